Context: an optimization exercise on an open-source flow, tuned for small area. The choices shown serve that exercise and are no tape-out recipe. Only simulation tests tie the RTL to the original design; equivalence was not proved. Order is by start time. A run may have started before the one above it ended, and the first run may already hold edits. Not every run is shown, and edits may drop behaviour that the tests do not exercise. In runs 9 to 11 the design's own scripts or RTL, not TritonCTS, make the clock network. The flow treats the clock pin as an ideal source. Dropping or thinning the clock tree relies on that and would not hold on a real chip. Power figures rest on the tool's default switching activity, not on a simulated workload.

==> flow/run.sh <==
#!/bin/bash
# synth_recipe.tcl (not shown) runs the flow's synth.tcl, then flattens the netlist and writes it again
# the make line also repeats each setting of config.mk as NAME=value (left out here)
make -C /OpenROAD-flow-scripts/flow DESIGN_CONFIG=/design/flow/config.mk WORK_HOME=/design/flow/orfs CLKGATE_MAP_FILE= SYNTH_SCRIPT=/design/flow/synth_recipe.tcl finish
==> flow/constraint.sdc <==
create_clock -name core_clock -period 10.0 [get_ports {clk}]
set_input_delay 2.0000 -clock core_clock [delete_from_list [all_inputs] [get_ports {clk}]]
set_output_delay 2.0000 -clock core_clock [all_outputs]
set_load 0.01 [all_outputs]
==> flow/config.mk <==
export PLATFORM = sky130hd
export DESIGN_NAME = dart
export DESIGN_NICKNAME = dart
export VERILOG_FILES = /design/flow/design.v
export SDC_FILE = /design/flow/constraint.sdc
export NUM_CORES = 4
export LEC_CHECK = 0
export CAP_MARGIN = 20
export CORE_MARGIN = 2
export CORE_UTILIZATION = 40
export SLEW_MARGIN = 20
==> flow/design.v <==
`timescale 1ns / 1ps
module dart(
            game_set_o, 
            player_1_done_o, 
            player_2_done_o, 
            player_1_win_o, 
            player_2_win_o, 
            player_1_pt_o,
            player_2_pt_o,
            dart_come_i, 
            dart_position_x_i, 
            dart_position_y_i, 
            clk,
            reset
            );
parameter [3:0] START         =4'b0000; 
parameter [3:0] INITIALIZE    =4'b0001; 
parameter [3:0] IDLE          =4'b0010; 
parameter [3:0] TOUCH         =4'b0011; 
parameter [3:0] COUNT         =4'b0100; 
parameter [3:0] COMPARE       =4'b0101; 
parameter [3:0] PLAYER_DONE   =4'b0110; 
parameter [3:0] RESULT        =4'b1100; 
parameter [3:0] FINISH        =4'b1101; 
output              game_set_o;
output              player_1_done_o;
output              player_2_done_o;
output              player_1_win_o;
output              player_2_win_o;
output [8:0]        player_1_pt_o;
output [8:0]        player_2_pt_o;
input               dart_come_i;
input  [7:0]        dart_position_x_i;
input  [7:0]        dart_position_y_i;
input               clk;
input               reset;
reg  [3:0]          state; 
reg  [3:0]          next_state; 
reg  [9-1:0]        player_1_point; 
reg  [9-1:0]        player_2_point; 
reg  [9-1:0]        dart_point; 
reg  [1:0]          counter;
reg                 who_turn;
wire  [9-1:0]       point_table[0:30][0:30]; 
wire  [961*9-1:0]   temp_table; 
assign player_1_done_o=(state==PLAYER_DONE&&who_turn==1'b0)?1'b1:1'b0;
assign player_2_done_o=(state==PLAYER_DONE&&who_turn==1'b1)?1'b1:1'b0;
assign player_1_win_o=(player_1_point==9'd0)?1'b1:1'b0;
assign player_2_win_o=(player_2_point==9'd0)?1'b1:1'b0;
assign player_1_pt_o=player_1_point;
assign player_2_pt_o=player_2_point;
assign game_set_o=(next_state==RESULT)?1'b1:1'b0;
assign temp_table={ 9'd0, 9'd0, 9'd0, 9'd0, 9'd0, 9'd0, 9'd0, 9'd0, 9'd0, 9'd0, 9'd0, 9'd0, 9'd0, 9'd0, 9'd0, 9'd40, 9'd0, 9'd0, 9'd0, 9'd0, 9'd0, 9'd0, 9'd0, 9'd0, 9'd0, 9'd0, 9'd0, 9'd0, 9'd0, 9'd0, 9'd0,
                    9'd0, 9'd0, 9'd0, 9'd0, 9'd0, 9'd0, 9'd0, 9'd0, 9'd0, 9'd0, 9'd10, 9'd10, 9'd10, 9'd40, 9'd40, 9'd20, 9'd40, 9'd40, 9'd2, 9'd2, 9'd2, 9'd0, 9'd0, 9'd0, 9'd0, 9'd0, 9'd0, 9'd0, 9'd0, 9'd0, 9'd0,
                    9'd0, 9'd0, 9'd0, 9'd0, 9'd0, 9'd0, 9'd0, 9'd0, 9'd24, 9'd10, 9'd5, 9'd5, 9'd5, 9'd20, 9'd20, 9'd20, 9'd20, 9'd20, 9'd1, 9'd1, 9'd1, 9'd2, 9'd36, 9'd0, 9'd0, 9'd0, 9'd0, 9'd0, 9'd0, 9'd0, 9'd0,
                    9'd0, 9'd0, 9'd0, 9'd0, 9'd0, 9'd0, 9'd24, 9'd24, 9'd12, 9'd5, 9'd5, 9'd5, 9'd5, 9'd5, 9'd60, 9'd60, 9'd60, 9'd1, 9'd1, 9'd1, 9'd1, 9'd1, 9'd18, 9'd36, 9'd36, 9'd0, 9'd0, 9'd0, 9'd0, 9'd0, 9'd0,
                    9'd0, 9'd0, 9'd0, 9'd0, 9'd0, 9'd24, 9'd24, 9'd12, 9'd12, 9'd12, 9'd15, 9'd15, 9'd15, 9'd15, 9'd20, 9'd20, 9'd20, 9'd3, 9'd3, 9'd3, 9'd3, 9'd18, 9'd18, 9'd18, 9'd36, 9'd36, 9'd0, 9'd0, 9'd0, 9'd0, 9'd0,
                    9'd0, 9'd0, 9'd0, 9'd0, 9'd18, 9'd24, 9'd12, 9'd12, 9'd12, 9'd36, 9'd15, 9'd5, 9'd5, 9'd5, 9'd20, 9'd20, 9'd20, 9'd1, 9'd1, 9'd1, 9'd3, 9'd54, 9'd18, 9'd18, 9'd18, 9'd8, 9'd8, 9'd0, 9'd0, 9'd0, 9'd0,
                    9'd0, 9'd0, 9'd0, 9'd18, 9'd18, 9'd9, 9'd12, 9'd36, 9'd36, 9'd12, 9'd12, 9'd5, 9'd5, 9'd5, 9'd20, 9'd20, 9'd20, 9'd1, 9'd1, 9'd1, 9'd18, 9'd18, 9'd54, 9'd54, 9'd4, 9'd4, 9'd8, 9'd8, 9'd0, 9'd0, 9'd0,
                    9'd0, 9'd0, 9'd0, 9'd18, 9'd9, 9'd9, 9'd27, 9'd36, 9'd12, 9'd12, 9'd12, 9'd5, 9'd5, 9'd5, 9'd20, 9'd20, 9'd20, 9'd1, 9'd1, 9'd1, 9'd18, 9'd18, 9'd18, 9'd12, 9'd12, 9'd4, 9'd4, 9'd8, 9'd0, 9'd0, 9'd0,
                    9'd0, 9'd0, 9'd18, 9'd9, 9'd9, 9'd9, 9'd27, 9'd9, 9'd12, 9'd12, 9'd12, 9'd12, 9'd5, 9'd5, 9'd20, 9'd20, 9'd20, 9'd1, 9'd1, 9'd18, 9'd18, 9'd18, 9'd4, 9'd4, 9'd12, 9'd4, 9'd4, 9'd4, 9'd8, 9'd0, 9'd0,
                    9'd0, 9'd0, 9'd28, 9'd14, 9'd9, 9'd27, 9'd9, 9'd9, 9'd9, 9'd12, 9'd12, 9'd12, 9'd5, 9'd5, 9'd5, 9'd20, 9'd1, 9'd1, 9'd1, 9'd18, 9'd18, 9'd4, 9'd4, 9'd4, 9'd4, 9'd12, 9'd4, 9'd13, 9'd26, 9'd0, 9'd0,
                    9'd0, 9'd28, 9'd14, 9'd14, 9'd42, 9'd42, 9'd9, 9'd9, 9'd9, 9'd9, 9'd12, 9'd12, 9'd12, 9'd5, 9'd5, 9'd20, 9'd1, 9'd1, 9'd18, 9'd18, 9'd4, 9'd4, 9'd4, 9'd4, 9'd4, 9'd39, 9'd39, 9'd13, 9'd13, 9'd26, 9'd0,
                    9'd0, 9'd28, 9'd14, 9'd14, 9'd42, 9'd14, 9'd14, 9'd14, 9'd9, 9'd9, 9'd9, 9'd12, 9'd12, 9'd5, 9'd5, 9'd20, 9'd1, 9'd1, 9'd18, 9'd4, 9'd4, 9'd4, 9'd4, 9'd13, 9'd13, 9'd13, 9'd39, 9'd13, 9'd13, 9'd26, 9'd0,
                    9'd0, 9'd28, 9'd14, 9'd14, 9'd42, 9'd14, 9'd14, 9'd14, 9'd14, 9'd14, 9'd9, 9'd9, 9'd12, 9'd12, 9'd5, 9'd20, 9'd1, 9'd18, 9'd4, 9'd4, 9'd4, 9'd13, 9'd13, 9'd13, 9'd13, 9'd13, 9'd39, 9'd13, 9'd13, 9'd26, 9'd0,
                    9'd0, 9'd22, 9'd11, 9'd14, 9'd42, 9'd14, 9'd14, 9'd14, 9'd14, 9'd14, 9'd14, 9'd14, 9'd9, 9'd12, 9'd50, 9'd50, 9'd50, 9'd4, 9'd4, 9'd13, 9'd13, 9'd13, 9'd13, 9'd13, 9'd13, 9'd13, 9'd39, 9'd13, 9'd6, 9'd12, 9'd0,
                    9'd0, 9'd22, 9'd11, 9'd33, 9'd11, 9'd11, 9'd11, 9'd11, 9'd11, 9'd14, 9'd14, 9'd14, 9'd14, 9'd50, 9'd50, 9'd50, 9'd50, 9'd50, 9'd13, 9'd13, 9'd13, 9'd13, 9'd6, 9'd6, 9'd6, 9'd6, 9'd6, 9'd18, 9'd6, 9'd12, 9'd0,
                    9'd22, 9'd11, 9'd11, 9'd33, 9'd11, 9'd11, 9'd11, 9'd11, 9'd11, 9'd11, 9'd11, 9'd11, 9'd11, 9'd50, 9'd50, 9'd50, 9'd50, 9'd50, 9'd6, 9'd6, 9'd6, 9'd6, 9'd6, 9'd6, 9'd6, 9'd6, 9'd6, 9'd18, 9'd6, 9'd6, 9'd12, 
                    9'd0, 9'd22, 9'd11, 9'd33, 9'd11, 9'd11, 9'd11, 9'd11, 9'd11, 9'd8, 9'd8, 9'd8, 9'd8, 9'd50, 9'd50, 9'd50, 9'd50, 9'd50, 9'd10, 9'd10, 9'd10, 9'd10, 9'd6, 9'd6, 9'd6, 9'd6, 9'd6, 9'd18, 9'd6, 9'd12, 9'd0,
                    9'd0, 9'd22, 9'd11, 9'd8, 9'd24, 9'd8, 9'd8, 9'd8, 9'd8, 9'd8, 9'd8, 9'd8, 9'd16, 9'd16, 9'd50, 9'd50, 9'd50, 9'd2, 9'd15, 9'd10, 9'd10, 9'd10, 9'd10, 9'd10, 9'd10, 9'd10, 9'd30, 9'd10, 9'd6, 9'd12, 9'd0,
                    9'd0, 9'd16, 9'd8, 9'd8, 9'd24, 9'd8, 9'd8, 9'd8, 9'd8, 9'd8, 9'd16, 9'd16, 9'd16, 9'd7, 9'd19, 9'd3, 9'd17, 9'd2, 9'd2, 9'd15, 9'd15, 9'd10, 9'd10, 9'd10, 9'd10, 9'd10, 9'd30, 9'd10, 9'd10, 9'd20, 9'd0,
                    9'd0, 9'd16, 9'd8, 9'd8, 9'd24, 9'd8, 9'd8, 9'd8, 9'd16, 9'd16, 9'd16, 9'd16, 9'd7, 9'd19, 9'd19, 9'd3, 9'd17, 9'd17, 9'd2, 9'd2, 9'd15, 9'd15, 9'd15, 9'd10, 9'd10, 9'd10, 9'd30, 9'd10, 9'd10, 9'd20, 9'd0,
                    9'd0, 9'd16, 9'd8, 9'd8, 9'd24, 9'd24, 9'd16, 9'd16, 9'd16, 9'd16, 9'd16, 9'd7, 9'd7, 9'd19, 9'd19, 9'd3, 9'd17, 9'd17, 9'd2, 9'd2, 9'd2, 9'd15, 9'd15, 9'd15, 9'd15, 9'd30, 9'd30, 9'd10, 9'd10, 9'd20, 9'd0,
                    9'd0, 9'd0, 9'd16, 9'd8, 9'd16, 9'd48, 9'd16, 9'd16, 9'd16, 9'd16, 9'd7, 9'd7, 9'd19, 9'd19, 9'd19, 9'd3, 9'd17, 9'd17, 9'd17, 9'd2, 9'd2, 9'd2, 9'd15, 9'd15, 9'd15, 9'd45, 9'd15, 9'd10, 9'd20, 9'd0, 9'd0,
                    9'd0, 9'd0, 9'd32, 9'd16, 9'd16, 9'd16, 9'd48, 9'd16, 9'd16, 9'd7, 9'd7, 9'd7, 9'd19, 9'd19, 9'd3, 9'd3, 9'd3, 9'd17, 9'd17, 9'd2, 9'd2, 9'd2, 9'd2, 9'd15, 9'd45, 9'd15, 9'd15, 9'd15, 9'd30, 9'd0, 9'd0,
                    9'd0, 9'd0, 9'd0, 9'd32, 9'd16, 9'd16, 9'd48, 9'd48, 9'd7, 9'd7, 9'd7, 9'd19, 9'd19, 9'd19, 9'd3, 9'd3, 9'd3, 9'd17, 9'd17, 9'd17, 9'd2, 9'd2, 9'd2, 9'd6, 9'd45, 9'd15, 9'd15, 9'd30, 9'd0, 9'd0, 9'd0,
                    9'd0, 9'd0, 9'd0, 9'd32, 9'd32, 9'd16, 9'd16, 9'd21, 9'd21, 9'd7, 9'd7, 9'd19, 9'd19, 9'd19, 9'd3, 9'd3, 9'd3, 9'd17, 9'd17, 9'd17, 9'd2, 9'd2, 9'd6, 9'd6, 9'd2, 9'd15, 9'd30, 9'd30, 9'd0, 9'd0, 9'd0,
                    9'd0, 9'd0, 9'd0, 9'd0, 9'd32, 9'd32, 9'd7, 9'd7, 9'd7, 9'd21, 9'd57, 9'd19, 9'd19, 9'd19, 9'd3, 9'd3, 9'd3, 9'd17, 9'd17, 9'd17, 9'd51, 9'd6, 9'd2, 9'd2, 9'd2, 9'd4, 9'd30, 9'd0, 9'd0, 9'd0, 9'd0,
                    9'd0, 9'd0, 9'd0, 9'd0, 9'd0, 9'd14, 9'd14, 9'd7, 9'd7, 9'd7, 9'd57, 9'd57, 9'd57, 9'd57, 9'd3, 9'd3, 9'd3, 9'd51, 9'd51, 9'd51, 9'd51, 9'd2, 9'd2, 9'd2, 9'd4, 9'd4, 9'd0, 9'd0, 9'd0, 9'd0, 9'd0,
                    9'd0, 9'd0, 9'd0, 9'd0, 9'd0, 9'd0, 9'd14, 9'd14, 9'd7, 9'd19, 9'd19, 9'd19, 9'd19, 9'd19, 9'd9, 9'd9, 9'd9, 9'd17, 9'd17, 9'd17, 9'd17, 9'd17, 9'd2, 9'd4, 9'd4, 9'd0, 9'd0, 9'd0, 9'd0, 9'd0, 9'd0,
                    9'd0, 9'd0, 9'd0, 9'd0, 9'd0, 9'd0, 9'd0, 9'd0, 9'd14, 9'd38, 9'd19, 9'd19, 9'd19, 9'd3, 9'd3, 9'd3, 9'd3, 9'd3, 9'd17, 9'd17, 9'd17, 9'd34, 9'd4, 9'd0, 9'd0, 9'd0, 9'd0, 9'd0, 9'd0, 9'd0, 9'd0,
                    9'd0, 9'd0, 9'd0, 9'd0, 9'd0, 9'd0, 9'd0, 9'd0, 9'd0, 9'd0, 9'd38, 9'd38, 9'd38, 9'd6, 9'd6, 9'd3, 9'd6, 9'd6, 9'd34, 9'd34, 9'd34, 9'd0, 9'd0, 9'd0, 9'd0, 9'd0, 9'd0, 9'd0, 9'd0, 9'd0, 9'd0,
                    9'd0, 9'd0, 9'd0, 9'd0, 9'd0, 9'd0, 9'd0, 9'd0, 9'd0, 9'd0, 9'd0, 9'd0, 9'd0, 9'd0, 9'd0, 9'd6, 9'd0, 9'd0, 9'd0, 9'd0, 9'd0, 9'd0, 9'd0, 9'd0, 9'd0, 9'd0, 9'd0, 9'd0, 9'd0, 9'd0, 9'd0
                    };
genvar i;
generate 
    for(i=0; i<31; i=i+1) begin 
        assign point_table[0][i]=temp_table[8648-279*0-i*9:8640-279*0-i*9];
        assign point_table[1][i]=temp_table[8648-279*1-i*9:8640-279*1-i*9];
        assign point_table[2][i]=temp_table[8648-279*2-i*9:8640-279*2-i*9];
        assign point_table[3][i]=temp_table[8648-279*3-i*9:8640-279*3-i*9];
        assign point_table[4][i]=temp_table[8648-279*4-i*9:8640-279*4-i*9];
        assign point_table[5][i]=temp_table[8648-279*5-i*9:8640-279*5-i*9];
        assign point_table[6][i]=temp_table[8648-279*6-i*9:8640-279*6-i*9];
        assign point_table[7][i]=temp_table[8648-279*7-i*9:8640-279*7-i*9];
        assign point_table[8][i]=temp_table[8648-279*8-i*9:8640-279*8-i*9];
        assign point_table[9][i]=temp_table[8648-279*9-i*9:8640-279*9-i*9];
        assign point_table[10][i]=temp_table[8648-279*10-i*9:8640-279*10-i*9];
        assign point_table[11][i]=temp_table[8648-279*11-i*9:8640-279*11-i*9];
        assign point_table[12][i]=temp_table[8648-279*12-i*9:8640-279*12-i*9];
        assign point_table[13][i]=temp_table[8648-279*13-i*9:8640-279*13-i*9];
        assign point_table[14][i]=temp_table[8648-279*14-i*9:8640-279*14-i*9];
        assign point_table[15][i]=temp_table[8648-279*15-i*9:8640-279*15-i*9];
        assign point_table[16][i]=temp_table[8648-279*16-i*9:8640-279*16-i*9];
        assign point_table[17][i]=temp_table[8648-279*17-i*9:8640-279*17-i*9];
        assign point_table[18][i]=temp_table[8648-279*18-i*9:8640-279*18-i*9];
        assign point_table[19][i]=temp_table[8648-279*19-i*9:8640-279*19-i*9];
        assign point_table[20][i]=temp_table[8648-279*20-i*9:8640-279*20-i*9];
        assign point_table[21][i]=temp_table[8648-279*21-i*9:8640-279*21-i*9];
        assign point_table[22][i]=temp_table[8648-279*22-i*9:8640-279*22-i*9];
        assign point_table[23][i]=temp_table[8648-279*23-i*9:8640-279*23-i*9];
        assign point_table[24][i]=temp_table[8648-279*24-i*9:8640-279*24-i*9];
        assign point_table[25][i]=temp_table[8648-279*25-i*9:8640-279*25-i*9];
        assign point_table[26][i]=temp_table[8648-279*26-i*9:8640-279*26-i*9];
        assign point_table[27][i]=temp_table[8648-279*27-i*9:8640-279*27-i*9];
        assign point_table[28][i]=temp_table[8648-279*28-i*9:8640-279*28-i*9];
        assign point_table[29][i]=temp_table[8648-279*29-i*9:8640-279*29-i*9];
        assign point_table[30][i]=temp_table[8648-279*30-i*9:8640-279*30-i*9];
    end
endgenerate
always@(*)begin 
    case (state)
        START:
            next_state=INITIALIZE;
        INITIALIZE:
            next_state=IDLE;
        IDLE:
            if(dart_come_i)next_state=TOUCH;
            else next_state=IDLE;
        TOUCH:
            next_state=COUNT;
        COUNT:
            next_state=PLAYER_DONE;
        PLAYER_DONE:
            if(player_1_win_o||player_2_win_o)next_state=RESULT;
            else next_state=IDLE;
        RESULT:
            next_state=FINISH;
        FINISH:
            next_state=FINISH;
        default:
            next_state=START;
    endcase
end
always@(posedge clk)begin 
    if(~reset)state<=START;
    else state<=next_state;
end
always@(posedge clk)begin 
    if(~reset)dart_point<=9'd0;
    else if(state==TOUCH)dart_point<=(dart_position_x_i<8'd31&&dart_position_y_i<8'd31)?point_table[dart_position_y_i][dart_position_x_i]:9'd0; 
    else dart_point<=dart_point;
end
always@(posedge clk)begin 
    if(~reset)player_1_point<=9'd0;
    else if(state==INITIALIZE)player_1_point<=9'd501;
    else if(state==COUNT&&who_turn==1'b0)player_1_point<=(player_1_point>=dart_point)?player_1_point-dart_point:player_1_point;
    else player_1_point<=player_1_point;
end
always@(posedge clk)begin 
    if(~reset)player_2_point<=9'd0;
    else if(state==INITIALIZE)player_2_point<=9'd501;
    else if(state==COUNT&&who_turn==1'b1)player_2_point<=(player_2_point>=dart_point)?player_2_point-dart_point:player_2_point;
    else player_2_point<=player_2_point;
end
always@(posedge clk)begin 
    if(~reset)counter<=2'b00;
    else if(state==TOUCH)counter<=(counter==2'b10)?2'b00:counter+2'b01;
	else if(state==COUNT&&who_turn==1'b0)counter<=(player_1_point>=dart_point)?counter:2'b00;
	else if(state==COUNT&&who_turn==1'b1)counter<=(player_2_point>=dart_point)?counter:2'b00;
    else counter<=counter;
end
always@(posedge clk)begin 
    if(~reset)who_turn<=1'b0;
    else if(state==PLAYER_DONE&&counter==2'b00)who_turn<=~who_turn;
    else who_turn<=who_turn;
end
endmodule
==> metrics.yaml, run 1 <==
fmax_mhz: 115
synth-async-reset-ratio: 0
drtPass1Iterations: 11
ys_ff_latch: 31
h-tree-depth: 2
synth-edff-count: 0
grt_use_met3: 0.232
die-area_um2: 22700
path_delay_family: "adder cells"
syn_area_um2: 8590
clk_pin_slew_ns: 0.05
met2_usage: 0.624
setup_tns_ns: 0
antenna_found_initial: 4
min_path_type: "reg2reg"
die_y_um: 151
worstMarginPinSlew_ns: 1.32
yosysTopAreaCell: "dfxtp_1"
grt_util_all_layers: 0.462
ys_seq_area_frac: 0.0723
port_buffers: 41
synth_cells: 1310
grt_overflow: 0
viasPerCell: 7.63
rows: 53
core-area_um2: 21000
crit_required_ns: 10.20
ant_nets: 0
area_growth_syn_to_layout_pct: 12.8
synth_commonest_cells: "nor2_1, nand2_1, o21ai_0"
cts_setup_buffers: 0
cp_cell_sequence: "clkdlybuf4s50_1 > fa_1 > inv_1 > fa_1 > fa_1 > inv_1 > ha_1 > and2b_1 > buf_4 > o22ai_4 > xor2_4 > buf_4 > o21ai_0 > o211ai_1 > o211ai_1 > nor4_1 > a31oi_1 > nor4_1 > nand4_1 > a31oi_1"
synth_area_leaders: "dfxtp_1, nor2_1, fa_1, o21ai_0, nand2_1"
hold_violations: 0
crit_top_cell: "fa_1"
dp_hpwl_mm: 39.4
grt-busiest-layer: "met2"
rsz0062_at_grt: "false"
io_pins: 42
wl_per_cell_um: 33.3
grtUsageMet1: 0.593
grt_max_degree: 45
yosys_warnings: 1
drt_iter0_drc: 2476
place.gp.congestion: 1.21
fin_skew_ns: 0.00535
preCtsSetupSlack_ns: 1.20
synth_top_area_frac: 0.0723
insertion_delay_ns: 0.28
drive_above_1_share: 0.0960
drc: 0
max_stage_delay_ns: 0.67
r2r_slack_ns: 6.57
grt_pass1_wl_mm: 76.2
finalMaxSlewViolations: 0
vias: 12200
cts_buffers: 5
cp-end-kind: "flop"
cpMaxStageDelayCell: "xor2_4"
clock_sinks: 31
worst-path-buf-inv: 5
cts_resized: 0
die_w_um: 151
cts.path.max_buffers: 2
yosysMostFrequentCell: "nor2_1"
timing.max_cap.violations: 0
fin_nets: 1396
status: "complete, no violations"
start_util: 0.408
start_kind: "primary input"
antennaDiodeCount: 0
cts_hold_buf: 0
syn_nets: 1384
synth_cell_types: 96
worst_ep_arrival_time_ns: 8.92
relSlewSlack: 0.114
fin_crit_ns: 8.72
finalSetupViolCount: 0
crit_fanout: 24
fin_crit_sh: 0.872
synthFlopType: "dfxtp_1"
grt_pass1_vias: 11200
root_buffer: "clkbuf_16"
wl_mm: 53.2
syn_avg_cell_area_um2: 6.55
setup_ws_ns: 1.28
cts_tree: "done"
criticalPathCategory: "in2reg"
==> area by class of cell <==
type | count | area (µm²)
flip-flops and latches | 31 | 621
multi-input cells | 1098 | 7280
well taps | 275 | 344
repair buffers | 121 | 1020
clock inverters | 2 | 35.0
fillers | 2206 | 11300
clock buffers | 6 | 139
inverters | 65 | 244
==> logic make-up after synthesis <==
| family | after synthesis | share of synthesized area |
|---|---|---|
| fa+ha+maj | 56 | 0.104 |
| compound gates | 469 | 0.377 |
| flops | 31 | 0.0723 |
| xor+xnor | 34 | 0.0455 |
| mux | 24 | 0.0283 |
| simple gates | 515 | 0.285 |
| buf+inv | 181 | 0.0882 |
==> state kept, by name, summed over array words and instances, names as in the netlist <==
signal and flops:
who_turn 1, state 4, player_1_point 9, counter 2, player_2_point 9, dart_point 6
==> final timing paths <==
kind,to,start,depth (start not counted)
worst min-delay path,dart_point[2],dart_point[2],2
worst min register to register,dart_point[2],dart_point[2],2
worst max-delay path,dart_point[5],dart_position_y_i[3],20
worst max register to register,player_2_point[8],dart_point[1],13
==> placed cells by master (no fill, tap or decap), types with 7 or more instances in the layout <==
master,instances
a221oi_1,13
xnor2_1,16
nor4_1,32
nand4_1,19
fa_1,26
o221ai_1,13
dfxtp_1,31
o21ai_0,97
a32oi_1,13
o2111ai_1,11
buf_4,79
xor2_1,7
nor2_1,151
a22oi_1,22
o31ai_1,13
nand3_1,48
a21o_1,8
a21oi_1,83
mux2i_1,22
o22ai_1,30
nor3_1,65
nand2_1,126
ha_1,28
and2_1,7
o32ai_1,11
inv_1,63
a31oi_1,32
nand2b_1,11
a211oi_1,23
clkdlybuf4s50_1,41
nor2b_1,11
o211ai_1,14
==> worst reg2reg max path, cell delays in order, from the launching register on <==
cell	delay, ns
dfxtp_1	0.44
inv_1	0.10
ha_1	0.30
nor2b_1	0.12
o21ai_0	0.11
a21boi_0	0.25
o21ai_0	0.14
a21boi_0	0.34
o41ai_1	0.15
nor2_1	0.69
nand2_1	0.19
nor3_1	0.23
xor2_1	0.10
o21a_1	0.17
==> layer usage <==
layer	part of all wire	vias to the layer above
met1	0.37	5633
met4	0.079	6
met5	0.0023	-
met2	0.38	1213
met3	0.18	357
li1	-	4991
==> metrics by stage <==
stage	utilization	cell area, µm²	hold slack [ns]	instances
after detailed placement	0.452	9510	0.454	1590
after global placement	0.452	9510	0.448	1590
after floorplan	-	8590	0.432	1310
after CTS	0.461	9690	0.462	1598
after global routing	0.461	9690	0.490	1598
final	0.461	9690	0.467	1598
Power of run 1 is left out: the tool's default activity adds up to more than one toggle a clock period on the data nets, which glitch-free logic cannot reach.
==> inputs of run 2 (changes only) <==
==> flow/design.v (replaced) <==
`timescale 1ns / 1ps
module dart(
            game_set_o,
            player_1_done_o,
            player_2_done_o,
            player_1_win_o,
            player_2_win_o,
            player_1_pt_o,
            player_2_pt_o,
            dart_come_i,
            dart_position_x_i,
            dart_position_y_i,
            clk,
            reset
            );
localparam [2:0] START       = 3'd0;
localparam [2:0] INITIALIZE  = 3'd1;
localparam [2:0] IDLE        = 3'd2;
localparam [2:0] TOUCH       = 3'd3;
localparam [2:0] COUNT       = 3'd4;
localparam [2:0] PLAYER_DONE = 3'd5;
localparam [2:0] RESULT      = 3'd6;
localparam [2:0] FINISH      = 3'd7;
output              game_set_o;
output              player_1_done_o;
output              player_2_done_o;
output              player_1_win_o;
output              player_2_win_o;
output [8:0]        player_1_pt_o;
output [8:0]        player_2_pt_o;
input               dart_come_i;
input  [7:0]        dart_position_x_i;
input  [7:0]        dart_position_y_i;
input               clk;
input               reset;
reg  [2:0]          state;
reg  [2:0]          next_state;
reg  [8:0]          player_1_point;
reg  [8:0]          player_2_point;
reg  [5:0]          dart_point;
reg  [1:0]          counter;
reg                 who_turn;
wire [7:0] px = dart_position_x_i;
wire [7:0] py = dart_position_y_i;
wire on_board = (px[7:5] == 3'd0) && (py[7:5] == 3'd0) && (px[4:0] != 5'd31) && (py[4:0] != 5'd31);
wire [3:0] ax = px[4] ? px[3:0] + 4'd1 : ~px[3:0];
wire [3:0] ay = py[4] ? py[3:0] + 4'd1 : ~py[3:0];
wire       right = px[4];      
wire       upper = ~py[4];     
reg  [1:0] ring_m;     
reg  [2:0] ang_band;
always @(*) begin
    case ({ax, ay})
            8'd0: begin ring_m = 2'd2; ang_band = 3'd7; end
            8'd1: begin ring_m = 2'd2; ang_band = 3'd7; end
            8'd2: begin ring_m = 2'd2; ang_band = 3'd7; end
            8'd3: begin ring_m = 2'd1; ang_band = 3'd0; end
            8'd4: begin ring_m = 2'd1; ang_band = 3'd0; end
            8'd5: begin ring_m = 2'd1; ang_band = 3'd0; end
            8'd6: begin ring_m = 2'd1; ang_band = 3'd0; end
            8'd7: begin ring_m = 2'd1; ang_band = 3'd0; end
            8'd8: begin ring_m = 2'd1; ang_band = 3'd0; end
            8'd9: begin ring_m = 2'd1; ang_band = 3'd0; end
            8'd10: begin ring_m = 2'd1; ang_band = 3'd0; end
            8'd11: begin ring_m = 2'd1; ang_band = 3'd0; end
            8'd12: begin ring_m = 2'd3; ang_band = 3'd0; end
            8'd13: begin ring_m = 2'd1; ang_band = 3'd0; end
            8'd14: begin ring_m = 2'd1; ang_band = 3'd0; end
            8'd15: begin ring_m = 2'd2; ang_band = 3'd0; end
            8'd16: begin ring_m = 2'd2; ang_band = 3'd7; end
            8'd17: begin ring_m = 2'd2; ang_band = 3'd7; end
            8'd18: begin ring_m = 2'd2; ang_band = 3'd7; end
            8'd19: begin ring_m = 2'd1; ang_band = 3'd1; end
            8'd20: begin ring_m = 2'd1; ang_band = 3'd1; end
            8'd21: begin ring_m = 2'd1; ang_band = 3'd1; end
            8'd22: begin ring_m = 2'd1; ang_band = 3'd1; end
            8'd23: begin ring_m = 2'd1; ang_band = 3'd0; end
            8'd24: begin ring_m = 2'd1; ang_band = 3'd0; end
            8'd25: begin ring_m = 2'd1; ang_band = 3'd0; end
            8'd26: begin ring_m = 2'd1; ang_band = 3'd0; end
            8'd27: begin ring_m = 2'd1; ang_band = 3'd0; end
            8'd28: begin ring_m = 2'd3; ang_band = 3'd0; end
            8'd29: begin ring_m = 2'd1; ang_band = 3'd0; end
            8'd30: begin ring_m = 2'd2; ang_band = 3'd0; end
            8'd31: begin ring_m = 2'd0; ang_band = 3'd0; end
            8'd32: begin ring_m = 2'd2; ang_band = 3'd7; end
            8'd33: begin ring_m = 2'd2; ang_band = 3'd7; end
            8'd34: begin ring_m = 2'd1; ang_band = 3'd6; end
            8'd35: begin ring_m = 2'd1; ang_band = 3'd2; end
            8'd36: begin ring_m = 2'd1; ang_band = 3'd1; end
            8'd37: begin ring_m = 2'd1; ang_band = 3'd1; end
            8'd38: begin ring_m = 2'd1; ang_band = 3'd1; end
            8'd39: begin ring_m = 2'd1; ang_band = 3'd1; end
            8'd40: begin ring_m = 2'd1; ang_band = 3'd1; end
            8'd41: begin ring_m = 2'd1; ang_band = 3'd1; end
            8'd42: begin ring_m = 2'd1; ang_band = 3'd1; end
            8'd43: begin ring_m = 2'd3; ang_band = 3'd1; end
            8'd44: begin ring_m = 2'd1; ang_band = 3'd1; end
            8'd45: begin ring_m = 2'd1; ang_band = 3'd0; end
            8'd46: begin ring_m = 2'd2; ang_band = 3'd0; end
            8'd47: begin ring_m = 2'd0; ang_band = 3'd0; end
            8'd48: begin ring_m = 2'd1; ang_band = 3'd5; end
            8'd49: begin ring_m = 2'd1; ang_band = 3'd4; end
            8'd50: begin ring_m = 2'd1; ang_band = 3'd3; end
            8'd51: begin ring_m = 2'd1; ang_band = 3'd6; end
            8'd52: begin ring_m = 2'd1; ang_band = 3'd2; end
            8'd53: begin ring_m = 2'd1; ang_band = 3'd2; end
            8'd54: begin ring_m = 2'd1; ang_band = 3'd1; end
            8'd55: begin ring_m = 2'd1; ang_band = 3'd1; end
            8'd56: begin ring_m = 2'd1; ang_band = 3'd1; end
            8'd57: begin ring_m = 2'd1; ang_band = 3'd1; end
            8'd58: begin ring_m = 2'd1; ang_band = 3'd1; end
            8'd59: begin ring_m = 2'd3; ang_band = 3'd1; end
            8'd60: begin ring_m = 2'd1; ang_band = 3'd1; end
            8'd61: begin ring_m = 2'd1; ang_band = 3'd1; end
            8'd62: begin ring_m = 2'd2; ang_band = 3'd1; end
            8'd63: begin ring_m = 2'd0; ang_band = 3'd1; end
            8'd64: begin ring_m = 2'd1; ang_band = 3'd5; end
            8'd65: begin ring_m = 2'd1; ang_band = 3'd4; end
            8'd66: begin ring_m = 2'd1; ang_band = 3'd4; end
            8'd67: begin ring_m = 2'd1; ang_band = 3'd3; end
            8'd68: begin ring_m = 2'd1; ang_band = 3'd6; end
            8'd69: begin ring_m = 2'd1; ang_band = 3'd2; end
            8'd70: begin ring_m = 2'd1; ang_band = 3'd2; end
            8'd71: begin ring_m = 2'd1; ang_band = 3'd2; end
            8'd72: begin ring_m = 2'd1; ang_band = 3'd1; end
            8'd73: begin ring_m = 2'd1; ang_band = 3'd1; end
            8'd74: begin ring_m = 2'd1; ang_band = 3'd1; end
            8'd75: begin ring_m = 2'd3; ang_band = 3'd1; end
            8'd76: begin ring_m = 2'd1; ang_band = 3'd1; end
            8'd77: begin ring_m = 2'd1; ang_band = 3'd1; end
            8'd78: begin ring_m = 2'd2; ang_band = 3'd1; end
            8'd79: begin ring_m = 2'd0; ang_band = 3'd1; end
            8'd80: begin ring_m = 2'd1; ang_band = 3'd5; end
            8'd81: begin ring_m = 2'd1; ang_band = 3'd4; end
            8'd82: begin ring_m = 2'd1; ang_band = 3'd4; end
            8'd83: begin ring_m = 2'd1; ang_band = 3'd3; end
            8'd84: begin ring_m = 2'd1; ang_band = 3'd3; end
            8'd85: begin ring_m = 2'd1; ang_band = 3'd6; end
            8'd86: begin ring_m = 2'd1; ang_band = 3'd2; end
            8'd87: begin ring_m = 2'd1; ang_band = 3'd2; end
            8'd88: begin ring_m = 2'd1; ang_band = 3'd2; end
            8'd89: begin ring_m = 2'd1; ang_band = 3'd2; end
            8'd90: begin ring_m = 2'd3; ang_band = 3'd1; end
            8'd91: begin ring_m = 2'd3; ang_band = 3'd1; end
            8'd92: begin ring_m = 2'd1; ang_band = 3'd1; end
            8'd93: begin ring_m = 2'd1; ang_band = 3'd1; end
            8'd94: begin ring_m = 2'd2; ang_band = 3'd1; end
            8'd95: begin ring_m = 2'd0; ang_band = 3'd1; end
            8'd96: begin ring_m = 2'd1; ang_band = 3'd5; end
            8'd97: begin ring_m = 2'd1; ang_band = 3'd4; end
            8'd98: begin ring_m = 2'd1; ang_band = 3'd4; end
            8'd99: begin ring_m = 2'd1; ang_band = 3'd4; end
            8'd100: begin ring_m = 2'd1; ang_band = 3'd3; end
            8'd101: begin ring_m = 2'd1; ang_band = 3'd3; end
            8'd102: begin ring_m = 2'd1; ang_band = 3'd6; end
            8'd103: begin ring_m = 2'd1; ang_band = 3'd2; end
            8'd104: begin ring_m = 2'd1; ang_band = 3'd2; end
            8'd105: begin ring_m = 2'd1; ang_band = 3'd2; end
            8'd106: begin ring_m = 2'd3; ang_band = 3'd2; end
            8'd107: begin ring_m = 2'd1; ang_band = 3'd2; end
            8'd108: begin ring_m = 2'd1; ang_band = 3'd1; end
            8'd109: begin ring_m = 2'd2; ang_band = 3'd1; end
            8'd110: begin ring_m = 2'd0; ang_band = 3'd1; end
            8'd111: begin ring_m = 2'd0; ang_band = 3'd1; end
            8'd112: begin ring_m = 2'd1; ang_band = 3'd5; end
            8'd113: begin ring_m = 2'd1; ang_band = 3'd5; end
            8'd114: begin ring_m = 2'd1; ang_band = 3'd4; end
            8'd115: begin ring_m = 2'd1; ang_band = 3'd4; end
            8'd116: begin ring_m = 2'd1; ang_band = 3'd3; end
            8'd117: begin ring_m = 2'd1; ang_band = 3'd3; end
            8'd118: begin ring_m = 2'd1; ang_band = 3'd3; end
            8'd119: begin ring_m = 2'd1; ang_band = 3'd6; end
            8'd120: begin ring_m = 2'd1; ang_band = 3'd2; end
            8'd121: begin ring_m = 2'd3; ang_band = 3'd2; end
            8'd122: begin ring_m = 2'd1; ang_band = 3'd2; end
            8'd123: begin ring_m = 2'd1; ang_band = 3'd2; end
            8'd124: begin ring_m = 2'd1; ang_band = 3'd2; end
            8'd125: begin ring_m = 2'd2; ang_band = 3'd2; end
            8'd126: begin ring_m = 2'd0; ang_band = 3'd1; end
            8'd127: begin ring_m = 2'd0; ang_band = 3'd1; end
            8'd128: begin ring_m = 2'd1; ang_band = 3'd5; end
            8'd129: begin ring_m = 2'd1; ang_band = 3'd5; end
            8'd130: begin ring_m = 2'd1; ang_band = 3'd4; end
            8'd131: begin ring_m = 2'd1; ang_band = 3'd4; end
            8'd132: begin ring_m = 2'd1; ang_band = 3'd4; end
            8'd133: begin ring_m = 2'd1; ang_band = 3'd3; end
            8'd134: begin ring_m = 2'd1; ang_band = 3'd3; end
            8'd135: begin ring_m = 2'd1; ang_band = 3'd3; end
            8'd136: begin ring_m = 2'd3; ang_band = 3'd6; end
            8'd137: begin ring_m = 2'd3; ang_band = 3'd2; end
            8'd138: begin ring_m = 2'd1; ang_band = 3'd2; end
            8'd139: begin ring_m = 2'd1; ang_band = 3'd2; end
            8'd140: begin ring_m = 2'd2; ang_band = 3'd2; end
            8'd141: begin ring_m = 2'd0; ang_band = 3'd2; end
            8'd142: begin ring_m = 2'd0; ang_band = 3'd2; end
            8'd143: begin ring_m = 2'd0; ang_band = 3'd2; end
            8'd144: begin ring_m = 2'd1; ang_band = 3'd5; end
            8'd145: begin ring_m = 2'd1; ang_band = 3'd5; end
            8'd146: begin ring_m = 2'd1; ang_band = 3'd4; end
            8'd147: begin ring_m = 2'd1; ang_band = 3'd4; end
            8'd148: begin ring_m = 2'd1; ang_band = 3'd4; end
            8'd149: begin ring_m = 2'd1; ang_band = 3'd3; end
            8'd150: begin ring_m = 2'd1; ang_band = 3'd3; end
            8'd151: begin ring_m = 2'd3; ang_band = 3'd3; end
            8'd152: begin ring_m = 2'd3; ang_band = 3'd3; end
            8'd153: begin ring_m = 2'd1; ang_band = 3'd6; end
            8'd154: begin ring_m = 2'd1; ang_band = 3'd2; end
            8'd155: begin ring_m = 2'd2; ang_band = 3'd2; end
            8'd156: begin ring_m = 2'd2; ang_band = 3'd2; end
            8'd157: begin ring_m = 2'd0; ang_band = 3'd2; end
            8'd158: begin ring_m = 2'd0; ang_band = 3'd2; end
            8'd159: begin ring_m = 2'd0; ang_band = 3'd2; end
            8'd160: begin ring_m = 2'd1; ang_band = 3'd5; end
            8'd161: begin ring_m = 2'd1; ang_band = 3'd5; end
            8'd162: begin ring_m = 2'd1; ang_band = 3'd4; end
            8'd163: begin ring_m = 2'd1; ang_band = 3'd4; end
            8'd164: begin ring_m = 2'd1; ang_band = 3'd4; end
            8'd165: begin ring_m = 2'd3; ang_band = 3'd4; end
            8'd166: begin ring_m = 2'd3; ang_band = 3'd3; end
            8'd167: begin ring_m = 2'd1; ang_band = 3'd3; end
            8'd168: begin ring_m = 2'd1; ang_band = 3'd3; end
            8'd169: begin ring_m = 2'd1; ang_band = 3'd3; end
            8'd170: begin ring_m = 2'd2; ang_band = 3'd6; end
            8'd171: begin ring_m = 2'd2; ang_band = 3'd2; end
            8'd172: begin ring_m = 2'd0; ang_band = 3'd2; end
            8'd173: begin ring_m = 2'd0; ang_band = 3'd2; end
            8'd174: begin ring_m = 2'd0; ang_band = 3'd2; end
            8'd175: begin ring_m = 2'd0; ang_band = 3'd2; end
            8'd176: begin ring_m = 2'd1; ang_band = 3'd5; end
            8'd177: begin ring_m = 2'd1; ang_band = 3'd5; end
            8'd178: begin ring_m = 2'd3; ang_band = 3'd4; end
            8'd179: begin ring_m = 2'd3; ang_band = 3'd4; end
            8'd180: begin ring_m = 2'd3; ang_band = 3'd4; end
            8'd181: begin ring_m = 2'd3; ang_band = 3'd4; end
            8'd182: begin ring_m = 2'd1; ang_band = 3'd3; end
            8'd183: begin ring_m = 2'd1; ang_band = 3'd3; end
            8'd184: begin ring_m = 2'd1; ang_band = 3'd3; end
            8'd185: begin ring_m = 2'd2; ang_band = 3'd3; end
            8'd186: begin ring_m = 2'd2; ang_band = 3'd3; end
            8'd187: begin ring_m = 2'd0; ang_band = 3'd6; end
            8'd188: begin ring_m = 2'd0; ang_band = 3'd2; end
            8'd189: begin ring_m = 2'd0; ang_band = 3'd2; end
            8'd190: begin ring_m = 2'd0; ang_band = 3'd2; end
            8'd191: begin ring_m = 2'd0; ang_band = 3'd2; end
            8'd192: begin ring_m = 2'd3; ang_band = 3'd5; end
            8'd193: begin ring_m = 2'd3; ang_band = 3'd5; end
            8'd194: begin ring_m = 2'd1; ang_band = 3'd4; end
            8'd195: begin ring_m = 2'd1; ang_band = 3'd4; end
            8'd196: begin ring_m = 2'd1; ang_band = 3'd4; end
            8'd197: begin ring_m = 2'd1; ang_band = 3'd4; end
            8'd198: begin ring_m = 2'd1; ang_band = 3'd4; end
            8'd199: begin ring_m = 2'd1; ang_band = 3'd3; end
            8'd200: begin ring_m = 2'd2; ang_band = 3'd3; end
            8'd201: begin ring_m = 2'd2; ang_band = 3'd3; end
            8'd202: begin ring_m = 2'd0; ang_band = 3'd3; end
            8'd203: begin ring_m = 2'd0; ang_band = 3'd3; end
            8'd204: begin ring_m = 2'd0; ang_band = 3'd6; end
            8'd205: begin ring_m = 2'd0; ang_band = 3'd2; end
            8'd206: begin ring_m = 2'd0; ang_band = 3'd2; end
            8'd207: begin ring_m = 2'd0; ang_band = 3'd2; end
            8'd208: begin ring_m = 2'd1; ang_band = 3'd5; end
            8'd209: begin ring_m = 2'd1; ang_band = 3'd5; end
            8'd210: begin ring_m = 2'd1; ang_band = 3'd5; end
            8'd211: begin ring_m = 2'd1; ang_band = 3'd4; end
            8'd212: begin ring_m = 2'd1; ang_band = 3'd4; end
            8'd213: begin ring_m = 2'd1; ang_band = 3'd4; end
            8'd214: begin ring_m = 2'd2; ang_band = 3'd4; end
            8'd215: begin ring_m = 2'd2; ang_band = 3'd3; end
            8'd216: begin ring_m = 2'd0; ang_band = 3'd3; end
            8'd217: begin ring_m = 2'd0; ang_band = 3'd3; end
            8'd218: begin ring_m = 2'd0; ang_band = 3'd3; end
            8'd219: begin ring_m = 2'd0; ang_band = 3'd3; end
            8'd220: begin ring_m = 2'd0; ang_band = 3'd3; end
            8'd221: begin ring_m = 2'd0; ang_band = 3'd6; end
            8'd222: begin ring_m = 2'd0; ang_band = 3'd2; end
            8'd223: begin ring_m = 2'd0; ang_band = 3'd2; end
            8'd224: begin ring_m = 2'd1; ang_band = 3'd5; end
            8'd225: begin ring_m = 2'd2; ang_band = 3'd5; end
            8'd226: begin ring_m = 2'd2; ang_band = 3'd5; end
            8'd227: begin ring_m = 2'd2; ang_band = 3'd4; end
            8'd228: begin ring_m = 2'd2; ang_band = 3'd4; end
            8'd229: begin ring_m = 2'd2; ang_band = 3'd4; end
            8'd230: begin ring_m = 2'd0; ang_band = 3'd4; end
            8'd231: begin ring_m = 2'd0; ang_band = 3'd4; end
            8'd232: begin ring_m = 2'd0; ang_band = 3'd3; end
            8'd233: begin ring_m = 2'd0; ang_band = 3'd3; end
            8'd234: begin ring_m = 2'd0; ang_band = 3'd3; end
            8'd235: begin ring_m = 2'd0; ang_band = 3'd3; end
            8'd236: begin ring_m = 2'd0; ang_band = 3'd3; end
            8'd237: begin ring_m = 2'd0; ang_band = 3'd3; end
            8'd238: begin ring_m = 2'd0; ang_band = 3'd6; end
            8'd239: begin ring_m = 2'd0; ang_band = 3'd2; end
            8'd240: begin ring_m = 2'd2; ang_band = 3'd5; end
            8'd241: begin ring_m = 2'd0; ang_band = 3'd5; end
            8'd242: begin ring_m = 2'd0; ang_band = 3'd5; end
            8'd243: begin ring_m = 2'd0; ang_band = 3'd4; end
            8'd244: begin ring_m = 2'd0; ang_band = 3'd4; end
            8'd245: begin ring_m = 2'd0; ang_band = 3'd4; end
            8'd246: begin ring_m = 2'd0; ang_band = 3'd4; end
            8'd247: begin ring_m = 2'd0; ang_band = 3'd4; end
            8'd248: begin ring_m = 2'd0; ang_band = 3'd3; end
            8'd249: begin ring_m = 2'd0; ang_band = 3'd3; end
            8'd250: begin ring_m = 2'd0; ang_band = 3'd3; end
            8'd251: begin ring_m = 2'd0; ang_band = 3'd3; end
            8'd252: begin ring_m = 2'd0; ang_band = 3'd3; end
            8'd253: begin ring_m = 2'd0; ang_band = 3'd3; end
            8'd254: begin ring_m = 2'd0; ang_band = 3'd3; end
            8'd255: begin ring_m = 2'd0; ang_band = 3'd6; end
    endcase
end
reg  [4:0] sector_val;
always @(*) begin
    case ({ang_band, right, upper})
            5'd0: sector_val = 5'd3;
            5'd1: sector_val = 5'd20;
            5'd2: sector_val = 5'd3;
            5'd3: sector_val = 5'd20;
            5'd4: sector_val = 5'd19;
            5'd5: sector_val = 5'd5;
            5'd6: sector_val = 5'd17;
            5'd7: sector_val = 5'd1;
            5'd8: sector_val = 5'd7;
            5'd9: sector_val = 5'd12;
            5'd10: sector_val = 5'd2;
            5'd11: sector_val = 5'd18;
            5'd12: sector_val = 5'd16;
            5'd13: sector_val = 5'd9;
            5'd14: sector_val = 5'd15;
            5'd15: sector_val = 5'd4;
            5'd16: sector_val = 5'd8;
            5'd17: sector_val = 5'd14;
            5'd18: sector_val = 5'd10;
            5'd19: sector_val = 5'd13;
            5'd20: sector_val = 5'd11;
            5'd21: sector_val = 5'd11;
            5'd22: sector_val = 5'd6;
            5'd23: sector_val = 5'd6;
            5'd24: sector_val = 5'd16;
            5'd25: sector_val = 5'd12;
            5'd26: sector_val = 5'd2;
            5'd27: sector_val = 5'd4;
            5'd28: sector_val = 5'd25;
            5'd29: sector_val = 5'd25;
            5'd30: sector_val = 5'd25;
            5'd31: sector_val = 5'd25;
        default: sector_val = 5'd0;
    endcase
end
wire [1:0] mult = ring_m & {2{on_board}};
wire [5:0] lookup_point = ({6{mult[0]}} & {1'b0, sector_val}) + ({6{mult[1]}} & {sector_val, 1'b0});
wire p1_win = (player_1_point == 9'd0);
wire p2_win = (player_2_point == 9'd0);
assign player_1_done_o = (state == PLAYER_DONE) && !who_turn;
assign player_2_done_o = (state == PLAYER_DONE) && who_turn;
assign player_1_win_o  = p1_win;
assign player_2_win_o  = p2_win;
assign player_1_pt_o   = player_1_point;
assign player_2_pt_o   = player_2_point;
assign game_set_o      = (state == PLAYER_DONE) && (p1_win || p2_win);
always @(*) begin
    case (state)
        START:       next_state = INITIALIZE;
        INITIALIZE:  next_state = IDLE;
        IDLE:        next_state = dart_come_i ? TOUCH : IDLE;
        TOUCH:       next_state = COUNT;
        COUNT:       next_state = PLAYER_DONE;
        PLAYER_DONE: next_state = (p1_win || p2_win) ? RESULT : IDLE;
        RESULT:      next_state = FINISH;
        default:     next_state = FINISH;
    endcase
end
always @(posedge clk) begin
    if (~reset) state <= START;
    else        state <= next_state;
end
always @(posedge clk) begin
    dart_point <= lookup_point;
end
wire [8:0] cur_point = who_turn ? player_2_point : player_1_point;
wire [9:0] diff = {1'b0, cur_point} - {4'd0, dart_point};
wire       bust = diff[9];
always @(posedge clk) begin
    if (~reset)                                   player_1_point <= 9'd0;
    else if (state == INITIALIZE)                 player_1_point <= 9'd501;
    else if (state == COUNT && !who_turn && !bust) player_1_point <= diff[8:0];
end
always @(posedge clk) begin
    if (~reset)                                   player_2_point <= 9'd0;
    else if (state == INITIALIZE)                 player_2_point <= 9'd501;
    else if (state == COUNT && who_turn && !bust)  player_2_point <= diff[8:0];
end
always @(posedge clk) begin
    if (~reset)                     counter <= 2'd0;
    else if (state == TOUCH)        counter <= (counter == 2'd2) ? 2'd0 : counter + 2'd1;
    else if (state == COUNT && bust) counter <= 2'd0;
end
always @(posedge clk) begin
    if (~reset)                                     who_turn <= 1'b0;
    else if (state == PLAYER_DONE && counter == 2'd0) who_turn <= ~who_turn;
end
endmodule
--- a/flow/config.mk
+++ b/flow/config.mk
@@ -7,2 +7,3 @@
 export LEC_CHECK = 0
+export ABC_AREA = 1
 export CAP_MARGIN = 20
==> metrics.yaml, run 2 <==
start_util: 0.414
drtPass1Iterations: 5
cts_resized: 0
antenna_found_initial: 0
filler_cell_count: 908
viasPerCell: 5.66
core-area_um2: 8720
cp_cell_sequence: "clkdlybuf4s50_1 > ha_1 > o21ai_4 > inv_2 > nand2_1 > o21ai_1 > nand2_1 > o21ai_1 > o21ai_4 > inv_2 > nand3_1 > nand3_1 > nand2_1 > nor2_1 > ha_1 > fa_1 > a31oi_1 > inv_1 > nand2_1 > nand2_1"
pwr-share-comb: 0.546
syn_nets: 623
rows: 34
final_cell_mix: "nand2_1, nand3_1, inv_1"
p_switching_w: 0.000264
yosysMostFrequentCell: "nand2_1"
place.gp.congestion: 0.942
cts.path.max_buffers: 2
clock_sinks: 30
criticalPathCategory: "in2reg"
internal_power_w: 0.000330
fin_crit_ns: 6.23
multiInputGateArea_um2: 2610
die_y_um: 99.0
status: "complete, no violations"
vias: 4009
synth_cell_types: 49
synthFlopType: "dfxtp_1"
ys_seq_area_frac: 0.166
dp_hpwl_mm: 8.21
die_w_um: 99.0
synth-edff-count: 0
min_path_type: "reg2reg"
synth_commonest_cells: "nand2_1, nand3_1, inv_1"
power.density_nw_per_um2: 144
syn_avg_cell_area_um2: 6.33
fin_nets: 651
synth_cells: 571
rsz0062_at_grt: "false"
root_buffer: "clkbuf_8"
ant_nets: 0
grt_overflow: 0
port_buffers: 41
worst_ep_arrival_time_ns: 6.41
cts_tree: "done"
relSlewSlack: 0.369
area_growth_syn_to_layout_pct: 14.2
synth-async-reset-ratio: 0
insertion_delay_ns: 0.29
vdd_drop_max_mv: 0.0605
finalMaxSlewViolations: 0
finalSetupViolCount: 0
start_kind: "primary input"
drc: 0
fmax_mhz: 161
hold_violations: 0
wl_per_cell_um: 14.9
grt_pass1_wl_mm: 17.8
total_power_w: 0.000594
wl_mm: 10.6
timing.max_cap.violations: 0
yosys_warnings: 1
yosysTopAreaCell: "dfxtp_1"
cts_hold_buf: 0
top_regs: "player_1_point: 9 flops, player_2_point: 9 flops, dart_point: 6 flops"
drt_iter0_drc: 486
synth_area_leaders: "dfxtp_1, nand2_1, ha_1, nand3_1, o21ai_0"
fin_crit_sh: 0.623
setup_tns_ns: 0
drive_above_1_share: 0.0883
ys_ff_latch: 30
antennaDiodeCount: 0
grt_pass1_vias: 3756
io_pins: 42
synth_top_area_frac: 0.166
h-tree-depth: 2
regArea_um2: 601
crit_required_ns: 10.18
syn_area_um2: 3610
power_leakage_nw: 1.86
grt_max_degree: 34
grt_util_all_layers: 0.218
crit_top_cell: "nand2_1"
final_common_cell: "nand2_1"
crit_fanout: 27
max_stage_delay_ns: 1.09
clockPowerShare: 0.203
worstMarginPinSlew_ns: 0.943
clk_pin_slew_ns: 0.07
cp-end-kind: "flop"
fin_skew_ns: 0.00696
cpMaxStageDelayCell: "clkdlybuf4s50_1"
cts_setup_buffers: 0
seqPwrFrac: 0.250
die-area_um2: 9810
switching_share: 0.444
cts_buffers: 5
run 2: kinds of logic (layout without fill, tap and decap cells):
| group | after synthesis | in the layout | share of synthesized area |
|---|---|---|---|
| buffers and inverters | 88 | 117 | 0.110 |
| AND/OR/NAND/NOR | 289 | 289 | 0.367 |
| XOR/XNOR | 11 | 11 | 0.0371 |
| flip-flops | 30 | 30 | 0.166 |
| AO/OA/AOI/OAI | 120 | 120 | 0.201 |
| adder cells (fa/ha/maj) | 33 | 33 | 0.118 |
run 2: stage by stage:
| step | cells | instance area (µm²) | util | hold slack, ns | setup slack (ns) |
|---|---|---|---|---|---|
| global placement | 700 | 4020 | 0.461 | 0.457 | 3.60 |
| detailed placement | 700 | 4020 | 0.461 | 0.449 | 3.53 |
| CTS | 708 | 4130 | 0.473 | 0.459 | 3.81 |
| finish | 708 | 4130 | 0.473 | 0.461 | 3.77 |
| global route | 708 | 4130 | 0.473 | 0.482 | 3.33 |
| floorplan | 571 | 3610 | - | 0.433 | 4.92 |
run 2: final cells by class:
| class | count | area share |
|---|---|---|
| Multi-Input combinational cell | 453 | 0.633 |
| Timing Repair Buffer | 41 | 0.0995 |
| Clock buffer | 5 | 0.0167 |
| Clock inverter | 3 | 0.00970 |
| Tap cell | 108 | 0.0327 |
| Inverter | 68 | 0.0625 |
| Sequential cell | 30 | 0.146 |
run 2: final timing paths:
check / from / endpoint / slack, ns / depth (start not counted)
max: dart_position_x_i[0] / dart_point[5] / 3.77 / 20
min: counter[1] / counter[1] / 0.46 / 1
max reg2reg: who_turn / player_2_point[2] / 6.03 / 17
min reg2reg: counter[1] / counter[1] / 0.46 / 1
run 2: routing by layer:
layer | vias up | GRT usage | wire length [µm]
met3 | 33 | 0.0404 | 836
met4 | 0 | 0.0622 | 284
li1 | 1987 | - | -
met5 | - | 0 | 0
met1 | 1797 | 0.301 | 4830
met2 | 192 | 0.348 | 4620
run 2: worst max-delay path: cells and delay by family:
kind	cells	cell delay (ns)
buffers and inverters	4	1.55
and+or+nand+nor	8	0.62
AOI/OAI and AO/OA	5	1.18
adders and majority gates	3	1.06
run 2: power groups by stage:
stage               Sequential [W]  Clock (W)  Combinational, W
floorplan                 0.000153          0          0.000222
global placement          0.000151          0          0.000319
detailed placement        0.000151          0          0.000319
CTS                       0.000148   0.000124          0.000320
global route              0.000151   0.000129          0.000362
finish                    0.000149   0.000121          0.000325
==> inputs of run 3 (changes only) <==
==> flow/design.v (replaced) <==
`timescale 1ns / 1ps
module dart(
            game_set_o,
            player_1_done_o,
            player_2_done_o,
            player_1_win_o,
            player_2_win_o,
            player_1_pt_o,
            player_2_pt_o,
            dart_come_i,
            dart_position_x_i,
            dart_position_y_i,
            clk,
            reset
            );
localparam [2:0] START       = 3'd0;
localparam [2:0] INITIALIZE  = 3'd1;
localparam [2:0] IDLE        = 3'd2;
localparam [2:0] TOUCH       = 3'd3;
localparam [2:0] COUNT       = 3'd4;
localparam [2:0] PLAYER_DONE = 3'd5;
localparam [2:0] RESULT      = 3'd6;
localparam [2:0] FINISH      = 3'd7;
output              game_set_o;
output              player_1_done_o;
output              player_2_done_o;
output              player_1_win_o;
output              player_2_win_o;
output [8:0]        player_1_pt_o;
output [8:0]        player_2_pt_o;
input               dart_come_i;
input  [7:0]        dart_position_x_i;
input  [7:0]        dart_position_y_i;
input               clk;
input               reset;
reg  [2:0]          state;
reg  [2:0]          next_state;
reg  [8:0]          player_1_point;
reg  [8:0]          player_2_point;
reg  [5:0]          dart_point;
reg  [1:0]          counter;
reg                 who_turn;
genvar gi;
function ge5;
    input [4:0] a;
    input [4:0] b;
    integer i;
    reg g;
    begin
        g = 1'b1;
        for (i = 0; i < 5; i = i + 1) g = (a[i] & ~b[i]) | (~(a[i] ^ b[i]) & g);
        ge5 = g;
    end
endfunction
wire [7:0] px = dart_position_x_i;
wire [7:0] py = dart_position_y_i;
wire on_board = (px[7:5] == 3'd0) && (py[7:5] == 3'd0) && (px[4:0] != 5'd31) && (py[4:0] != 5'd31);
wire [3:0] px_inc = {px[3] ^ (px[2] & px[1] & px[0]), px[2] ^ (px[1] & px[0]), px[1] ^ px[0], ~px[0]};
wire [3:0] py_inc = {py[3] ^ (py[2] & py[1] & py[0]), py[2] ^ (py[1] & py[0]), py[1] ^ py[0], ~py[0]};
wire [3:0] ax = px[4] ? px_inc : ~px[3:0];
wire [3:0] ay = py[4] ? py_inc : ~py[3:0];
wire       right = px[4];      
wire       upper = ~py[4];     
wire [1:0] ring_m;
wire rg_n11;
wire rg_n12;
wire rg_n13;
wire rg_n14;
wire rg_n15;
wire rg_n16;
wire rg_n17;
wire rg_n18;
wire rg_n19;
wire rg_n20;
wire rg_n21;
wire rg_n22;
wire rg_n23;
wire rg_n24;
wire rg_n25;
wire rg_n26;
wire rg_n27;
wire rg_n28;
wire rg_n29;
wire rg_n30;
wire rg_n31;
wire rg_n32;
wire rg_n33;
wire rg_n34;
wire rg_n35;
wire rg_n36;
wire rg_n37;
wire rg_n38;
wire rg_n39;
wire rg_n40;
wire rg_n41;
wire rg_n42;
wire rg_n43;
wire rg_n44;
wire rg_n45;
wire rg_n46;
wire rg_n47;
wire rg_n48;
wire rg_n49;
wire rg_n50;
wire rg_n51;
wire rg_n52;
wire rg_n53;
wire rg_n54;
wire rg_n55;
wire rg_n56;
wire rg_n57;
wire rg_n58;
wire rg_n59;
wire rg_n60;
wire rg_n61;
wire rg_n62;
wire rg_n63;
wire rg_n64;
wire rg_n65;
wire rg_n66;
wire rg_n67;
wire rg_n68;
wire rg_n69;
wire rg_n70;
wire rg_n71;
wire rg_n72;
wire rg_n73;
wire rg_n74;
wire rg_n75;
wire rg_n76;
wire rg_n77;
wire rg_n78;
wire rg_n79;
wire rg_n80;
wire rg_n81;
wire rg_n82;
wire rg_n83;
wire rg_n84;
wire rg_n85;
wire rg_n86;
wire rg_n87;
wire rg_n88;
wire rg_n89;
wire rg_n90;
wire rg_n91;
wire rg_n92;
wire rg_n93;
wire rg_n94;
wire rg_n95;
wire rg_n96;
wire rg_n97;
wire rg_n98;
wire rg_n99;
wire rg_n100;
wire rg_n101;
wire rg_n102;
wire rg_n103;
wire rg_n104;
wire rg_n106;
wire rg_n107;
wire rg_n108;
wire rg_n109;
wire rg_n110;
wire rg_n111;
wire rg_n112;
wire rg_n113;
wire rg_n114;
wire rg_n115;
wire rg_n116;
wire rg_n117;
wire rg_n118;
wire rg_n119;
wire rg_n120;
wire rg_n121;
wire rg_n122;
wire rg_n123;
wire rg_n124;
wire rg_n125;
assign rg_n11 = (ay[2] & ay[1]);
assign rg_n12 = (~ax[3] & ay[3]);
assign rg_n13 = (ay[0] & rg_n12);
assign rg_n14 = (~ax[1] & ~ay[1]);
assign rg_n15 = (ax[1] & ~ay[2]);
assign rg_n16 = (~rg_n14 & ~rg_n15);
assign rg_n17 = (rg_n13 & rg_n16);
assign rg_n18 = (~rg_n11 & rg_n17);
assign rg_n19 = (ax[1] & ax[0]);
assign rg_n20 = (~ay[0] & rg_n12);
assign rg_n21 = (ay[1] & rg_n20);
assign rg_n22 = (~rg_n19 & rg_n21);
assign rg_n23 = (~ax[1] & ay[2]);
assign rg_n24 = (~rg_n15 & ~rg_n23);
assign rg_n25 = (rg_n22 & ~rg_n24);
assign rg_n26 = (ax[1] & ay[1]);
assign rg_n27 = (ax[1] & rg_n13);
assign rg_n28 = (~rg_n21 & ~rg_n27);
assign rg_n29 = (~rg_n26 & ~rg_n28);
assign rg_n30 = (ax[1] & ~ay[1]);
assign rg_n31 = (~ay[2] & ~ay[0]);
assign rg_n32 = (rg_n30 & ~rg_n31);
assign rg_n33 = (~ay[3] & ~rg_n26);
assign rg_n34 = (~ax[1] & ~rg_n11);
assign rg_n35 = (rg_n33 & ~rg_n34);
assign rg_n36 = (~rg_n32 & rg_n35);
assign rg_n37 = (ax[0] & ~rg_n36);
assign rg_n38 = (ax[3] & ~rg_n37);
assign rg_n39 = (~rg_n29 & ~rg_n38);
assign rg_n40 = (~ay[3] & rg_n26);
assign rg_n41 = (~rg_n14 & ~rg_n40);
assign rg_n42 = (ax[3] & ~ay[2]);
assign rg_n43 = (~rg_n41 & rg_n42);
assign rg_n44 = (ax[3] & ~ay[3]);
assign rg_n45 = (rg_n32 & rg_n44);
assign rg_n46 = (~rg_n43 & ~rg_n45);
assign rg_n47 = (~ax[0] & rg_n46);
assign rg_n48 = (~rg_n39 & ~rg_n47);
assign rg_n49 = (~rg_n25 & ~rg_n48);
assign rg_n50 = (~rg_n18 & rg_n49);
assign rg_n51 = (ax[2] & ~rg_n50);
assign rg_n52 = (ay[0] & ~rg_n14);
assign rg_n53 = (~rg_n26 & ~rg_n52);
assign rg_n54 = (ay[3] & rg_n26);
assign rg_n55 = (~rg_n33 & ~rg_n54);
assign rg_n56 = (ax[3] & ax[0]);
assign rg_n57 = (rg_n55 & rg_n56);
assign rg_n58 = (~rg_n53 & rg_n57);
assign rg_n59 = (ay[0] & rg_n54);
assign rg_n60 = (~ax[3] & ~ay[3]);
assign rg_n61 = (~ay[1] & rg_n60);
assign rg_n62 = (~rg_n19 & rg_n61);
assign rg_n63 = (~rg_n59 & ~rg_n62);
assign rg_n64 = (~rg_n56 & ~rg_n63);
assign rg_n65 = (~rg_n58 & ~rg_n64);
assign rg_n66 = (~ay[2] & ~rg_n65);
assign rg_n67 = (ax[3] & rg_n14);
assign rg_n68 = (ay[3] & rg_n67);
assign rg_n69 = (~ay[0] & rg_n68);
assign rg_n70 = (~ax[3] & ~ax[1]);
assign rg_n71 = (~rg_n54 & ~rg_n70);
assign rg_n72 = (~rg_n12 & ~rg_n71);
assign rg_n73 = (rg_n31 & rg_n72);
assign rg_n74 = (~rg_n69 & ~rg_n73);
assign rg_n75 = (ay[3] & ~ay[0]);
assign rg_n76 = (rg_n14 & rg_n75);
assign rg_n77 = (rg_n30 & rg_n44);
assign rg_n78 = (ax[0] & rg_n77);
assign rg_n79 = (~rg_n76 & ~rg_n78);
assign rg_n80 = (rg_n20 & rg_n26);
assign rg_n81 = (rg_n79 & ~rg_n80);
assign rg_n82 = (ay[2] & ~rg_n81);
assign rg_n83 = (ax[1] & ~ay[0]);
assign rg_n84 = (~rg_n70 & ~rg_n83);
assign rg_n85 = (~ax[0] & ~rg_n60);
assign rg_n86 = (rg_n11 & rg_n85);
assign rg_n87 = (~rg_n84 & rg_n86);
assign rg_n88 = (~rg_n75 & rg_n87);
assign rg_n89 = (~rg_n82 & ~rg_n88);
assign rg_n90 = (rg_n74 & rg_n89);
assign rg_n91 = (~rg_n66 & rg_n90);
assign rg_n92 = (~ax[2] & ~rg_n91);
assign rg_n93 = (~ay[2] & ~rg_n68);
assign rg_n94 = (ay[0] & rg_n44);
assign rg_n95 = (rg_n30 & rg_n94);
assign rg_n96 = (~ax[0] & ay[2]);
assign rg_n97 = (~rg_n95 & rg_n96);
assign rg_n98 = (~rg_n20 & ~rg_n94);
assign rg_n99 = (~ax[1] & rg_n11);
assign rg_n100 = (~rg_n98 & rg_n99);
assign rg_n101 = (ax[0] & ~rg_n100);
assign rg_n102 = (~rg_n97 & ~rg_n101);
assign rg_n103 = (~rg_n93 & rg_n102);
assign rg_n104 = (~rg_n92 & ~rg_n103);
assign ring_m[1] = ~((~rg_n51 & rg_n104));
assign rg_n106 = (rg_n60 & rg_n92);
assign rg_n107 = (~ax[2] & ~ax[0]);
assign rg_n108 = (ay[1] & ~rg_n107);
assign rg_n109 = (rg_n53 & ~rg_n108);
assign rg_n110 = (~ax[2] & ~ay[1]);
assign rg_n111 = (ay[3] & ~rg_n110);
assign rg_n112 = (ay[2] & rg_n111);
assign rg_n113 = (~rg_n109 & rg_n112);
assign rg_n114 = (ax[0] & rg_n52);
assign rg_n115 = (~ax[2] & ~ay[2]);
assign rg_n116 = (~rg_n114 & rg_n115);
assign rg_n117 = (~ay[3] & ~rg_n32);
assign rg_n118 = (~ax[0] & rg_n117);
assign rg_n119 = (~rg_n116 & ~rg_n118);
assign rg_n120 = (~rg_n26 & ~rg_n119);
assign rg_n121 = (ax[2] & ~rg_n34);
assign rg_n122 = (~ay[3] & ~rg_n121);
assign rg_n123 = (ax[3] & ~rg_n122);
assign rg_n124 = (~rg_n120 & rg_n123);
assign rg_n125 = (~rg_n113 & ~rg_n124);
assign ring_m[0] = (~rg_n106 & rg_n125);
wire bull = (ax[3:2] == 2'd0) && (ay[3:2] == 2'd0) && !(ax[1] && ay[1]) && !(ax[1] && ax[0]) && !(ay[1] && ay[0]);
wire b0 = (ax == 4'd0) || (ax == 4'd1 && (ay[3] || ay[2] & ay[1] & ay[0])) || (ax == 4'd2 && ay[3] & ay[2] & (ay[1] | ay[0]));
wire b5 = (ay == 4'd0) || (ay == 4'd1 && (ax[3] || ax[2] & ax[1] & ax[0])) || (ay == 4'd2 && ax[3] & ax[2] & (ax[1] | ax[0]));
wire b1 = ge5({1'b0, ay}, {ax, 1'b0});
wire h2 = ge5({1'b0, ax}, {ay, 1'b0});
wire lt = ~ge5({1'b0, ax}, {1'b0, ay});
wire eq = (ax == ay);
reg  [4:0] sector_val;
always @(*) begin
    if (bull)       sector_val = 5'd25;
    else if (b0)    case ({right, upper}) 2'd0: sector_val = 5'd3; 2'd1: sector_val = 5'd20; 2'd2: sector_val = 5'd3; default: sector_val = 5'd20; endcase
    else if (b1)    case ({right, upper}) 2'd0: sector_val = 5'd19; 2'd1: sector_val = 5'd5; 2'd2: sector_val = 5'd17; default: sector_val = 5'd1; endcase
    else if (lt)    case ({right, upper}) 2'd0: sector_val = 5'd7; 2'd1: sector_val = 5'd12; 2'd2: sector_val = 5'd2; default: sector_val = 5'd18; endcase
    else if (eq)    case ({right, upper}) 2'd0: sector_val = 5'd16; 2'd1: sector_val = 5'd12; 2'd2: sector_val = 5'd2; default: sector_val = 5'd4; endcase
    else if (~h2)   case ({right, upper}) 2'd0: sector_val = 5'd16; 2'd1: sector_val = 5'd9; 2'd2: sector_val = 5'd15; default: sector_val = 5'd4; endcase
    else if (~b5)   case ({right, upper}) 2'd0: sector_val = 5'd8; 2'd1: sector_val = 5'd14; 2'd2: sector_val = 5'd10; default: sector_val = 5'd13; endcase
    else            case ({right, upper}) 2'd0: sector_val = 5'd11; 2'd1: sector_val = 5'd11; 2'd2: sector_val = 5'd6; default: sector_val = 5'd6; endcase
end
wire [1:0] mult = ring_m & {2{on_board}};
wire [5:0] pa = {6{mult[0]}} & {1'b0, sector_val};
wire [5:0] pb = {6{mult[1]}} & {sector_val, 1'b0};
wire [6:0] pc;
wire [5:0] lookup_point;
assign pc[0] = 1'b0;
generate for (gi = 0; gi < 6; gi = gi + 1) begin : g_mul
    assign lookup_point[gi] = pa[gi] ^ pb[gi] ^ pc[gi];
    assign pc[gi+1] = (pa[gi] & pb[gi]) | ((pa[gi] ^ pb[gi]) & pc[gi]);
end endgenerate
wire p1_win = (player_1_point == 9'd0);
wire p2_win = (player_2_point == 9'd0);
assign player_1_done_o = (state == PLAYER_DONE) && !who_turn;
assign player_2_done_o = (state == PLAYER_DONE) && who_turn;
assign player_1_win_o  = p1_win;
assign player_2_win_o  = p2_win;
assign player_1_pt_o   = player_1_point;
assign player_2_pt_o   = player_2_point;
assign game_set_o      = (state == PLAYER_DONE) && (p1_win || p2_win);
always @(*) begin
    case (state)
        START:       next_state = INITIALIZE;
        INITIALIZE:  next_state = IDLE;
        IDLE:        next_state = dart_come_i ? TOUCH : IDLE;
        TOUCH:       next_state = COUNT;
        COUNT:       next_state = PLAYER_DONE;
        PLAYER_DONE: next_state = (p1_win || p2_win) ? RESULT : IDLE;
        RESULT:      next_state = FINISH;
        default:     next_state = FINISH;
    endcase
end
always @(posedge clk) begin
    if (~reset) state <= START;
    else        state <= next_state;
end
always @(posedge clk) begin
    dart_point <= lookup_point;
end
wire [8:0] cur_point = who_turn ? player_2_point : player_1_point;
wire [8:0] sub_b = {3'd0, dart_point};
wire [9:0] brw;
wire [8:0] diff;
assign brw[0] = 1'b0;
generate for (gi = 0; gi < 9; gi = gi + 1) begin : g_sub
    assign diff[gi]  = cur_point[gi] ^ sub_b[gi] ^ brw[gi];
    assign brw[gi+1] = (~cur_point[gi] & sub_b[gi]) | (~(cur_point[gi] ^ sub_b[gi]) & brw[gi]);
end endgenerate
wire bust = brw[9];
wire init_st = (state == INITIALIZE);
wire ld1 = init_st | ((state == COUNT) & ~who_turn & ~bust);
wire ld2 = init_st | ((state == COUNT) &  who_turn & ~bust);
wire [8:0] new_point = init_st ? 9'd501 : diff;
wire en1 = reset & ld1, hold1 = reset & ~ld1;
wire en2 = reset & ld2, hold2 = reset & ~ld2;
always @(posedge clk) begin
    player_1_point <= ({9{en1}} & new_point) | ({9{hold1}} & player_1_point);
    player_2_point <= ({9{en2}} & new_point) | ({9{hold2}} & player_2_point);
end
always @(posedge clk) begin
    if (~reset)                      counter <= 2'd0;
    else if (state == TOUCH)         counter <= (counter == 2'd2) ? 2'd0 : counter + 2'd1;
    else if (state == COUNT && bust) counter <= 2'd0;
end
always @(posedge clk) begin
    if (~reset)                                       who_turn <= 1'b0;
    else if (state == PLAYER_DONE && counter == 2'd0) who_turn <= ~who_turn;
end
endmodule
==> metrics.yaml, run 3 <==
status: "complete, no violations"
io_pins: 42
viasPerCell: 5.10
final_common_cell: "nand2_1"
grt_overflow: 0
die_y_um: 89.1
cts_setup_buffers: 0
synth_compound_area_frac: 0.163
timing.max_cap.violations: 0
filler_cell_count: 775
synthMuxAreaShare: 0
clockPowerShare: 0.230
cts_tree: "done"
cpMaxStageDelayCell: "clkdlybuf4s50_1"
place.gp.congestion: 0.933
max_stage_delay_ns: 0.84
antennaDiodeCount: 0
clock_sinks: 30
ant_nets: 0
cts_resized: 0
grt_pass1_vias: 2667
area_growth_syn_to_layout_pct: 19.4
synth_cells: 448
synthAdderAreaFrac: 0.150
cp-end-kind: "flop"
fin_nets: 534
synth_top_family_by_area: "simple AND/OR/NAND/NOR gates"
core-area_um2: 7140
synth_cell_types: 42
yosysTopAreaCell: "dfxtp_1"
wl_mm: 7.25
fin_crit_sh: 0.621
synth-async-reset-ratio: 0
start_util: 0.406
clk_pin_slew_ns: 0.07
power.density_nw_per_um2: 128
grt_max_degree: 23
final_cell_mix: "nand2_1, inv_1, clkdlybuf4s50_1"
ys_seq_area_frac: 0.207
crit_top_cell: "nand2_1"
root_buffer: "clkbuf_8"
path_delay_family: "adder cells"
finalSetupViolCount: 0
fmax_mhz: 161
drtPass1Iterations: 4
place_inst: 577
relSlewSlack: 0.533
dp_hpwl_mm: 5.72
port_buffers: 41
ys_ff_latch: 30
drc: 0
cts_buffers: 5
switching_share: 0.399
synth-simple-area-share: 0.346
finalMaxSlewViolations: 0
fin_skew_ns: 0.00571
die_w_um: 89.1
top_regs: "player_1_point: 9 flops, player_2_point: 9 flops, dart_point: 6 flops"
worstMarginPinSlew_ns: 0.699
pwr-share-comb: 0.457
synthXorXnorAreaFrac: 0
drive_above_1_share: 0.0741
rows: 31
p_switching_w: 0.000177
synth_commonest_cells: "nand2_1, inv_1, nand3_1"
cts.path.max_buffers: 2
crit_required_ns: 10.18
synth-edff-count: 0
min_path_type: "reg2reg"
synth_top_area_frac: 0.207
yosysMostFrequentCell: "nand2_1"
setup_tns_ns: 0
grt_util_all_layers: 0.193
crit_fanout: 13
syn_area_um2: 2900
h-tree-depth: 2
worst-path-buf-inv: 6
synthFlopType: "dfxtp_1"
worst_ep_arrival_time_ns: 6.39
grt_pass1_wl_mm: 12.3
antenna_found_initial: 0
drt_iter0_drc: 178
vdd_drop_max_mv: 0.0559
finalNonFillerCells: 585
die-area_um2: 7940
start_kind: "primary input"
wl_per_cell_um: 12.4
synth_area_leaders: "dfxtp_1, nand2_1, inv_1, ha_1, nand3_1"
fin_crit_ns: 6.21
cts_hold_buf: 0
hold_violations: 0
insertion_delay_ns: 0.28
criticalPathCategory: "in2reg"
rsz0062_at_grt: "false"
vias: 2986
internal_power_w: 0.000267
power_leakage_nw: 1.62
syn_avg_cell_area_um2: 6.47
yosys_warnings: 1
syn_nets: 497
seqPwrFrac: 0.313
[run 3: changes by cell type in the layout (fill, tap and decap cells not counted), sizes merged, moves of 4 or more]
cell	before	now
nand2	132	119
inv	67	86
o21ai	58	26
o22ai	2	19
o211ai	6	2
fa	2	8
a21oi	32	16
nand4	7	13
ha	31	22
nand3	81	40
xor2	9	0
nor2	52	31
a31oi	7	3
[run 3: logic make-up (layout without fill, tap and decap cells)]
logic type               Yosys count  in the layout
AND/OR/NAND/NOR                  217            217
buffers and inverters             97            135
AO/OA/AOI/OAI                     74             74
adder cells (fa/ha/maj)           30             30
flip-flops                        30             30
[run 3: power groups by stage]
stage	registers (W)	clock network, W	logic [W]
4_1_cts	0.000139	0.000105	0.000202
5_1_grt	0.000140	0.000111	0.000231
2_1_floorplan	0.000143	0	0.000133
6_report	0.000139	0.000102	0.000203
3_5_place_dp	0.000142	0	0.000201
3_3_place_gp	0.000142	0	0.000202
[run 3: through the flow]
| step | hold WS (ns) | utilization | area (µm²) | total power [W] | setup WS, ns |
|---|---|---|---|---|---|
| 2_1_floorplan | 0.403 | - | 2900 | 0.000276 | 4.87 |
| 3_3_place_gp | 0.414 | 0.472 | 3370 | 0.000343 | 3.60 |
| 3_5_place_dp | 0.416 | 0.472 | 3370 | 0.000343 | 3.55 |
| 4_1_cts | 0.425 | 0.485 | 3460 | 0.000446 | 3.87 |
| 5_1_grt | 0.476 | 0.485 | 3460 | 0.000483 | 3.45 |
| 6_report | 0.423 | 0.485 | 3460 | 0.000444 | 3.79 |
[run 3: area by class of cell]
class	instances	area [µm²]	area share
multi-input combinational	321	1910	0.551
sequential	30	601	0.173
timing repair buffer	41	410	0.119
inverter	86	323	0.0932
tap	99	124	0.0358
clock buffer	6	82.6	0.0239
clock inverter	2	12.5	0.00361
[run 3: routing by layer]
metal,GRT usage,share of wire
met1,0.271,0.48
met2,0.301,0.46
met3,0.0434,0.048
met4,0.0488,0.012
met5,0,0
[run 3: worst register-to-register path, delay by kind of cell, from the launching register on]
family / cells / cell delay (ns)
adders and majority gates: 9 / 2.45
DFF: 1 / 0.77
AOI/OAI and AO/OA: 2 / 0.48
and+or+nand+nor: 3 / 0.46
buffers and inverters: 3 / 0.22
[run 3: final timing paths]
path	from	cells after the start	slack (ns)	to
setup / recovery	dart_position_x_i[0]	25	3.79	dart_point[5]
hold reg to reg	counter[1]	1	0.42	counter[1]
hold / removal	counter[1]	1	0.42	counter[1]
setup reg to reg	who_turn	17	5.58	player_2_point[5]
==> inputs of run 4 (changes only) <==
--- a/flow/config.mk
+++ b/flow/config.mk
@@ -11,2 +11,5 @@
 export CORE_UTILIZATION = 40
+export CTS_BUF_LIST = sky130_fd_sc_hd__clkbuf_4
+export CTS_CLUSTER_DIAMETER = 300
+export CTS_CLUSTER_SIZE = 40
 export SLEW_MARGIN = 20
==> metrics.yaml, run 4 <==
yosysMostFrequentCell: "nand2_1"
ys_ff_latch: 30
grt_pass1_wl_mm: 12.3
core-area_um2: 7140
syn_area_um2: 2900
drive_above_1_share: 0.0720
drt_iter0_drc: 169
hold_violations: 0
setup_ws_ns: 3.84
setup_tns_ns: 0
die_w_um: 89.1
h-tree-depth: 2
filler_cell_count: 781
grt_max_degree: 23
timing.max_cap.violations: 0
relSlewSlack: 0.533
min_to: "counter[1]"
yosysTopAreaCell: "dfxtp_1"
syn_nets: 497
synth_area_leaders: "dfxtp_1, nand2_1, inv_1, ha_1, nand3_1"
r2r_end: "player_2_point[5]"
die-area_um2: 7940
io_pins: 42
rsz0062_at_grt: "false"
cts_resized: 0
grt_pass1_vias: 2662
final_common_cell: "nand2_1"
finalNonFillerCells: 585
drc: 0
place.gp.congestion: 0.933
reg2reg_depth: 17
ant_nets: 0
fin_crit_ns: 6.16
vdd_drop_max_mv: 0.0467
syn_avg_cell_area_um2: 6.47
grt_overflow: 0
rows: 31
fin_skew_ns: 0.0155
synth-edff-count: 0
status: "complete, no violations"
min_from: "counter[1]"
drtPass1Iterations: 5
crit_fanout: 13
antenna_found_initial: 0
finalMaxSlewViolations: 0
root_buffer: "clkbuf_4"
cts_tree: "done"
worst_ep_arrival_time_ns: 6.40
crit_required_ns: 10.23
area_growth_syn_to_layout_pct: 18.0
cts_setup_buffers: 0
fin_nets: 534
viasPerCell: 5.12
yosys_warnings: 1
cts_hold_buf: 0
synth_commonest_cells: "nand2_1, inv_1, nand3_1"
cts.path.max_buffers: 2
synthFlopType: "dfxtp_1"
synth_cell_types: 42
start_util: 0.406
die_y_um: 89.1
power_leakage_nw: 1.60
holdPathStages: 1
regArea_um2: 601
multiInputGateArea_um2: 1910
port_buffers: 41
synth_top_area_frac: 0.207
ys_seq_area_frac: 0.207
criticalPathCategory: "in2reg"
synth-async-reset-ratio: 0
cts_buffers: 5
insertion_delay_ns: 0.34
preCtsSetupSlack_ns: 3.55
vias: 2994
final_cell_mix: "nand2_1, inv_1, clkdlybuf4s50_1"
synth_cells: 448
wl_mm: 7.22
fin_crit_sh: 0.616
power.density_nw_per_um2: 120
finalSetupViolCount: 0
clock_sinks: 30
top_regs: "player_1_point: 9 flops, player_2_point: 9 flops, dart_point: 6 flops"
place_inst: 577
worstMarginPinSlew_ns: 0.700
grt_util_all_layers: 0.193
clk_pin_slew_ns: 0.09
cp-end-kind: "flop"
fmax_mhz: 162
fin_util: 0.479
antennaDiodeCount: 0
hold-worst-slack_ns: 0.428
r2r_slack_ns: 5.57
start_kind: "primary input"
min_path_type: "reg2reg"
wl_per_cell_um: 12.3
crit_start: "dart_position_x_i[0]"
r2r_start: "who_turn"
dp_hpwl_mm: 5.72
==> run 4: final cells by class <==
type / instances / area share
Tap cell: 99 / 0.0362
Sequential cell: 30 / 0.176
Timing Repair Buffer: 41 / 0.120
Clock buffer: 5 / 0.0110
Clock inverter: 3 / 0.00475
Multi-Input combinational cell: 321 / 0.558
Inverter: 86 / 0.0944
==> run 4: power breakdown <==
group          internal (W)  switching [W]
registers          0.000130     0.00000865
logic             0.0000812       0.000121
clock network     0.0000261      0.0000435
==> run 4: logic make-up (layout without fill, tap and decap cells) <==
family	Yosys count	count (layout)	share of synthesized area
fa+ha+maj	30	30	0.150
compound gates	74	74	0.163
flops	30	30	0.207
buf+inv	97	135	0.134
simple gates	217	217	0.346
==> run 4: metrics by stage <==
stage,cell area [µm²],power [W]
finish,3420,0.000411
global route,3420,0.000451
global placement,3370,0.000343
CTS,3420,0.000414
floorplan,2900,0.000276
detailed placement,3370,0.000343
==> run 4: how the worst max path moves through the flow <==
stage / slack [ns] / to / cells past startpoint
finish: 3.84 / dart_point[5] / 25
floorplan: 4.87 / dart_point[5] / 22
detailed placement: 3.55 / dart_point[5] / 25
global route: 3.53 / dart_point[5] / 25
global placement: 3.60 / dart_point[5] / 25
CTS: 3.92 / dart_point[5] / 25
==> run 4: per-layer routing <==
layer | up-vias | GRT usage | share of wire
met5 | - | 0 | 0
met4 | 0 | 0.0448 | 0.011
met3 | 11 | 0.0489 | 0.055
met2 | 87 | 0.300 | 0.46
met1 | 1359 | 0.271 | 0.48
li1 | 1537 | - | -
==> run 4: worst max-delay path, stage by stage <==
cell and delay (ns):
clkdlybuf4s50_1 0.85, ha_1 0.33, nand2_1 0.07, o21ai_2 0.14, inv_2 0.23, ha_1 0.30
inv_1 0.09, a21oi_1 0.24, inv_1 0.06, nand2_1 0.06, inv_1 0.04, nand3_1 0.05
nand2_1 0.06, nand2_1 0.06, nand3_1 0.13, nand4_1 0.10, nand2_1 0.13, nor2_1 0.14
ha_1 0.17, fa_1 0.16, inv_1 0.05, fa_1 0.37, fa_1 0.40, nand4_1 0.11
nand2_1 0.05
==> inputs of run 5 (changes only) <==
==> flow/flow/run.sh (new file) <==
#!/bin/bash
# Own layout flow: the standard flow with two changes:
#  - synthesis maps with an area-oriented ABC script (flow/abc_area.script, run by
#    ORFS's unchanged synth scripts from a copy of the scripts folder);
#  - port buffers use the smallest buffer cell (buf_1).
# Each step's full output goes to a log file in this folder.
set -euo pipefail
W=$(pwd)
rm -rf "$W/scripts_area"
cp -r "$FLOW_HOME/scripts" "$W/scripts_area"
cp "$W/flow/abc_area.script" "$W/scripts_area/abc_area.script"
bash "$W/standard.sh" "SCRIPTS_DIR=$W/scripts_area" ABC_AREA=1 synth > "$W/synth.log" 2>&1
bash "$W/standard.sh" "BUFFER_PORTS_ARGS=-buffer_cell sky130_fd_sc_hd__buf_1" finish > "$W/layout.log" 2>&1
test -f "$W/out/final.def"
==> flow/flow/abc_area.script (new file) <==
strash
&get -n
&fraig -x
&put
scorr
dc2
dretime
strash
&get -n
&dch -f
&nf -R 1000
&put
topo
dnsize -c
==> flow/standard.sh (new file) <==
#!/bin/bash
# synth_recipe.tcl (not shown) runs the flow's synth.tcl, then flattens the netlist and writes it again
# the make line also repeats each setting of config.mk as NAME=value (left out here)
make -C /OpenROAD-flow-scripts/flow DESIGN_CONFIG=/design/flow/config.mk WORK_HOME=/design/flow/orfs CLKGATE_MAP_FILE= SYNTH_SCRIPT=/design/flow/synth_recipe.tcl "${@:-finish}"
removed: flow/run.sh
==> metrics.yaml, run 5 <==
fin_crit_ns: 6.79
cp_cell_sequence: "buf_1 > ha_1 > nand2b_1 > xnor2_1 > clkinv_1 > nor2_1 > or4b_1 > a21oi_1 > o21ai_0 > a32o_1 > a211oi_1 > a21oi_1 > a21oi_1 > and2_0 > fa_1 > clkinv_1 > fa_1 > fa_1 > clkinv_1"
cp-end-kind: "flop"
grt_pass1_vias: 2305
switching_share: 0.420
synth_cell_types: 46
finalMaxSlewViolations: 0
dp_hpwl_mm: 4.65
ant_nets: 0
rsz0062_at_grt: "false"
clockPowerShare: 0.184
io_pins: 42
fmax_mhz: 147
internal_power_w: 0.000219
wl_per_cell_um: 14.1
synth-edff-count: 0
drtPass1Iterations: 5
fin_nets: 405
viasPerCell: 5.84
fin_crit_sh: 0.679
yosysTopAreaCell: "dfxtp_1"
drt_iter0_drc: 109
yosys_warnings: 1
synth-async-reset-ratio: 0
fin_skew_ns: 0.00771
cpMaxStageDelayCell: "xnor2_1"
antennaDiodeCount: 0
max_stage_delay_ns: 0.71
die-area_um2: 6800
place.gp.congestion: 0.922
final_common_cell: "buf_1"
antenna_found_initial: 0
worstMarginPinSlew_ns: 0.913
drive_above_1_share: 0.0224
cts_buffers: 5
grt_pass1_wl_mm: 10.0
die_y_um: 82.4
core-area_um2: 5920
vdd_drop_max_mv: 0.0861
criticalPathCategory: "in2reg"
insertion_delay_ns: 0.32
power.density_nw_per_um2: 137
clock_sinks: 30
port_buffers: 41
worst-path-buf-inv: 4
setup_tns_ns: 0
crit_fanout: 17
synth_cells: 308
cts_tree: "done"
worst_ep_arrival_time_ns: 7.02
syn_area_um2: 2460
cts.path.max_buffers: 2
yosysMostFrequentCell: "nor2_1"
p_switching_w: 0.000159
synth_area_leaders: "dfxtp_1, ha_1, fa_1, a22o_1, nor2_1"
root_buffer: "clkbuf_4"
relSlewSlack: 0.385
die_w_um: 82.4
synth_commonest_cells: "nor2_1, dfxtp_1, nand2_1"
pwr-share-comb: 0.437
min_path_type: "reg2reg"
drc: 0
rows: 28
timing.max_cap.violations: 0
cts_resized: 0
top_regs: "player_1_point: 9 flops, player_2_point: 9 flops, dart_point: 6 flops"
wl_mm: 6.09
total_power_w: 0.000378
filler_cell_count: 612
clk_pin_slew_ns: 0.09
hold_violations: 0
cts_setup_buffers: 0
status: "complete, no violations"
vias: 2523
crit_required_ns: 10.23
cts_hold_buf: 0
synthFlopType: "dfxtp_1"
seqPwrFrac: 0.378
area_growth_syn_to_layout_pct: 12.4
start_kind: "primary input"
finalSetupViolCount: 0
power_leakage_nw: 1.06
start_util: 0.416
path_delay_family: "adder cells"
syn_avg_cell_area_um2: 7.99
syn_nets: 357
final_cell_mix: "buf_1, nor2_1, nand2_1, dfxtp_1, clkinv_1"
grt_util_all_layers: 0.190
synth_top_area_frac: 0.244
grt_overflow: 0
h-tree-depth: 2
ys_seq_area_frac: 0.244
grt_max_degree: 18
ys_ff_latch: 30
[run 5: changes by cell type after synthesis, sizes merged, moves of 8 or more]
cell | previous run | this run
a22o | 0 | 16
nand2 | 119 | 30
clkinv | 0 | 22
inv | 86 | 0
nand3 | 40 | 9
nand4 | 13 | 4
o22ai | 19 | 2
nor2b | 0 | 8
mux2i | 0 | 8
[run 5: layout make-up]
cell class / instances / area, µm² / share of cell area
Tap cell: 75 / 93.8 / 0.0339
Inverter: 22 / 82.6 / 0.0299
Clock buffer: 6 / 45.0 / 0.0163
Clock inverter: 2 / 8.76 / 0.00317
Multi-Input combinational cell: 255 / 1770 / 0.641
Timing Repair Buffer: 42 / 161 / 0.0583
Sequential cell: 30 / 601 / 0.217
[run 5: power by group through the flow]
stage | combinational (W) | clock [W] | sequential, W
3_5_place_dp | 0.000164 | 0 | 0.000146
6_report | 0.000166 | 0.0000697 | 0.000143
4_1_cts | 0.000164 | 0.0000726 | 0.000143
2_1_floorplan | 0.000114 | 0 | 0.000147
3_3_place_gp | 0.000165 | 0 | 0.000146
5_1_grt | 0.000187 | 0.0000779 | 0.000145
[run 5: cells by family after synthesis]
family	synth area share
simple gates	0.223
compound gates	0.263
fa+ha+maj	0.177
flops	0.244
buf+inv	0.0351
mux	0.0371
xor+xnor	0.0214
[run 5: path summary, 6_finish.rpt]
| path | to | startpoint | cells past startpoint | slack (ns) |
|---|---|---|---|---|
| min reg2reg | player_1_point[3] | player_1_point[3] | 1 | 0.53 |
| max | dart_point[4] | dart_position_y_i[0] | 19 | 3.22 |
| min | player_1_point[3] | player_1_point[3] | 1 | 0.53 |
| max reg2reg | player_2_point[3] | who_turn | 16 | 5.28 |
[run 5: per-stage QoR]
step	setup slack [ns]	instance area [µm²]	util	hold slack [ns]	std cells
3_5_place_dp	2.97	2710	0.458	0.506	424
4_1_cts	3.31	2770	0.467	0.532	432
3_3_place_gp	3.00	2710	0.458	0.514	424
2_1_floorplan	3.94	2460	-	0.488	308
5_1_grt	2.80	2770	0.467	0.562	432
6_report	3.22	2770	0.467	0.528	432
[run 5: routing by layer]
layer / GRT usage / vias up / share of wire
li1: - / 1243 / -
met1: 0.226 / 1127 / 0.44
met2: 0.330 / 124 / 0.46
met3: 0.0370 / 29 / 0.077
met4: 0.0800 / 0 / 0.024
met5: 0 / - / 0
==> inputs of run 6 (changes only) <==
==> flow/flow/run.sh (replaced) <==
#!/bin/bash
# Own layout flow: the standard flow with these changes:
#  - synthesis maps with an area-oriented ABC script (flow/abc_area.script, run by
#    ORFS's unchanged synth scripts from a copy of the scripts folder);
#  - port buffers use the smallest buffer cell (buf_1);
#  - clock tree synthesis without dummy loads.
# Each step's full output goes to a log file in this folder.
set -euo pipefail
W=$(pwd)
rm -rf "$W/scripts_area"
cp -r "$FLOW_HOME/scripts" "$W/scripts_area"
cp "$W/flow/abc_area.script" "$W/scripts_area/abc_area.script"
bash "$W/standard.sh" "SCRIPTS_DIR=$W/scripts_area" ABC_AREA=1 synth > "$W/synth.log" 2>&1
bash "$W/standard.sh" \
  "BUFFER_PORTS_ARGS=-buffer_cell sky130_fd_sc_hd__buf_1" \
  "CTS_ARGS=-sink_clustering_enable -repair_clock_nets -dont_use_dummy_load -buf_list sky130_fd_sc_hd__clkbuf_4 -sink_clustering_size 40 -sink_clustering_max_diameter 300" \
  finish > "$W/layout.log" 2>&1
test -f "$W/out/final.def"
==> metrics.yaml, run 6 <==
cts.path.max_buffers: 2
clockPowerShare: 0.164
wl_per_cell_um: 14.2
fin_crit_ns: 6.76
antenna_found_initial: 0
grtUsageMet1: 0.224
crit_fanout: 17
syn_nets: 357
r2r_slack_ns: 5.28
root_buffer: "clkbuf_4"
cts_tree: "done"
core-area_um2: 5920
syn_avg_cell_area_um2: 7.99
setup_tns_ns: 0
die_w_um: 82.4
synth-async-reset-ratio: 0
reg2reg_depth: 16
seqPwrFrac: 0.388
grt_use_met3: 0.0370
pwr-share-comb: 0.448
clk_pin_slew_ns: 0.09
dp_hpwl_mm: 4.65
ys_seq_area_frac: 0.244
drive_above_1_share: 0.0169
cts_hold_buf: 0
synth_cell_types: 46
worstMarginPinSlew_ns: 0.912
cts_resized: 0
finalMaxSlewViolations: 0
status: "complete, no violations"
timing.max_cap.violations: 0
final_common_cell: "buf_1"
synth_cells: 308
synth-edff-count: 0
port_buffers: 41
fin_nets: 405
rsz0062_at_grt: "false"
min_from: "player_1_point[3]"
filler_cell_count: 610
internal_power_w: 0.000214
top_regs: "player_1_point: 9 flops, player_2_point: 9 flops, dart_point: 6 flops"
fin_skew_ns: 0.0173
yosysTopAreaCell: "dfxtp_1"
crit_required_ns: 10.23
synthFlopType: "dfxtp_1"
p_switching_w: 0.000156
cts_buffers: 5
start_util: 0.416
synth_commonest_cells: "nor2_1, dfxtp_1, nand2_1"
h-tree-depth: 2
antennaDiodeCount: 0
syn_area_um2: 2460
grt_util_all_layers: 0.188
insertion_delay_ns: 0.32
switching_share: 0.421
place.gp.congestion: 0.922
grt_pass1_vias: 2297
yosysMostFrequentCell: "nor2_1"
vias: 2498
area_growth_syn_to_layout_pct: 11.7
grt_max_degree: 18
power_leakage_nw: 1.05
r2r_start: "who_turn"
vdd_drop_max_mv: 0.0900
rows: 28
relSlewSlack: 0.385
io_pins: 42
power.density_nw_per_um2: 134
holdPathStages: 1
viasPerCell: 5.82
drtPass1Iterations: 5
yosys_warnings: 1
start_kind: "primary input"
fin_crit_sh: 0.676
final_cell_mix: "buf_1, nor2_1, nand2_1, dfxtp_1"
hold_violations: 0
grt_overflow: 0
clock_sinks: 30
wl_mm: 6.11
finalSetupViolCount: 0
die-area_um2: 6800
min_path_type: "reg2reg"
worst_ep_arrival_time_ns: 6.99
cts_setup_buffers: 0
met2_usage: 0.331
ant_nets: 0
drt_iter0_drc: 130
hold-worst-slack_ns: 0.530
grt_pass1_wl_mm: 9.99
synth_area_leaders: "dfxtp_1, ha_1, fa_1, a22o_1, nor2_1"
synth_top_area_frac: 0.244
cp-end-kind: "flop"
grt-busiest-layer: "met2"
r2r_end: "player_2_point[3]"
ys_ff_latch: 30
fmax_mhz: 148
criticalPathCategory: "in2reg"
min_to: "player_1_point[3]"
drc: 0
die_y_um: 82.4
## run 6: cell counts after synthesis
No cell type changed its count.
## run 6: worst max path at each step
stage | cells after the start | slack, ns | to | start
global placement | 19 | 3.00 | dart_point[4] | dart_position_y_i[0]
floorplan | 18 | 3.94 | dart_point[4] | dart_position_y_i[0]
finish | 19 | 3.24 | dart_point[4] | dart_position_y_i[0]
CTS | 19 | 3.30 | dart_point[4] | dart_position_y_i[0]
detailed placement | 19 | 2.97 | dart_point[4] | dart_position_y_i[0]
global route | 19 | 2.79 | dart_point[4] | dart_position_y_i[0]
## run 6: per-layer routing
metal | share of wire | wire length, µm
met5 | 0 | 0
met4 | 0.018 | 107
met1 | 0.44 | 2690
met3 | 0.075 | 456
met2 | 0.47 | 2850
## run 6: critical path, cell delays in order
cell      delay, ns
buf_1          0.30
ha_1           0.33
nand2b_1       0.15
xnor2_1        0.68
clkinv_1       0.37
nor2_1         0.22
or4b_1         0.54
a21oi_1        0.16
o21ai_0        0.09
a32o_1         0.27
a211oi_1       0.24
a21oi_1        0.07
a21oi_1        0.19
and2_0         0.19
fa_1           0.18
clkinv_1       0.07
fa_1           0.37
fa_1           0.49
clkinv_1       0.05
## run 6: logic make-up (layout without fill, tap and decap cells)
family                     Yosys count  in the layout  synth area share
and+or+nand+nor                    115            115             0.223
buffers and inverters               23             69            0.0351
xor gates and xnor gates             6              6            0.0214
AOI/OAI and AO/OA                   95             95             0.263
muxes                                9              9            0.0371
adders and majority gates           30             30             0.177
DFF                                 30             30             0.244
## run 6: final cells by class
type	count	area, µm²	share of cell area
timing repair buffer	42	161	0.0587
inverter	22	82.6	0.0300
tap	75	93.8	0.0341
multi-input combinational	255	1770	0.645
clock buffer	5	37.5	0.0136
sequential	30	601	0.218
## run 6: power by group through the flow
stage               sequential [W]  clock (W)  combinational, W
floorplan                 0.000147          0          0.000114
global placement          0.000146          0          0.000165
detailed placement        0.000146          0          0.000164
CTS                       0.000143  0.0000629          0.000164
global route              0.000145  0.0000678          0.000187
finish                    0.000143  0.0000607          0.000166
## run 6: stage by stage
stage / area [µm²] / power, W / cells / util / setup slack (ns)
3_5_place_dp: 2710 / 0.000310 / 424 / 0.458 / 2.97
4_1_cts: 2750 / 0.000371 / 429 / 0.464 / 3.30
2_1_floorplan: 2460 / 0.000261 / 308 / - / 3.94
6_report: 2750 / 0.000369 / 429 / 0.464 / 3.24
3_3_place_gp: 2710 / 0.000310 / 424 / 0.458 / 3.00
5_1_grt: 2750 / 0.000400 / 429 / 0.464 / 2.79
==> inputs of run 7 (changes only) <==
==> flow/design.v (replaced) <==
`timescale 1ns / 1ps
module dart(
            game_set_o,
            player_1_done_o,
            player_2_done_o,
            player_1_win_o,
            player_2_win_o,
            player_1_pt_o,
            player_2_pt_o,
            dart_come_i,
            dart_position_x_i,
            dart_position_y_i,
            clk,
            reset
            );
localparam [2:0] START       = 3'd0;
localparam [2:0] INITIALIZE  = 3'd1;
localparam [2:0] IDLE        = 3'd2;
localparam [2:0] TOUCH       = 3'd3;
localparam [2:0] COUNT       = 3'd4;
localparam [2:0] PLAYER_DONE = 3'd5;
localparam [2:0] RESULT      = 3'd6;
localparam [2:0] FINISH      = 3'd7;
output              game_set_o;
output              player_1_done_o;
output              player_2_done_o;
output              player_1_win_o;
output              player_2_win_o;
output [8:0]        player_1_pt_o;
output [8:0]        player_2_pt_o;
input               dart_come_i;
input  [7:0]        dart_position_x_i;
input  [7:0]        dart_position_y_i;
input               clk;
input               reset;
reg  [2:0]          state;
reg  [2:0]          next_state;
reg  [8:0]          player_1_point;
reg  [8:0]          player_2_point;
reg  [5:0]          dart_point;
reg  [1:0]          counter;
reg                 who_turn;
genvar gi;
function ge5;
    input [4:0] a;
    input [4:0] b;
    integer i;
    reg g;
    begin
        g = 1'b1;
        for (i = 0; i < 5; i = i + 1) g = (a[i] & ~b[i]) | (~(a[i] ^ b[i]) & g);
        ge5 = g;
    end
endfunction
wire [7:0] px = dart_position_x_i;
wire [7:0] py = dart_position_y_i;
wire on_board = (px[7:5] == 3'd0) && (py[7:5] == 3'd0) && (px[4:0] != 5'd31) && (py[4:0] != 5'd31);
wire [3:0] px_inc = {px[3] ^ (px[2] & px[1] & px[0]), px[2] ^ (px[1] & px[0]), px[1] ^ px[0], ~px[0]};
wire [3:0] py_inc = {py[3] ^ (py[2] & py[1] & py[0]), py[2] ^ (py[1] & py[0]), py[1] ^ py[0], ~py[0]};
wire [3:0] ax = px[4] ? px_inc : ~px[3:0];
wire [3:0] ay = py[4] ? py_inc : ~py[3:0];
wire       right = px[4];      
wire       upper = ~py[4];     
wire lt = ~ge5({1'b0, ax}, {1'b0, ay});       
wire eq = (ax == ay);
wire [3:0] lo = lt ? ax : ay;
wire [3:0] hi = lt ? ay : ax;
wire [1:0] ring_m;
wire rg_n11;
wire rg_n12;
wire rg_n13;
wire rg_n14;
wire rg_n15;
wire rg_n16;
wire rg_n17;
wire rg_n18;
wire rg_n19;
wire rg_n20;
wire rg_n21;
wire rg_n22;
wire rg_n23;
wire rg_n24;
wire rg_n25;
wire rg_n26;
wire rg_n27;
wire rg_n28;
wire rg_n29;
wire rg_n30;
wire rg_n31;
wire rg_n32;
wire rg_n33;
wire rg_n34;
wire rg_n35;
wire rg_n36;
wire rg_n37;
wire rg_n38;
wire rg_n39;
wire rg_n40;
wire rg_n41;
wire rg_n42;
wire rg_n43;
wire rg_n44;
wire rg_n45;
wire rg_n46;
wire rg_n47;
wire rg_n48;
wire rg_n49;
wire rg_n50;
wire rg_n51;
wire rg_n52;
wire rg_n54;
wire rg_n55;
wire rg_n56;
wire rg_n57;
wire rg_n58;
wire rg_n59;
wire rg_n60;
wire rg_n61;
wire rg_n62;
wire rg_n63;
wire rg_n64;
wire rg_n65;
assign rg_n11 = (~lo[0] & ~hi[2]);
assign rg_n12 = (lo[3] & rg_n11);
assign rg_n13 = (hi[3] & hi[2]);
assign rg_n14 = (~hi[0] & rg_n13);
assign rg_n15 = (~lo[1] & rg_n14);
assign rg_n16 = (~rg_n12 & ~rg_n15);
assign rg_n17 = (~hi[1] & ~rg_n16);
assign rg_n18 = (~lo[1] & hi[3]);
assign rg_n19 = (hi[1] & hi[0]);
assign rg_n20 = (lo[0] & rg_n19);
assign rg_n21 = (~hi[2] & rg_n20);
assign rg_n22 = (rg_n18 & ~rg_n21);
assign rg_n23 = (~lo[0] & ~rg_n13);
assign rg_n24 = (~rg_n18 & ~rg_n23);
assign rg_n25 = (lo[3] & ~rg_n24);
assign rg_n26 = (~rg_n22 & rg_n25);
assign rg_n27 = (~rg_n17 & ~rg_n26);
assign rg_n28 = (~lo[2] & ~rg_n27);
assign rg_n29 = (lo[2] & lo[1]);
assign rg_n30 = (~rg_n11 & rg_n29);
assign rg_n31 = (~lo[2] & ~hi[2]);
assign rg_n32 = (~lo[2] & ~lo[1]);
assign rg_n33 = (~lo[0] & rg_n32);
assign rg_n34 = (hi[2] & ~rg_n33);
assign rg_n35 = (~lo[1] & ~lo[0]);
assign rg_n36 = (~rg_n34 & rg_n35);
assign rg_n37 = (~rg_n31 & ~rg_n36);
assign rg_n38 = (~rg_n30 & rg_n37);
assign rg_n39 = (~hi[0] & ~rg_n38);
assign rg_n40 = (~hi[1] & ~rg_n30);
assign rg_n41 = (hi[3] & ~rg_n40);
assign rg_n42 = (~lo[1] & rg_n31);
assign rg_n43 = (~rg_n29 & ~rg_n42);
assign rg_n44 = (~rg_n34 & rg_n43);
assign rg_n45 = (rg_n19 & ~rg_n44);
assign rg_n46 = (~lo[3] & ~rg_n45);
assign rg_n47 = (rg_n41 & rg_n46);
assign rg_n48 = (~rg_n39 & rg_n47);
assign rg_n49 = (~lo[3] & ~hi[3]);
assign rg_n50 = (~rg_n19 & rg_n49);
assign rg_n51 = (rg_n42 & rg_n50);
assign rg_n52 = (~rg_n48 & ~rg_n51);
assign ring_m[1] = ~((~rg_n28 & rg_n52));
assign rg_n54 = (lo[3] & hi[3]);
assign rg_n55 = (rg_n20 & rg_n54);
assign rg_n56 = (~rg_n13 & ~rg_n55);
assign rg_n57 = (hi[1] & ~rg_n33);
assign rg_n58 = (lo[3] & ~rg_n11);
assign rg_n59 = (~rg_n57 & ~rg_n58);
assign rg_n60 = (hi[0] & rg_n29);
assign rg_n61 = (~rg_n19 & ~rg_n60);
assign rg_n62 = (rg_n59 & rg_n61);
assign rg_n63 = (~rg_n56 & ~rg_n62);
assign rg_n64 = (lo[3] & ~rg_n32);
assign rg_n65 = (~rg_n51 & ~rg_n64);
assign ring_m[0] = (~rg_n63 & rg_n65);
wire bull = (hi[3:2] == 2'd0) && !(hi[1] && hi[0]) && !(lo[1] && hi[1]);
wire ob0 = (lo == 4'd0) || (lo == 4'd1 && (hi[3] || hi[2] & hi[1] & hi[0])) || (lo == 4'd2 && hi[3] & hi[2] & (hi[1] | hi[0]));
wire ob1 = ge5({1'b0, hi}, {lo, 1'b0});
reg  [4:0] sector_val;
always @(*) begin
    if (bull)            sector_val = 5'd25;
    else if (lt & ob0)   case ({right, upper}) 2'd0: sector_val = 5'd3; 2'd1: sector_val = 5'd20; 2'd2: sector_val = 5'd3; default: sector_val = 5'd20; endcase
    else if (lt & ob1)   case ({right, upper}) 2'd0: sector_val = 5'd19; 2'd1: sector_val = 5'd5; 2'd2: sector_val = 5'd17; default: sector_val = 5'd1; endcase
    else if (lt)         case ({right, upper}) 2'd0: sector_val = 5'd7; 2'd1: sector_val = 5'd12; 2'd2: sector_val = 5'd2; default: sector_val = 5'd18; endcase
    else if (eq)         case ({right, upper}) 2'd0: sector_val = 5'd16; 2'd1: sector_val = 5'd12; 2'd2: sector_val = 5'd2; default: sector_val = 5'd4; endcase
    else if (~ob1)       case ({right, upper}) 2'd0: sector_val = 5'd16; 2'd1: sector_val = 5'd9; 2'd2: sector_val = 5'd15; default: sector_val = 5'd4; endcase
    else if (~ob0)       case ({right, upper}) 2'd0: sector_val = 5'd8; 2'd1: sector_val = 5'd14; 2'd2: sector_val = 5'd10; default: sector_val = 5'd13; endcase
    else                 case ({right, upper}) 2'd0: sector_val = 5'd11; 2'd1: sector_val = 5'd11; 2'd2: sector_val = 5'd6; default: sector_val = 5'd6; endcase
end
wire [1:0] mult = ring_m & {2{on_board}};
wire [5:0] pa = {6{mult[0]}} & {1'b0, sector_val};
wire [5:0] pb = {6{mult[1]}} & {sector_val, 1'b0};
wire [6:0] pc;
wire [5:0] lookup_point;
assign pc[0] = 1'b0;
generate for (gi = 0; gi < 6; gi = gi + 1) begin : g_mul
    assign lookup_point[gi] = pa[gi] ^ pb[gi] ^ pc[gi];
    assign pc[gi+1] = (pa[gi] & pb[gi]) | ((pa[gi] ^ pb[gi]) & pc[gi]);
end endgenerate
wire p1_win = (player_1_point == 9'd0);
wire p2_win = (player_2_point == 9'd0);
assign player_1_done_o = (state == PLAYER_DONE) && !who_turn;
assign player_2_done_o = (state == PLAYER_DONE) && who_turn;
assign player_1_win_o  = p1_win;
assign player_2_win_o  = p2_win;
assign player_1_pt_o   = player_1_point;
assign player_2_pt_o   = player_2_point;
assign game_set_o      = (state == PLAYER_DONE) && (p1_win || p2_win);
always @(*) begin
    case (state)
        START:       next_state = INITIALIZE;
        INITIALIZE:  next_state = IDLE;
        IDLE:        next_state = dart_come_i ? TOUCH : IDLE;
        TOUCH:       next_state = COUNT;
        COUNT:       next_state = PLAYER_DONE;
        PLAYER_DONE: next_state = (p1_win || p2_win) ? RESULT : IDLE;
        RESULT:      next_state = FINISH;
        default:     next_state = FINISH;
    endcase
end
always @(posedge clk) begin
    if (~reset) state <= START;
    else        state <= next_state;
end
always @(posedge clk) begin
    dart_point <= lookup_point;
end
wire [8:0] cur_point = who_turn ? player_2_point : player_1_point;
wire [8:0] sub_b = {3'd0, dart_point};
wire [9:0] brw;
wire [8:0] diff;
assign brw[0] = 1'b0;
generate for (gi = 0; gi < 9; gi = gi + 1) begin : g_sub
    assign diff[gi]  = cur_point[gi] ^ sub_b[gi] ^ brw[gi];
    assign brw[gi+1] = (~cur_point[gi] & sub_b[gi]) | (~(cur_point[gi] ^ sub_b[gi]) & brw[gi]);
end endgenerate
wire bust = brw[9];
wire init_st = (state == INITIALIZE);
wire ld1 = init_st | ((state == COUNT) & ~who_turn & ~bust);
wire ld2 = init_st | ((state == COUNT) &  who_turn & ~bust);
wire [8:0] new_point = init_st ? 9'd501 : diff;
wire en1 = reset & ld1, hold1 = reset & ~ld1;
wire en2 = reset & ld2, hold2 = reset & ~ld2;
always @(posedge clk) begin
    player_1_point <= ({9{en1}} & new_point) | ({9{hold1}} & player_1_point);
    player_2_point <= ({9{en2}} & new_point) | ({9{hold2}} & player_2_point);
end
always @(posedge clk) begin
    if (~reset)                      counter <= 2'd0;
    else if (state == TOUCH)         counter <= (counter == 2'd2) ? 2'd0 : counter + 2'd1;
    else if (state == COUNT && bust) counter <= 2'd0;
end
always @(posedge clk) begin
    if (~reset)                                       who_turn <= 1'b0;
    else if (state == PLAYER_DONE && counter == 2'd0) who_turn <= ~who_turn;
end
endmodule
==> metrics.yaml, run 7 <==
die_w_um: 79.5
die-area_um2: 6330
hold_violations: 0
synth_cell_types: 41
antennaDiodeCount: 0
start_kind: "primary input"
cpMaxStageDelayCell: "a21oi_2"
final_cell_mix: "buf_1, nor2_1, dfxtp_1"
fin_crit_sh: 0.764
yosysTopAreaCell: "dfxtp_1"
criticalPathCategory: "in2reg"
power.density_nw_per_um2: 158
h-tree-depth: 2
grt_pass1_wl_mm: 8.65
syn_avg_cell_area_um2: 8.27
fin_skew_ns: 0.0210
relSlewSlack: 0.510
cts_resized: 0
rsz0062_at_grt: "false"
final_common_cell: "buf_1"
port_buffers: 41
fmax_mhz: 131
top_regs: "player_1_point: 9 flops, player_2_point: 9 flops, dart_point: 6 flops"
root_buffer: "clkbuf_4"
synth_commonest_cells: "nor2_1, dfxtp_1, nand2_1"
synth-async-reset-ratio: 0
vdd_drop_max_mv: 0.0766
yosysMostFrequentCell: "nor2_1"
crit_fanout: 19
status: "complete, no violations"
path_delay_family: "adder cells"
place.gp.congestion: 0.857
drtPass1Iterations: 4
cts_hold_buf: 0
power_leakage_nw: 0.986
crit_required_ns: 10.21
syn_area_um2: 2280
postPlaceCellArea_um2: 2520
clock_sinks: 30
grt_max_degree: 20
wl_per_cell_um: 13.1
start_util: 0.414
pwr-share-comb: 0.502
io_pins: 42
internal_power_w: 0.000230
finalSetupViolCount: 0
synthFlopType: "dfxtp_1"
ys_seq_area_frac: 0.263
fin_area_um2: 2560
cts_setup_buffers: 0
worstMarginPinSlew_ns: 0.733
synth_area_leaders: "dfxtp_1, ha_1, fa_1, a22o_1, nor2_1"
viasPerCell: 5.45
antenna_found_initial: 0
fin_nets: 371
p_switching_w: 0.000177
yosys_warnings: 1
cp-end-kind: "flop"
drc: 0
finalMaxSlewViolations: 0
syn_nets: 324
synth_cells: 276
worst_ep_arrival_time_ns: 7.85
timing.max_cap.violations: 0
grt_overflow: 0
drive_above_1_share: 0.0187
clockPowerShare: 0.146
dp_hpwl_mm: 4.09
max_stage_delay_ns: 0.56
cts_buffers: 5
ant_nets: 0
die_y_um: 79.5
rows: 27
grt_util_all_layers: 0.170
core-area_um2: 5510
insertion_delay_ns: 0.32
seqPwrFrac: 0.352
grt_pass1_vias: 1949
fin_crit_ns: 7.64
cts.path.max_buffers: 2
area_growth_syn_to_layout_pct: 12.3
clk_pin_slew_ns: 0.08
drt_iter0_drc: 94
synth-edff-count: 0
crit_top_cell: "ha_1"
synth_top_area_frac: 0.263
worst-path-buf-inv: 4
wl_mm: 5.16
ys_ff_latch: 30
vias: 2142
switching_share: 0.435
cts_tree: "done"
min_path_type: "reg2reg"
setup_tns_ns: 0
[run 7: power groups by stage]
stage / combinational [W] / clock [W] / sequential [W]
3_3_place_gp: 0.000201 / 0 / 0.000146
2_1_floorplan: 0.000147 / 0 / 0.000147
4_1_cts: 0.000202 / 0.0000619 / 0.000143
3_5_place_dp: 0.000201 / 0 / 0.000146
6_report: 0.000204 / 0.0000591 / 0.000143
5_1_grt: 0.000231 / 0.0000669 / 0.000145
[run 7: routing by layer]
metal	up-vias	track usage	part of all wire
met2	68	0.300	0.48
met1	972	0.208	0.46
met4	0	0.0655	0.015
met5	-	0	0
li1	1097	-	-
met3	5	0.0249	0.042
[run 7: worst paths after layout]
kind / start / endpoint / slack (ns) / cells past startpoint
hold / removal: counter[1] / counter[1] / 0.47 / 1
hold reg to reg: counter[1] / counter[1] / 0.47 / 1
setup / recovery: dart_position_y_i[0] / dart_point[4] / 2.36 / 27
setup reg to reg: who_turn / player_2_point[3] / 5.27 / 16
[run 7: area by class of cell]
type                       instances  area (µm²)
sequential                        30         601
clock buffer                       5        37.5
multi-input combinational        227        1610
timing repair buffer              41         154
fill                             559        2940
inverter                          18        67.6
tap                               72        90.1
[run 7: cell families after synthesis]
group | share of synthesized area
AND/OR/NAND/NOR | 0.233
AO/OA/AOI/OAI | 0.219
flip-flops | 0.263
adder cells (fa/ha/maj) | 0.185
buffers and inverters | 0.0312
multiplexers | 0.0488
XOR/XNOR | 0.0192
[run 7: through the flow]
stage                util  hold WS [ns]  total power, W  cells  setup WS (ns)
global placement    0.458         0.451        0.000347    388           1.71
floorplan               -         0.425        0.000294    276           2.58
global route        0.466         0.518        0.000443    393           1.74
detailed placement  0.458         0.452        0.000347    388           1.63
CTS                 0.465         0.466        0.000407    393           1.98
finish              0.466         0.467        0.000406    393           2.36
==> inputs of run 8 (changes only) <==
--- a/flow/flow/run.sh
+++ b/flow/flow/run.sh
@@ -3,3 +3,4 @@
 #  - synthesis maps with an area-oriented ABC script (flow/abc_area.script, run by
-#    ORFS's unchanged synth scripts from a copy of the scripts folder);
+#    ORFS's unchanged synth scripts from a copy of the scripts folder) and leaves
+#    adders to ABC instead of mapping them to full/half-adder cells first;
 #  - port buffers use the smallest buffer cell (buf_1);
@@ -12,3 +13,3 @@
 cp "$W/flow/abc_area.script" "$W/scripts_area/abc_area.script"
-bash "$W/standard.sh" "SCRIPTS_DIR=$W/scripts_area" ABC_AREA=1 synth > "$W/synth.log" 2>&1
+bash "$W/standard.sh" "SCRIPTS_DIR=$W/scripts_area" ABC_AREA=1 ADDER_MAP_FILE= synth > "$W/synth.log" 2>&1
 bash "$W/standard.sh" \
==> flow/flow/abc_area.script (replaced) <==
strash
 ifraig
 dc2
 balance -l
 resub -K 6 -l
 rewrite -l
 resub -K 6 -N 2 -l
 refactor -l
 resub -K 8 -l
 balance -l
 resub -K 8 -N 2 -l
 rewrite -l
 resub -K 10 -l
 rewrite -z -l
 resub -K 10 -N 2 -l
 balance -l
 resub -K 12 -l
 refactor -z -l
 resub -K 12 -N 2 -l
 rewrite -z -l
 balance -l
 dc2
 balance -l
 resub -K 6 -l
 rewrite -l
 resub -K 6 -N 2 -l
 refactor -l
 resub -K 8 -l
 balance -l
 resub -K 8 -N 2 -l
 rewrite -l
 resub -K 10 -l
 rewrite -z -l
 resub -K 10 -N 2 -l
 balance -l
 resub -K 12 -l
 refactor -z -l
 resub -K 12 -N 2 -l
 rewrite -z -l
 balance -l
 dch -f
 amap
==> metrics.yaml, run 8 <==
dp_hpwl_mm: 4.29
finalMaxSlewViolations: 0
start_util: 0.420
status: "complete, no violations"
cts_buffers: 5
fin_util: 0.477
worst_ep_arrival_time_ns: 7.84
hold_violations: 0
setup_tns_ns: 0
antennaDiodeCount: 0
die_w_um: 74.9
die_y_um: 74.9
cts_resized: 0
cts.path.max_buffers: 2
area_growth_syn_to_layout_pct: 13.7
core-area_um2: 4790
antenna_found_initial: 0
synth-async-reset-ratio: 0
timing.max_cap.violations: 0
drive_above_1_share: 0.0140
min_path_type: "reg2reg"
synth_commonest_cells: "clkinv_1, nor2_1, o22ai_1"
cp-end-kind: "flop"
wl_mm: 5.47
criticalPathCategory: "in2reg"
syn_nets: 329
h-tree-depth: 2
rsz0062_at_grt: "false"
grt_util_all_layers: 0.214
viasPerCell: 5.54
ys_seq_area_frac: 0.299
final_common_cell: "clkinv_1"
synth_area_leaders: "dfxtp_1, o22ai_1, clkinv_1, nor2_1, o21ai_0"
ys_ff_latch: 30
fin_nets: 377
synth_cells: 310
fin_crit_sh: 0.765
start_kind: "primary input"
port_buffers: 41
io_pins: 42
syn_area_um2: 2010
grt_pass1_vias: 2144
ant_nets: 0
cts_hold_buf: 0
clock_sinks: 30
synthFlopType: "dfxtp_1"
worstMarginPinSlew_ns: 0.709
finalSetupViolCount: 0
yosysMostFrequentCell: "clkinv_1"
drt_iter0_drc: 125
fin_crit_ns: 7.65
crit_required_ns: 10.19
root_buffer: "clkbuf_4"
place.gp.congestion: 0.931
rows: 25
vdd_drop_max_mv: 0.0669
grt_max_degree: 14
grt_pass1_wl_mm: 9.36
power_leakage_nw: 0.732
cts_tree: "done"
grt_overflow: 0
cts_setup_buffers: 0
die-area_um2: 5610
synth_top_area_frac: 0.299
drtPass1Iterations: 4
relSlewSlack: 0.524
power.density_nw_per_um2: 162
insertion_delay_ns: 0.32
wl_per_cell_um: 12.9
yosysTopAreaCell: "dfxtp_1"
crit_fanout: 13
synth_cell_types: 30
yosys_warnings: 1
top_regs: "player_1_point: 9 flops, player_2_point: 9 flops, dart_point: 6 flops"
synth-edff-count: 0
clk_pin_slew_ns: 0.10
final_cell_mix: "clkinv_1, nor2_1, buf_1"
fmax_mhz: 131
vias: 2343
drc: 0
syn_avg_cell_area_um2: 6.48
fin_skew_ns: 0.0337
## run 8: changes by cell type in the layout (fill, tap and decap cells not counted), moves of 5 or more
cell	delta
nand2_1	-12
fa_1	-8
nor2b_1	-6
nand2b_1	-6
nor2_1	+18
a22o_1	-16
o21ai_0	+19
o22ai_1	+39
clkinv_1	+41
ha_1	-21
mux2i_1	-10
a22oi_1	+7
a21oi_1	+5
## run 8: critical path, cell delays in order
cell and delay [ns]:
buf_1 0.27, clkinv_1 0.27, a21oi_1 0.30, o21ai_0 0.14
o21ai_0 0.27, clkinv_1 0.14, nor2_1 0.33, o221ai_1 0.22
o21ai_1 0.43, clkinv_1 0.49, o22ai_1 0.43, clkinv_1 0.15
a211oi_1 0.33, o21ai_0 0.12, a31oi_1 0.27, clkinv_1 0.16
nor2_1 0.27, o221ai_1 0.21, or2_0 0.25, nor2_1 0.17
a21oi_1 0.08, and2_0 0.19, o21ai_0 0.20, o21ai_0 0.13
## run 8: power by group
part | switching, W | internal (W)
logic | 0.000111 | 0.0000568
registers | 0.0000102 | 0.000131
clock network | 0.0000373 | 0.0000234
total | 0.000159 | 0.000211
## run 8: cell type report
class / count / area (µm²)
multi-input combinational: 221 / 1190
inverter: 59 / 221
fill: 525 / 2500
sequential: 30 / 601
tap: 67 / 83.8
clock buffer: 5 / 37.5
timing repair buffer: 41 / 154
## run 8: per-layer routing
layer / share of wire / vias to the layer above / global-route usage
li1: - / 1229 / -
met1: 0.47 / 1031 / 0.285
met2: 0.46 / 73 / 0.342
met3: 0.056 / 10 / 0.0495
met4: 0.014 / 0 / 0.0694
met5: 0 / - / 0
## run 8: final timing paths
path / slack (ns) / cells after the start / end / startpoint
max: 2.35 / 24 / dart_point[5] / dart_position_y_i[4]
min: 0.49 / 1 / counter[1] / counter[1]
max reg2reg: 5.50 / 20 / player_2_point[7] / who_turn
min reg2reg: 0.49 / 1 / counter[1] / counter[1]
## run 8: cells by family (layout without fill, tap and decap cells)
logic type / count (synthesis) / in the layout / synth area share
DFF: 30 / 30 / 0.299
AOI/OAI and AO/OA: 124 / 124 / 0.380
and+or+nand+nor: 97 / 97 / 0.210
buffers and inverters: 59 / 105 / 0.110
## run 8: stage by stage
stage / setup slack (ns) / hold slack [ns] / power, W / instances / cell area [µm²]
2_1_floorplan: 3.45 / 0.450 / 0.000265 / 310 / 2010
3_3_place_gp: 2.03 / 0.474 / 0.000312 / 418 / 2250
3_5_place_dp: 2.00 / 0.478 / 0.000310 / 418 / 2250
4_1_cts: 2.32 / 0.490 / 0.000371 / 423 / 2280
5_1_grt: 1.37 / 0.527 / 0.000402 / 423 / 2280
6_report: 2.35 / 0.486 / 0.000370 / 423 / 2280
==> inputs of run 9 (changes only) <==
--- a/flow/design.v
+++ b/flow/design.v
@@ -15,10 +15,7 @@
             );
-localparam [2:0] START       = 3'd0;
-localparam [2:0] INITIALIZE  = 3'd1;
-localparam [2:0] IDLE        = 3'd2;
-localparam [2:0] TOUCH       = 3'd3;
-localparam [2:0] COUNT       = 3'd4;
-localparam [2:0] PLAYER_DONE = 3'd5;
-localparam [2:0] RESULT      = 3'd6;
-localparam [2:0] FINISH      = 3'd7;
+localparam [1:0] PH_IDLE  = 2'd0, PH_TOUCH = 2'd1, PH_COUNT = 2'd2, PH_DONE  = 2'd3;
+localparam [3:0] START      = 4'b0011;
+localparam [3:0] INITIALIZE = 4'b0111;
+localparam [3:0] RESULT     = 4'b1011;
+localparam [3:0] FINISH     = 4'b1111;
 output              game_set_o;
@@ -35,4 +32,4 @@
 input               reset;
-reg  [2:0]          state;
-reg  [2:0]          next_state;
+reg  [3:0]          state;
+reg  [3:0]          next_state;
 reg  [8:0]          player_1_point;
@@ -40,3 +37,2 @@
 reg  [5:0]          dart_point;
-reg  [1:0]          counter;
 reg                 who_turn;
@@ -204,4 +200,9 @@
 wire p2_win = (player_2_point == 9'd0);
-assign player_1_done_o = (state == PLAYER_DONE) && !who_turn;
-assign player_2_done_o = (state == PLAYER_DONE) && who_turn;
+wire [1:0] phase = state[3:2];
+wire [1:0] cnt   = state[1:0];
+wire special  = (cnt == 2'd3);
+wire st_done  = (phase == PH_DONE) & ~special;
+wire st_count = (phase == PH_COUNT) & ~special;
+assign player_1_done_o = st_done && !who_turn;
+assign player_2_done_o = st_done && who_turn;
 assign player_1_win_o  = p1_win;
@@ -210,14 +211,18 @@
 assign player_2_pt_o   = player_2_point;
-assign game_set_o      = (state == PLAYER_DONE) && (p1_win || p2_win);
+assign game_set_o      = st_done && (p1_win || p2_win);
 always @(*) begin
-    case (state)
-        START:       next_state = INITIALIZE;
-        INITIALIZE:  next_state = IDLE;
-        IDLE:        next_state = dart_come_i ? TOUCH : IDLE;
-        TOUCH:       next_state = COUNT;
-        COUNT:       next_state = PLAYER_DONE;
-        PLAYER_DONE: next_state = (p1_win || p2_win) ? RESULT : IDLE;
-        RESULT:      next_state = FINISH;
-        default:     next_state = FINISH;
-    endcase
+    if (special) begin
+        case (phase)
+            2'd0:    next_state = INITIALIZE;
+            2'd1:    next_state = {PH_IDLE, 2'd0};
+            default: next_state = FINISH;
+        endcase
+    end else begin
+        case (phase)
+            PH_IDLE:  next_state = dart_come_i ? {PH_TOUCH, cnt} : state;
+            PH_TOUCH: next_state = {PH_COUNT, (cnt == 2'd2) ? 2'd0 : cnt + 2'd1};
+            PH_COUNT: next_state = {PH_DONE, bust ? 2'd0 : cnt};
+            default:  next_state = (p1_win || p2_win) ? RESULT : {PH_IDLE, cnt};
+        endcase
+    end
 end
@@ -241,4 +246,4 @@
 wire init_st = (state == INITIALIZE);
-wire ld1 = init_st | ((state == COUNT) & ~who_turn & ~bust);
-wire ld2 = init_st | ((state == COUNT) &  who_turn & ~bust);
+wire ld1 = init_st | (st_count & ~who_turn & ~bust);
+wire ld2 = init_st | (st_count &  who_turn & ~bust);
 wire [8:0] new_point = init_st ? 9'd501 : diff;
@@ -251,9 +256,4 @@
 always @(posedge clk) begin
-    if (~reset)                      counter <= 2'd0;
-    else if (state == TOUCH)         counter <= (counter == 2'd2) ? 2'd0 : counter + 2'd1;
-    else if (state == COUNT && bust) counter <= 2'd0;
-end
-always @(posedge clk) begin
     if (~reset)                                       who_turn <= 1'b0;
-    else if (state == PLAYER_DONE && counter == 2'd0) who_turn <= ~who_turn;
+    else if (st_done && cnt == 2'd0) who_turn <= ~who_turn;
 end
==> flow/flow/run.sh (replaced) <==
#!/bin/bash
# Own layout flow: the standard flow (standard.sh, ORFS) with these changes:
#  - synthesis maps with an area-oriented ABC script (flow/abc_area.script) and
#    leaves adders to ABC instead of mapping them to full/half-adder cells first;
#  - port buffers use the smallest buffer cell (buf_1);
#  - the clock is distributed by one clock buffer (flow/clock_buffer.tcl) in place of
#    TritonCTS's tree; the rest of ORFS's CTS step runs unchanged.
# ORFS runs from a copy of its scripts folder that differs only in those two files.
# Each step's full output goes to a log file in this folder.
set -euo pipefail
W=$(pwd)
S="$W/scripts_own"
rm -rf "$S"
cp -r "$FLOW_HOME/scripts" "$S"
cp "$W/flow/abc_area.script" "$S/abc_area.script"
cp "$W/flow/clock_buffer.tcl" "$S/clock_buffer.tcl"
python3 - "$S/cts.tcl" <<'PY'
import sys
p = sys.argv[1]
s = open(p).read()
old = "log_cmd clock_tree_synthesis {*}$cts_args"
assert s.count(old) == 1
open(p, "w").write(s.replace(old, "source $::env(SCRIPTS_DIR)/clock_buffer.tcl"))
PY
bash "$W/standard.sh" "SCRIPTS_DIR=$S" ABC_AREA=1 ADDER_MAP_FILE= synth > "$W/synth.log" 2>&1
bash "$W/standard.sh" "SCRIPTS_DIR=$S" \
  "BUFFER_PORTS_ARGS=-buffer_cell sky130_fd_sc_hd__buf_1" \
  "CLOCK_BUFFER_CELL=sky130_fd_sc_hd__clkbuf_16" \
  finish > "$W/layout.log" 2>&1
test -f "$W/out/final.def"
==> flow/flow/abc_area.script (replaced) <==
strash
ifraig
dc2
balance -l
resub -K 6 -l
rewrite -l
resub -K 6 -N 2 -l
refactor -l
resub -K 8 -l
balance -l
resub -K 8 -N 2 -l
rewrite -l
resub -K 10 -l
rewrite -z -l
resub -K 10 -N 2 -l
balance -l
resub -K 12 -l
refactor -z -l
resub -K 12 -N 2 -l
rewrite -z -l
balance -l
dc2
balance -l
resub -K 6 -l
rewrite -l
resub -K 6 -N 2 -l
refactor -l
resub -K 8 -l
balance -l
resub -K 8 -N 2 -l
rewrite -l
resub -K 10 -l
rewrite -z -l
resub -K 10 -N 2 -l
balance -l
resub -K 12 -l
refactor -z -l
resub -K 12 -N 2 -l
rewrite -z -l
balance -l
dch -f
amap -E 0.5
==> flow/flow/clock_buffer.tcl (new file) <==
# Clock distribution for a small design: one clock buffer, placed at the centroid of
# the registers, drives every clock sink. It replaces TritonCTS's H-tree inside
# ORFS's cts.tcl; the rest of that step (legalisation, timing repair) is unchanged.
set cb_db [ord::get_db]
set cb_block [ord::get_db_block]
set cb_src [lindex [get_property [lindex [all_clocks] 0] sources] 0]
set cb_bterm [$cb_block findBTerm [get_full_name $cb_src]]
set cb_clk_net [$cb_bterm getNet]
set cb_master [$cb_db findMaster $::env(CLOCK_BUFFER_CELL)]
set cb_inst [odb::dbInst_create $cb_block $cb_master clkbuf_root]
set cb_net [odb::dbNet_create $cb_block clknet_root]
$cb_net setSigType CLOCK
$cb_clk_net setSigType CLOCK
set cb_n 0
set cb_sx 0
set cb_sy 0
foreach cb_it [$cb_clk_net getITerms] {
  set cb_i [$cb_it getInst]
  $cb_it disconnect
  $cb_it connect $cb_net
  set cb_box [$cb_i getBBox]
  set cb_sx [expr {$cb_sx + ([$cb_box xMin] + [$cb_box xMax]) / 2}]
  set cb_sy [expr {$cb_sy + ([$cb_box yMin] + [$cb_box yMax]) / 2}]
  incr cb_n
}
[$cb_inst findITerm A] connect $cb_clk_net
[$cb_inst findITerm X] connect $cb_net
$cb_inst setLocation [expr {$cb_sx / $cb_n}] [expr {$cb_sy / $cb_n}]
$cb_inst setPlacementStatus PLACED
puts "clock_buffer: $::env(CLOCK_BUFFER_CELL) drives $cb_n clock sinks"
set_propagated_clock [all_clocks]
--- a/flow/config.mk
+++ b/flow/config.mk
@@ -11,5 +11,3 @@
 export CORE_UTILIZATION = 40
-export CTS_BUF_LIST = sky130_fd_sc_hd__clkbuf_4
-export CTS_CLUSTER_DIAMETER = 300
-export CTS_CLUSTER_SIZE = 40
+export GPL_TIMING_DRIVEN = 0
 export SLEW_MARGIN = 20
==> metrics.yaml, run 9 <==
preCtsSetupSlack_ns: 1.97
synth-async-reset-ratio: 0
dp_hpwl_mm: 4.12
drt_iter0_drc: 126
synthFlopType: "dfxtp_1"
start_kind: "primary input"
finalSetupViolCount: 0
grt_util_all_layers: 0.192
crit_required_ns: 10.08
worst_ep_arrival_time_ns: 8.00
syn_nets: 320
crit_path_end: "dart_point[4]"
cts_setup_buffers: 0
syn_area_um2: 1950
yosysTopAreaCell: "dfxtp_1"
timing.max_cap.violations: 0
place_inst: 409
vias: 2257
max_stage_delay_ns: 0.64
wl_per_cell_um: 12.7
synth_cell_types: 30
setup_tns_ns: 0
cp-end-kind: "flop"
fin_skew_ns: 0.00282
power.density_nw_per_um2: 233
crit_start: "dart_position_y_i[4]"
synth_cells: 301
fin_crit_sh: 0.792
cts_resized: 0
synth-edff-count: 0
place.gp.congestion: 0.858
ys_ff_latch: 29
cpMaxStageDelayCell: "o22ai_1"
fin_util: 0.470
power_leakage_nw: 0.704
die_y_um: 73.8
synth_area_leaders: "dfxtp_1, o22ai_1, o21ai_0, nor2_1, clkinv_1"
ant_nets: 0
die_w_um: 73.8
synth_commonest_cells: "nor2_1, clkinv_1, o21ai_0"
finalNonFillerCells: 410
top_regs: "player_1_point: 9 flops, player_2_point: 9 flops, dart_point: 6 flops"
drtPass1Iterations: 4
antennaDiodeCount: 0
r2r_slack_ns: 5.23
viasPerCell: 5.50
reg2reg_depth: 21
filler_cell_count: 518
criticalPathCategory: "in2reg"
r2r_end: "player_1_point[1]"
insertion_delay_ns: 0.17
final_common_cell: "nor2_1"
grt_pass1_vias: 1971
wl_mm: 5.21
relSlewSlack: 0.445
io_pins: 42
hold_violations: 0
grt_max_degree: 30
finalMaxSlewViolations: 0
fin_nets: 364
holdPathStages: 2
drive_above_1_share: 0.00583
antenna_found_initial: 0
vdd_drop_max_mv: 0.107
final_cell_mix: "nor2_1, clkinv_1, buf_1"
start_util: 0.413
setup_ws_ns: 2.08
drc: 0
worstMarginPinSlew_ns: 0.827
cts_hold_buf: 0
yosysMostFrequentCell: "nor2_1"
ys_seq_area_frac: 0.298
min_path_type: "reg2reg"
r2r_start: "who_turn"
grt_overflow: 0
area_growth_syn_to_layout_pct: 13.7
core-area_um2: 4720
die-area_um2: 5450
clk_pin_slew_ns: 0.11
crit_top_cell: "nor2_1"
fmax_mhz: 126
synth_top_area_frac: 0.298
crit_fanout: 13
grt_pass1_wl_mm: 8.83
rows: 25
fin_crit_ns: 7.92
status: "complete, no violations"
yosys_warnings: 1
port_buffers: 41
syn_avg_cell_area_um2: 6.48
rsz0062_at_grt: "false"
## run 9: layer usage
metal / global-route usage / vias to the layer above / wire length [µm]
li1: - / 1189 / -
met1: 0.282 / 1011 / 2540
met2: 0.327 / 55 / 2480
met3: 0.00412 / 2 / 164
met4: 0.0121 / 0 / 19
met5: 0 / - / 0
## run 9: stage by stage
step	power [W]	hold slack (ns)	cell area, µm²
floorplan	0.000384	0.474	1950
global placement	0.000467	0.492	2190
detailed placement	0.000470	0.498	2190
CTS	0.000519	0.515	2220
global route	0.000570	0.529	2220
finish	0.000517	0.512	2220
## run 9: area by class of cell
| cell class | instances | area (µm²) | share of cell area |
|---|---|---|---|
| inverter | 47 | 176 | 0.0795 |
| buffer | 1 | 25.0 | 0.0113 |
| timing repair buffer | 41 | 154 | 0.0694 |
| multi-input combinational | 225 | 1200 | 0.540 |
| tap | 67 | 83.8 | 0.0378 |
| sequential | 29 | 581 | 0.262 |
## run 9: worst max-delay path, delay by kind of cell
family / cells / cell delay, ns
buf+inv: 6 / 1.50
compound gates: 11 / 2.68
simple gates: 14 / 1.81
## run 9: cells by family after synthesis
family | count (synthesis) | synth area share
AOI/OAI and AO/OA | 117 | 0.366
DFF | 29 | 0.298
buffers and inverters | 47 | 0.0904
xor gates and xnor gates | 1 | 0.00449
and+or+nand+nor | 107 | 0.242
## run 9: worst min path at each step
stage	from	endpoint	slack (ns)
floorplan	state[0]	state[1]	0.47
global route	player_1_point[7]	player_1_point[7]	0.53
detailed placement	player_1_point[6]	player_1_point[6]	0.50
global placement	player_1_point[6]	player_1_point[6]	0.49
CTS	player_2_point[6]	player_2_point[6]	0.52
finish	player_1_point[3]	player_1_point[3]	0.51
## run 9: power breakdown
| group | switching [W] | internal (W) |
|---|---|---|
| sequential | 0.0000347 | 0.000151 |
| combinational | 0.000182 | 0.000100 |
| clock | 0.0000298 | 0.0000186 |
==> inputs of run 10 (changes only) <==
--- a/flow/design.v
+++ b/flow/design.v
@@ -15,3 +15,3 @@
             );
-localparam [1:0] PH_IDLE  = 2'd0, PH_TOUCH = 2'd1, PH_COUNT = 2'd2, PH_DONE  = 2'd3;
+localparam [1:0] PH_IDLE  = 2'd2, PH_TOUCH = 2'd3, PH_COUNT = 2'd0, PH_DONE  = 2'd1;
 localparam [3:0] START      = 4'b0011;
==> metrics.yaml, run 10 <==
syn_area_um2: 1940
syn_nets: 313
synth_cells: 294
min_path_type: "reg2reg"
yosysMostFrequentCell: "clkinv_1"
antennaDiodeCount: 0
hold_violations: 0
port_buffers: 41
die-area_um2: 5420
criticalPathCategory: "in2reg"
finalSetupViolCount: 0
rsz0062_at_grt: "false"
crit_top_cell: "clkinv_1"
vias: 2279
path_delay_family: "compound AO/OA/AOI/OAI gates"
finalNonFillerCells: 391
syn_avg_cell_area_um2: 6.60
relSlewSlack: 0.454
drtPass1Iterations: 4
viasPerCell: 5.83
power_leakage_nw: 0.685
setup_tns_ns: 0
grt_util_all_layers: 0.190
io_pins: 42
fin_util: 0.469
top_regs: "player_1_point: 9 flops, player_2_point: 9 flops, dart_point: 6 flops"
power.density_nw_per_um2: 244
fmax_mhz: 132
drt_iter0_drc: 192
ys_seq_area_frac: 0.299
drc: 0
fin_crit_ns: 7.59
insertion_delay_ns: 0.17
wl_mm: 5.32
synth-async-reset-ratio: 0
filler_cell_count: 513
core-area_um2: 4690
rows: 25
grt_overflow: 0
final_cell_mix: "clkinv_1, nor2_1, buf_1"
place_inst: 390
antenna_found_initial: 0
die_y_um: 73.7
crit_required_ns: 10.07
clk_pin_slew_ns: 0.11
place.gp.congestion: 0.807
max_stage_delay_ns: 0.61
yosysTopAreaCell: "dfxtp_1"
fin_skew_ns: 0.00253
synth-edff-count: 0
area_growth_syn_to_layout_pct: 13.3
fin_nets: 358
wl_per_cell_um: 13.6
finalMaxSlewViolations: 0
vdd_drop_max_mv: 0.101
synth_cell_types: 30
synth_area_leaders: "dfxtp_1, o22ai_1, clkinv_1, nor2_1, o21ai_0"
die_w_um: 73.7
dp_hpwl_mm: 4.07
cts_hold_buf: 0
grt_max_degree: 30
cp-end-kind: "flop"
start_kind: "primary input"
yosys_warnings: 1
ant_nets: 0
start_util: 0.414
cts_resized: 0
synth_top_area_frac: 0.299
grt_pass1_wl_mm: 8.59
synth_commonest_cells: "clkinv_1, nor2_1, o22ai_1"
timing.max_cap.violations: 0
cts_setup_buffers: 0
fin_crit_sh: 0.759
synthFlopType: "dfxtp_1"
crit_fanout: 10
final_common_cell: "clkinv_1"
cpMaxStageDelayCell: "o22ai_1"
worst-path-buf-inv: 9
grt_pass1_vias: 1946
ys_ff_latch: 29
drive_above_1_share: 0.00890
status: "complete, no violations"
worstMarginPinSlew_ns: 0.814
worst_ep_arrival_time_ns: 7.65
run 10: power by group:
| part | switching, W | leakage (nW) | internal, W |
|---|---|---|---|
| logic | 0.000196 | 0.436 | 0.000106 |
| clock network | 0.0000310 | 0.0123 | 0.0000187 |
| registers | 0.0000330 | 0.237 | 0.000151 |
run 10: worst reg2reg max path, delay by kind of cell (launching register included):
kind            cells  cell delay [ns]
buf+inv             3             0.60
simple gates       10             1.36
compound gates      9             2.04
flops               1             0.67
run 10: layer usage:
metal | GRT usage | share of wire | up-vias
met5 | 0 | 0 | -
met4 | 0.0182 | 0.0036 | 0
met3 | 0.0137 | 0.050 | 2
met2 | 0.305 | 0.44 | 64
met1 | 0.288 | 0.51 | 1036
li1 | - | - | 1177
run 10: path summary, 6_finish.rpt:
check        depth (start not counted)  slack [ns]           endpoint                 start
max                                 30        2.41      dart_point[4]  dart_position_y_i[4]
min                                  2        0.51  player_2_point[1]     player_2_point[1]
max reg2reg                         22        5.22  player_2_point[0]              who_turn
min reg2reg                          2        0.51  player_2_point[1]     player_2_point[1]
run 10: layout make-up:
class	count	area, µm²	area share
tap	54	67.6	0.0307
inverter	46	173	0.0785
buffer	1	25.0	0.0114
timing repair buffer	42	161	0.0734
sequential	29	581	0.264
multi-input combinational	219	1190	0.542
run 10: kinds of logic (layout without fill, tap and decap cells):
kind of cell,Yosys count,count (layout),share of synthesized area
AOI/OAI and AO/OA,122,122,0.398
and+or+nand+nor,96,96,0.210
buffers and inverters,46,89,0.0890
DFF,29,29,0.299
xor gates and xnor gates,1,1,0.00451
run 10: per-stage QoR:
step / total power (W) / setup slack, ns / hold WS [ns] / cell area [µm²]
final: 0.000536 / 2.41 / 0.512 / 2200
after global placement: 0.000482 / 1.66 / 0.489 / 2160
after detailed placement: 0.000486 / 2.43 / 0.490 / 2170
after floorplan: 0.000396 / 3.32 / 0.471 / 1940
after CTS: 0.000535 / 2.60 / 0.508 / 2200
after global routing: 0.000587 / 1.78 / 0.536 / 2200
==> inputs of run 11 (changes only) <==
--- a/flow/config.mk
+++ b/flow/config.mk
@@ -8,3 +8,3 @@
 export ABC_AREA = 1
-export CAP_MARGIN = 20
+export CAP_MARGIN = 0
 export CORE_MARGIN = 2
@@ -12,2 +12,2 @@
 export GPL_TIMING_DRIVEN = 0
-export SLEW_MARGIN = 20
+export SLEW_MARGIN = 0
==> metrics.yaml, run 11 <==
start_kind: "primary input"
clk_pin_slew_ns: 0.11
fin_crit_ns: 7.95
start_util: 0.414
viasPerCell: 5.92
min_to: "player_1_point[5]"
drc: 0
cp-end-kind: "flop"
criticalPathCategory: "in2reg"
path_delay_family: "compound AO/OA/AOI/OAI gates"
fmax_mhz: 126
switching_share: 0.485
place.gp.congestion: 0.807
yosys_warnings: 1
min_from: "player_1_point[5]"
synth_cell_types: 30
die-area_um2: 5420
grt_use_met3: 0.00412
power.density_nw_per_um2: 244
fin_skew_ns: 0.00298
setup_tns_ns: 0
io_pins: 42
rsz0062_at_grt: "false"
syn_nets: 313
worst-path-buf-inv: 7
drtPass1Iterations: 5
antenna_found_initial: 0
vias: 2309
worst_ep_arrival_time_ns: 8.06
fin_crit_sh: 0.795
filler_cell_count: 512
hold-worst-slack_ns: 0.513
grt_util_all_layers: 0.190
synthFlopType: "dfxtp_1"
relSlewSlack: 0.146
cts_resized: 0
grt_max_degree: 30
syn_area_um2: 1940
core-area_um2: 4690
r2r_start: "who_turn"
status: "complete, no violations"
grt-busiest-layer: "met2"
crit_fanout: 16
r2r_end: "player_2_point[6]"
crit_start: "dart_position_y_i[4]"
final_common_cell: "clkinv_1"
ant_nets: 0
synth_cells: 294
fin_nets: 357
synth-async-reset-ratio: 0
ys_ff_latch: 29
wl_per_cell_um: 13.5
die_y_um: 73.7
area_growth_syn_to_layout_pct: 12.7
cts_setup_buffers: 0
pwr-share-comb: 0.563
max_stage_delay_ns: 0.58
worstMarginPinSlew_ns: 1.27
antennaDiodeCount: 0
grt_pass1_vias: 1857
finalSetupViolCount: 0
die_w_um: 73.7
wl_mm: 5.27
crit_required_ns: 10.11
drt_iter0_drc: 183
finalMaxSlewViolations: 0
syn_avg_cell_area_um2: 6.60
synth_top_area_frac: 0.299
top_regs: "player_1_point: 9 flops, player_2_point: 9 flops, dart_point: 6 flops"
port_buffers: 41
seqPwrFrac: 0.345
met2_usage: 0.313
cpMaxStageDelayCell: "o21ai_1"
yosysMostFrequentCell: "clkinv_1"
synth-edff-count: 0
synth_area_leaders: "dfxtp_1, o22ai_1, clkinv_1, nor2_1, o21ai_0"
vdd_drop_max_mv: 0.101
clockPowerShare: 0.092
dp_hpwl_mm: 4.09
cts_hold_buf: 0
drive_above_1_share: 0.00298
r2r_slack_ns: 4.76
reg2reg_depth: 22
p_switching_w: 0.000259
holdPathStages: 2
fin_util: 0.466
hold_violations: 0
synth_commonest_cells: "clkinv_1, nor2_1, o22ai_1"
grt_overflow: 0
final_cell_mix: "clkinv_1, nor2_1, buf_1"
rows: 25
yosysTopAreaCell: "dfxtp_1"
timing.max_cap.violations: 0
grt_pass1_wl_mm: 8.54
ys_seq_area_frac: 0.299
grtUsageMet1: 0.293
power_leakage_nw: 0.678
crit_top_cell: "clkinv_1"
internal_power_w: 0.000275
min_path_type: "reg2reg"
insertion_delay_ns: 0.17
[run 11: cell counts after synthesis]
Identical to the previous run, type by type.
[run 11: worst min-delay path: stages, from the launching register on]
cell and delay (ns):
dfxtp_1 0.36, clkinv_1 0.05, o22ai_1 0.07
[run 11: logic make-up (layout without fill, tap and decap cells)]
logic type | Yosys count | count (layout) | share of synthesized area
flip-flops | 29 | 29 | 0.299
AO/OA/AOI/OAI | 122 | 122 | 0.398
AND/OR/NAND/NOR | 96 | 96 | 0.210
buffers and inverters | 46 | 88 | 0.0890
XOR/XNOR | 1 | 1 | 0.00451
[run 11: layout make-up]
cell class	count	area, µm²	area share
tap	54	67.6	0.0309
sequential	29	581	0.265
buffer	1	25.0	0.0114
multi-input combinational	219	1190	0.543
inverter	46	173	0.0789
timing repair buffer	41	154	0.0704
[run 11: worst max-delay path by stage]
| stage | cells after the start | endpoint | slack, ns |
|---|---|---|---|
| 2_1_floorplan | 24 | dart_point[4] | 3.32 |
| 3_3_place_gp | 23 | dart_point[5] | 1.66 |
| 3_5_place_dp | 27 | dart_point[5] | 2.07 |
| 4_1_cts | 28 | dart_point[4] | 2.21 |
| 5_1_grt | 29 | dart_point[4] | 1.40 |
| 6_report | 28 | dart_point[4] | 2.05 |
[run 11: layer usage]
metal  wire [µm]  up-vias
li1            -     1176
met1        2630     1066
met2        2400       65
met3         221        2
met4          19        0
met5           0        -
[run 11: stage by stage]
step / worst slack, ns / cells / cell area, µm² / power (W)
2_1_floorplan: 3.32 / 294 / 1940 / 0.000396
5_1_grt: 1.40 / 390 / 2190 / 0.000582
3_3_place_gp: 1.66 / 389 / 2160 / 0.000482
3_5_place_dp: 2.07 / 389 / 2160 / 0.000484
6_report: 2.05 / 390 / 2190 / 0.000534
4_1_cts: 2.21 / 390 / 2190 / 0.000533
[run 11: power by group through the flow]
| stage | clock network (W) | registers, W | logic (W) |
|---|---|---|---|
| global placement | 0 | 0.000186 | 0.000296 |
| CTS | 0.0000504 | 0.000184 | 0.000298 |
| detailed placement | 0 | 0.000187 | 0.000297 |
| global route | 0.0000539 | 0.000188 | 0.000340 |
| floorplan | 0 | 0.000194 | 0.000202 |
| finish | 0.0000493 | 0.000184 | 0.000300 |

re-timing with driven ports:
No port has a modelled driver above. Below, the same layouts with a new extraction and two added sets of constraints. Step 1, drivers: a clkbuf_16 drives clk and a buf_2 each remaining input, both assumed. Step 2 adds t to the input delays and takes it off the output delays; t is the mean of the earliest and latest rising clock arrival at the registers after step 1. Input paths then give back, and output paths get back, about the clock's delay inside the block. Slacks: ideal ports / drivers / drivers and shift; pairs: ideal ports / drivers.
run	t (ns)	setup WS [ns]	hold slack, ns	worst setup path after step 2	worst register clock-pin slew, ns
run 1	0.316	1.283 / 1.295 / 0.979	0.467 / 0.467 / 0.467	input to register	0.06 / 0.06
run 2	0.308	3.772 / 3.776 / 3.467	0.461 / 0.461 / 0.461	input to register	0.07 / 0.07
run 3	0.310	3.791 / 3.800 / 3.490	0.423 / 0.423 / 0.423	input to register	0.07 / 0.07
run 4	0.354	3.838 / 3.841 / 3.487	0.428 / 0.428 / 0.428	input to register	0.11 / 0.11
run 5	0.347	3.215 / 3.223 / 2.876	0.528 / 0.528 / 0.528	input to register	0.09 / 0.09
run 6	0.342	3.238 / 3.246 / 2.904	0.530 / 0.530 / 0.530	input to register	0.09 / 0.09
run 7	0.334	2.365 / 2.371 / 2.037	0.467 / 0.467 / 0.467	input to register	0.09 / 0.09
run 8	0.329	2.353 / 2.357 / 2.028	0.486 / 0.486 / 0.486	input to register	0.10 / 0.10
run 9	0.195	2.080 / 2.087 / 1.892	0.512 / 0.512 / 0.512	input to register	0.11 / 0.11
run 10	0.198	2.415 / 2.418 / 2.221	0.512 / 0.512 / 0.512	input to register	0.11 / 0.11
run 11	0.198	2.049 / 2.054 / 1.857	0.513 / 0.513 / 0.513	input to register	0.11 / 0.11
After both steps setup and hold are still met in every run listed. The setup slack of run 4, which loses most, moves by +0.003 ns with the drivers and by -0.351 ns with both steps.
